Context: an optimization exercise on an open-source flow, tuned for small area and a short achievable clock period. The choices shown serve that exercise and are no tape-out recipe.
RTL that was checked went through simulation tests only; none was proved equivalent to the original.
Runs are listed by start time; runs that overlapped did not see each other's results, and the first one shown may already differ from the original design.
Not every run is shown, and edits may drop behaviour that the tests do not exercise.
Function not checked in runs 2 to 4, 8 to 10, 16 and 20: the RTL went through the layout flow alone.
Power figures rest on the tool's default switching activity, not on a simulated workload.

==> flow/run.sh <==
#!/bin/bash
# synth_recipe.tcl (not shown) runs the flow's synth.tcl, then flattens the netlist and writes it again
# the make line also repeats each setting of config.mk as NAME=value (left out here)
make -C /OpenROAD-flow-scripts/flow DESIGN_CONFIG=/design/flow/config.mk WORK_HOME=/design/flow/orfs CLKGATE_MAP_FILE= SYNTH_SCRIPT=/design/flow/synth_recipe.tcl finish
==> flow/config.mk <==
export PLATFORM = sky130hd
export DESIGN_NAME = SingleCycleCPU
export DESIGN_NICKNAME = SingleCycleCPU
export VERILOG_FILES = /design/flow/design.v
export SDC_FILE = /design/flow/constraint.sdc
export NUM_CORES = 8
export LEC_CHECK = 0
export CAP_MARGIN = 30
export CORE_MARGIN = 2
export CORE_UTILIZATION = 22
export SLEW_MARGIN = 30
==> flow/constraint.sdc <==
create_clock -name core_clock -period 20.0 [get_ports {clk}]
set_input_delay 4.0000 -clock core_clock [delete_from_list [all_inputs] [get_ports {clk}]]
set_output_delay 4.0000 -clock core_clock [all_outputs]
set_load 0.01 [all_outputs]
==> flow/design.v <==
`timescale 1ns / 1ps
module Extend(
    input [15:0] Immediate,
    input ExtSel,
    output [31:0] ImExt
    );
    assign ImExt = (ExtSel == 1 && Immediate[15] == 1) ? 
                   {16'hFFFF, Immediate} : {16'h0000, Immediate};
endmodule
`timescale 1ns / 1ps
module Ins_Mem(
    input [31:0] Ins,
    input InsMemRW,
    output [5:0] opCode,   
    output [4:0] rs, rt, rd,  
    output [15:0] Immediate,
    output [25:0] j_addr,
    output [5:0] sa
    );
    assign opCode = Ins[31:26];
    assign rs = Ins[25:21];
    assign rt = Ins[20:16];
    assign rd = Ins[15:11];
    assign Immediate = Ins[15:0];
    assign j_addr = Ins[25:0];
    assign sa = Ins[10:6];
endmodule
`timescale 1ns / 1ps
module PC(
    input PCWre,
    input [1:0] PCSrc,
    input CLK,
    input Reset,
    input [31:0] ImExt,  
    input [25:0] j_addr,       
    output reg [31:0] currentPC,
    output reg [31:0] nextPC
    );
    always @(posedge CLK or negedge Reset) begin
        if (Reset == 0) begin
            currentPC <= 0;
        end
        else if (PCWre == 1) begin
            currentPC <= nextPC;
        end 
    end
    always @(*) begin
        if (PCWre == 1) begin
            if (PCSrc == 2'b00) 
                nextPC = currentPC + 4;
            else if (PCSrc == 2'b01)
                nextPC = currentPC + 4 + (ImExt << 2);
            else if (PCSrc == 2'b10) begin
                nextPC = currentPC + 4;
                nextPC[27:2] = j_addr;
                nextPC[1:0] = 2'b00;
            end
            else
                nextPC = currentPC + 4;
        end
        else nextPC = currentPC;
    end
endmodule
`timescale 1ns / 1ps
module CU(
    input [5:0] opCode,
    input zero,
    output InsMemRW,
    output ExtSel,
    output PCWre,
    output RegDst,
    output RegWre,
    output reg [2:0] ALUOp,
    output ALUSrcA,
    output ALUSrcB,
    output reg [1:0] PCSrc,
    output mRD,
    output mWR,
    output DBDataSrc
    );
    assign PCWre = (opCode == 6'b111111) ? 0:1;
    assign ALUSrcA = (opCode == 6'b011000) ? 1:0;
    assign ALUSrcB = (opCode == 6'b000001 || opCode == 6'b010000 || opCode == 6'b011011 || opCode == 6'b100110 || opCode == 6'b100111) ? 1:0;
    assign DBDataSrc = (opCode == 6'b100111) ? 1:0;
    assign InsMemRW = 0;
    assign mRD = (opCode == 6'b100111) ? 1:0;
    assign mWR = (opCode == 6'b100110) ? 1:0;
    assign RegDst = (opCode == 6'b000001 || opCode == 6'b010000 || opCode == 6'b100111 || opCode == 6'b011011) ? 0:1;
    assign RegWre = (opCode == 6'b110000 || opCode == 6'b110001 || opCode == 6'b100110 || opCode == 6'b111111 || opCode == 6'b111000) ? 0:1;
    assign ExtSel = (opCode == 6'b010000) ? 0:1;
    always @(opCode or zero) begin
        if ((opCode == 6'b110000&&zero == 1) || (opCode == 6'b110001&&zero == 0))
            PCSrc = 2'b01;
        else if (opCode == 6'b111000)
            PCSrc = 2'b10;
        else
            PCSrc = 2'b00;
        if (opCode == 6'b000000 || opCode == 6'b000001 || opCode == 6'b100110 || opCode == 6'b100111)
            ALUOp = 3'b000;
        else if (opCode == 6'b000010 || opCode == 6'b110000 || opCode == 6'b110001)
            ALUOp = 3'b001;
        else if (opCode == 6'b011000)
            ALUOp = 3'b010;
        else if (opCode == 6'b010000 || opCode == 6'b010010)
            ALUOp = 3'b011;
        else if (opCode == 6'b010001)
            ALUOp = 3'b100;
        else if (opCode == 6'b011011 )
            ALUOp = 3'b110;
        else
            ALUOp= 3'b000;
    end
endmodule
`timescale 1ns / 1ps
module ALU(
    input ALUSrcA,
    input ALUSrcB,
    input [4:0] sa,
    input [2:0] ALUOp,
    input [31:0] ReadData1,
    input [31:0] ReadData2,
    input [31:0] ImExt,
    output reg [31:0] result, 
    output reg zero
    );
    wire [31:0] A, B;
    assign A = (ALUSrcA == 0) ? ReadData1 : {24'h000000, 3'b000, sa};
    assign B = (ALUSrcB == 0) ? ReadData2 : ImExt;
    always @( ALUOp or A or B ) begin
        case (ALUOp)
            3'b000 : result = A + B;
            3'b001 : result = A - B;
            3'b010 : result = B << A;
            3'b011 : result = A | B;
            3'b100 : result = A & B;
            3'b101 : result = (A < B) ? 1 : 0;
            3'b110 : begin 
                        if(A < B && (A[31] == B[31])) result = 1;
                        else if (A[31] == 1 && B[31] == 0) result = 1;
                        else result = 0;
                     end
            3'b111 : result = A ^ B;
            default : begin
                result = 32'h00000000;
            end
        endcase
        zero = (result == 0) ? 1 : 0;
    end
endmodule
`timescale 1ns / 1ps
module Data_Mem(
    input clk,
    input RST,
    input [31:0] address,
    input [31:0] DataIn,  
    input mRD,  
    input mWR,  
    output [31:0] DataOut
    );
    reg [7:0] ram [0:63];
    integer i;  
    wire [5:0] a0 = address[5:0];
    wire [5:0] a1 = address[5:0] + 6'd1;
    wire [5:0] a2 = address[5:0] + 6'd2;
    wire [5:0] a3 = address[5:0] + 6'd3;
    assign DataOut[7:0] = (mRD==1)?ram[a3]:8'b0;
    assign DataOut[15:8] = (mRD==1)?ram[a2]:8'b0;
    assign DataOut[23:16] = (mRD==1)?ram[a1]:8'b0;
    assign DataOut[31:24] = (mRD==1)?ram[a0]:8'b0;
    always@( posedge clk or negedge RST) begin
        if (RST == 0) begin
            for (i = 0; i < 64; i = i+1) ram[i] <= 0;
        end
        else if( mWR==1 ) begin
            ram[a0] <= DataIn[31:24];
            ram[a1] <= DataIn[23:16];
            ram[a2] <= DataIn[15:8];
            ram[a3] <= DataIn[7:0];
        end
    end
endmodule
`timescale 1ns / 1ps
module RegisterFile(
    input CLK,
    input RST,
    input RegWre,
    input RegDst,
    input DBDataSrc,
    input [4:0] rs,
    input [4:0] rt,
    input [4:0] rd,
    input [31:0] ALUresult,
    input [31:0] DMDataOut,
    output [31:0] ReadData1,
    output [31:0] ReadData2
    );
    wire [4:0] WriteReg;
    wire [31:0] WriteData;
    reg [31:0] regFile[1:31];
    integer i;
    assign WriteReg = (RegDst == 1) ? rd : rt;
    assign WriteData = (DBDataSrc == 1) ? DMDataOut : ALUresult;
    assign ReadData1 = (rs == 0) ? 0 : regFile[rs];
    assign ReadData2 = (rt == 0) ? 0 : regFile[rt];
    always @ (posedge CLK or negedge RST) begin  
        if (RST == 0) begin
            for(i = 1; i < 32; i = i+1)
                regFile[i] <= 0;
        end
        else if(RegWre == 1 && WriteReg != 0)  
            regFile[WriteReg] <= WriteData;
    end
endmodule
`timescale 1ns / 1ps
module SingleCycleCPU(
    input clk, Reset,
    input [31:0] instr,
    output [5:0] opCode,
    output [31:0] ReadData1, ReadData2, currentPC, nextPC, result, DMOut,
    output [4:0] rs, rt
);
    wire [4:0] rd;
    wire [2:0] ALUOp;
    wire [1:0] PCSrc;
    wire [31:0] ImExt;
    wire [15:0] Immediate;
    wire [5:0] sa;
    wire [25:0] j_addr;
    wire zero, PCWre, ALUSrcA, ALUSrcB, DBDataSrc, RegWre, InsMemRW, mRD, mWR, ExtSel, RegDst;
    PC pc(PCWre, PCSrc, clk, Reset, ImExt, j_addr, currentPC, nextPC);
    Ins_Mem im(instr, InsMemRW, opCode, rs, rt, rd, Immediate, j_addr, sa);
    CU cu(opCode, zero, InsMemRW, ExtSel, PCWre, RegDst, RegWre, ALUOp, ALUSrcA, ALUSrcB, PCSrc, mRD, mWR, DBDataSrc);
    ALU alu(ALUSrcA, ALUSrcB, sa, ALUOp, ReadData1, ReadData2, ImExt, result, zero);
    Data_Mem dm(clk, Reset, result, ReadData2, mRD, mWR, DMOut);
    RegisterFile rf(clk, Reset, RegWre, RegDst, DBDataSrc, rs, rt, rd, result, DMOut, ReadData1, ReadData2);
    Extend ext(Immediate, ExtSel, ImExt);
endmodule
==> flow_summary.json, run 1 <==
{
  "clockBufferDepth": 4,
  "dieArea_um2": 509300,
  "viasPerCell": 6.870,
  "p_leak_nw": 56.35,
  "cp_slowest_cell": "nor4_1",
  "cts_setup_buffers": 0,
  "drv_slew": 0,
  "die-height_um": 713.6,
  "top_layer": "met5",
  "clk_latency_ps": 1020,
  "max_clock_freq_ghz": 0.05142,
  "postRouteAntennaNets": 0,
  "die_w_um": 713.6,
  "clk_pin_slew_ps": 50,
  "arrival_ps": 15450,
  "crit_family": "simple AND/OR/NAND/NOR gates",
  "synth_cells": 14221,
  "r2r-start": "rf.regFile[30][4]",
  "root_buffer": "clkbuf_16",
  "fill_cells": 54406,
  "yosysWarningCount": 8,
  "met1Wirelength_um": 442100,
  "wire_per_inst_um": 53.16,
  "finalPower_mw": 26.92,
  "ioPinCount": 242,
  "power_density_nw_per_um2": 195.6,
  "coreArea_um2": 501600,
  "cpMostUsedCell": "buf_4",
  "irDropWorstVdd_uv": 159.7,
  "syn_avg_cell_area_um2": 7.791,
  "ys_async_sr_fraction_pct": 100.0,
  "first_pass_iters": 10,
  "crit_buf_inv": 10,
  "crit_start": "instr[19]",
  "ys_types": 106,
  "crit_path_end_kind": "output pin",
  "maxCapViolCount": 0,
  "routabilityCongestion": 1.102,
  "layout-drive-gt1-share_pct": 16.28,
  "utilization_pct": 27.44,
  "period_needed_ps": 19450,
  "finalSetupTns_ps": 0,
  "vias": 147911,
  "status": "finished clean",
  "cts.sinks": 1536,
  "wl_um": 1145000,
  "placedCellCount": 21022,
  "hp-start": "dm.ram[32][6]",
  "cts_tree": "built",
  "grt_setup_unrepaired": "false",
  "relSlewSlack_pct": 16.23,
  "grt.total_usage_pct": 42.97,
  "cp_max_fo": 27,
  "start_util_pct": 22.09,
  "antenna_found_initial": 248,
  "wl_met3_um": 170400,
  "ctsResizeCount": 0,
  "netlist_area_um2": 110800,
  "htreeDepth": 4,
  "holdBufCountCts": 0,
  "hold_viol": 0,
  "worst_clock_skew_ps": 94.49,
  "dp_hpwl_um": 844900,
  "synth_top_flop_cell": "dfrtp_1",
  "globalRouteOverflowTotal": 0,
  "setup_viol": 0,
  "worstMarginPinSlew_ps": 1257,
  "port_buffers": 241,
  "drc_errors": 0,
  "instances_no_fill": 21531,
  "min_period_over_period_pct": 97.23,
  "cts_buffers": 192,
  "start_kind": "primary input",
  "rows": 260,
  "met2_length_um": 431800,
  "fin_nets": 14710,
  "grt_max_degree": 170,
  "synth-edff-count": 0,
  "cp.required_ps": 16000,
  "drt_iter0_drc": 28717,
  "area_delta_synth_final_pct": 24.22,
  "ys_seq_elements": 1536,
  "grt_pass1_vias": 129201,
  "max_stage_delay_ps": 810,
  "seq_area_frac_synth_pct": 34.69,
  "hp-class": "flip-flop to flip-flop",
  "grt_first_pass_wirelength_um": 1444000,
  "critPathKind": "primary input to output pin"
}
## layer usage
layer | GRT usage, % | vias to the layer above
li1 | - | 54421
met2 | 56.60 | 14856
met4 | 30.42 | 94
met5 | 0.3488 | -
met3 | 21.56 | 4009
met1 | 53.43 | 74531
## Yosys cell counts (89+ instances only)
cell type  count  share of area, %
nand2_1     1823               6.2
dfrtp_1     1536                35
o21ai_0     1322               6.0
clkbuf_1    1204               4.1
a21oi_1     1158               5.2
nor2_1      1120               3.8
a211oi_1     765               5.2
a22oi_1      591               4.0
and3_1       581               3.3
nand3_1      458               2.1
nand4_1      307               1.7
a221oi_1     258               2.0
mux2i_1      236               2.1
nor3_1       232               1.0
a22o_1       229               1.8
inv_1        188              0.64
a2111oi_0    171               1.4
buf_1        170              0.58
ha_1         127               1.4
buf_2        113              0.51
nor4_1       112              0.63
a31oi_1      105              0.59
o211ai_1     104              0.70
mux2_2        89              0.90
## worst register-to-register path: cells and delay by family, from the launching register on
kind	cells	cell delay, ps
adder cells (fa/ha/maj)	1	320
AND/OR/NAND/NOR	8	2310
flip-flops	1	510
AO/OA/AOI/OAI	14	5330
buffers and inverters	9	2220
## logic make-up (layout without fill, tap and decap cells)
| kind of cell | Yosys count | in the layout | share of synthesized area (%) |
|---|---|---|---|
| xor+xnor | 84 | 84 | 0.6708 |
| buf+inv | 1723 | 2196 | 6.101 |
| flops | 1536 | 1536 | 34.69 |
| compound gates | 5408 | 5408 | 32.43 |
| simple gates | 4995 | 4995 | 21.17 |
| mux | 345 | 345 | 3.443 |
| other cells | 0 | 156 | 0 |
| fa+ha+maj | 130 | 130 | 1.488 |
## path summary, 6_finish.rpt
| path | cells after the start | slack, ps | endpoint |
|---|---|---|---|
| setup / recovery | 34 | 550 | DMOut[9] |
| hold / removal | 2 | 480 | dm.ram[32][6] |
| setup reg to reg | 32 | 9150 | rf.regFile[29][28] |
| hold reg to reg | 2 | 480 | dm.ram[32][6] |
| max in group asynchronous | 6 | 12900 | dm.ram[4][2] |
| min in group asynchronous | 1 | 2850 | rf.regFile[31][17] |
## where the power goes
group / internal (mW) / switching, mW / leakage [nW]
registers: 4.21 / 2.14 / 20.2
logic: 4.29 / 12.5 / 32.9
clock network: 2.12 / 1.69 / 3.16
total: 10.6 / 16.3 / 56.4
## stage by stage
stage | hold WS, ps | instance area [um^2] | setup WS, ps
finish | 478.3 | 137600 | 553.7
global route | 516.2 | 137300 | 690.4
CTS | 485.9 | 136900 | 1088
detailed placement | 473.5 | 130500 | 1122
global placement | 466.5 | 130100 | 408.0
floorplan | 455.3 | 110800 | 3659
## final cells by class
type	instances	area (um^2)	area share (%)
Antenna cell	156	390.4	0.2837
Tap cell	6681	8359	6.074
Timing Repair Buffer	1653	14760	10.72
Inverter	201	764.5	0.5555
Clock buffer	258	5455	3.964
Multi-Input combinational cell	10962	68460	49.74
Sequential cell	1536	38440	27.93
Clock inverter	84	999.7	0.7264
## flip-flops by register name (all words and copies together) (netlist names)
name,count
rf.regFile,992
dm.ram,512
pc.currentPC,32
## cells in the final DEF (no fill, tap or decap), types with 122 or more instances in the layout
cell             netlist  final
o21ai_0             1322   1315
a221oi_1             258    255
nor3_1               232    122
buf_4                 30   1270
buf_12                 0    125
a21oi_1             1158   1116
a22oi_1              591    590
dfrtp_1             1536   1535
a2111oi_0            171    156
a211oi_1             765    758
clkdlybuf4s50_1        0    222
nand2_1             1823   1789
nand4_1              307    307
clkbuf_16              0    194
mux2i_1              236    234
inv_1                188    185
a22o_1               229    228
and3_1               581    577
nor2_1              1120   1025
diode_2                0    156
ha_1                 127    127
nand3_1              458    452
==> inputs of run 2 (changes only) <==
==> flow/design.v (replaced) <==
`timescale 1ns / 1ps
module g_aoi222(input a1, b1, a2, b2, a3, b3, output y);
    assign y = ~((a1 & b1) | (a2 & b2) | (a3 & b3));
endmodule
module g_nand2(input a, b, output y);
    assign y = ~(a & b);
endmodule
module g_nand3(input a, b, c, output y);
    assign y = ~(a & b & c);
endmodule
module g_nand4(input a, b, c, d, output y);
    assign y = ~(a & b & c & d);
endmodule
module g_or2(input a, b, output y);
    assign y = a | b;
endmodule
module g_or3(input a, b, c, output y);
    assign y = a | b | c;
endmodule
module g_ha(input a, b, output s, co);
    assign s = a ^ b;
    assign co = a & b;
endmodule
module g_mux2(input a0, a1, s, output y);
    assign y = s ? a1 : a0;
endmodule
module g_inv(input a, output y);
    assign y = ~a;
endmodule
module g_xor2(input a, b, output y);
    assign y = a ^ b;
endmodule
module g_and2(input a, b, output y);
    assign y = a & b;
endmodule
`timescale 1ns / 1ps
module aor31(input [30:0] d, input [30:0] s, output q);
    wire [10:0] n;
    genvar i;
    generate
        for (i = 0; i < 10; i = i + 1) begin : a
            g_aoi222 u(d[3*i], s[3*i], d[3*i+1], s[3*i+1], d[3*i+2], s[3*i+2], n[i]);
        end
    endgenerate
    g_nand2 u10(d[30], s[30], n[10]);
    wire x0, x1, x2;
    g_nand4 c0(n[0], n[1], n[2], n[3], x0);
    g_nand4 c1(n[4], n[5], n[6], n[7], x1);
    g_nand3 c2(n[8], n[9], n[10], x2);
    g_or3 o(x0, x1, x2, q);
endmodule
module aor16(input [15:0] d, input [15:0] s, output q);
    wire [5:0] n;
    genvar i;
    generate
        for (i = 0; i < 5; i = i + 1) begin : a
            g_aoi222 u(d[3*i], s[3*i], d[3*i+1], s[3*i+1], d[3*i+2], s[3*i+2], n[i]);
        end
    endgenerate
    g_nand2 u5(d[15], s[15], n[5]);
    wire x0, x1;
    g_nand3 c0(n[0], n[1], n[2], x0);
    g_nand3 c1(n[3], n[4], n[5], x1);
    g_or2 o(x0, x1, q);
endmodule
module aor4(input [3:0] d, input [3:0] s, output q);
    wire n0, n1;
    g_aoi222 u0(d[0], s[0], d[1], s[1], d[2], s[2], n0);
    g_nand2 u1(d[3], s[3], n1);
    g_nand2 o(n0, n1, q);
endmodule
module aor5(input [4:0] d, input [4:0] s, output q);
    wire n0, n1, n2;
    g_aoi222 u0(d[0], s[0], d[1], s[1], d[2], s[2], n0);
    g_nand2 u1(d[3], s[3], n1);
    g_nand2 u2(d[4], s[4], n2);
    g_nand3 o(n0, n1, n2, q);
endmodule
module aor3(input [2:0] d, input [2:0] s, output q);
    wire n0;
    g_aoi222 u0(d[0], s[0], d[1], s[1], d[2], s[2], n0);
    g_inv o(n0, q);
endmodule
module aorn #(parameter N = 8) (input [N-1:0] d, input [N-1:0] s, output q);
    localparam G = N / 3;               
    localparam R = N - 3 * G;           
    localparam L = G + R;               
    wire [L-1:0] n;
    genvar i;
    generate
        for (i = 0; i < G; i = i + 1) begin : a
            g_aoi222 u(d[3*i], s[3*i], d[3*i+1], s[3*i+1], d[3*i+2], s[3*i+2], n[i]);
        end
        for (i = 0; i < R; i = i + 1) begin : b
            g_nand2 u(d[3*G+i], s[3*G+i], n[G+i]);
        end
        if (N == 1) begin : c1
            g_and2 o(d[0], s[0], q);
        end else if (L == 1) begin : c2
            g_inv o(n[0], q);
        end else if (L == 2) begin : c3
            g_nand2 o(n[0], n[1], q);
        end else if (L == 3) begin : c4
            g_nand3 o(n[0], n[1], n[2], q);
        end else begin : c5
            g_nand4 o(n[0], n[1], n[2], n[3], q);
        end
    endgenerate
endmodule
`timescale 1ns / 1ps
module inc_r #(parameter W = 14) (input [W-1:0] a, input ci, output [W-1:0] y, output co);
    wire [W:0] c;
    assign c[0] = ci;
    genvar i;
    generate
        for (i = 0; i < W; i = i + 1) begin : b
            g_ha h(.a(a[i]), .b(c[i]), .s(y[i]), .co(c[i+1]));
        end
    endgenerate
    assign co = c[W];
endmodule
module dec_r #(parameter W = 14) (input [W-1:0] a, output [W-1:0] y);
    wire [W-1:0] an = ~a;
    wire [W-1:0] yn;
    wire co;
    inc_r #(W) u(.a(an), .ci(1'b1), .y(yn), .co(co));    
    assign y = ~yn;
endmodule
module add16c(input [15:0] a, input [15:0] b, output [15:0] s, output co);
    wire [16:0] p, g;
    adder #(17) u(.a({1'b0, a}), .b({1'b0, b}), .cin(1'b1), .s({co, s}), .p(p), .g(g));
endmodule
module PC(
    input [29:0] pc,
    input halt,
    input beq, bne, eq,
    input jump,
    input [15:0] imm,
    input [25:0] j_addr,
    output [29:0] npc
    );
    wire [15:0] p4_lo, bt_lo;
    wire c_lo, c16, c_y;
    inc_r #(16) il(.a(pc[15:0]), .ci(1'b1), .y(p4_lo), .co(c_lo));
    add16c al(.a(pc[15:0]), .b(imm), .s(bt_lo), .co(c16));
    wire [13:0] hi_p, hi_m;
    inc_r #(14) ip(.a(pc[29:16]), .ci(1'b1), .y(hi_p), .co(c_y));
    dec_r #(14) im(.a(pc[29:16]), .y(hi_m));
    wire taken = eq ? beq : bne;
    wire seq = ~(halt | jump);            
    wire s_bt = taken;
    wire s_p4 = taken ? 1'b0 : seq;
    wire b_same = c16 == imm[15];
    wire b_inc = c16 & ~imm[15];
    wire b_dec = ~c16 & imm[15];
    wire n_same = halt | (seq & ~c_lo);
    wire n_inc = seq & c_lo;
    wire s_same = taken ? b_same : n_same;
    wire s_inc = taken ? b_inc : n_inc;
    wire s_dec = taken & b_dec;
    wire s_same_j = taken ? b_same : (n_same | (jump & ~c_lo));    
    wire s_inc_j = taken ? b_inc : (n_inc | (jump & c_lo));
    genvar i;
    generate
        for (i = 0; i < 16; i = i + 1) begin : lo
            aor4 m(.d({bt_lo[i], j_addr[i], pc[i], p4_lo[i]}), .s({s_bt, jump, halt, s_p4}), .q(npc[i]));
        end
        for (i = 16; i < 26; i = i + 1) begin : mid
            aor4 m(.d({j_addr[i], hi_m[i-16], hi_p[i-16], pc[i]}),
                   .s({jump, s_dec, s_inc, s_same}), .q(npc[i]));
        end
        for (i = 26; i < 30; i = i + 1) begin : hi
            aor3 m(.d({hi_m[i-16], hi_p[i-16], pc[i]}),
                   .s({s_dec, s_inc_j, s_same_j}), .q(npc[i]));
        end
    endgenerate
endmodule
`timescale 1ns / 1ps
module CU(
    input [5:0] opCode,
    output op_ori, op_and, op_or, op_sll, op_slti,
    output op_sw, op_lw, op_beq, op_bne, op_j, op_halt,
    output useImm,    
    output subtract,  
    output RegWre,    
    output RegDst     
    );
    wire op_addi = opCode == 6'b000001;
    wire op_sub  = opCode == 6'b000010;
    assign op_ori  = opCode == 6'b010000;
    assign op_and  = opCode == 6'b010001;
    assign op_or   = opCode == 6'b010010;
    assign op_sll  = opCode == 6'b011000;
    assign op_slti = opCode == 6'b011011;
    assign op_sw   = opCode == 6'b100110;
    assign op_lw   = opCode == 6'b100111;
    assign op_beq  = opCode == 6'b110000;
    assign op_bne  = opCode == 6'b110001;
    assign op_j    = opCode == 6'b111000;
    assign op_halt = opCode == 6'b111111;
    assign useImm = op_addi | op_sw | op_lw | op_slti;
    assign subtract = op_sub | op_beq | op_bne | op_slti;
    assign RegWre = ~(op_sw | op_beq | op_bne | op_j | op_halt);
    assign RegDst = ~(op_addi | op_ori | op_lw | op_slti);
endmodule
`timescale 1ns / 1ps
module prefix #(parameter N = 32) (input [N-1:0] g, input [N-1:0] p, input cin, output [N-1:0] c);
    reg [N-1:0] G, P, Gn, Pn;
    integer l, i;
    always @(*) begin
        G = g;
        P = p;
        G[0] = g[0] | (p[0] & cin);
        for (l = 1; l < N; l = l * 2) begin
            Gn = G;
            Pn = P;
            for (i = l; i < N; i = i + 1) begin
                Gn[i] = G[i] | (P[i] & G[i-l]);
                Pn[i] = P[i] & P[i-l];
            end
            G = Gn;
            P = Pn;
        end
    end
    assign c = {G[N-2:0], cin};
endmodule
module adder #(parameter N = 32) (input [N-1:0] a, input [N-1:0] b, input cin,
                                  output [N-1:0] s, output [N-1:0] p, output [N-1:0] g);
    wire [N-1:0] c;
    genvar i;
    generate
        for (i = 0; i < N; i = i + 1) begin : b_
            g_xor2 xp(a[i], b[i], p[i]);
            g_and2 ag(a[i], b[i], g[i]);
            g_xor2 xs(p[i], c[i], s[i]);
        end
    endgenerate
    prefix #(N) pf(.g(g), .p(p), .cin(cin), .c(c));
endmodule
module eq32(input [31:0] a, input [31:0] b, output eq);
    assign eq = a == b;
endmodule
module shl32(input [31:0] a, input [4:0] sh, output [31:0] y);
    wire [3:0] d1 = 4'b1 << sh[1:0];
    wire [7:0] d2 = 8'b1 << sh[4:2];
    wire [31:0] t;
    genvar i, k;
    generate
        for (i = 0; i < 32; i = i + 1) begin : s1
            localparam N1 = (i < 3) ? i + 1 : 4;
            wire [N1-1:0] dd;
            for (k = 0; k < N1; k = k + 1) begin : t_
                assign dd[k] = a[i-k];
            end
            aorn #(N1) m(.d(dd), .s(d1[N1-1:0]), .q(t[i]));
        end
        for (i = 0; i < 32; i = i + 1) begin : s2
            localparam N2 = i / 4 + 1;
            wire [N2-1:0] dd;
            for (k = 0; k < N2; k = k + 1) begin : t_
                assign dd[k] = t[i-4*k];
            end
            aorn #(N2) m(.d(dd), .s(d2[N2-1:0]), .q(y[i]));
        end
    endgenerate
endmodule
module ALU(
    input [31:0] A,         
    input [31:0] R2,
    input [15:0] imm,
    input [4:0] sa,
    input op_ori, op_and, op_or, op_sll, op_slti,
    input useImm, subtract,
    output [31:0] result
    );
    wire useI = useImm | op_ori;
    wire [31:0] ext = {{16{imm[15] & ~op_ori}}, imm};
    wire [31:0] B = (useI ? ext : R2) ^ {32{subtract}};
    wire [31:0] sum, p, g;
    adder #(32) add(.a(A), .b(B), .cin(subtract), .s(sum), .p(p), .g(g));
    wire lt = (A[31] ^ imm[15]) ? A[31] : sum[31];
    wire [31:0] shl;
    shl32 sh(.a(R2), .sh(sa), .y(shl));
    wire is_sum = ~(op_ori | op_and | op_or | op_sll | op_slti);
    wire s_or = op_ori | op_or;           
    wire s_g = s_or | op_and;             
    aor5 r0(.d({sum[0], op_slti & lt, shl[0], g[0], p[0]}),
            .s({is_sum, 1'b1, op_sll, s_g, s_or}), .q(result[0]));
    genvar i;
    generate
        for (i = 1; i < 32; i = i + 1) begin : r
            aor4 m(.d({sum[i], shl[i], g[i], p[i]}), .s({is_sum, op_sll, s_g, s_or}), .q(result[i]));
        end
    endgenerate
endmodule
`timescale 1ns / 1ps
module MemSel(
    input [5:0] address,
    input we,
    output [63:0] rsel,       
    output [63:0] wen,
    output [15:0] wsel,       
    output [15:0] osel_n      
    );
    wire [3:0] row = address[5:2];
    wire [1:0] off = address[1:0];
    wire [15:0] oh = 16'b1 << row;
    wire [15:0] oh1 = {oh[14:0], oh[15]};
    genvar k, i;
    generate
        for (k = 0; k < 4; k = k + 1) begin : bank
            assign rsel[16*k +: 16] = (k < off) ? oh1 : oh;
            assign wen[16*k +: 16] = ((k < off) ? oh1 : oh) & {16{we}};
            for (i = 0; i < 4; i = i + 1) begin : b
                assign wsel[4*k + i] = ((k - off) & 2'd3) == i;
                assign osel_n[4*i + k] = ((off + i) & 2'd3) == k;
            end
        end
    endgenerate
endmodule
module MemRead(
    input [511:0] ram,         
    input [63:0] rsel,
    input [15:0] osel,
    output [31:0] word
    );
    wire [7:0] bout [0:3];
    genvar k, b, r, i;
    generate
        for (k = 0; k < 4; k = k + 1) begin : bank
            for (b = 0; b < 8; b = b + 1) begin : bit_
                wire [15:0] col;
                for (r = 0; r < 16; r = r + 1) begin : rr
                    assign col[r] = ram[8*(4*r+k) + b];
                end
                aor16 m(.d(col), .s(rsel[16*k +: 16]), .q(bout[k][b]));
            end
        end
        for (i = 0; i < 4; i = i + 1) begin : ob
            for (b = 0; b < 8; b = b + 1) begin : bit_
                aor4 m(.d({bout[3][b], bout[2][b], bout[1][b], bout[0][b]}),
                       .s(osel[4*i +: 4]), .q(word[31-8*i-7+b]));
            end
        end
    endgenerate
endmodule
module MemWData(
    input [31:0] DataIn,
    input [15:0] wsel,
    output [31:0] wbytes       
    );
    genvar k, b;
    generate
        for (k = 0; k < 4; k = k + 1) begin : bank
            for (b = 0; b < 8; b = b + 1) begin : bit_
                aor4 m(.d({DataIn[b], DataIn[8+b], DataIn[16+b], DataIn[24+b]}),
                       .s({wsel[4*k+3], wsel[4*k+2], wsel[4*k+1], wsel[4*k+0]}),
                       .q(wbytes[8*k+b]));
            end
        end
    endgenerate
endmodule
`timescale 1ns / 1ps
module RegRead(
    input [31*32-1:0] d,      
    input [31:1] valid,
    input [4:0] ra,
    output [31:0] q
    );
    wire [31:0] oh = 32'b1 << ra;
    wire [30:0] s = oh[31:1] & valid;
    genvar b, i;
    generate
        for (b = 0; b < 32; b = b + 1) begin : bit_
            wire [30:0] col;
            for (i = 0; i < 31; i = i + 1) begin : r
                assign col[i] = d[32*i + b];
            end
            aor31 m(.d(col), .s(s), .q(q[b]));
        end
    endgenerate
endmodule
`timescale 1ns / 1ps
module SingleCycleCPU(
    input clk, Reset,
    input [31:0] instr,
    output [5:0] opCode,
    output [31:0] ReadData1, ReadData2, currentPC, nextPC, result, DMOut,
    output [4:0] rs, rt
);
    wire [4:0] rd = instr[15:11];
    wire [4:0] sa = instr[10:6];
    wire [15:0] imm = instr[15:0];
    assign opCode = instr[31:26];
    assign rs = instr[25:21];
    assign rt = instr[20:16];
    wire op_ori, op_and, op_or, op_sll, op_slti, op_sw, op_lw, op_beq, op_bne, op_j, op_halt;
    wire useImm, subtract, RegWre, RegDst;
    CU cu(.opCode(opCode), .op_ori(op_ori), .op_and(op_and), .op_or(op_or), .op_sll(op_sll),
          .op_slti(op_slti), .op_sw(op_sw), .op_lw(op_lw), .op_beq(op_beq), .op_bne(op_bne),
          .op_j(op_j), .op_halt(op_halt), .useImm(useImm), .subtract(subtract),
          .RegWre(RegWre), .RegDst(RegDst));
    reg [31:2] pc;                
    reg [31:0] regFile [1:31];    
    reg [31:1] valid;             
    reg [7:0] ram [0:63];         
    reg [63:0] mvalid;            
    wire [31*32-1:0] rflat;
    genvar g;
    generate
        for (g = 1; g < 32; g = g + 1) begin : rf
            assign rflat[32*(g-1) +: 32] = regFile[g];
        end
    endgenerate
    RegRead rp1(.d(rflat), .valid(valid), .ra(rs), .q(ReadData1));
    RegRead rp2(.d(rflat), .valid(valid), .ra(rt), .q(ReadData2));
    ALU alu(.A(ReadData1), .R2(ReadData2), .imm(imm), .sa(sa),
            .op_ori(op_ori), .op_and(op_and), .op_or(op_or), .op_sll(op_sll),
            .op_slti(op_slti), .useImm(useImm), .subtract(subtract), .result(result));
    wire [5:0] maddr, ap, ag;     
    adder #(6) aa(.a(ReadData1[5:0]), .b(imm[5:0]), .cin(1'b0), .s(maddr), .p(ap), .g(ag));
    wire eq;
    eq32 cmp(.a(ReadData1), .b(ReadData2), .eq(eq));
    wire [29:0] npc;
    PC pcl(.pc(pc), .halt(op_halt), .beq(op_beq), .bne(op_bne), .eq(eq), .jump(op_j),
           .imm(imm), .j_addr(instr[25:0]), .npc(npc));
    assign currentPC = {pc, 2'b00};
    assign nextPC = {npc, 2'b00};
    wire [63:0] rsel, wen;
    wire [15:0] wsel, osel_n;
    MemSel ms(.address(maddr), .we(op_sw), .rsel(rsel), .wen(wen), .wsel(wsel), .osel_n(osel_n));
    wire [511:0] rambits;
    generate
        for (g = 0; g < 64; g = g + 1) begin : rb
            assign rambits[8*g +: 8] = ram[g];
        end
    endgenerate
    wire [63:0] rsel_v;
    generate
        for (g = 0; g < 64; g = g + 1) begin : rv
            assign rsel_v[g] = rsel[g] & mvalid[4*(g%16) + g/16];
        end
    endgenerate
    MemRead mr(.ram(rambits), .rsel(rsel_v), .osel(osel_n), .word(DMOut));
    wire [31:0] wd = op_lw ? DMOut : result;
    wire [31:0] wbytes;
    MemWData mw(.DataIn(ReadData2), .wsel(wsel), .wbytes(wbytes));
    wire [4:0] wa = RegDst ? rd : rt;
    integer j;
    always @(posedge clk or negedge Reset) begin
        if (Reset == 0) pc <= 0;
        else pc <= npc;
    end
    generate
        for (g = 1; g < 32; g = g + 1) begin : w
            wire wen_r = RegWre && wa == g;
            always @(posedge clk) if (wen_r) regFile[g] <= wd;
            always @(posedge clk or negedge Reset) begin
                if (Reset == 0) valid[g] <= 1'b0;
                else if (wen_r) valid[g] <= 1'b1;
            end
        end
        for (g = 0; g < 64; g = g + 1) begin : m
            always @(posedge clk) if (wen[16*(g%4) + g/4]) ram[g] <= wbytes[8*(g%4) +: 8];
            always @(posedge clk or negedge Reset) begin
                if (Reset == 0) mvalid[g] <= 1'b0;
                else if (wen[16*(g%4) + g/4]) mvalid[g] <= 1'b1;
            end
        end
    endgenerate
endmodule
==> flow/flow/run.sh (new file) <==
#!/bin/bash
# Layout flow: the standard synthesis unchanged, then the standard ORFS
# steps with our own port buffers, clock tree settings and timing target.
set -euo pipefail
HERE=$(cd "$(dirname "$0")" && pwd)
source "$HERE/settings.sh"

bash standard.sh synth > synth.log 2>&1
bash standard.sh \
  BUFFER_PORTS_ARGS="$PORT_BUF_ARGS" \
  CTS_ARGS="$CTS_ARGS_V" \
  SETUP_SLACK_MARGIN="$SETUP_MARGIN" \
  $EXTRA_MAKE_ARGS \
  finish > layout.log 2>&1
==> flow/flow/settings.sh (new file) <==
# Settings read by run.sh
PORT_BUF_ARGS="-buffer_cell sky130_fd_sc_hd__buf_2"
CTS_ARGS_V="-sink_clustering_enable -repair_clock_nets -buf_list {sky130_fd_sc_hd__clkbuf_8} -sink_clustering_size 16 -sink_clustering_max_diameter 50 -dont_use_dummy_load"
SETUP_MARGIN=9
EXTRA_MAKE_ARGS=""
==> flow/standard.sh (new file) <==
#!/bin/bash
# synth_recipe.tcl (not shown) runs the flow's synth.tcl, then flattens the netlist and writes it again
# the make line also repeats each setting of config.mk as NAME=value (left out here)
make -C /OpenROAD-flow-scripts/flow DESIGN_CONFIG=/design/flow/config.mk WORK_HOME=/design/flow/orfs CLKGATE_MAP_FILE= SYNTH_SCRIPT=/design/flow/synth_recipe.tcl "${@:-finish}"
--- a/flow/config.mk
+++ b/flow/config.mk
@@ -11 +11,3 @@
 export SLEW_MARGIN = 30
+export SYNTH_HIERARCHICAL = 1
+export SYNTH_MINIMUM_KEEP_SIZE = 0
removed: flow/run.sh
==> run 2 against run 1 <==
Compared with the run above:
- register-to-register slack better by 3800 ps
- design area is 35% lower
- first-iteration DRC count down 44%
- clock power down 55%
- non-clock buffer count is 826 lower
- core utilization increased by 0.19 points
- sequential power shrank 29%
- sequential share of layout area grew 26 points
- setup slack gained 5800 ps
- synthesized area down 36%
- largest power group is now sequential cells
- highest routed layer unchanged
==> flow_summary.json, run 2 <==
{
  "start_util_pct": 22.13,
  "first_pass_iters": 17,
  "htreeDepth": 4,
  "dieArea_um2": 327900,
  "min_period_over_period_pct": 68.44,
  "largest-register": "regFile",
  "port_buffers": 237,
  "cts.sinks": 1629,
  "wire_per_inst_um": 33.55,
  "die-height_um": 572.6,
  "globalRouteOverflowTotal": 0,
  "setup_viol": 0,
  "root_buffer": "clkbuf_8",
  "wl_um": 335900,
  "clk_latency_ps": 1000,
  "relSlewSlack_pct": 26.95,
  "r2r-start": "valid[9]",
  "hold_end": "mvalid[11]",
  "worst_clock_skew_ps": 176.7,
  "power_density_nw_per_um2": 106.2,
  "postRouteAntennaNets": 0,
  "vias": 59144,
  "hold_viol": 0,
  "period_needed_ps": 13690,
  "cp_max_fo": 8,
  "cts_tree": "built",
  "crit_path_end_kind": "output pin",
  "r2r-end": "regFile[29][5]",
  "dp_hpwl_um": 186400,
  "fin_nets": 5761,
  "rows": 208,
  "final_common_cell": "edfxtp_1",
  "regToRegSetupSlack_ps": 12940,
  "seq_power_share_pct": 47.5,
  "layout_common_cells": "edfxtp_1 (1504), a222oi_1 (992), buf_4 (434)",
  "p_int_mw": 5.981,
  "hp-start": "mvalid[11]",
  "hp-class": "flip-flop to flip-flop",
  "coreArea_um2": 321400,
  "antenna_found_initial": 38,
  "synth_cells": 4754,
  "instances_no_fill": 10014,
  "holdBufCountCts": 0,
  "die_w_um": 572.6,
  "viasPerCell": 5.906,
  "layout-drive-gt1-share_pct": 29.44,
  "status": "finished clean",
  "grt_max_degree": 68,
  "drc_errors": 0,
  "finalSetupTns_ps": 0,
  "maxCapViolCount": 0,
  "utilization_pct": 27.63,
  "fill_cells": 32163,
  "routabilityCongestion": 0.9035,
  "grt_first_pass_wirelength_um": 449800,
  "comb_power_share_pct": 34.3,
  "pwr-share-clk_pct": 18.2,
  "place_ws_ps": 4845,
  "rr_worst_depth": 23,
  "grt_pass1_vias": 54691,
  "cts_buffers": 140,
  "cp.required_ps": 16000,
  "grt_setup_unrepaired": "true",
  "yosysWarningCount": 13,
  "p_leak_nw": 30.88,
  "worstMarginPinSlew_ps": 1096,
  "clk_pin_slew_ps": 90,
  "netSwitchingPower_mw": 3.446,
  "ioPinCount": 242,
  "arrival_ps": 9690,
  "critPathKind": "primary input to output pin",
  "largest_reg_flops": 992,
  "reg_top3": "regFile: 992 flops, ram: 512 flops, mvalid: 64 flops",
  "start_kind": "primary input",
  "finalInstanceArea_um2": 88790,
  "setup_ws_ps": 6312,
  "min_path_cells": 1,
  "clockBufferDepth": 3,
  "grt.total_usage_pct": 19.58,
  "finalPower_mw": 9.427,
  "drt_iter0_drc": 16029,
  "drv_slew": 0,
  "irDropWorstVdd_uv": 92.55,
  "area_delta_synth_final_pct": 24.82,
  "hold_slack_ps": 466.4,
  "switching_share_pct": 36.56,
  "max_clock_freq_ghz": 0.07305,
  "dpl-instance-area_um2": 78920,
  "netlist_area_um2": 71130,
  "placedCellCount": 9286,
  "syn_avg_cell_area_um2": 14.96
}
run 2: power by group through the flow:
stage                     clock network [mW]  logic (mW)  registers (mW)
after floorplan                            0        1.25            4.49
after global placement                     0        2.38            4.52
after detailed placement                   0        2.44            4.52
after CTS                               1.71        3.00            4.47
after global routing                    1.83        3.31            4.49
final                                   1.72        3.23            4.48
run 2: critical path, cell delays in order:
cell and delay [ps]:
buf_12 120, and3b_2 270, and3_4 240, a222oi_1 390
nand4_1 370, or3_4 570, xor2_4 250, nand2_2 100
o21ai_4 200, a21o_1 230, xor2_4 360, or2_4 300
buf_6 140, nor2_1 50, and2_4 190, a222oi_1 600
nand3_1 130, or2_4 320, a222oi_1 340, nand2_2 260
buf_6 190
run 2: worst max path at each step:
stage / from / end / slack, ps / cells after the start
2_1_floorplan: instr[25] / DMOut[31] / 7940 / 19
3_3_place_gp: instr[25] / DMOut[12] / 4980 / 22
3_5_place_dp: instr[25] / DMOut[12] / 4840 / 22
4_1_cts: instr[23] / DMOut[3] / 6510 / 23
5_1_grt: instr[22] / DMOut[19] / 6250 / 20
6_report: instr[22] / DMOut[23] / 6310 / 21
run 2: area by class of cell:
type	instances	area, um^2	share of cell area [%]
inverter	74	279.0	0.3142
timing repair buffer	827	7579	8.535
sequential	1629	48290	54.39
tap	4305	5386	6.066
antenna	30	75.07	0.08455
clock buffer	140	1927	2.170
multi-input combinational	3009	25250	28.44
run 2: what timing repair did:
action                     CTS  global route
setup endpoints to repair   94            97
gates resized for setup    549           115
gates cloned                70             5
setup buffers              398            84
pin swaps                  417           253
run 2: metal layers:
layer	track usage, %	part of all wire (%)	up-vias
li1	-	-	22752
met1	22.03	32	29223
met2	30.33	44	5737
met3	7.444	15	1410
met4	14.23	9.5	22
met5	0	0.059	-
==> inputs of run 3 (changes only) <==
==> flow/flow/settings.sh (replaced) <==
# Settings read by run.sh
PORT_BUF_ARGS="-buffer_cell sky130_fd_sc_hd__buf_2"
CTS_ARGS_V="-sink_clustering_enable -repair_clock_nets -buf_list {sky130_fd_sc_hd__clkbuf_8} -sink_clustering_size 16 -sink_clustering_max_diameter 50 -dont_use_dummy_load"
SETUP_MARGIN=12
EXTRA_MAKE_ARGS=""
==> run 3 against run 2 <==
Compared with the run above:
- the flow now stops in global routing (5_1_grt)
- synthesized area stayed put
- synthesized cell count stayed put
==> flow_summary.json, run 3 <==
{
  "status": "stopped before the end",
  "lastStage": "global routing (5_1_grt)",
  "tool.error": "[ERROR GRT-0232] Routing congestion too high. Check the congestion heatmap in the GUI.",
  "holdBufCountCts": 0,
  "netlist_area_um2": 71130,
  "start_util_pct": 22.13,
  "port_buffers": 237,
  "yosysWarningCount": 13,
  "htreeDepth": 4,
  "grt.total_usage_pct": 21.67,
  "cts.sinks": 1629,
  "rows": 208,
  "dp_hpwl_um": 190600,
  "grt_max_degree": 122,
  "ioPinCount": 242,
  "die_w_um": 572.6,
  "clockBufferDepth": 3,
  "syn_avg_cell_area_um2": 14.96,
  "root_buffer": "clkbuf_8",
  "routabilityCongestion": 0.9392,
  "synth_cells": 4754,
  "placedCellCount": 9280,
  "die-height_um": 572.6,
  "globalRouteOverflowTotal": 1,
  "cts_buffers": 142
}
==> run 3: metrics by stage <==
step | area, um^2 | hold slack [ps] | setup slack (ps)
2_1_floorplan | 72380 | 430.0 | 7940
3_3_place_gp | 79070 | 441.4 | 5307
3_5_place_dp | 79190 | 444.5 | 5172
4_1_cts | 90100 | 463.7 | 6696
==> run 3: timing repair <==
action	4_1_cts
gates cloned	157
resized for setup	826
endpoints found under the hold margin	0
setup buffers	479
endpoints found under the setup margin	2159
pin swaps	479
==> run 3: worst max-delay path by stage <==
stage	start	endpoint	slack, ps
after detailed placement	instr[21]	DMOut[0]	5170
after global placement	instr[21]	DMOut[0]	5310
after CTS	instr[21]	DMOut[23]	6700
after floorplan	instr[25]	DMOut[15]	7940
==> run 3: metal layers <==
layer / global-route usage (%) / GRT overflow
met5: 1.675 / 0
met4: 15.01 / 0
met3: 12.13 / 1
met2: 31.07 / 0
met1: 24.13 / 0
==> run 3: power by group through the flow <==
stage,Combinational (mW),Clock (mW),Sequential [mW]
CTS,3.74,1.73,4.46
floorplan,1.28,0,4.49
global placement,2.46,0,4.51
detailed placement,2.52,0,4.52
==> inputs of run 4 (changes only) <==
--- a/flow/design.v
+++ b/flow/design.v
@@ -299,2 +299,3 @@
     input we,
+    input [63:0] mvalid,      
     output [63:0] rsel,       
@@ -304,11 +305,18 @@
     );
-    wire [3:0] row = address[5:2];
     wire [1:0] off = address[1:0];
-    wire [15:0] oh = 16'b1 << row;
-    wire [15:0] oh1 = {oh[14:0], oh[15]};
-    genvar k, i;
+    wire [3:0] lo = 4'b1 << address[3:2];
+    wire [3:0] hi = 4'b1 << address[5:4];
+    wire [3:0] lo1 = {lo[2:0], lo[3]};
+    wire [3:0] hi1 = {hi[2:0], hi[3]};
+    genvar k, i, r;
     generate
         for (k = 0; k < 4; k = k + 1) begin : bank
-            assign rsel[16*k +: 16] = (k < off) ? oh1 : oh;
-            assign wen[16*k +: 16] = ((k < off) ? oh1 : oh) & {16{we}};
+            wire nx = k < off;
+            wire [3:0] lo_k = nx ? lo1 : lo;
+            wire [3:0] hi_k = (nx & lo[3]) ? hi1 : hi;
+            wire [3:0] lo_kw = lo_k & {4{we}};
+            for (r = 0; r < 16; r = r + 1) begin : row
+                assign rsel[16*k + r] = hi_k[r/4] & lo_k[r%4] & mvalid[4*r + k];
+                assign wen[16*k + r] = hi_k[r/4] & lo_kw[r%4];
+            end
             for (i = 0; i < 4; i = i + 1) begin : b
@@ -430,3 +438,3 @@
     wire [15:0] wsel, osel_n;
-    MemSel ms(.address(maddr), .we(op_sw), .rsel(rsel), .wen(wen), .wsel(wsel), .osel_n(osel_n));
+    MemSel ms(.address(maddr), .we(op_sw), .mvalid(mvalid), .rsel(rsel), .wen(wen), .wsel(wsel), .osel_n(osel_n));
     wire [511:0] rambits;
@@ -437,9 +445,3 @@
     endgenerate
-    wire [63:0] rsel_v;
-    generate
-        for (g = 0; g < 64; g = g + 1) begin : rv
-            assign rsel_v[g] = rsel[g] & mvalid[4*(g%16) + g/16];
-        end
-    endgenerate
-    MemRead mr(.ram(rambits), .rsel(rsel_v), .osel(osel_n), .word(DMOut));
+    MemRead mr(.ram(rambits), .rsel(rsel), .osel(osel_n), .word(DMOut));
     wire [31:0] wd = op_lw ? DMOut : result;
==> flow/flow/settings.sh (replaced) <==
# Settings read by run.sh
PORT_BUF_ARGS="-buffer_cell sky130_fd_sc_hd__buf_2"
CTS_ARGS_V="-sink_clustering_enable -repair_clock_nets -buf_list {sky130_fd_sc_hd__clkbuf_8} -sink_clustering_size 16 -sink_clustering_max_diameter 50 -dont_use_dummy_load"
SETUP_MARGIN=7
EXTRA_MAKE_ARGS=""
==> run 4 against run 3 <==
Compared with the run above:
- now clean on timing, DRC and antenna
- synthesized cell count decreased by 0.84%
- synthesized area decreased by 0.18%
==> flow_summary.json, run 4 <==
{
  "wl_um": 319400,
  "grt_max_degree": 83,
  "final_common_cell": "edfxtp_1",
  "cts_tree": "built",
  "worst_clock_skew_ps": 185.0,
  "cts_buffers": 153,
  "synth_cells": 4714,
  "fin_nets": 5519,
  "dieArea_um2": 327300,
  "grt_setup_unrepaired": "true",
  "clk_latency_ps": 1000,
  "drv_slew": 0,
  "holdBufCountCts": 0,
  "syn_avg_cell_area_um2": 15.06,
  "setup_viol": 0,
  "area_delta_synth_final_pct": 21.34,
  "hp-class": "flip-flop to flip-flop",
  "seq_power_share_pct": 48.5,
  "drt_iter0_drc": 14493,
  "clockBufferDepth": 4,
  "critPathKind": "primary input to output pin",
  "coreArea_um2": 321100,
  "hold_viol": 0,
  "htreeDepth": 4,
  "max_clock_freq_ghz": 0.07442,
  "cts.sinks": 1629,
  "vias": 56082,
  "port_buffers": 237,
  "grt_first_pass_wirelength_um": 420200,
  "placedCellCount": 9320,
  "wire_per_inst_um": 32.70,
  "largest_reg_flops": 992,
  "p_int_mw": 5.829,
  "routabilityCongestion": 0.9298,
  "postRouteAntennaNets": 0,
  "period_needed_ps": 13440,
  "start_kind": "primary input",
  "arrival_ps": 9440,
  "min_period_over_period_pct": 67.18,
  "pwr-share-clk_pct": 19.5,
  "status": "finished clean",
  "root_buffer": "clkbuf_8",
  "dp_hpwl_um": 195900,
  "globalRouteOverflowTotal": 0,
  "yosysWarningCount": 13,
  "largest-register": "regFile",
  "worstMarginPinSlew_ps": 1109,
  "p_leak_nw": 29.80,
  "rows": 208,
  "finalSetupTns_ps": 0,
  "relSlewSlack_pct": 26.04,
  "reg_top3": "regFile: 992 flops, ram: 512 flops, mvalid: 64 flops",
  "crit_path_end_kind": "output pin",
  "layout-drive-gt1-share_pct": 24.65,
  "power_density_nw_per_um2": 106.7,
  "netlist_area_um2": 71000,
  "die_w_um": 572.1,
  "instances_no_fill": 9767,
  "comb_power_share_pct": 32.0,
  "cp_max_fo": 8,
  "netSwitchingPower_mw": 3.362,
  "layout_common_cells": "edfxtp_1 (1504), a222oi_1 (992), nand2_1 (458)",
  "antenna_found_initial": 54,
  "cp.required_ps": 16000,
  "finalPower_mw": 9.192,
  "switching_share_pct": 36.58,
  "fill_cells": 32539,
  "die-height_um": 572.1,
  "drc_errors": 0,
  "grt_pass1_vias": 52218,
  "start_util_pct": 22.11,
  "first_pass_iters": 17,
  "grt.total_usage_pct": 18.17,
  "ioPinCount": 242,
  "irDropWorstVdd_uv": 74.26,
  "viasPerCell": 5.742,
  "maxCapViolCount": 0,
  "clk_pin_slew_ps": 50
}
run 4: what timing repair did:
action / CTS / global route
gates resized for setup: 480 / 167
pin swaps: 227 / 196
endpoints found under the setup margin: 89 / 82
gates cloned: 24 / 17
buffers inserted: 123 / 104
hold endpoints to repair: 0 / 0
run 4: power groups by stage:
| stage | combinational (mW) | sequential, mW | clock [mW] |
|---|---|---|---|
| after floorplan | 1.18 | 4.49 | 0 |
| after global placement | 2.37 | 4.52 | 0 |
| after detailed placement | 2.43 | 4.53 | 0 |
| after CTS | 2.71 | 4.46 | 1.80 |
| after global routing | 3.00 | 4.47 | 1.91 |
| final | 2.94 | 4.46 | 1.79 |
run 4: layer usage:
layer	up-vias	wire, um	global-route usage (%)	part of all wire, %
li1	22147	-	-	-
met1	28036	104100	20.99	33
met2	4862	141100	28.12	44
met3	1011	44920	5.435	14
met4	26	29110	14.26	9.1
met5	-	177	0.1029	0.055
run 4: final cells by class:
class                      instances  area (um^2)  area share [%]
sequential                      1629        48290           56.05
inverter                          74        279.0          0.3239
timing repair buffer             662         6280           7.289
clock buffer                     153         2106           2.444
tap                             4305         5386           6.252
multi-input combinational       2919        23750           27.56
antenna                           25        62.56         0.07262
run 4: path summary, 6_finish.rpt:
path                       startpoint         endpoint  slack [ps]  depth (start not counted)
setup reg to reg             valid[1]  regFile[28][12]       13260                         22
hold reg to reg            mvalid[19]       mvalid[19]         460                          1
setup / recovery            instr[22]        DMOut[28]        6560                         23
hold / removal             mvalid[19]       mvalid[19]         460                          1
min in group asynchronous       Reset           pc[11]        3150                          1
max in group asynchronous       Reset           pc[25]       15560                          2
run 4: per-stage QoR:
stage / utilization [%] / cell area (um^2) / hold WS (ps) / setup slack [ps]
after global routing: 26.81 / 86110 / 470.0 / 6523
after global placement: 24.41 / 78400 / 442.5 / 5236
final: 26.83 / 86150 / 460.4 / 6563
after detailed placement: 24.44 / 78490 / 444.5 / 5185
after CTS: 26.21 / 84180 / 460.9 / 6711
after floorplan: - / 71030 / 430.1 / 7401
run 4: critical path: stages:
cell      delay, ps
buf_12          110
and3b_2         250
and3_4          190
buf_12          130
a222oi_1        380
nand4_1         320
or3_4           520
and2_4          190
a21oi_4         170
o21ai_2          90
buf_4           160
xor2_4          210
buf_12          160
buf_4           140
nand2b_4        110
mux2i_4         130
and3_4          250
a222oi_1        520
nand3_1         300
or2_4           350
a222oi_1        320
nand2_1         190
buf_2           180
==> inputs of run 5 (changes only) <==
--- a/flow/design.v
+++ b/flow/design.v
@@ -35,2 +35,17 @@
 endmodule
+module g_xnor2(input a, b, output y);
+    assign y = ~(a ^ b);
+endmodule
+module g_nor2(input a, b, output y);
+    assign y = ~(a | b);
+endmodule
+module g_aoi21(input a1, a2, b, output y);
+    assign y = ~((a1 & a2) | b);
+endmodule
+module g_oai21(input a1, a2, b, output y);
+    assign y = ~((a1 | a2) & b);
+endmodule
+module g_and4(input a, b, c, d, output y);
+    assign y = a & b & c & d;
+endmodule
 `timescale 1ns / 1ps
@@ -279,3 +294,3 @@
     wire [31:0] sum, p, g;
-    adder #(32) add(.a(A), .b(B), .cin(subtract), .s(sum), .p(p), .g(g));
+    adder32k add(.a(A), .b(B), .cin(subtract), .s(sum), .p(p), .g(g));
     wire lt = (A[31] ^ imm[15]) ? A[31] : sum[31];
@@ -295,5 +310,372 @@
 endmodule
+module adder32k(input [31:0] a, input [31:0] b, input cin,
+               output [31:0] s, output [31:0] p, output [31:0] g);
+    wire w0, w1, w2, w3, w4, w5, w6, w7, w8, w9, w10, w11, w12, w13, w14, w15, w16, w17, w18, w19, w20, w21, w22, w23, w24, w25, w26, w27, w28, w29, w30, w31, w32, w33, w34, w35, w36, w37, w38, w39, w40, w41, w42, w43, w44, w45, w46, w47, w48, w49, w50, w51, w52, w53, w54, w55, w56, w57, w58, w59, w60, w61, w62, w63, w64, w65, w66, w67, w68, w69, w70, w71, w72, w73, w74, w75, w76, w77, w78, w79, w80, w81, w82, w83, w84, w85, w86, w87, w88, w89, w90, w91, w92, w93, w94, w95, w96, w97, w98, w99, w100, w101, w102, w103, w104, w105, w106, w107, w108, w109, w110, w111, w112, w113, w114, w115, w116, w117, w118, w119, w120, w121, w122, w123, w124, w125, w126, w127, w128, w129, w130, w131, w132, w133, w134, w135, w136, w137, w138, w139, w140, w141, w142, w143, w144, w145, w146, w147, w148, w149, w150, w151, w152, w153, w154, w155, w156, w157, w158, w159, w160, w161, w162, w163, w164, w165, w166, w167, w168, w169, w170, w171, w172, w173, w174, w175, w176, w177, w178, w179, w180, w181, w182, w183, w184, w185, w186, w187, w188, w189, w190, w191, w192, w193, w194, w195, w196, w197, w198, w199, w200, w201, w202, w203, w204, w205, w206, w207, w208, w209, w210, w211, w212, w213, w214, w215, w216, w217, w218, w219, w220, w221, w222, w223, w224, w225, w226, w227, w228, w229, w230, w231, w232, w233, w234, w235, w236, w237, w238;
+    g_xor2 xp0(a[0], b[0], p[0]);
+    g_and2 ag0(a[0], b[0], g[0]);
+    g_xor2 xp1(a[1], b[1], p[1]);
+    g_and2 ag1(a[1], b[1], g[1]);
+    g_xor2 xp2(a[2], b[2], p[2]);
+    g_and2 ag2(a[2], b[2], g[2]);
+    g_xor2 xp3(a[3], b[3], p[3]);
+    g_and2 ag3(a[3], b[3], g[3]);
+    g_xor2 xp4(a[4], b[4], p[4]);
+    g_and2 ag4(a[4], b[4], g[4]);
+    g_xor2 xp5(a[5], b[5], p[5]);
+    g_and2 ag5(a[5], b[5], g[5]);
+    g_xor2 xp6(a[6], b[6], p[6]);
+    g_and2 ag6(a[6], b[6], g[6]);
+    g_xor2 xp7(a[7], b[7], p[7]);
+    g_and2 ag7(a[7], b[7], g[7]);
+    g_xor2 xp8(a[8], b[8], p[8]);
+    g_and2 ag8(a[8], b[8], g[8]);
+    g_xor2 xp9(a[9], b[9], p[9]);
+    g_and2 ag9(a[9], b[9], g[9]);
+    g_xor2 xp10(a[10], b[10], p[10]);
+    g_and2 ag10(a[10], b[10], g[10]);
+    g_xor2 xp11(a[11], b[11], p[11]);
+    g_and2 ag11(a[11], b[11], g[11]);
+    g_xor2 xp12(a[12], b[12], p[12]);
+    g_and2 ag12(a[12], b[12], g[12]);
+    g_xor2 xp13(a[13], b[13], p[13]);
+    g_and2 ag13(a[13], b[13], g[13]);
+    g_xor2 xp14(a[14], b[14], p[14]);
+    g_and2 ag14(a[14], b[14], g[14]);
+    g_xor2 xp15(a[15], b[15], p[15]);
+    g_and2 ag15(a[15], b[15], g[15]);
+    g_xor2 xp16(a[16], b[16], p[16]);
+    g_and2 ag16(a[16], b[16], g[16]);
+    g_xor2 xp17(a[17], b[17], p[17]);
+    g_and2 ag17(a[17], b[17], g[17]);
+    g_xor2 xp18(a[18], b[18], p[18]);
+    g_and2 ag18(a[18], b[18], g[18]);
+    g_xor2 xp19(a[19], b[19], p[19]);
+    g_and2 ag19(a[19], b[19], g[19]);
+    g_xor2 xp20(a[20], b[20], p[20]);
+    g_and2 ag20(a[20], b[20], g[20]);
+    g_xor2 xp21(a[21], b[21], p[21]);
+    g_and2 ag21(a[21], b[21], g[21]);
+    g_xor2 xp22(a[22], b[22], p[22]);
+    g_and2 ag22(a[22], b[22], g[22]);
+    g_xor2 xp23(a[23], b[23], p[23]);
+    g_and2 ag23(a[23], b[23], g[23]);
+    g_xor2 xp24(a[24], b[24], p[24]);
+    g_and2 ag24(a[24], b[24], g[24]);
+    g_xor2 xp25(a[25], b[25], p[25]);
+    g_and2 ag25(a[25], b[25], g[25]);
+    g_xor2 xp26(a[26], b[26], p[26]);
+    g_and2 ag26(a[26], b[26], g[26]);
+    g_xor2 xp27(a[27], b[27], p[27]);
+    g_and2 ag27(a[27], b[27], g[27]);
+    g_xor2 xp28(a[28], b[28], p[28]);
+    g_and2 ag28(a[28], b[28], g[28]);
+    g_xor2 xp29(a[29], b[29], p[29]);
+    g_and2 ag29(a[29], b[29], g[29]);
+    g_xor2 xp30(a[30], b[30], p[30]);
+    g_and2 ag30(a[30], b[30], g[30]);
+    g_xor2 xp31(a[31], b[31], p[31]);
+    g_and2 ag31(a[31], b[31], g[31]);
+    g_xor2 xs0(p[0], cin, s[0]);
+    g_xnor2 xs1(p[1], w0, s[1]);
+    g_xnor2 xs2(p[2], w2, s[2]);
+    g_xor2 xs3(p[3], w63, s[3]);
+    g_xor2 xs4(p[4], w64, s[4]);
+    g_xnor2 xs5(p[5], w122, s[5]);
+    g_xnor2 xs6(p[6], w124, s[6]);
+    g_xnor2 xs7(p[7], w125, s[7]);
+    g_xnor2 xs8(p[8], w126, s[8]);
+    g_xor2 xs9(p[9], w175, s[9]);
+    g_xor2 xs10(p[10], w176, s[10]);
+    g_xor2 xs11(p[11], w178, s[11]);
+    g_xor2 xs12(p[12], w180, s[12]);
+    g_xor2 xs13(p[13], w181, s[13]);
+    g_xor2 xs14(p[14], w182, s[14]);
+    g_xor2 xs15(p[15], w183, s[15]);
+    g_xor2 xs16(p[16], w184, s[16]);
+    g_xnor2 xs17(p[17], w218, s[17]);
+    g_xnor2 xs18(p[18], w220, s[18]);
+    g_xnor2 xs19(p[19], w221, s[19]);
+    g_xnor2 xs20(p[20], w222, s[20]);
+    g_xnor2 xs21(p[21], w224, s[21]);
+    g_xnor2 xs22(p[22], w226, s[22]);
+    g_xnor2 xs23(p[23], w228, s[23]);
+    g_xnor2 xs24(p[24], w230, s[24]);
+    g_xnor2 xs25(p[25], w231, s[25]);
+    g_xnor2 xs26(p[26], w232, s[26]);
+    g_xnor2 xs27(p[27], w233, s[27]);
+    g_xnor2 xs28(p[28], w234, s[28]);
+    g_xnor2 xs29(p[29], w235, s[29]);
+    g_xnor2 xs30(p[30], w236, s[30]);
+    g_xnor2 xs31(p[31], w237, s[31]);
+    g_aoi21 u0(p[0], cin, g[0], w0);
+    g_inv u1(w0, w1);
+    g_aoi21 u2(p[1], w1, g[1], w2);
+    g_aoi21 u3(p[2], g[1], g[2], w3);
+    g_nand2 u4(p[2], p[1], w4);
+    g_aoi21 u5(p[3], g[2], g[3], w5);
+    g_nand2 u6(p[3], p[2], w6);
+    g_aoi21 u7(p[4], g[3], g[4], w7);
+    g_nand2 u8(p[4], p[3], w8);
+    g_aoi21 u9(p[5], g[4], g[5], w9);
+    g_nand2 u10(p[5], p[4], w10);
+    g_aoi21 u11(p[6], g[5], g[6], w11);
+    g_nand2 u12(p[6], p[5], w12);
+    g_aoi21 u13(p[7], g[6], g[7], w13);
+    g_nand2 u14(p[7], p[6], w14);
+    g_aoi21 u15(p[8], g[7], g[8], w15);
+    g_nand2 u16(p[8], p[7], w16);
+    g_aoi21 u17(p[9], g[8], g[9], w17);
+    g_nand2 u18(p[9], p[8], w18);
+    g_aoi21 u19(p[10], g[9], g[10], w19);
+    g_nand2 u20(p[10], p[9], w20);
+    g_aoi21 u21(p[11], g[10], g[11], w21);
+    g_nand2 u22(p[11], p[10], w22);
+    g_aoi21 u23(p[12], g[11], g[12], w23);
+    g_nand2 u24(p[12], p[11], w24);
+    g_aoi21 u25(p[13], g[12], g[13], w25);
+    g_nand2 u26(p[13], p[12], w26);
+    g_aoi21 u27(p[14], g[13], g[14], w27);
+    g_nand2 u28(p[14], p[13], w28);
+    g_aoi21 u29(p[15], g[14], g[15], w29);
+    g_nand2 u30(p[15], p[14], w30);
+    g_aoi21 u31(p[16], g[15], g[16], w31);
+    g_nand2 u32(p[16], p[15], w32);
+    g_aoi21 u33(p[17], g[16], g[17], w33);
+    g_nand2 u34(p[17], p[16], w34);
+    g_aoi21 u35(p[18], g[17], g[18], w35);
+    g_nand2 u36(p[18], p[17], w36);
+    g_aoi21 u37(p[19], g[18], g[19], w37);
+    g_nand2 u38(p[19], p[18], w38);
+    g_aoi21 u39(p[20], g[19], g[20], w39);
+    g_nand2 u40(p[20], p[19], w40);
+    g_aoi21 u41(p[21], g[20], g[21], w41);
+    g_nand2 u42(p[21], p[20], w42);
+    g_aoi21 u43(p[22], g[21], g[22], w43);
+    g_nand2 u44(p[22], p[21], w44);
+    g_aoi21 u45(p[23], g[22], g[23], w45);
+    g_nand2 u46(p[23], p[22], w46);
+    g_aoi21 u47(p[24], g[23], g[24], w47);
+    g_nand2 u48(p[24], p[23], w48);
+    g_aoi21 u49(p[25], g[24], g[25], w49);
+    g_nand2 u50(p[25], p[24], w50);
+    g_aoi21 u51(p[26], g[25], g[26], w51);
+    g_nand2 u52(p[26], p[25], w52);
+    g_aoi21 u53(p[27], g[26], g[27], w53);
+    g_nand2 u54(p[27], p[26], w54);
+    g_aoi21 u55(p[28], g[27], g[28], w55);
+    g_nand2 u56(p[28], p[27], w56);
+    g_aoi21 u57(p[29], g[28], g[29], w57);
+    g_nand2 u58(p[29], p[28], w58);
+    g_aoi21 u59(p[30], g[29], g[30], w59);
+    g_nand2 u60(p[30], p[29], w60);
+    g_aoi21 u61(p[31], g[30], g[31], w61);
+    g_nand2 u62(p[31], p[30], w62);
+    g_oai21 u63(w4, w0, w3, w63);
+    g_oai21 u64(w6, w2, w5, w64);
+    g_oai21 u65(w8, w3, w7, w65);
+    g_nor2 u66(w8, w4, w66);
+    g_oai21 u67(w10, w5, w9, w67);
+    g_nor2 u68(w10, w6, w68);
+    g_oai21 u69(w12, w7, w11, w69);
+    g_nor2 u70(w12, w8, w70);
+    g_oai21 u71(w14, w9, w13, w71);
+    g_nor2 u72(w14, w10, w72);
+    g_oai21 u73(w16, w11, w15, w73);
+    g_nor2 u74(w16, w12, w74);
+    g_oai21 u75(w18, w13, w17, w75);
+    g_nor2 u76(w18, w14, w76);
+    g_oai21 u77(w20, w15, w19, w77);
+    g_nor2 u78(w20, w16, w78);
+    g_oai21 u79(w22, w17, w21, w79);
+    g_nor2 u80(w22, w18, w80);
+    g_oai21 u81(w24, w19, w23, w81);
+    g_nor2 u82(w24, w20, w82);
+    g_oai21 u83(w26, w21, w25, w83);
+    g_nor2 u84(w26, w22, w84);
+    g_oai21 u85(w28, w23, w27, w85);
+    g_nor2 u86(w28, w24, w86);
+    g_oai21 u87(w30, w25, w29, w87);
+    g_nor2 u88(w30, w26, w88);
+    g_oai21 u89(w32, w27, w31, w89);
+    g_nor2 u90(w32, w28, w90);
+    g_oai21 u91(w34, w29, w33, w91);
+    g_nor2 u92(w34, w30, w92);
+    g_oai21 u93(w36, w31, w35, w93);
+    g_nor2 u94(w36, w32, w94);
+    g_oai21 u95(w38, w33, w37, w95);
+    g_nor2 u96(w38, w34, w96);
+    g_oai21 u97(w40, w35, w39, w97);
+    g_nor2 u98(w40, w36, w98);
+    g_oai21 u99(w42, w37, w41, w99);
+    g_nor2 u100(w42, w38, w100);
+    g_oai21 u101(w44, w39, w43, w101);
+    g_nor2 u102(w44, w40, w102);
+    g_oai21 u103(w46, w41, w45, w103);
+    g_nor2 u104(w46, w42, w104);
+    g_oai21 u105(w48, w43, w47, w105);
+    g_nor2 u106(w48, w44, w106);
+    g_oai21 u107(w50, w45, w49, w107);
+    g_nor2 u108(w50, w46, w108);
+    g_oai21 u109(w52, w47, w51, w109);
+    g_nor2 u110(w52, w48, w110);
+    g_oai21 u111(w54, w49, w53, w111);
+    g_nor2 u112(w54, w50, w112);
+    g_oai21 u113(w56, w51, w55, w113);
+    g_nor2 u114(w56, w52, w114);
+    g_oai21 u115(w58, w53, w57, w115);
+    g_nor2 u116(w58, w54, w116);
+    g_oai21 u117(w60, w55, w59, w117);
+    g_nor2 u118(w60, w56, w118);
+    g_oai21 u119(w62, w57, w61, w119);
+    g_nor2 u120(w62, w58, w120);
+    g_inv u121(w0, w121);
+    g_aoi21 u122(w66, w121, w65, w122);
+    g_inv u123(w2, w123);
+    g_aoi21 u124(w68, w123, w67, w124);
+    g_aoi21 u125(w70, w63, w69, w125);
+    g_aoi21 u126(w72, w64, w71, w126);
+    g_aoi21 u127(w74, w65, w73, w127);
+    g_nand2 u128(w74, w66, w128);
+    g_aoi21 u129(w76, w67, w75, w129);
+    g_nand2 u130(w76, w68, w130);
+    g_aoi21 u131(w78, w69, w77, w131);
+    g_nand2 u132(w78, w70, w132);
+    g_aoi21 u133(w80, w71, w79, w133);
+    g_nand2 u134(w80, w72, w134);
+    g_aoi21 u135(w82, w73, w81, w135);
+    g_nand2 u136(w82, w74, w136);
+    g_aoi21 u137(w84, w75, w83, w137);
+    g_nand2 u138(w84, w76, w138);
+    g_aoi21 u139(w86, w77, w85, w139);
+    g_nand2 u140(w86, w78, w140);
+    g_aoi21 u141(w88, w79, w87, w141);
+    g_nand2 u142(w88, w80, w142);
+    g_aoi21 u143(w90, w81, w89, w143);
+    g_nand2 u144(w90, w82, w144);
+    g_aoi21 u145(w92, w83, w91, w145);
+    g_nand2 u146(w92, w84, w146);
+    g_aoi21 u147(w94, w85, w93, w147);
+    g_nand2 u148(w94, w86, w148);
+    g_aoi21 u149(w96, w87, w95, w149);
+    g_nand2 u150(w96, w88, w150);
+    g_aoi21 u151(w98, w89, w97, w151);
+    g_nand2 u152(w98, w90, w152);
+    g_aoi21 u153(w100, w91, w99, w153);
+    g_nand2 u154(w100, w92, w154);
+    g_aoi21 u155(w102, w93, w101, w155);
+    g_nand2 u156(w102, w94, w156);
+    g_aoi21 u157(w104, w95, w103, w157);
+    g_nand2 u158(w104, w96, w158);
+    g_aoi21 u159(w106, w97, w105, w159);
+    g_nand2 u160(w106, w98, w160);
+    g_aoi21 u161(w108, w99, w107, w161);
+    g_nand2 u162(w108, w100, w162);
+    g_aoi21 u163(w110, w101, w109, w163);
+    g_nand2 u164(w110, w102, w164);
+    g_aoi21 u165(w112, w103, w111, w165);
+    g_nand2 u166(w112, w104, w166);
+    g_aoi21 u167(w114, w105, w113, w167);
+    g_nand2 u168(w114, w106, w168);
+    g_aoi21 u169(w116, w107, w115, w169);
+    g_nand2 u170(w116, w108, w170);
+    g_aoi21 u171(w118, w109, w117, w171);
+    g_nand2 u172(w118, w110, w172);
+    g_aoi21 u173(w120, w111, w119, w173);
+    g_nand2 u174(w120, w112, w174);
+    g_oai21 u175(w128, w0, w127, w175);
+    g_oai21 u176(w130, w2, w129, w176);
+    g_inv u177(w63, w177);
+    g_oai21 u178(w132, w177, w131, w178);
+    g_inv u179(w64, w179);
+    g_oai21 u180(w134, w179, w133, w180);
+    g_oai21 u181(w136, w122, w135, w181);
+    g_oai21 u182(w138, w124, w137, w182);
+    g_oai21 u183(w140, w125, w139, w183);
+    g_oai21 u184(w142, w126, w141, w184);
+    g_oai21 u185(w144, w127, w143, w185);
+    g_nor2 u186(w144, w128, w186);
+    g_oai21 u187(w146, w129, w145, w187);
+    g_nor2 u188(w146, w130, w188);
+    g_oai21 u189(w148, w131, w147, w189);
+    g_nor2 u190(w148, w132, w190);
+    g_oai21 u191(w150, w133, w149, w191);
+    g_nor2 u192(w150, w134, w192);
+    g_oai21 u193(w152, w135, w151, w193);
+    g_nor2 u194(w152, w136, w194);
+    g_oai21 u195(w154, w137, w153, w195);
+    g_nor2 u196(w154, w138, w196);
+    g_oai21 u197(w156, w139, w155, w197);
+    g_nor2 u198(w156, w140, w198);
+    g_oai21 u199(w158, w141, w157, w199);
+    g_nor2 u200(w158, w142, w200);
+    g_oai21 u201(w160, w143, w159, w201);
+    g_nor2 u202(w160, w144, w202);
+    g_oai21 u203(w162, w145, w161, w203);
+    g_nor2 u204(w162, w146, w204);
+    g_oai21 u205(w164, w147, w163, w205);
+    g_nor2 u206(w164, w148, w206);
+    g_oai21 u207(w166, w149, w165, w207);
+    g_nor2 u208(w166, w150, w208);
+    g_oai21 u209(w168, w151, w167, w209);
+    g_nor2 u210(w168, w152, w210);
+    g_oai21 u211(w170, w153, w169, w211);
+    g_nor2 u212(w170, w154, w212);
+    g_oai21 u213(w172, w155, w171, w213);
+    g_nor2 u214(w172, w156, w214);
+    g_oai21 u215(w174, w157, w173, w215);
+    g_nor2 u216(w174, w158, w216);
+    g_inv u217(w0, w217);
+    g_aoi21 u218(w186, w217, w185, w218);
+    g_inv u219(w2, w219);
+    g_aoi21 u220(w188, w219, w187, w220);
+    g_aoi21 u221(w190, w63, w189, w221);
+    g_aoi21 u222(w192, w64, w191, w222);
+    g_inv u223(w122, w223);
+    g_aoi21 u224(w194, w223, w193, w224);
+    g_inv u225(w124, w225);
+    g_aoi21 u226(w196, w225, w195, w226);
+    g_inv u227(w125, w227);
+    g_aoi21 u228(w198, w227, w197, w228);
+    g_inv u229(w126, w229);
+    g_aoi21 u230(w200, w229, w199, w230);
+    g_aoi21 u231(w202, w175, w201, w231);
+    g_aoi21 u232(w204, w176, w203, w232);
+    g_aoi21 u233(w206, w178, w205, w233);
+    g_aoi21 u234(w208, w180, w207, w234);
+    g_aoi21 u235(w210, w181, w209, w235);
+    g_aoi21 u236(w212, w182, w211, w236);
+    g_aoi21 u237(w214, w183, w213, w237);
+    g_aoi21 u238(w216, w184, w215, w238);
+endmodule
 `timescale 1ns / 1ps
+module SumDec4(input [3:0] a, input [3:0] b, output [15:0] m);
+    wire [3:0] x, xn, o, g;
+    genvar i, r;
+    generate
+        for (i = 0; i < 4; i = i + 1) begin : b_
+            g_xor2 ux(a[i], b[i], x[i]);
+            g_inv un(x[i], xn[i]);
+            g_or2 uo(a[i], b[i], o[i]);
+            g_and2 ua(a[i], b[i], g[i]);
+        end
+        wire [3:0] t1, t2, t3;
+        for (i = 1; i < 4; i = i + 1) begin : t_
+            wire e00, e01, e10, e11;
+            g_xnor2 u00(x[i], o[i-1], e00);    
+            g_xor2  u01(x[i], o[i-1], e01);    
+            g_xnor2 u10(x[i], g[i-1], e10);    
+            g_xor2  u11(x[i], g[i-1], e11);    
+            if (i == 1) assign t1 = {e11, e10, e01, e00};
+            if (i == 2) assign t2 = {e11, e10, e01, e00};
+            if (i == 3) assign t3 = {e11, e10, e01, e00};
+        end
+        for (r = 0; r < 16; r = r + 1) begin : m_
+            g_and4 u(r[0] ? x[0] : xn[0],
+                     t1[{r[0], r[1]}], t2[{r[1], r[2]}], t3[{r[2], r[3]}], m[r]);
+        end
+    endgenerate
+endmodule
 module MemSel(
-    input [5:0] address,
+    input [5:0] ra,           
+    input [5:0] ia,           
     input we,
@@ -305,7 +687,28 @@
     );
-    wire [1:0] off = address[1:0];
-    wire [3:0] lo = 4'b1 << address[3:2];
-    wire [3:0] hi = 4'b1 << address[5:4];
-    wire [3:0] lo1 = {lo[2:0], lo[3]};
-    wire [3:0] hi1 = {hi[2:0], hi[3]};
+    reg [43:0] sel;
+    always @(*) begin
+        case ({ra[1:0], ia[1:0]})
+            4'd0: sel = {16'h8421, 16'h8421, 12'h249};
+            4'd1: sel = {16'h1842, 16'h4218, 12'h24a};
+            4'd2: sel = {16'h2184, 16'h2184, 12'h252};
+            4'd3: sel = {16'h4218, 16'h1842, 12'h292};
+            4'd4: sel = {16'h1842, 16'h4218, 12'h24a};
+            4'd5: sel = {16'h2184, 16'h2184, 12'h252};
+            4'd6: sel = {16'h4218, 16'h1842, 12'h292};
+            4'd7: sel = {16'h8421, 16'h8421, 12'h492};
+            4'd8: sel = {16'h2184, 16'h2184, 12'h252};
+            4'd9: sel = {16'h4218, 16'h1842, 12'h292};
+            4'd10: sel = {16'h8421, 16'h8421, 12'h492};
+            4'd11: sel = {16'h1842, 16'h4218, 12'h494};
+            4'd12: sel = {16'h4218, 16'h1842, 12'h292};
+            4'd13: sel = {16'h8421, 16'h8421, 12'h492};
+            4'd14: sel = {16'h1842, 16'h4218, 12'h494};
+            4'd15: sel = {16'h2184, 16'h2184, 12'h4a4};
+            default: sel = 44'b0;
+        endcase
+    end
+    assign osel_n = sel[43:28];
+    assign wsel = sel[27:12];
+    wire [15:0] m;
+    SumDec4 sd(.a(ra[5:2]), .b(ia[5:2]), .m(m));
     genvar k, i, r;
@@ -313,13 +716,7 @@
         for (k = 0; k < 4; k = k + 1) begin : bank
-            wire nx = k < off;
-            wire [3:0] lo_k = nx ? lo1 : lo;
-            wire [3:0] hi_k = (nx & lo[3]) ? hi1 : hi;
-            wire [3:0] lo_kw = lo_k & {4{we}};
+            wire s0 = sel[3*k], s1 = sel[3*k+1], s2 = sel[3*k+2];
+            wire [15:0] rs = ({16{s0}} & m) | ({16{s1}} & {m[14:0], m[15]}) | ({16{s2}} & {m[13:0], m[15:14]});
             for (r = 0; r < 16; r = r + 1) begin : row
-                assign rsel[16*k + r] = hi_k[r/4] & lo_k[r%4] & mvalid[4*r + k];
-                assign wen[16*k + r] = hi_k[r/4] & lo_kw[r%4];
-            end
-            for (i = 0; i < 4; i = i + 1) begin : b
-                assign wsel[4*k + i] = ((k - off) & 2'd3) == i;
-                assign osel_n[4*i + k] = ((off + i) & 2'd3) == k;
+                assign rsel[16*k + r] = rs[r] & mvalid[4*r + k];
+                assign wen[16*k + r] = rs[r] & we;
             end
@@ -427,4 +824,2 @@
             .op_slti(op_slti), .useImm(useImm), .subtract(subtract), .result(result));
-    wire [5:0] maddr, ap, ag;     
-    adder #(6) aa(.a(ReadData1[5:0]), .b(imm[5:0]), .cin(1'b0), .s(maddr), .p(ap), .g(ag));
     wire eq;
@@ -438,3 +833,3 @@
     wire [15:0] wsel, osel_n;
-    MemSel ms(.address(maddr), .we(op_sw), .mvalid(mvalid), .rsel(rsel), .wen(wen), .wsel(wsel), .osel_n(osel_n));
+    MemSel ms(.ra(ReadData1[5:0]), .ia(imm[5:0]), .we(op_sw), .mvalid(mvalid), .rsel(rsel), .wen(wen), .wsel(wsel), .osel_n(osel_n));
     wire [511:0] rambits;
==> flow/flow/settings.sh (replaced) <==
# Settings read by run.sh
PORT_BUF_ARGS="-buffer_cell sky130_fd_sc_hd__buf_2"
CTS_ARGS_V="-sink_clustering_enable -repair_clock_nets -buf_list {sky130_fd_sc_hd__clkbuf_8} -sink_clustering_size 16 -sink_clustering_max_diameter 50 -dont_use_dummy_load"
SETUP_MARGIN=6
EXTRA_MAKE_ARGS=""
--- a/flow/config.mk
+++ b/flow/config.mk
@@ -9,3 +9,3 @@
 export CORE_MARGIN = 2
-export CORE_UTILIZATION = 22
+export CORE_UTILIZATION = 40
 export SLEW_MARGIN = 30
==> run 5 against run 4 <==
Compared with the run above:
- critical path depth shrank 6
- clock skew decreased by 54 ps
- critical endpoint is now nextPC[19]
- core utilization rose by 18 points
- synthesized area increased by 2.1%
- worst hold slack worse by 4.5 ps
- combinational power shrank 25%
- sequential power is 1% lower
- sequential share of layout area is 4.1 points higher
- via count fell by 2.1%
- register-to-register slack worse by 120 ps
- clock-buffer cell count is 1 higher
==> flow_summary.json, run 5 <==
{
  "cp_cell_sequence": "buf_2 -> and3b_1 -> and3_1 -> buf_4 -> a222oi_1 -> nand4_1 -> or3_2 -> xor2_1 -> nor4_4 -> nand4_1 -> nor2_1 -> mux2_4 -> nor2b_4 -> a21oi_2 -> a222oi_1 -> nand2_1 -> buf_2",
  "hold_viol": 0,
  "antenna_found_initial": 17,
  "netlist_area_um2": 72500,
  "largest_reg_flops": 992,
  "wire_per_inst_um": 36.71,
  "crit_path_end_kind": "output pin",
  "holdBufCountCts": 0,
  "cts_buffers": 154,
  "yosysWarningCount": 12,
  "crit_family": "simple AND/OR/NAND/NOR gates",
  "ioPinCount": 242,
  "cts.sinks": 1629,
  "min_period_over_period_pct": 70.55,
  "drt_iter0_drc": 12420,
  "hp-class": "flip-flop to flip-flop",
  "max_clock_freq_ghz": 0.07087,
  "start_util_pct": 40.20,
  "cp_slowest_cell": "or3_2",
  "start_kind": "primary input",
  "grt.total_usage_pct": 29.76,
  "switching_share_pct": 34.32,
  "drv_slew": 0,
  "finalPower_mw": 8.376,
  "power_density_nw_per_um2": 104.3,
  "reg_top3": "regFile: 992 flops, ram: 512 flops, mvalid: 64 flops",
  "cts_tree": "built",
  "htreeDepth": 4,
  "die-height_um": 429.7,
  "grt_pass1_vias": 52394,
  "comb_power_share_pct": 26.4,
  "clockBufferDepth": 3,
  "syn_avg_cell_area_um2": 14.77,
  "cp.required_ps": 16000,
  "fin_nets": 5459,
  "vias": 54904,
  "dpl-instance-area_um2": 77660,
  "final_common_cell": "edfxtp_1",
  "p_int_mw": 5.502,
  "p_leak_nw": 27.56,
  "hold_slack_ps": 455.8,
  "largest-register": "regFile",
  "rows": 156,
  "maxCapViolCount": 0,
  "finalSetupTns_ps": 0,
  "status": "finished clean",
  "layout-drive-gt1-share_pct": 18.90,
  "dp_hpwl_um": 184600,
  "dieArea_um2": 184700,
  "fill_cells": 16044,
  "die_w_um": 429.7,
  "first_pass_iters": 17,
  "layout_common_cells": "edfxtp_1 (1504), a222oi_1 (992), nand2_1 (504)",
  "postRouteAntennaNets": 0,
  "grt_setup_unrepaired": "true",
  "setup_viol": 0,
  "viasPerCell": 7.082,
  "coreArea_um2": 180400,
  "finalInstanceArea_um2": 80310,
  "irDropWorstVdd_uv": 72.34,
  "utilization_pct": 44.53,
  "grt_max_degree": 73,
  "period_needed_ps": 14110,
  "cp_max_fo": 25,
  "globalRouteOverflowTotal": 0,
  "synth_cells": 4908,
  "critPathKind": "primary input to output pin",
  "worstMarginPinSlew_ps": 1035,
  "drc_errors": 0,
  "max_stage_delay_ps": 860,
  "seq_power_share_pct": 52.7,
  "clk_pin_slew_ps": 30,
  "root_buffer": "clkbuf_8",
  "pwr-share-clk_pct": 20.9,
  "arrival_ps": 10110,
  "clk_latency_ps": 970,
  "relSlewSlack_pct": 30.98,
  "crit_buf_inv": 3,
  "netSwitchingPower_mw": 2.875,
  "wl_um": 284600,
  "worst_clock_skew_ps": 130.8,
  "port_buffers": 237,
  "area_delta_synth_final_pct": 10.78,
  "routabilityCongestion": 1.026,
  "grt_first_pass_wirelength_um": 393800
}
==> run 5: final timing paths <==
check	start	end	slack, ps	cells past startpoint
worst max-delay path	instr[19]	nextPC[19]	5890	17
max in group asynchronous	Reset	mvalid[52]	15540	2
worst min-delay path	mvalid[52]	mvalid[52]	460	1
min in group asynchronous	Reset	mvalid[25]	3140	1
worst min register to register	mvalid[52]	mvalid[52]	460	1
worst max register to register	valid[2]	regFile[22][14]	13140	16
==> run 5: timing repair <==
item                                    in CTS  in global routing
buffers inserted                             1                  5
endpoints found under the setup margin      64                 64
gates resized for setup                     36                 71
pin swaps                                    1                  8
==> run 5: metal layers <==
metal  part of all wire, %  track usage (%)  wire, um
met1                    35            36.86    100000
met2                    45            45.49    126900
met3                    12            7.878     35010
met4                   7.9            20.56     22560
met5                 0.050           0.3383       143
==> run 5: power by group through the flow <==
stage | logic, mW | clock network [mW] | registers (mW)
4_1_cts | 2.14 | 1.78 | 4.41
3_5_place_dp | 2.14 | 0 | 4.48
5_1_grt | 2.31 | 1.89 | 4.43
6_report | 2.21 | 1.75 | 4.41
2_1_floorplan | 1.10 | 0 | 4.45
3_3_place_gp | 2.10 | 0 | 4.48
==> run 5: cell type report <==
cell class	count	area, um^2	area share (%)
inverters	76	285.3	0.3552
diodes	6	15.01	0.01870
well taps	2370	2965	3.692
flip-flops and latches	1629	48290	60.13
multi-input cells	3082	23880	29.73
clock buffers	154	2120	2.639
repair buffers	436	2755	3.431
==> run 5: stage by stage <==
stage                     setup slack (ps)  cells
after global placement                5306   7583
final                                 5890   7753
after CTS                             6002   7741
after detailed placement              5128   7586
after global routing                  5903   7749
after floorplan                       7842   4914
==> inputs of run 6 (changes only) <==
--- a/flow/config.mk
+++ b/flow/config.mk
@@ -9,3 +9,4 @@
 export CORE_MARGIN = 2
-export CORE_UTILIZATION = 40
+export CORE_UTILIZATION = 55
+export PLACE_DENSITY = 0.7
 export SLEW_MARGIN = 30
==> run 6 against run 5 <==
Compared with the run above:
- still clean on timing, DRC and antenna
- routed wire length is 4.1% lower
- global-route usage increased by 9.2 points
- maximum frequency is 0.45% higher
==> flow_summary.json, run 6 <==
{
  "status": "finished clean",
  "port_buffers": 237,
  "setup_viol": 0,
  "crit_path_end_kind": "output pin",
  "postRouteAntennaNets": 0,
  "placedCellCount": 6954,
  "largest_reg_flops": 992,
  "grt_setup_unrepaired": "true",
  "dp_hpwl_um": 171900,
  "maxCapViolCount": 0,
  "max_clock_freq_ghz": 0.07119,
  "reg_top3": "regFile: 992 flops, ram: 512 flops, mvalid: 64 flops",
  "cp_max_fo": 32,
  "wire_per_inst_um": 38.40,
  "arrival_ps": 10050,
  "hold_viol": 0,
  "irDropWorstVdd_uv": 84.52,
  "instances_no_fill": 7106,
  "yosysWarningCount": 12,
  "ioPinCount": 242,
  "coreArea_um2": 131100,
  "start_kind": "primary input",
  "worst_clock_skew_ps": 154.1,
  "grt_max_degree": 65,
  "dieArea_um2": 134700,
  "period_needed_ps": 14050,
  "holdBufCountCts": 0,
  "fin_nets": 5426,
  "die-height_um": 367.1,
  "hp-class": "flip-flop to flip-flop",
  "grt_first_pass_wirelength_um": 375800,
  "p_leak_nw": 27.39,
  "cp.required_ps": 16000,
  "clockBufferDepth": 3,
  "die_w_um": 367.1,
  "synth_cells": 4908,
  "worstMarginPinSlew_ps": 1191,
  "clk_pin_slew_ps": 60,
  "rows": 133,
  "routabilityCongestion": 1.042,
  "grt.total_usage_pct": 38.93,
  "drv_slew": 0,
  "layout_common_cells": "edfxtp_1 (1504), a222oi_1 (992), nand2_1 (508)",
  "cts_tree": "built",
  "first_pass_iters": 22,
  "finalSetupTns_ps": 0,
  "final_common_cell": "edfxtp_1",
  "netlist_area_um2": 72500,
  "cts_buffers": 145,
  "area_delta_synth_final_pct": 9.111,
  "antenna_found_initial": 17,
  "wl_um": 272800,
  "grt_pass1_vias": 52227,
  "clk_latency_ps": 950,
  "place_ws_ps": 5521,
  "drc_errors": 0,
  "drt_iter0_drc": 15485,
  "critPathKind": "primary input to output pin",
  "layout-drive-gt1-share_pct": 17.70,
  "min_period_over_period_pct": 70.23,
  "start_util_pct": 55.29,
  "cts.sinks": 1629,
  "syn_avg_cell_area_um2": 14.77,
  "relSlewSlack_pct": 20.62,
  "globalRouteOverflowTotal": 0,
  "largest-register": "regFile",
  "cts_setup_buffers": 0,
  "vias": 56554,
  "setup_ws_ps": 5954,
  "root_buffer": "clkbuf_8",
  "power_density_nw_per_um2": 105.8,
  "viasPerCell": 7.959,
  "htreeDepth": 4
}
## run 6: repair_timing
item,4_1_cts,5_1_grt
pin swaps,1,3
setup endpoints to repair,33,51
gates resized for setup,17,36
cloned,0,0
## run 6: per-layer routing
metal | vias to the layer above | routed length (um) | global-route usage [%]
met1 | 27503 | 90270 | 50.14
met5 | - | 96 | 0
li1 | 22331 | - | -
met2 | 5625 | 114800 | 55.65
met4 | 14 | 22200 | 25.98
met3 | 1081 | 45490 | 13.75
## run 6: path summary, 6_finish.rpt
path / startpoint / endpoint / slack, ps / cells past startpoint
max in group asynchronous: Reset / mvalid[40] / 15670 / 2
worst max register to register: valid[13] / regFile[28][14] / 13060 / 16
worst min-delay path: mvalid[36] / mvalid[36] / 460 / 1
worst max-delay path: instr[25] / DMOut[14] / 5950 / 18
min in group asynchronous: Reset / pc[3] / 3120 / 1
worst min register to register: mvalid[36] / mvalid[36] / 460 / 1
## run 6: metrics by stage
step | hold WS [ps] | total power [mW] | utilization [%] | area [um^2]
finish | 463.5 | 8.373 | 60.32 | 79100
global route | 466.4 | 8.529 | 60.31 | 79090
CTS | 461.9 | 8.230 | 60.16 | 78890
detailed placement | 446.8 | 6.602 | 58.58 | 76810
global placement | 442.7 | 6.552 | 58.45 | 76650
floorplan | 432.4 | 5.550 | - | 72520
## run 6: layout make-up
type	instances	area, um^2
well taps	1755	2196
multi-input cells	3082	23710
diodes	7	17.52
inverters	76	285.3
flip-flops and latches	1629	48290
clock buffers	145	1996
fillers	10101	52030
repair buffers	412	2603
## run 6: power by group
group / total (mW) / switching [mW] / internal (mW)
sequential: 4.41 / 0.0821 / 4.33
clock: 1.69 / 1.05 / 0.646
combinational: 2.27 / 1.79 / 0.482
## run 6: worst max-delay path: stages
cell      delay (ps)
buf_2            220
and3b_2          270
and3_1           180
buf_4            280
a222oi_1         510
nand4_1          390
or3_4            630
or2_1            300
xnor2_1          320
and4_2           540
o21ai_0          190
a21boi_0         830
a222oi_1         290
nand3_1          230
or2_1            300
nand2_1           90
nand2_1          240
buf_2            190
==> inputs of run 7 (changes only) <==
==> flow/flow/settings.sh (replaced) <==
# Settings read by run.sh
PORT_BUF_ARGS="-buffer_cell sky130_fd_sc_hd__buf_2"
CTS_ARGS_V="-sink_clustering_enable -repair_clock_nets -buf_list {sky130_fd_sc_hd__clkbuf_8} -sink_clustering_size 16 -sink_clustering_max_diameter 50 -dont_use_dummy_load"
SETUP_MARGIN=7
EXTRA_MAKE_ARGS=""
--- a/flow/config.mk
+++ b/flow/config.mk
@@ -9,4 +9,3 @@
 export CORE_MARGIN = 2
-export CORE_UTILIZATION = 55
-export PLACE_DENSITY = 0.7
+export CORE_UTILIZATION = 22
 export SLEW_MARGIN = 30
==> run 7 against run 6 <==
Compared with the run above:
- final cell count increased by 39%
- non-clock buffer count rose by 205
- routed wire length up 16%
- worst hold slack gained 5.2 ps
- highest routed layer unchanged
- clock power barely moved
- still clean
- critical path type unchanged
- combinational power increased by 19%
- first-iteration DRC count fell by 11%
==> flow_summary.json, run 7 <==
{
  "status": "finished clean",
  "met1Wirelength_um": 111800,
  "hold_viol": 0,
  "area_delta_synth_final_pct": 19.17,
  "first_pass_iters": 17,
  "grt_max_degree": 66,
  "clk_latency_ps": 960,
  "crit_path_end_kind": "output pin",
  "final_common_cell": "edfxtp_1",
  "instances_no_fill": 9908,
  "worstMarginPinSlew_ps": 1092,
  "clockBufferDepth": 4,
  "setup_ws_ps": 6602,
  "root_buffer": "clkbuf_8",
  "cpMostUsedCell": "a222oi_1",
  "start_util_pct": 22.13,
  "p_leak_nw": 28.86,
  "finalPower_mw": 8.835,
  "placedCellCount": 9554,
  "synth_cells": 4908,
  "relSlewSlack_pct": 27.17,
  "fill_cells": 33266,
  "max_clock_freq_ghz": 0.07464,
  "antenna_found_initial": 15,
  "port_buffers": 237,
  "cp.required_ps": 16000,
  "cts.sinks": 1629,
  "holdBufCountCts": 0,
  "layout_common_cells": "edfxtp_1 (1504), a222oi_1 (992), nand2_1 (473)",
  "syn_avg_cell_area_um2": 14.77,
  "seq_power_share_pct": 50.0,
  "top_layer": "met5",
  "period_needed_ps": 13400,
  "min_period_over_period_pct": 66.99,
  "dp_hpwl_um": 200900,
  "maxCapViolCount": 0,
  "drc_errors": 0,
  "grt.total_usage_pct": 17.79,
  "comb_power_share_pct": 30.6,
  "cts_buffers": 142,
  "grt_setup_unrepaired": "true",
  "drt_iter0_drc": 13843,
  "place_ws_ps": 5305,
  "globalRouteOverflowTotal": 0,
  "largest_reg_flops": 992,
  "power_density_nw_per_um2": 102.3,
  "hold_slack_ps": 468.8,
  "wire_per_inst_um": 32.05,
  "p_int_mw": 5.617,
  "start_kind": "primary input",
  "irDropWorstVdd_uv": 76.94,
  "postRouteAntennaNets": 0,
  "die-height_um": 578.0,
  "switching_share_pct": 36.42,
  "worst_clock_skew_ps": 146.4,
  "rows": 210,
  "critPathKind": "primary input to output pin",
  "vias": 57425,
  "finalSetupTns_ps": 0,
  "die_w_um": 578.0,
  "fin_nets": 5632,
  "cp_max_fo": 10,
  "hp-class": "flip-flop to flip-flop",
  "clk_pin_slew_ps": 100,
  "wl_um": 317500,
  "pwr-share-clk_pct": 19.5,
  "reg_top3": "regFile: 992 flops, ram: 512 flops, mvalid: 64 flops",
  "dieArea_um2": 334100,
  "cp_cell_sequence": "buf_8 -> and3b_2 -> and3_4 -> buf_12 -> buf_4 -> a222oi_1 -> nand4_1 -> or3_4 -> or2_1 -> xnor2_1 -> and4_4 -> a22oi_2 -> a21boi_4 -> a222oi_1 -> nand3_1 -> or2_4 -> a222oi_1 -> nand2_1 -> buf_2",
  "viasPerCell": 5.796,
  "coreArea_um2": 327700,
  "netSwitchingPower_mw": 3.218,
  "htreeDepth": 4,
  "yosysWarningCount": 12,
  "largest-register": "regFile",
  "grt_pass1_vias": 53760,
  "layout-drive-gt1-share_pct": 25.12,
  "cp_slowest_cell": "a222oi_1",
  "max_stage_delay_ps": 650,
  "setup_viol": 0,
  "grt_first_pass_wirelength_um": 425500,
  "met2_length_um": 137900,
  "ioPinCount": 242,
  "cts_tree": "built",
  "drv_slew": 0,
  "routabilityCongestion": 0.9586,
  "arrival_ps": 9400,
  "wl_met3_um": 47510,
  "netlist_area_um2": 72500
}
## run 7: changes by cell type in the layout (fill, tap and decap cells not counted), moves of 24 or more
cell,delta
nand2_1,-35
buf_12,+36
xor2_1,-26
a21boi_1,-35
buf_2,-30
or3_4,+32
a21boi_2,+26
nand2_2,+27
or3_1,-33
buf_6,+55
buf_4,+123
xor2_2,+24
## run 7: power groups by stage
stage,Combinational (mW),Sequential (mW),Clock [mW]
after floorplan,1.10,4.45,0
after global placement,2.32,4.48,0
after detailed placement,2.36,4.49,0
after CTS,2.51,4.41,1.73
after global routing,2.79,4.42,1.86
final,2.70,4.41,1.72
## run 7: cell type report
| cell class | count | area, um^2 | area share (%) |
|---|---|---|---|
| timing repair buffer | 617 | 5201 | 6.020 |
| sequential | 1629 | 48290 | 55.90 |
| inverter | 76 | 285.3 | 0.3302 |
| antenna | 12 | 30.03 | 0.03476 |
| multi-input combinational | 3086 | 25200 | 29.16 |
| clock buffer | 142 | 1954 | 2.262 |
| tap | 4346 | 5438 | 6.294 |
## run 7: worst paths after layout
path	cells past startpoint	startpoint	slack [ps]	endpoint
worst max-delay path	19	instr[21]	6600	DMOut[4]
worst min-delay path	1	mvalid[29]	470	mvalid[29]
worst max register to register	18	valid[22]	13460	regFile[21][29]
worst min register to register	1	mvalid[29]	470	mvalid[29]
max in group asynchronous	2	Reset	15600	pc[31]
min in group asynchronous	1	Reset	3140	pc[5]
## run 7: through the flow
stage | cell area [um^2] | utilization (%)
2_1_floorplan | 72520 | -
3_3_place_gp | 79980 | 24.41
3_5_place_dp | 80010 | 24.42
4_1_cts | 84620 | 25.83
5_1_grt | 86370 | 26.36
6_report | 86400 | 26.37
## run 7: what timing repair did
action	4_1_cts	5_1_grt
cloned	10	12
setup endpoints to repair	92	88
resized for setup	399	211
pin swaps	182	190
setup buffers	102	75
## run 7: metal layers
metal	track usage (%)	up-vias
li1	-	22745
met1	22.04	29016
met2	27.24	4809
met3	5.974	849
met4	9.653	6
met5	0	-
## run 7: worst max-delay path, delay by kind of cell
family / cells / cell delay (ps)
buf+inv: 4 / 630
simple gates: 9 / 2660
compound gates: 5 / 1870
xor+xnor: 1 / 210
==> inputs of run 8 (changes only) <==
--- a/flow/design.v
+++ b/flow/design.v
@@ -164,5 +164,7 @@
     wire taken = eq ? beq : bne;
+    wire taken_n = ~taken;
     wire seq = ~(halt | jump);            
-    wire s_bt = taken;
-    wire s_p4 = taken ? 1'b0 : seq;
+    wire n_same = halt | ((seq | jump) & ~c_lo);    
+    wire n_inc = (seq | jump) & c_lo;               
+    wire [29:0] other, bt;
     wire b_same = c16 == imm[15];
@@ -170,9 +172,2 @@
     wire b_dec = ~c16 & imm[15];
-    wire n_same = halt | (seq & ~c_lo);
-    wire n_inc = seq & c_lo;
-    wire s_same = taken ? b_same : n_same;
-    wire s_inc = taken ? b_inc : n_inc;
-    wire s_dec = taken & b_dec;
-    wire s_same_j = taken ? b_same : (n_same | (jump & ~c_lo));    
-    wire s_inc_j = taken ? b_inc : (n_inc | (jump & c_lo));
     genvar i;
@@ -180,11 +175,19 @@
         for (i = 0; i < 16; i = i + 1) begin : lo
-            aor4 m(.d({bt_lo[i], j_addr[i], pc[i], p4_lo[i]}), .s({s_bt, jump, halt, s_p4}), .q(npc[i]));
+            aor3 m(.d({j_addr[i], pc[i], p4_lo[i]}), .s({jump, halt, seq}), .q(other[i]));
+            assign bt[i] = bt_lo[i];
         end
         for (i = 16; i < 26; i = i + 1) begin : mid
-            aor4 m(.d({j_addr[i], hi_m[i-16], hi_p[i-16], pc[i]}),
-                   .s({jump, s_dec, s_inc, s_same}), .q(npc[i]));
+            aor3 m(.d({j_addr[i], hi_p[i-16], pc[i]}), .s({jump, n_inc & ~jump, n_same & ~jump}), .q(other[i]));
         end
         for (i = 26; i < 30; i = i + 1) begin : hi
-            aor3 m(.d({hi_m[i-16], hi_p[i-16], pc[i]}),
-                   .s({s_dec, s_inc_j, s_same_j}), .q(npc[i]));
+            aor3 m(.d({1'b0, hi_p[i-16], pc[i]}), .s({1'b0, n_inc, ~n_inc}), .q(other[i]));
+        end
+        for (i = 16; i < 30; i = i + 1) begin : bh
+            aor3 m(.d({hi_m[i-16], hi_p[i-16], pc[i]}), .s({b_dec, b_inc, b_same}), .q(bt[i]));
+        end
+        for (i = 0; i < 30; i = i + 1) begin : f
+            wire n0, n1;
+            g_nand2 u0(other[i], taken_n, n0);
+            g_nand2 u1(bt[i], taken, n1);
+            g_nand2 u2(n0, n1, npc[i]);
         end
@@ -711,2 +714,3 @@
     assign wsel = sel[27:12];
+    wire we_n = ~we;
     wire [15:0] m;
@@ -716,7 +720,9 @@
         for (k = 0; k < 4; k = k + 1) begin : bank
-            wire s0 = sel[3*k], s1 = sel[3*k+1], s2 = sel[3*k+2];
-            wire [15:0] rs = ({16{s0}} & m) | ({16{s1}} & {m[14:0], m[15]}) | ({16{s2}} & {m[13:0], m[15:14]});
             for (r = 0; r < 16; r = r + 1) begin : row
-                assign rsel[16*k + r] = rs[r] & mvalid[4*r + k];
-                assign wen[16*k + r] = rs[r] & we;
+                wire n;    
+                g_aoi222 u(m[r], sel[3*k], m[(r+15)%16], sel[3*k+1], m[(r+14)%16], sel[3*k+2], n);
+                wire vn;
+                g_inv uv(mvalid[4*r + k], vn);
+                g_nor2 ur(n, vn, rsel[16*k + r]);
+                g_nor2 uw(n, we_n, wen[16*k + r]);
             end
==> flow/flow/settings.sh (replaced) <==
# Settings read by run.sh
PORT_BUF_ARGS="-buffer_cell sky130_fd_sc_hd__buf_2"
CTS_ARGS_V="-sink_clustering_enable -repair_clock_nets -buf_list {sky130_fd_sc_hd__clkbuf_8} -sink_clustering_size 16 -sink_clustering_max_diameter 50 -dont_use_dummy_load"
SETUP_MARGIN=6
EXTRA_MAKE_ARGS=""
==> run 8 against run 7 <==
Compared with the run above:
- still clean
- clock skew grew 21 ps
- combinational power down 6%
- power down 2.0%
- via count is 3.2% lower
- setup slack worse by 610 ps
- sequential share of layout area increased by 2.6 points
- worst hold slack worse by 0.89 ps
- register-to-register slack lost 210 ps
- routed wire length down 7.3%
- core utilization shrank 1.1 points
- clock-buffer cell count grew 1
- largest cell class unchanged
- highest routed layer unchanged
==> flow_summary.json, run 8 <==
{
  "first_pass_iters": 22,
  "routabilityCongestion": 0.9332,
  "fin_nets": 5563,
  "cts_buffers": 143,
  "worstMarginPinSlew_ps": 1082,
  "root_buffer": "clkbuf_8",
  "critPathKind": "primary input to output pin",
  "instances_no_fill": 9853,
  "drv_slew": 0,
  "grt_max_degree": 66,
  "grt_setup_unrepaired": "false",
  "worst_clock_skew_ps": 167.2,
  "utilization_pct": 25.25,
  "syn_avg_cell_area_um2": 14.57,
  "p_leak_nw": 27.94,
  "finalInstanceArea_um2": 82520,
  "placedCellCount": 9647,
  "ioPinCount": 242,
  "port_buffers": 237,
  "area_delta_synth_final_pct": 14.29,
  "die-height_um": 576.9,
  "start_kind": "primary input",
  "dp_hpwl_um": 194600,
  "layout-drive-gt1-share_pct": 17.08,
  "dpl-instance-area_um2": 79840,
  "layout_common_cells": "edfxtp_1 (1504), a222oi_1 (1070), nand2_1 (529)",
  "hp-class": "flip-flop to flip-flop",
  "htreeDepth": 4,
  "finalPower_mw": 8.659,
  "cts_tree": "built",
  "setup_viol": 0,
  "fill_cells": 33689,
  "setup_ws_ps": 5992,
  "final_common_cell": "edfxtp_1",
  "drt_iter0_drc": 13886,
  "cts.sinks": 1629,
  "die_w_um": 576.9,
  "wire_per_inst_um": 29.87,
  "clockBufferDepth": 3,
  "antenna_found_initial": 42,
  "multi_input_area_um2": 23360,
  "maxCapViolCount": 0,
  "relSlewSlack_pct": 27.89,
  "seqCellArea_um2": 48290,
  "crit_path_end_kind": "output pin",
  "max_clock_freq_ghz": 0.07139,
  "netlist_area_um2": 72200,
  "coreArea_um2": 326900,
  "period_needed_ps": 14010,
  "largest-register": "regFile",
  "clk_latency_ps": 1010,
  "grt.total_usage_pct": 16.82,
  "drc_errors": 0,
  "hold_slack_ps": 467.9,
  "reg_top3": "regFile: 992 flops, ram: 512 flops, mvalid: 64 flops",
  "start_util_pct": 22.09,
  "cp.required_ps": 16000,
  "largest_reg_flops": 992,
  "holdBufCountCts": 0,
  "power_density_nw_per_um2": 104.9,
  "irDropWorstVdd_uv": 85.29,
  "finalSetupTns_ps": 0,
  "yosysWarningCount": 12,
  "arrival_ps": 10010,
  "dieArea_um2": 332800,
  "grt_first_pass_wirelength_um": 403000,
  "hold_viol": 0,
  "cp_max_fo": 32,
  "grt_pass1_vias": 52392,
  "min_period_over_period_pct": 70.04,
  "synth_cells": 4954,
  "place_ws_ps": 4757,
  "viasPerCell": 5.641,
  "globalRouteOverflowTotal": 0,
  "vias": 55582,
  "postRouteAntennaNets": 0,
  "rows": 210,
  "wl_um": 294300,
  "clk_pin_slew_ps": 70,
  "status": "finished clean"
}
## run 8: path summary, 6_finish.rpt
check / startpoint / end / slack (ps) / depth (start not counted)
setup / recovery: instr[23] / DMOut[23] / 5990 / 19
hold / removal: mvalid[42] / mvalid[42] / 470 / 1
setup reg to reg: valid[1] / regFile[15][9] / 13250 / 17
hold reg to reg: mvalid[42] / mvalid[42] / 470 / 1
max in group asynchronous: Reset / valid[14] / 15440 / 2
min in group asynchronous: Reset / mvalid[40] / 3080 / 1
## run 8: critical path, cell delays in order
cell and delay (ps):
buf_2 250, nor2_1 110, and3_1 190, buf_4 270, a222oi_1 460, nand4_1 400
or3_4 570, or2_1 280, xor2_1 220, and4_2 400, a222oi_1 790, nor2_1 300
nand2_1 140, nand3_1 90, or2_1 380, a222oi_1 660, nand2_2 90, buf_6 180
buf_2 140
## run 8: layout make-up
type,instances,share of cell area [%]
clock buffers,143,2.385
diodes,26,0.07884
inverters,183,0.8324
multi-input cells,3099,28.31
well taps,4346,6.590
flip-flops and latches,1629,58.52
repair buffers,427,3.284
## run 8: power breakdown
part | switching, mW | total [mW] | internal, mW | leakage [nW]
sequential | 0.0871 | 4.42 | 4.33 | 15.2
clock | 1.07 | 1.71 | 0.637 | 1.03
combinational | 1.98 | 2.53 | 0.556 | 11.7
total | 3.13 | 8.66 | 5.52 | 27.9
## run 8: metal layers
| metal | up-vias | track usage [%] | wire, um |
|---|---|---|---|
| li1 | 22550 | - | - |
| met1 | 27885 | 20.54 | 103400 |
| met2 | 4414 | 26.99 | 134900 |
| met3 | 717 | 5.204 | 39870 |
| met4 | 16 | 7.945 | 15920 |
| met5 | - | 0 | 163 |
## run 8: timing repair
item / in CTS / in global routing
buffers inserted: 30 / 7
gates resized for setup: 41 / 64
setup endpoints to repair: 32 / 37
pin swaps: 43 / 44
==> inputs of run 9 (changes only) <==
--- a/flow/design.v
+++ b/flow/design.v
@@ -50,2 +50,5 @@
 endmodule
+module g_mux2i(input a0, a1, s, output y);
+    assign y = ~(s ? a1 : a0);
+endmodule
 `timescale 1ns / 1ps
@@ -147,2 +150,6 @@
 endmodule
+module takensel(input eq, beq, bne, beq_n, bne_n, output t, tn);
+    g_mux2i u0(.a0(bne_n), .a1(beq_n), .s(eq), .y(t));
+    g_mux2i u1(.a0(bne), .a1(beq), .s(eq), .y(tn));
+endmodule
 module PC(
@@ -163,4 +170,4 @@
     dec_r #(14) im(.a(pc[29:16]), .y(hi_m));
-    wire taken = eq ? beq : bne;
-    wire taken_n = ~taken;
+    wire beq_n = ~beq, bne_n = ~bne;
+    wire [4:0] tk, tkn;
     wire seq = ~(halt | jump);            
@@ -187,4 +194,9 @@
         end
+        for (i = 0; i < 5; i = i + 1) begin : tc
+            takensel ts(.eq(eq), .beq(beq), .bne(bne), .beq_n(beq_n), .bne_n(bne_n),
+                        .t(tk[i]), .tn(tkn[i]));
+        end
         for (i = 0; i < 30; i = i + 1) begin : f
             wire n0, n1;
+            wire taken = tk[i / 6], taken_n = tkn[i / 6];
             g_nand2 u0(other[i], taken_n, n0);
@@ -297,4 +309,5 @@
     wire [31:0] sum, p, g;
-    adder32k add(.a(A), .b(B), .cin(subtract), .s(sum), .p(p), .g(g));
-    wire lt = (A[31] ^ imm[15]) ? A[31] : sum[31];
+    wire c31;
+    adder32k add(.a(A), .b(B), .cin(subtract), .s(sum), .p(p), .g(g), .cm(c31));
+    wire lt = (A[31] ^ imm[15]) ? A[31] : ~c31;
     wire [31:0] shl;
@@ -314,4 +327,4 @@
 module adder32k(input [31:0] a, input [31:0] b, input cin,
-               output [31:0] s, output [31:0] p, output [31:0] g);
-    wire w0, w1, w2, w3, w4, w5, w6, w7, w8, w9, w10, w11, w12, w13, w14, w15, w16, w17, w18, w19, w20, w21, w22, w23, w24, w25, w26, w27, w28, w29, w30, w31, w32, w33, w34, w35, w36, w37, w38, w39, w40, w41, w42, w43, w44, w45, w46, w47, w48, w49, w50, w51, w52, w53, w54, w55, w56, w57, w58, w59, w60, w61, w62, w63, w64, w65, w66, w67, w68, w69, w70, w71, w72, w73, w74, w75, w76, w77, w78, w79, w80, w81, w82, w83, w84, w85, w86, w87, w88, w89, w90, w91, w92, w93, w94, w95, w96, w97, w98, w99, w100, w101, w102, w103, w104, w105, w106, w107, w108, w109, w110, w111, w112, w113, w114, w115, w116, w117, w118, w119, w120, w121, w122, w123, w124, w125, w126, w127, w128, w129, w130, w131, w132, w133, w134, w135, w136, w137, w138, w139, w140, w141, w142, w143, w144, w145, w146, w147, w148, w149, w150, w151, w152, w153, w154, w155, w156, w157, w158, w159, w160, w161, w162, w163, w164, w165, w166, w167, w168, w169, w170, w171, w172, w173, w174, w175, w176, w177, w178, w179, w180, w181, w182, w183, w184, w185, w186, w187, w188, w189, w190, w191, w192, w193, w194, w195, w196, w197, w198, w199, w200, w201, w202, w203, w204, w205, w206, w207, w208, w209, w210, w211, w212, w213, w214, w215, w216, w217, w218, w219, w220, w221, w222, w223, w224, w225, w226, w227, w228, w229, w230, w231, w232, w233, w234, w235, w236, w237, w238;
+               output [31:0] s, output [31:0] p, output [31:0] g, output cm);
+    wire w0, w1, w2, w3, w4, w5, w6, w7, w8, w9, w10, w11, w12, w13, w14, w15, w16, w17, w18, w19, w20, w21, w22, w23, w24, w25, w26, w27, w28, w29, w30, w31, w32, w33, w34, w35, w36, w37, w38, w39, w40, w41, w42, w43, w44, w45, w46, w47, w48, w49, w50, w51, w52, w53, w54, w55, w56, w57, w58, w59, w60, w61, w62, w63, w64, w65, w66, w67, w68, w69, w70, w71, w72, w73, w74, w75, w76, w77, w78, w79, w80, w81, w82, w83, w84, w85, w86, w87, w88, w89, w90, w91, w92, w93, w94, w95, w96, w97, w98, w99, w100, w101, w102, w103, w104, w105, w106, w107, w108, w109, w110, w111, w112, w113, w114, w115, w116, w117, w118, w119, w120, w121, w122, w123, w124, w125, w126, w127, w128, w129, w130, w131, w132, w133, w134, w135, w136, w137, w138, w139, w140, w141, w142, w143, w144, w145, w146, w147, w148, w149, w150, w151, w152, w153, w154, w155, w156, w157, w158, w159, w160, w161, w162, w163, w164, w165, w166, w167, w168, w169, w170, w171, w172, w173, w174, w175, w176, w177, w178, w179, w180, w181, w182, w183, w184, w185, w186, w187, w188, w189, w190, w191, w192, w193, w194, w195, w196, w197, w198, w199, w200, w201, w202, w203, w204, w205, w206, w207, w208, w209, w210, w211, w212, w213, w214, w215, w216, w217, w218, w219, w220, w221, w222, w223, w224, w225, w226, w227, w228, w229, w230, w231, w232, w233, w234, w235, w236, w237, w238, w239;
     g_xor2 xp0(a[0], b[0], p[0]);
@@ -412,2 +425,3 @@
     g_xnor2 xs31(p[31], w237, s[31]);
+    assign cm = w239;
     g_aoi21 u0(p[0], cin, g[0], w0);
@@ -651,2 +665,3 @@
     g_aoi21 u238(w216, w184, w215, w238);
+    g_inv u239(w237, w239);
 endmodule
--- a/flow/flow/run.sh
+++ b/flow/flow/run.sh
@@ -12,2 +12,3 @@
   SETUP_SLACK_MARGIN="$SETUP_MARGIN" \
+  PRE_RESIZE_TCL="$HERE/pre_resize.tcl" \
   $EXTRA_MAKE_ARGS \
==> flow/flow/pre_resize.tcl (new file) <==
# Stronger buffers on the input ports (they drive the decoders directly).
foreach inst [get_cells input*] {
  replace_cell $inst sky130_fd_sc_hd__buf_8
}
==> run 9 against run 8 <==
Compared with the run above:
- sequential power about the same
- largest power group unchanged
- flip-flop and latch count unchanged
- synthesized area rose by 0.14%
- still clean on timing, DRC and antenna
==> flow_summary.json, run 9 <==
{
  "largest-register": "regFile",
  "routabilityCongestion": 0.9493,
  "p_leak_nw": 27.96,
  "yosysWarningCount": 12,
  "cpMostUsedCell": "a222oi_1",
  "comb_power_share_pct": 29.1,
  "drc_errors": 0,
  "setup_viol": 0,
  "r2r-start": "valid[6]",
  "power_density_nw_per_um2": 104.3,
  "cp_cell_sequence": "buf_8 -> nor2b_1 -> and3_1 -> buf_6 -> a222oi_1 -> nand4_1 -> or3_4 -> and2_1 -> xor2_1 -> and4_1 -> a222oi_1 -> nor2_1 -> a222oi_1 -> nand3_1 -> or2_1 -> a222oi_1 -> nand2_1 -> buf_2",
  "globalRouteOverflowTotal": 0,
  "port_buffers": 237,
  "area_delta_synth_final_pct": 14.34,
  "layout-drive-gt1-share_pct": 16.44,
  "antenna_found_initial": 35,
  "critPathKind": "primary input to output pin",
  "place_ws_ps": 5122,
  "grt_pass1_vias": 53282,
  "hp-class": "flip-flop to flip-flop",
  "utilization_pct": 25.27,
  "ioPinCount": 242,
  "grt_first_pass_wirelength_um": 409200,
  "cp_max_fo": 32,
  "worstMarginPinSlew_ps": 1081,
  "status": "finished clean",
  "arrival_ps": 10040,
  "layout_common_cells": "edfxtp_1 (1504), a222oi_1 (1070), nand2_1 (537)",
  "irDropWorstVdd_uv": 81.27,
  "setup_ws_ps": 5957,
  "worst_clock_skew_ps": 153.8,
  "wire_per_inst_um": 30.72,
  "hold_slack_ps": 469.2,
  "drv_slew": 0,
  "fill_cells": 33597,
  "netlist_area_um2": 72300,
  "dp_hpwl_um": 197100,
  "cp.required_ps": 16000,
  "cts_buffers": 140,
  "max_clock_freq_ghz": 0.07121,
  "finalInstanceArea_um2": 82670,
  "synth_cells": 4964,
  "clk_pin_slew_ps": 50,
  "postRouteAntennaNets": 0,
  "cts.sinks": 1629,
  "reg_top3": "regFile: 992 flops, ram: 512 flops, mvalid: 64 flops",
  "coreArea_um2": 327100,
  "crit_start": "instr[23]",
  "min_period_over_period_pct": 70.22,
  "root_buffer": "clkbuf_8",
  "netSwitchingPower_mw": 3.117,
  "seq_power_share_pct": 51.2,
  "finalSetupTns_ps": 0,
  "cp_slowest_cell": "or3_4",
  "relSlewSlack_pct": 27.96,
  "p_int_mw": 5.507,
  "grt_max_degree": 69,
  "largest_reg_flops": 992,
  "syn_avg_cell_area_um2": 14.57,
  "grt_setup_unrepaired": "false",
  "htreeDepth": 4,
  "switching_share_pct": 36.15,
  "holdBufCountCts": 0,
  "viasPerCell": 5.741,
  "max_stage_delay_ps": 630,
  "dieArea_um2": 333200,
  "rows": 210,
  "first_pass_iters": 23,
  "pwr-share-clk_pct": 19.7,
  "grt.total_usage_pct": 17.14,
  "regToRegSetupSlack_ps": 12960,
  "start_kind": "primary input",
  "period_needed_ps": 14040,
  "clockBufferDepth": 3,
  "cts_tree": "built",
  "hold_viol": 0,
  "fin_nets": 5550,
  "crit_path_end_kind": "output pin",
  "maxCapViolCount": 0,
  "final_common_cell": "edfxtp_1",
  "drt_iter0_drc": 14083,
  "r2r-end": "regFile[9][19]",
  "wl_um": 301900,
  "die-height_um": 577.3,
  "clk_latency_ps": 970,
  "vias": 56425,
  "die_w_um": 577.3,
  "start_util_pct": 22.10,
  "min_path_cells": 1,
  "cp-endpoint": "DMOut[27]",
  "dpl-instance-area_um2": 80150,
  "rr_worst_depth": 17
}
==> run 9: worst min path at each step <==
stage	startpoint	end	slack [ps]
after floorplan	mvalid[0]	mvalid[0]	440
after global placement	mvalid[16]	mvalid[16]	450
after detailed placement	mvalid[43]	mvalid[43]	450
after CTS	mvalid[8]	mvalid[8]	470
after global routing	mvalid[4]	mvalid[4]	480
final	mvalid[8]	mvalid[8]	470
==> run 9: repair_timing <==
action	CTS	global route
resized for setup	17	57
buffers inserted	7	21
endpoints found under the setup margin	32	44
gates cloned	0	1
pin swaps	15	65
==> run 9: power by group through the flow <==
stage	combinational [mW]	clock, mW	sequential (mW)
after floorplan	1.17	0	4.46
after global placement	2.33	0	4.48
after detailed placement	2.40	0	4.49
after CTS	2.41	1.71	4.41
after global routing	2.60	1.83	4.43
final	2.51	1.70	4.42
==> run 9: metrics by stage <==
step           cells  power, mW
2_1_floorplan   5008      5.634
4_1_cts         9791      8.528
5_1_grt         9817      8.860
3_5_place_dp    9644      6.885
3_3_place_gp    9644      6.817
6_report        9829      8.624
==> run 9: layout make-up <==
class,count,area [um^2],share of cell area (%)
Multi-Input combinational cell,3106,23410,28.32
Tap cell,4346,5438,6.578
Timing Repair Buffer,407,2864,3.465
Sequential cell,1629,48290,58.42
Inverter,186,698.2,0.8446
Clock buffer,140,1927,2.331
Antenna cell,15,37.54,0.04541
==> run 9: metal layers <==
metal / up-vias / routed length, um / global-route usage, % / part of all wire (%)
met2: 4712 / 133500 / 26.49 / 44
met5: - / 51 / 0 / 0.017
met4: 8 / 19750 / 10.00 / 6.5
li1: 22561 / - / - / -
met1: 28282 / 106500 / 20.85 / 35
met3: 862 / 42090 / 5.627 / 14
==> run 9: worst max-delay path: cells and delay by family <==
| kind | cells | cell delay, ps |
|---|---|---|
| buf+inv | 3 | 590 |
| compound gates | 4 | 2110 |
| xor+xnor | 1 | 210 |
| simple gates | 10 | 3090 |
==> inputs of run 10 (changes only) <==
==> flow/flow/settings.sh (replaced) <==
# Settings read by run.sh
PORT_BUF_ARGS="-buffer_cell sky130_fd_sc_hd__buf_2"
CTS_ARGS_V="-sink_clustering_enable -repair_clock_nets -buf_list {sky130_fd_sc_hd__clkbuf_8} -sink_clustering_size 16 -sink_clustering_max_diameter 50 -dont_use_dummy_load"
SETUP_MARGIN=7
EXTRA_MAKE_ARGS=""
==> run 10 against run 9 <==
Compared with the run above:
- still clean on timing, DRC and antenna
- sequential share of layout area fell by 1.7 points
- maximum frequency is 2.1% higher
- synthesized area unchanged
- flip-flop and latch count stayed put
- clock skew fell by 5.8 ps
- power grew 1.7%
- worst hold slack got worse by 3.6 ps
- combinational power up 6%
- core utilization increased by 0.74 points
- sequential power about the same
- clock-buffer cell count unchanged
- non-clock buffer count rose by 141
- critical path type unchanged
- largest cell class unchanged
- largest power group unchanged
- highest routed layer unchanged
==> flow_summary.json, run 10 <==
{
  "min_period_over_period_pct": 68.76,
  "placedCellCount": 9644,
  "worst_clock_skew_ps": 148.0,
  "grt_pass1_vias": 54287,
  "largest_reg_flops": 992,
  "critPathKind": "primary input to output pin",
  "hold_slack_ps": 465.6,
  "setup_viol": 0,
  "dieArea_um2": 333200,
  "fin_nets": 5691,
  "layout_common_cells": "edfxtp_1 (1504), a222oi_1 (1070), nand2_1 (517)",
  "max_clock_freq_ghz": 0.07272,
  "clk_pin_slew_ps": 50,
  "clk_latency_ps": 970,
  "viasPerCell": 5.731,
  "die_w_um": 577.3,
  "die-height_um": 577.3,
  "antenna_found_initial": 30,
  "ioPinCount": 242,
  "grt_max_degree": 69,
  "cp.required_ps": 16000,
  "grt_first_pass_wirelength_um": 417200,
  "port_buffers": 237,
  "drt_iter0_drc": 13998,
  "utilization_pct": 26.02,
  "p_leak_nw": 28.97,
  "finalSetupTns_ps": 0,
  "drv_slew": 0,
  "rows": 210,
  "dp_hpwl_um": 197100,
  "yosysWarningCount": 12,
  "root_buffer": "clkbuf_8",
  "start_util_pct": 22.10,
  "cts_buffers": 140,
  "worstMarginPinSlew_ps": 1024,
  "area_delta_synth_final_pct": 17.71,
  "wl_um": 307500,
  "largest-register": "regFile",
  "syn_avg_cell_area_um2": 14.57,
  "reg_top3": "regFile: 992 flops, ram: 512 flops, mvalid: 64 flops",
  "postRouteAntennaNets": 0,
  "grt_setup_unrepaired": "true",
  "instances_no_fill": 9966,
  "start_kind": "primary input",
  "arrival_ps": 9750,
  "crit_path_end_kind": "output pin",
  "netlist_area_um2": 72300,
  "htreeDepth": 4,
  "wire_per_inst_um": 30.85,
  "grt.total_usage_pct": 17.50,
  "period_needed_ps": 13750,
  "coreArea_um2": 327100,
  "routabilityCongestion": 0.9493,
  "hp-class": "flip-flop to flip-flop",
  "layout-drive-gt1-share_pct": 20.75,
  "clockBufferDepth": 3,
  "cts.sinks": 1629,
  "vias": 57114,
  "synth_cells": 4964,
  "drc_errors": 0,
  "cts_tree": "built",
  "final_common_cell": "edfxtp_1",
  "hold_viol": 0,
  "globalRouteOverflowTotal": 0,
  "cp_max_fo": 8,
  "maxCapViolCount": 0,
  "power_density_nw_per_um2": 103.0,
  "irDropWorstVdd_uv": 81.16,
  "status": "finished clean",
  "first_pass_iters": 21,
  "relSlewSlack_pct": 31.71
}
## run 10: cell count changes in the layout (fill, tap and decap cells not counted), sizes merged
cell    change
bufbuf     +10
diode       -4
buf       +131
## run 10: worst paths after layout
| kind | startpoint | to | slack [ps] | cells after the start |
|---|---|---|---|---|
| max in group asynchronous | Reset | valid[2] | 15510 | 2 |
| hold reg to reg | mvalid[8] | mvalid[8] | 470 | 1 |
| setup / recovery | instr[24] | DMOut[17] | 6250 | 20 |
| min in group asynchronous | Reset | mvalid[28] | 3110 | 1 |
| hold / removal | mvalid[8] | mvalid[8] | 470 | 1 |
| setup reg to reg | valid[4] | regFile[3][21] | 13120 | 18 |
## run 10: per-layer routing
layer  vias to the layer above  global-route usage (%)  routed length [um]
met4                         6                   11.14               21900
met5                         -                       0                  56
met1                     28480                   21.12              106400
met3                       941                   5.858               44270
li1                      22806                       -                   -
met2                      4881                   26.73              134900
## run 10: where the power goes
| part | switching, mW | leakage [nW] | internal, mW |
|---|---|---|---|
| Combinational | 2.00 | 12.7 | 0.650 |
| Clock | 1.07 | 1.01 | 0.624 |
| Sequential | 0.0884 | 15.2 | 4.33 |
| Total | 3.16 | 29.0 | 5.61 |
## run 10: final cells by class
| class | count | area (um^2) |
|---|---|---|
| Inverter | 186 | 698.2 |
| Tap cell | 4346 | 5438 |
| Clock buffer | 140 | 1927 |
| Timing Repair Buffer | 548 | 4611 |
| Multi-Input combinational cell | 3106 | 24110 |
| Sequential cell | 1629 | 48290 |
| Fill cell | 33380 | 242000 |
| Antenna cell | 11 | 27.53 |
## run 10: worst max-delay path, cell delays in order
cell	delay (ps)
clkbuf_16	140
and3b_2	240
and3_4	200
buf_12	140
a222oi_1	350
nand4_1	430
or3_4	620
xor2_4	280
inv_1	170
and4_4	230
a222oi_1	560
nor2_2	150
buf_4	180
buf_4	130
a222oi_1	510
nand3_1	220
or2_4	340
a222oi_1	420
nand2_1	230
buf_6	180
## run 10: stage by stage
stage	total power, mW	cell area (um^2)	setup WS [ps]
after floorplan	5.634	72470	7163
after global placement	6.817	79810	4912
after detailed placement	6.885	80150	5122
after CTS	8.643	84420	6543
after global routing	9.007	85090	6276
final	8.769	85100	6249
## run 10: repair_timing
action / 4_1_cts / 5_1_grt
setup buffers: 121 / 39
cloned: 10 / 1
hold buffers: 0 / 0
pin swaps: 178 / 99
gates resized for setup: 276 / 63
setup endpoints to repair: 88 / 85
==> inputs of run 11 (changes only) <==
--- a/flow/design.v
+++ b/flow/design.v
@@ -695,2 +695,31 @@
 endmodule
+module SumDecC(input [3:0] a, input [3:0] b, input c, output [15:0] mn);
+    wire [3:0] x, o, g;
+    wire x0c, x0cn;
+    genvar i, r;
+    generate
+        for (i = 0; i < 4; i = i + 1) begin : b_
+            g_xor2 ux(a[i], b[i], x[i]);
+            g_or2 uo(a[i], b[i], o[i]);
+            g_and2 ua(a[i], b[i], g[i]);
+        end
+        g_xor2 uc(x[0], c, x0c);           
+        g_inv ucn(x0c, x0cn);
+        wire [3:0] t1, t2, t3;
+        for (i = 1; i < 4; i = i + 1) begin : t_
+            wire e00, e01, e10, e11;
+            g_xnor2 u00(x[i], o[i-1], e00);
+            g_xor2  u01(x[i], o[i-1], e01);
+            g_xnor2 u10(x[i], g[i-1], e10);
+            g_xor2  u11(x[i], g[i-1], e11);
+            if (i == 1) assign t1 = {e11, e10, e01, e00};
+            if (i == 2) assign t2 = {e11, e10, e01, e00};
+            if (i == 3) assign t3 = {e11, e10, e01, e00};
+        end
+        for (r = 0; r < 16; r = r + 1) begin : m_
+            g_nand4 u(r[0] ? x0c : x0cn,
+                      t1[{r[0], r[1]}], t2[{r[1], r[2]}], t3[{r[2], r[3]}], mn[r]);
+        end
+    endgenerate
+endmodule
 module MemSel(
@@ -705,39 +734,39 @@
     );
-    reg [43:0] sel;
+    reg [31:0] sel;
     always @(*) begin
         case ({ra[1:0], ia[1:0]})
-            4'd0: sel = {16'h8421, 16'h8421, 12'h249};
-            4'd1: sel = {16'h1842, 16'h4218, 12'h24a};
-            4'd2: sel = {16'h2184, 16'h2184, 12'h252};
-            4'd3: sel = {16'h4218, 16'h1842, 12'h292};
-            4'd4: sel = {16'h1842, 16'h4218, 12'h24a};
-            4'd5: sel = {16'h2184, 16'h2184, 12'h252};
-            4'd6: sel = {16'h4218, 16'h1842, 12'h292};
-            4'd7: sel = {16'h8421, 16'h8421, 12'h492};
-            4'd8: sel = {16'h2184, 16'h2184, 12'h252};
-            4'd9: sel = {16'h4218, 16'h1842, 12'h292};
-            4'd10: sel = {16'h8421, 16'h8421, 12'h492};
-            4'd11: sel = {16'h1842, 16'h4218, 12'h494};
-            4'd12: sel = {16'h4218, 16'h1842, 12'h292};
-            4'd13: sel = {16'h8421, 16'h8421, 12'h492};
-            4'd14: sel = {16'h1842, 16'h4218, 12'h494};
-            4'd15: sel = {16'h2184, 16'h2184, 12'h4a4};
-            default: sel = 44'b0;
+            4'd0: sel = {16'h8421, 16'h8421};
+            4'd1: sel = {16'h1842, 16'h4218};
+            4'd2: sel = {16'h2184, 16'h2184};
+            4'd3: sel = {16'h4218, 16'h1842};
+            4'd4: sel = {16'h1842, 16'h4218};
+            4'd5: sel = {16'h2184, 16'h2184};
+            4'd6: sel = {16'h4218, 16'h1842};
+            4'd7: sel = {16'h8421, 16'h8421};
+            4'd8: sel = {16'h2184, 16'h2184};
+            4'd9: sel = {16'h4218, 16'h1842};
+            4'd10: sel = {16'h8421, 16'h8421};
+            4'd11: sel = {16'h1842, 16'h4218};
+            4'd12: sel = {16'h4218, 16'h1842};
+            4'd13: sel = {16'h8421, 16'h8421};
+            4'd14: sel = {16'h1842, 16'h4218};
+            4'd15: sel = {16'h2184, 16'h2184};
+            default: sel = 32'b0;
         endcase
     end
-    assign osel_n = sel[43:28];
-    assign wsel = sel[27:12];
+    assign osel_n = sel[31:16];
+    assign wsel = sel[15:0];
     wire we_n = ~we;
-    wire [15:0] m;
-    SumDec4 sd(.a(ra[5:2]), .b(ia[5:2]), .m(m));
-    genvar k, i, r;
+    genvar k, r;
     generate
         for (k = 0; k < 4; k = k + 1) begin : bank
+            wire [5:0] bk = ia + 6'd3 - k;
+            wire ck = (ra[1] & bk[1]) | ((ra[1] | bk[1]) & ra[0] & bk[0]);
+            wire [15:0] mn;
+            SumDecC sd(.a(ra[5:2]), .b(bk[5:2]), .c(ck), .mn(mn));
             for (r = 0; r < 16; r = r + 1) begin : row
-                wire n;    
-                g_aoi222 u(m[r], sel[3*k], m[(r+15)%16], sel[3*k+1], m[(r+14)%16], sel[3*k+2], n);
                 wire vn;
                 g_inv uv(mvalid[4*r + k], vn);
-                g_nor2 ur(n, vn, rsel[16*k + r]);
-                g_nor2 uw(n, we_n, wen[16*k + r]);
+                g_nor2 ur(mn[r], vn, rsel[16*k + r]);
+                g_nor2 uw(mn[r], we_n, wen[16*k + r]);
             end
==> flow/flow/settings.sh (replaced) <==
# Settings read by run.sh
PORT_BUF_ARGS="-buffer_cell sky130_fd_sc_hd__buf_2"
CTS_ARGS_V="-sink_clustering_enable -repair_clock_nets -buf_list {sky130_fd_sc_hd__clkbuf_8} -sink_clustering_size 16 -sink_clustering_max_diameter 50 -dont_use_dummy_load"
SETUP_MARGIN=6
EXTRA_MAKE_ARGS=""
==> run 11 against run 10 <==
Compared with the run above:
- still clean on timing, DRC and antenna
- clock skew rose by 23 ps
- flip-flop and latch count unchanged
- design area is 2.2% lower
- worst hold slack improved by 4.8 ps
==> flow_summary.json, run 11 <==
{
  "start_util_pct": 22.10,
  "maxCapViolCount": 0,
  "placedCellCount": 9753,
  "arrival_ps": 9910,
  "cts.sinks": 1629,
  "rows": 211,
  "grt_pass1_vias": 53744,
  "wire_per_inst_um": 30.59,
  "cp.required_ps": 16000,
  "drt_iter0_drc": 14177,
  "netlist_area_um2": 72920,
  "coreArea_um2": 330000,
  "globalRouteOverflowTotal": 0,
  "layout-drive-gt1-share_pct": 15.64,
  "dp_hpwl_um": 199600,
  "cp_slowest_cell": "or3_4",
  "die_w_um": 579.7,
  "max_stage_delay_ps": 610,
  "die-height_um": 579.7,
  "crit_family": "simple AND/OR/NAND/NOR gates",
  "crit_buf_inv": 4,
  "wl_um": 304200,
  "largest-register": "regFile",
  "clk_pin_slew_ps": 80,
  "cts_tree": "built",
  "grt_first_pass_wirelength_um": 413000,
  "grt_setup_unrepaired": "false",
  "fill_cells": 33891,
  "finalSetupTns_ps": 0,
  "routabilityCongestion": 0.9705,
  "irDropWorstVdd_uv": 73.30,
  "cp_cell_sequence": "buf_8 -> and3b_1 -> and3_1 -> buf_4 -> a222oi_1 -> nand4_1 -> or3_4 -> nor2b_1 -> maj3_1 -> xor2_4 -> inv_1 -> nand4_1 -> nor2_1 -> a222oi_1 -> nand3_1 -> or2_1 -> a222oi_1 -> nand2_2 -> buf_2",
  "max_clock_freq_ghz": 0.07187,
  "relSlewSlack_pct": 27.46,
  "yosysWarningCount": 12,
  "crit_path_end_kind": "output pin",
  "p_leak_nw": 28.24,
  "power_density_nw_per_um2": 105.4,
  "port_buffers": 237,
  "worst_clock_skew_ps": 171.0,
  "htreeDepth": 4,
  "reg_top3": "regFile: 992 flops, ram: 512 flops, mvalid: 64 flops",
  "ioPinCount": 242,
  "setup_viol": 0,
  "hp-class": "flip-flop to flip-flop",
  "drc_errors": 0,
  "cpMostUsedCell": "a222oi_1",
  "syn_avg_cell_area_um2": 14.39,
  "clk_latency_ps": 970,
  "viasPerCell": 5.668,
  "largest_reg_flops": 992,
  "layout_common_cells": "edfxtp_1 (1504), a222oi_1 (1006), nand2_1 (541)",
  "hold_viol": 0,
  "final_common_cell": "edfxtp_1",
  "period_needed_ps": 13910,
  "root_buffer": "clkbuf_8",
  "area_delta_synth_final_pct": 14.09,
  "vias": 56360,
  "clockBufferDepth": 3,
  "worstMarginPinSlew_ps": 1058,
  "status": "finished clean",
  "rr_worst_depth": 16,
  "postRouteAntennaNets": 0,
  "antenna_found_initial": 46,
  "fin_nets": 5641,
  "first_pass_iters": 20,
  "synth_cells": 5067,
  "min_period_over_period_pct": 69.57,
  "dieArea_um2": 336100,
  "cts_buffers": 162,
  "start_kind": "primary input",
  "critPathKind": "primary input to output pin",
  "worst-path-stages": 19,
  "grt_max_degree": 65,
  "grt.total_usage_pct": 17.07,
  "instances_no_fill": 9943,
  "min_path_cells": 1,
  "drv_slew": 0,
  "cp_max_fo": 32
}
run 11: power by group:
part	internal [mW]	total, mW	switching (mW)
Clock	0.717	1.80	1.08
Sequential	4.32	4.41	0.0886
Combinational	0.556	2.55	2.00
run 11: timing repair:
| action | CTS | global route |
|---|---|---|
| endpoints found under the setup margin | 16 | 28 |
| pin swaps | 0 | 1 |
| setup buffers | 0 | 2 |
| hold endpoints to repair | 0 | 0 |
| gates resized for setup | 3 | 15 |
| hold buffers | 0 | 0 |
run 11: worst paths after layout:
check                                  endpoint        from  slack [ps]
worst max-delay path                  DMOut[21]   instr[24]        6090
worst min-delay path                 mvalid[47]  mvalid[47]         470
worst max register to register  regFile[30][13]   valid[10]       12990
worst min register to register       mvalid[47]  mvalid[47]         470
max in group asynchronous             valid[15]       Reset       15820
min in group asynchronous            mvalid[28]       Reset        2960
run 11: metrics by stage:
stage	setup WS, ps	area, um^2	util (%)	total power, mW	hold slack, ps
5_1_grt	6001	83140	25.19	8.992	485.6
2_1_floorplan	7642	72970	-	5.674	439.6
4_1_cts	6006	83020	25.16	8.693	468.9
3_3_place_gp	5485	80440	24.37	6.876	450.9
6_report	6086	83190	25.21	8.768	470.4
3_5_place_dp	5727	80780	24.48	6.946	453.1
run 11: final cells by class:
| cell class | count | area [um^2] | share of cell area (%) |
|---|---|---|---|
| flip-flops and latches | 1629 | 48290 | 58.05 |
| multi-input cells | 3170 | 23710 | 28.50 |
| well taps | 4366 | 5463 | 6.566 |
| repair buffers | 394 | 2695 | 3.240 |
| clock buffers | 162 | 2230 | 2.680 |
| inverters | 196 | 735.7 | 0.8843 |
| diodes | 26 | 65.06 | 0.07821 |
run 11: routing by layer:
layer,wire length (um),up-vias,track usage (%)
met2,137400,4656,27.05
met3,42810,875,5.439
li1,-,22727,-
met5,89,-,0
met4,20620,14,10.27
met1,103300,28088,20.18
==> inputs of run 12 (changes only) <==
==> flow/flow/settings.sh (replaced) <==
# Settings read by run.sh
PORT_BUF_ARGS="-buffer_cell sky130_fd_sc_hd__buf_2"
CTS_ARGS_V="-sink_clustering_enable -repair_clock_nets -buf_list {sky130_fd_sc_hd__clkbuf_8} -sink_clustering_size 16 -sink_clustering_max_diameter 50 -dont_use_dummy_load"
SETUP_MARGIN=7
EXTRA_MAKE_ARGS=""
==> run 12 against run 11 <==
Compared with the run above:
- setup slack improved by 800 ps
- sequential share of layout area decreased by 1.6 points
- design area increased by 2.8%
- via count increased by 1.8%
- die area unchanged
- flip-flop and latch count unchanged
- combinational power increased by 6%
- synthesized cell count unchanged
- global-route usage about the same
- critical path depth increased by 3
- critical endpoint is now result[0]
- largest power group unchanged
- highest routed layer unchanged
==> flow_summary.json, run 12 <==
{
  "status": "finished clean",
  "worst_clock_skew_ps": 146.4,
  "hp-class": "flip-flop to flip-flop",
  "seq_power_share_pct": 49.5,
  "hold_end": "mvalid[19]",
  "finalPower_mw": 8.917,
  "switching_share_pct": 36.32,
  "postRouteAntennaNets": 0,
  "setup_viol": 0,
  "grt_max_degree": 65,
  "fin_nets": 5736,
  "critPathKind": "primary input to output pin",
  "worstMarginPinSlew_ps": 1067,
  "min_path_cells": 1,
  "arrival_ps": 9120,
  "htreeDepth": 4,
  "crit_path_end_kind": "output pin",
  "port_buffers": 237,
  "largest-register": "regFile",
  "viasPerCell": 5.717,
  "vias": 57391,
  "cts_buffers": 162,
  "p_int_mw": 5.678,
  "netSwitchingPower_mw": 3.238,
  "finalSetupTns_ps": 0,
  "coreArea_um2": 330000,
  "relSlewSlack_pct": 28.71,
  "hold_viol": 0,
  "largest_reg_flops": 992,
  "die_w_um": 579.7,
  "hp-start": "mvalid[19]",
  "utilization_pct": 25.92,
  "power_density_nw_per_um2": 104.2,
  "grt.total_usage_pct": 17.11,
  "drc_errors": 0,
  "start_kind": "primary input",
  "fill_cells": 33702,
  "rr_worst_depth": 19,
  "period_needed_ps": 13120,
  "synth_cells": 5067,
  "regToRegSetupSlack_ps": 13790,
  "clk_pin_slew_ps": 80,
  "min_period_over_period_pct": 65.59,
  "netlist_area_um2": 72920,
  "holdBufCountCts": 0,
  "dp_hpwl_um": 199600,
  "clk_latency_ps": 970,
  "yosysWarningCount": 12,
  "rows": 211,
  "comb_power_share_pct": 30.3,
  "cp_max_fo": 32,
  "drt_iter0_drc": 14971,
  "layout-drive-gt1-share_pct": 20.32,
  "clockBufferDepth": 3,
  "cts_tree": "built",
  "start_util_pct": 22.10,
  "drv_slew": 0,
  "r2r-end": "regFile[15][10]",
  "setup_ws_ps": 6882,
  "pwr-share-clk_pct": 20.2,
  "reg_top3": "regFile: 992 flops, ram: 512 flops, mvalid: 64 flops",
  "max_clock_freq_ghz": 0.07623,
  "cts.sinks": 1629,
  "area_delta_synth_final_pct": 17.30,
  "layout_common_cells": "edfxtp_1 (1504), a222oi_1 (1006), nand2_1 (508)",
  "syn_avg_cell_area_um2": 14.39,
  "grt_first_pass_wirelength_um": 414400,
  "wire_per_inst_um": 31.08,
  "root_buffer": "clkbuf_8",
  "r2r-start": "valid[10]",
  "ioPinCount": 242,
  "antenna_found_initial": 42,
  "place_ws_ps": 5727,
  "wl_um": 312000,
  "final_common_cell": "edfxtp_1",
  "grt_setup_unrepaired": "true",
  "finalInstanceArea_um2": 85530,
  "cp.required_ps": 16000,
  "grt_pass1_vias": 53960,
  "die-height_um": 579.7,
  "routabilityCongestion": 0.9705,
  "dpl-instance-area_um2": 80780,
  "maxCapViolCount": 0,
  "irDropWorstVdd_uv": 76.04,
  "dieArea_um2": 336100,
  "first_pass_iters": 22,
  "p_leak_nw": 28.94,
  "globalRouteOverflowTotal": 0
}
-- run 12: cell count changes in the layout (fill, tap and decap cells not counted), sizes merged --
cell | before | now
buf | 394 | 476
clkbuf | 162 | 175
-- run 12: cell type report --
type                    instances  area (um^2)  share of cell area [%]
flip-flops and latches       1629        48290                   56.46
multi-input cells            3170        24710                   28.89
well taps                    4366         5463                   6.387
repair buffers                489         4034                   4.716
clock buffers                 162         2230                   2.607
inverters                     196        738.2                  0.8631
diodes                         26        65.06                 0.07607
-- run 12: critical path, cell delays in order --
cell      delay [ps]
buf_8            140
nor3b_2          210
and3_1           180
buf_4            280
a222oi_1         420
nand4_1          510
or3_4            540
buf_4            230
mux2i_2          210
xnor2_1          150
xor2_2           250
a21oi_2          200
o21ai_2          130
a21oi_2          180
o21ai_1          130
a21oi_2          200
inv_1             70
maj3_1           350
nor2b_1          180
nand2_1          120
nand3_4          160
buf_4            190
-- run 12: worst max path at each step --
| stage | cells past startpoint | start | to |
|---|---|---|---|
| after floorplan | 17 | instr[24] | DMOut[27] |
| after global placement | 19 | instr[25] | DMOut[22] |
| after detailed placement | 19 | instr[25] | DMOut[20] |
| after CTS | 19 | instr[24] | DMOut[27] |
| after global routing | 21 | instr[17] | result[25] |
| final | 22 | instr[17] | result[0] |
-- run 12: repair_timing --
action                                  4_1_cts  5_1_grt
pin swaps                                    64      145
endpoints found under the setup margin       59       72
resized for setup                           128      224
gates cloned                                  0       13
buffers inserted                             25       59
-- run 12: power by group through the flow --
stage | Sequential [mW] | Clock (mW) | Combinational, mW
after CTS | 4.41 | 1.82 | 2.52
after global routing | 4.43 | 1.94 | 2.77
after global placement | 4.48 | 0 | 2.40
final | 4.41 | 1.80 | 2.70
after detailed placement | 4.48 | 0 | 2.46
after floorplan | 4.45 | 0 | 1.22
-- run 12: per-stage QoR --
| stage | hold slack [ps] | std cells |
|---|---|---|
| 2_1_floorplan | 439.6 | 5080 |
| 3_3_place_gp | 450.9 | 9753 |
| 3_5_place_dp | 453.1 | 9753 |
| 4_1_cts | 468.9 | 9940 |
| 5_1_grt | 485.6 | 10017 |
| 6_report | 470.4 | 10038 |
-- run 12: routing by layer --
layer	share of wire [%]	track usage (%)
met5	0.053	0
met4	7.2	10.13
met3	14	5.359
met2	45	27.10
met1	34	20.35
==> inputs of run 13 (changes only) <==
--- a/flow/flow/pre_resize.tcl
+++ b/flow/flow/pre_resize.tcl
@@ -4 +4,9 @@
 }
+# The last gate of each register-file read bit drives the ALU, comparator,
+# memory and output port: use the strongest or3.
+foreach inst [get_cells -filter "ref_name == sky130_fd_sc_hd__or3_1"] {
+  set net [get_full_name [get_nets -of_objects [get_pins [get_full_name $inst]/A]]]
+  if {[string match "rp*" $net]} {
+    replace_cell $inst sky130_fd_sc_hd__or3_4
+  }
+}
==> run 13 against run 12 <==
Compared with the run above:
- critical path depth shrank 4
- final cell count shrank 0.16%
- power grew 0.22%
- synthesized area is the same
- still clean on timing, DRC and antenna
==> flow_summary.json, run 13 <==
{
  "dp_hpwl_um": 199600,
  "crit_family": "simple AND/OR/NAND/NOR gates",
  "worstMarginPinSlew_ps": 1052,
  "drt_iter0_drc": 14853,
  "cp_max_fo": 16,
  "clk_pin_slew_ps": 50,
  "syn_avg_cell_area_um2": 14.39,
  "cp.required_ps": 16000,
  "die-height_um": 579.7,
  "cp-endpoint": "DMOut[17]",
  "cpMostUsedCell": "a222oi_1",
  "cts_tree": "built",
  "first_pass_iters": 17,
  "utilization_pct": 25.97,
  "maxCapViolCount": 0,
  "cts_buffers": 162,
  "routabilityCongestion": 0.9705,
  "grt_setup_unrepaired": "true",
  "netlist_area_um2": 72920,
  "vias": 57228,
  "postRouteAntennaNets": 0,
  "cp_cell_sequence": "buf_12 -> and3b_2 -> and3_4 -> buf_12 -> buf_4 -> a222oi_1 -> nand4_1 -> or3_4 -> or2_1 -> xnor2_1 -> nand4_1 -> nor2_4 -> a222oi_1 -> nand3_1 -> or2_4 -> a222oi_1 -> nand2_1 -> buf_2",
  "start_util_pct": 22.10,
  "max_stage_delay_ps": 730,
  "synth_cells": 5067,
  "reg_top3": "regFile: 992 flops, ram: 512 flops, mvalid: 64 flops",
  "globalRouteOverflowTotal": 0,
  "yosysWarningCount": 12,
  "rr_worst_depth": 17,
  "period_needed_ps": 13140,
  "clockBufferDepth": 3,
  "max_clock_freq_ghz": 0.07611,
  "crit_buf_inv": 4,
  "setup_ws_ps": 6862,
  "p_leak_nw": 28.86,
  "largest-register": "regFile",
  "grt_max_degree": 65,
  "coreArea_um2": 330000,
  "r2r-end": "regFile[15][9]",
  "die_w_um": 579.7,
  "worst-path-stages": 18,
  "setup_viol": 0,
  "antenna_found_initial": 30,
  "power_density_nw_per_um2": 104.3,
  "irDropWorstVdd_uv": 73.48,
  "root_buffer": "clkbuf_8",
  "cp_slowest_cell": "or3_4",
  "hp-class": "flip-flop to flip-flop",
  "cts.sinks": 1629,
  "ioPinCount": 242,
  "wl_um": 311300,
  "worst_clock_skew_ps": 163.8,
  "instances_no_fill": 10022,
  "layout_common_cells": "edfxtp_1 (1504), a222oi_1 (1006), nand2_1 (510)",
  "rows": 211,
  "port_buffers": 237,
  "fin_nets": 5726,
  "fill_cells": 33740,
  "min_period_over_period_pct": 65.69,
  "viasPerCell": 5.710,
  "clk_latency_ps": 980,
  "dieArea_um2": 336100,
  "crit_path_end_kind": "output pin",
  "layout-drive-gt1-share_pct": 20.92,
  "finalSetupTns_ps": 0,
  "area_delta_synth_final_pct": 17.52,
  "crit_start": "instr[24]",
  "relSlewSlack_pct": 29.83,
  "largest_reg_flops": 992,
  "grt_pass1_vias": 53902,
  "critPathKind": "primary input to output pin",
  "place_ws_ps": 5967,
  "arrival_ps": 9140,
  "grt_first_pass_wirelength_um": 414900,
  "hp-start": "mvalid[31]",
  "final_common_cell": "edfxtp_1",
  "htreeDepth": 4,
  "placedCellCount": 9753,
  "wire_per_inst_um": 31.06,
  "drc_errors": 0,
  "r2r-start": "valid[1]",
  "grt.total_usage_pct": 17.15,
  "hold_viol": 0,
  "drv_slew": 0,
  "start_kind": "primary input",
  "holdBufCountCts": 0,
  "status": "finished clean",
  "regToRegSetupSlack_ps": 13680
}
[run 13: area by class of cell]
cell class	count	area (um^2)	share of cell area [%]
multi-input combinational	3170	24840	28.99
inverter	196	738.2	0.8614
antenna	20	50.05	0.05840
clock buffer	162	2230	2.602
timing repair buffer	479	4084	4.766
sequential	1629	48290	56.35
tap	4366	5463	6.375
[run 13: power breakdown]
part	internal [mW]	leakage [nW]	switching, mW
clock	0.717	1.16	1.09
sequential	4.32	15.2	0.0892
combinational	0.652	12.5	2.06
total	5.69	28.9	3.24
[run 13: metrics by stage]
stage          hold WS, ps  power [mW]  area, um^2
2_1_floorplan        439.6       5.674       72970
3_3_place_gp         450.9       6.876       80440
3_5_place_dp         452.7       6.967       81100
4_1_cts              468.8       8.782       84010
5_1_grt              488.4       9.154       85650
6_report             464.6       8.936       85690
[run 13: repair_timing]
action,CTS,global route
pin swaps,56,159
endpoints found under the setup margin,56,68
gates resized for setup,112,230
setup buffers,20,52
gates cloned,0,15
[run 13: per-layer routing]
layer / wire length [um] / up-vias / global-route usage (%) / share of wire, %
li1: - / 22871 / - / -
met1: 105900 / 28609 / 20.71 / 34
met2: 139400 / 4911 / 26.87 / 45
met3: 43450 / 827 / 4.984 / 14
met4: 22510 / 10 / 10.66 / 7.2
met5: 69 / - / 0 / 0.022
[run 13: worst min-delay path by stage]
stage	endpoint	depth (start not counted)	slack, ps
floorplan	mvalid[0]	1	440
global placement	mvalid[47]	1	450
detailed placement	mvalid[49]	1	450
CTS	mvalid[58]	1	470
global route	mvalid[4]	1	490
finish	mvalid[31]	1	460
==> inputs of run 14 (changes only) <==
--- a/flow/config.mk
+++ b/flow/config.mk
@@ -9,3 +9,4 @@
 export CORE_MARGIN = 2
-export CORE_UTILIZATION = 22
+export CORE_UTILIZATION = 35
+export PLACE_DENSITY = 0.65
 export SLEW_MARGIN = 30
==> run 14 against run 13 <==
Compared with the run above:
- via count down 0.82%
- maximum frequency up 0.49%
- synthesized area unchanged
- critical path depth up 1
- synthesized cell count unchanged
- die area down 37%
- final cell count down 16%
- first-iteration DRC count down 1.6%
- flip-flop and latch count unchanged
- sequential power about the same
- worst hold slack worse by 1.1 ps
- largest cell class unchanged
- highest routed layer unchanged
==> flow_summary.json, run 14 <==
{
  "hold_slack_ps": 463.6,
  "routabilityCongestion": 0.9604,
  "root_buffer": "clkbuf_8",
  "power_density_nw_per_um2": 102.9,
  "layout-drive-gt1-share_pct": 20.39,
  "irDropWorstVdd_uv": 86.70,
  "die-height_um": 460.5,
  "place_ws_ps": 5993,
  "cp_max_fo": 32,
  "drc_errors": 0,
  "grt_pass1_vias": 52138,
  "crit_buf_inv": 5,
  "relSlewSlack_pct": 35.03,
  "drv_slew": 0,
  "netlist_area_um2": 72920,
  "cts_buffers": 139,
  "rows": 167,
  "wl_um": 283800,
  "start_util_pct": 35.22,
  "clk_latency_ps": 990,
  "period_needed_ps": 13070,
  "max_clock_freq_ghz": 0.07649,
  "first_pass_iters": 17,
  "arrival_ps": 9070,
  "largest-register": "regFile",
  "synth_cells": 5067,
  "hold_viol": 0,
  "postRouteAntennaNets": 0,
  "cts.sinks": 1629,
  "vias": 56757,
  "start_kind": "primary input",
  "setup_viol": 0,
  "coreArea_um2": 207100,
  "worst_clock_skew_ps": 161.3,
  "yosysWarningCount": 12,
  "globalRouteOverflowTotal": 0,
  "max_stage_delay_ps": 550,
  "viasPerCell": 6.742,
  "r2r-start": "valid[9]",
  "crit_family": "simple AND/OR/NAND/NOR gates",
  "antenna_found_initial": 17,
  "grt_first_pass_wirelength_um": 380200,
  "holdBufCountCts": 0,
  "clockBufferDepth": 3,
  "status": "finished clean",
  "placedCellCount": 8169,
  "clk_pin_slew_ps": 50,
  "cp.required_ps": 16000,
  "cpMostUsedCell": "buf_12",
  "hp-class": "flip-flop to flip-flop",
  "cp_cell_sequence": "buf_12 -> nor3b_2 -> and3_4 -> buf_12 -> a222oi_1 -> nand4_1 -> or3_4 -> buf_12 -> xor2_4 -> buf_12 -> xnor2_2 -> nand4_1 -> nor2_4 -> a222oi_1 -> nand3_1 -> or2_4 -> a222oi_1 -> nand2_2 -> buf_6",
  "largest_reg_flops": 992,
  "maxCapViolCount": 0,
  "grt_setup_unrepaired": "true",
  "die_w_um": 460.5,
  "area_delta_synth_final_pct": 14.40,
  "grt_max_degree": 66,
  "dp_hpwl_um": 178200,
  "hp-start": "mvalid[61]",
  "worstMarginPinSlew_ps": 974.6,
  "reg_top3": "regFile: 992 flops, ram: 512 flops, mvalid: 64 flops",
  "finalSetupTns_ps": 0,
  "crit_path_end_kind": "output pin",
  "fin_nets": 5710,
  "setup_ws_ps": 6926,
  "dieArea_um2": 212000,
  "cp_slowest_cell": "a222oi_1",
  "layout_common_cells": "edfxtp_1 (1504), a222oi_1 (1006), nand2_1 (515)",
  "crit_start": "instr[24]",
  "min_period_over_period_pct": 65.37,
  "grt.total_usage_pct": 24.72,
  "cts_tree": "built",
  "ioPinCount": 242,
  "htreeDepth": 4,
  "wire_per_inst_um": 33.71,
  "critPathKind": "primary input to output pin",
  "drt_iter0_drc": 14614,
  "fill_cells": 18946,
  "instances_no_fill": 8418,
  "syn_avg_cell_area_um2": 14.39,
  "p_leak_nw": 28.75,
  "port_buffers": 237,
  "final_common_cell": "edfxtp_1"
}
## run 14: cell count changes in the layout (fill, tap and decap cells not counted), moves of 5 or more
cell and change:
and3_1 -6, and3_4 +8, buf_6 -5, clkbuf_8 -23, diode_2 -10, mux2i_1 +5, nand2_1 +5, nor2_2 +6
or2_1 +10, or2_4 -10, xor2_1 +9, xor2_2 -12
## run 14: timing repair
| item | 4_1_cts | 5_1_grt |
|---|---|---|
| pin swaps | 48 | 103 |
| setup endpoints to repair | 38 | 53 |
| hold endpoints to repair | 0 | 0 |
| resized for setup | 115 | 196 |
| setup buffers | 18 | 62 |
| gates cloned | 2 | 17 |
## run 14: power by group
group	leakage, nW	internal [mW]	switching [mW]
Clock	0.999	0.620	1.05
Combinational	12.5	0.639	1.86
Sequential	15.2	4.32	0.0900
## run 14: path summary, 6_finish.rpt
kind / end / slack, ps / cells after the start
max in group asynchronous: valid[6] / 15570 / 2
setup / recovery: DMOut[14] / 6930 / 19
hold reg to reg: mvalid[61] / 460 / 1
setup reg to reg: regFile[10][14] / 13920 / 18
min in group asynchronous: mvalid[13] / 3040 / 1
hold / removal: mvalid[61] / 460 / 1
## run 14: per-stage QoR
stage               total power, mW  utilization, %  cell area, um^2
floorplan                     5.674               -            72970
global placement              6.684           37.86            78410
detailed placement            6.767           38.20            79090
CTS                           8.422           39.45            81690
global route                  8.808           40.28            83410
finish                        8.585           40.29            83420
## run 14: layout make-up
type                            instances  area, um^2  share of cell area (%)
Sequential cell                      1629       48290                   57.89
Antenna cell                           10       25.02                 0.03000
Tap cell                             2788        3488                   4.181
Inverter                              196       735.7                  0.8819
Multi-Input combinational cell       3170       24750                   29.67
Timing Repair Buffer                  486        4220                   5.059
Clock buffer                          139        1913                   2.293
## run 14: per-layer routing
layer / up-vias / share of wire [%] / GRT usage, %
met4: 12 / 6.2 / 11.80
li1: 22826 / - / -
met3: 772 / 14 / 6.468
met2: 4774 / 45 / 38.21
met1: 28373 / 35 / 32.28
met5: - / 0.025 / 0
==> inputs of run 15 (changes only) <==
--- a/flow/flow/settings.sh
+++ b/flow/flow/settings.sh
@@ -4,2 +4,2 @@
 SETUP_MARGIN=7
-EXTRA_MAKE_ARGS=""
+EXTRA_MAKE_ARGS="TNS_END_PERCENT=20"
--- a/flow/config.mk
+++ b/flow/config.mk
@@ -9,4 +9,3 @@
 export CORE_MARGIN = 2
-export CORE_UTILIZATION = 35
-export PLACE_DENSITY = 0.65
+export CORE_UTILIZATION = 22
 export SLEW_MARGIN = 30
==> run 15 against run 14 <==
Compared with the run above:
- routed wire length grew 8.7%
- first-iteration DRC count shrank 1.7%
- synthesized cell count is the same
- clock skew grew 6.4 ps
- sequential share of layout area shrank 1.2 points
- die area grew 59%
- setup slack lost 150 ps
- still clean
- critical endpoint is now DMOut[17]
==> flow_summary.json, run 15 <==
{
  "vias": 57276,
  "clk_pin_slew_ps": 50,
  "clk_latency_ps": 970,
  "drt_iter0_drc": 14362,
  "worstMarginPinSlew_ps": 1038,
  "p_leak_nw": 28.63,
  "arrival_ps": 9220,
  "period_needed_ps": 13220,
  "setup_viol": 0,
  "grt_pass1_vias": 53890,
  "hold_end": "mvalid[31]",
  "seq_power_share_pct": 49.6,
  "first_pass_iters": 15,
  "utilization_pct": 25.79,
  "drv_slew": 0,
  "postRouteAntennaNets": 0,
  "irDropWorstVdd_uv": 70.97,
  "grt_setup_unrepaired": "true",
  "status": "finished clean",
  "largest_reg_flops": 992,
  "setup_ws_ps": 6781,
  "wire_per_inst_um": 30.86,
  "cp_max_fo": 16,
  "netSwitchingPower_mw": 3.227,
  "start_util_pct": 22.10,
  "place_ws_ps": 5967,
  "power_density_nw_per_um2": 104.6,
  "dieArea_um2": 336100,
  "min_path_cells": 1,
  "finalSetupTns_ps": 0,
  "area_delta_synth_final_pct": 16.73,
  "dp_hpwl_um": 199600,
  "worst_clock_skew_ps": 167.7,
  "critPathKind": "primary input to output pin",
  "hold_slack_ps": 463.7,
  "routabilityCongestion": 0.9705,
  "syn_avg_cell_area_um2": 14.39,
  "hold_viol": 0,
  "largest-register": "regFile",
  "switching_share_pct": 36.24,
  "drc_errors": 0,
  "layout-drive-gt1-share_pct": 19.91,
  "comb_power_share_pct": 30.1,
  "max_clock_freq_ghz": 0.07565,
  "cts.sinks": 1629,
  "rr_worst_depth": 16,
  "instances_no_fill": 10000,
  "cts_tree": "built",
  "cts_buffers": 162,
  "hp-class": "flip-flop to flip-flop",
  "min_period_over_period_pct": 66.10,
  "fin_nets": 5695,
  "die_w_um": 579.7,
  "p_int_mw": 5.676,
  "root_buffer": "clkbuf_8",
  "fill_cells": 33810,
  "grt.total_usage_pct": 17.13,
  "yosysWarningCount": 12,
  "grt_max_degree": 65,
  "relSlewSlack_pct": 30.79,
  "viasPerCell": 5.728,
  "grt_first_pass_wirelength_um": 414700,
  "clockBufferDepth": 3,
  "crit_path_end_kind": "output pin",
  "regToRegSetupSlack_ps": 13720,
  "htreeDepth": 4,
  "maxCapViolCount": 0,
  "die-height_um": 579.7,
  "synth_cells": 5067,
  "layout_common_cells": "edfxtp_1 (1504), a222oi_1 (1006), nand2_1 (514)",
  "reg_top3": "regFile: 992 flops, ram: 512 flops, mvalid: 64 flops",
  "coreArea_um2": 330000,
  "r2r-end": "regFile[23][9]",
  "finalPower_mw": 8.903,
  "rows": 211,
  "netlist_area_um2": 72920,
  "placedCellCount": 9753,
  "dpl-instance-area_um2": 81100,
  "port_buffers": 237,
  "wl_um": 308600,
  "start_kind": "primary input",
  "ioPinCount": 242,
  "finalInstanceArea_um2": 85120,
  "antenna_found_initial": 33,
  "r2r-start": "valid[2]",
  "globalRouteOverflowTotal": 0,
  "hp-start": "mvalid[31]",
  "holdBufCountCts": 0,
  "pwr-share-clk_pct": 20.3,
  "final_common_cell": "edfxtp_1",
  "cp.required_ps": 16000
}
run 15: area by class of cell:
class / instances / area, um^2 / area share [%]
flip-flops and latches: 1629 / 48290 / 56.73
multi-input cells: 3170 / 24730 / 29.05
well taps: 4366 / 5463 / 6.417
repair buffers: 448 / 3605 / 4.235
clock buffers: 162 / 2230 / 2.619
inverters: 196 / 735.7 / 0.8643
diodes: 29 / 72.57 / 0.08525
run 15: worst max path at each step:
stage	slack [ps]	end	from	cells after the start
after global routing	6860	DMOut[20]	instr[23]	20
final	6780	DMOut[17]	instr[23]	19
after floorplan	7640	DMOut[27]	instr[24]	17
after CTS	6850	result[31]	instr[18]	21
after global placement	5490	DMOut[22]	instr[25]	19
after detailed placement	5970	DMOut[22]	instr[25]	19
run 15: timing repair:
action | CTS | global route
endpoints found under the setup margin | 56 | 67
hold endpoints to repair | 0 | 0
gates resized for setup | 88 | 187
buffers inserted | 18 | 31
pin swaps | 47 | 103
cloned | 0 | 7
run 15: critical path, stage by stage:
cell	delay, ps
buf_8	140
nor2b_1	180
and3_4	250
buf_12	180
a222oi_1	410
nand4_1	510
or3_4	560
buf_12	170
xor2_4	200
xor2_4	200
buf_4	170
nand4_1	170
nor2_2	120
a222oi_1	460
nand3_1	270
or2_4	330
a222oi_1	400
nand2_1	240
buf_2	200
run 15: power groups by stage:
| stage | Combinational (mW) | Clock, mW | Sequential (mW) |
|---|---|---|---|
| 2_1_floorplan | 1.22 | 0 | 4.45 |
| 3_3_place_gp | 2.40 | 0 | 4.48 |
| 3_5_place_dp | 2.48 | 0 | 4.48 |
| 4_1_cts | 2.53 | 1.83 | 4.41 |
| 5_1_grt | 2.76 | 1.94 | 4.43 |
| 6_report | 2.68 | 1.81 | 4.41 |
run 15: metal layers:
layer / track usage, % / vias up / routed length (um) / share of wire, %
li1: - / 22818 / - / -
met1: 20.75 / 28701 / 105800 / 34
met2: 27.09 / 4870 / 138600 / 45
met3: 4.790 / 883 / 42360 / 14
met4: 10.21 / 4 / 21770 / 7.1
met5: 0 / - / 16 / 0.0052
==> inputs of run 16 (changes only) <==
--- a/flow/design.v
+++ b/flow/design.v
@@ -127,2 +127,14 @@
 endmodule
+module aor16h(input [15:0] d, input [15:0] s, output x0, x1);
+    wire [5:0] n;
+    genvar i;
+    generate
+        for (i = 0; i < 5; i = i + 1) begin : a
+            g_aoi222 u(d[3*i], s[3*i], d[3*i+1], s[3*i+1], d[3*i+2], s[3*i+2], n[i]);
+        end
+    endgenerate
+    g_nand2 u5(d[15], s[15], n[5]);
+    g_nand3 c0(n[0], n[1], n[2], x0);
+    g_nand3 c1(n[3], n[4], n[5], x1);
+endmodule
 `timescale 1ns / 1ps
@@ -781,3 +793,4 @@
     );
-    wire [7:0] bout [0:3];
+    wire [7:0] bx0 [0:3];
+    wire [7:0] bx1 [0:3];
     genvar k, b, r, i;
@@ -790,3 +803,3 @@
                 end
-                aor16 m(.d(col), .s(rsel[16*k +: 16]), .q(bout[k][b]));
+                aor16h m(.d(col), .s(rsel[16*k +: 16]), .x0(bx0[k][b]), .x1(bx1[k][b]));
             end
@@ -795,4 +808,7 @@
             for (b = 0; b < 8; b = b + 1) begin : bit_
-                aor4 m(.d({bout[3][b], bout[2][b], bout[1][b], bout[0][b]}),
-                       .s(osel[4*i +: 4]), .q(word[31-8*i-7+b]));
+                aorn #(8) m(.d({bx1[3][b], bx0[3][b], bx1[2][b], bx0[2][b],
+                                bx1[1][b], bx0[1][b], bx1[0][b], bx0[0][b]}),
+                            .s({osel[4*i+3], osel[4*i+3], osel[4*i+2], osel[4*i+2],
+                                osel[4*i+1], osel[4*i+1], osel[4*i], osel[4*i]}),
+                            .q(word[31-8*i-7+b]));
             end
--- a/flow/flow/settings.sh
+++ b/flow/flow/settings.sh
@@ -4,2 +4,2 @@
 SETUP_MARGIN=7
-EXTRA_MAKE_ARGS="TNS_END_PERCENT=20"
+EXTRA_MAKE_ARGS=""
--- a/flow/config.mk
+++ b/flow/config.mk
@@ -9,3 +9,4 @@
 export CORE_MARGIN = 2
-export CORE_UTILIZATION = 22
+export CORE_UTILIZATION = 35
+export PLACE_DENSITY = 0.65
 export SLEW_MARGIN = 30
==> run 16 against run 15 <==
Compared with the run above:
- power decreased by 2.6%
- die area is 37% lower
- largest cell class unchanged
- sequential power about the same
- critical path depth grew 3
- synthesized area rose by 0.45%
- register-to-register slack improved by 230 ps
- routed wire length decreased by 9.1%
- clock power shrank 7%
==> flow_summary.json, run 16 <==
{
  "die-height_um": 461.5,
  "setup_ws_ps": 6862,
  "first_pass_iters": 19,
  "finalSetupTns_ps": 0,
  "worstMarginPinSlew_ps": 975.3,
  "final_common_cell": "edfxtp_1",
  "r2r-end": "regFile[10][0]",
  "max_stage_delay_ps": 540,
  "grt_setup_unrepaired": "true",
  "reg_top3": "regFile: 992 flops, ram: 512 flops, mvalid: 64 flops",
  "layout-drive-gt1-share_pct": 20.40,
  "clk_pin_slew_ps": 70,
  "hp-start": "mvalid[28]",
  "netlist_area_um2": 73250,
  "hp-class": "flip-flop to flip-flop",
  "setup_viol": 0,
  "rows": 167,
  "cp_max_fo": 32,
  "globalRouteOverflowTotal": 0,
  "yosysWarningCount": 12,
  "irDropWorstVdd_uv": 82.42,
  "hold_viol": 0,
  "period_needed_ps": 13140,
  "finalInstanceArea_um2": 83770,
  "clk_latency_ps": 990,
  "cts.sinks": 1629,
  "cts_buffers": 143,
  "instances_no_fill": 8475,
  "syn_avg_cell_area_um2": 14.35,
  "holdBufCountCts": 0,
  "place_ws_ps": 6001,
  "clockBufferDepth": 3,
  "grt_pass1_vias": 52995,
  "ioPinCount": 242,
  "grt_first_pass_wirelength_um": 383900,
  "antenna_found_initial": 25,
  "htreeDepth": 4,
  "cp_slowest_cell": "or3_4",
  "critPathKind": "primary input to output pin",
  "start_util_pct": 35.30,
  "postRouteAntennaNets": 0,
  "cpMostUsedCell": "a21oi_2",
  "largest-register": "regFile",
  "cts_tree": "built",
  "crit_buf_inv": 5,
  "fill_cells": 18991,
  "coreArea_um2": 207500,
  "power_density_nw_per_um2": 103.5,
  "worst_clock_skew_ps": 205.4,
  "root_buffer": "clkbuf_8",
  "worst-path-stages": 22,
  "routabilityCongestion": 0.9734,
  "viasPerCell": 6.710,
  "drt_iter0_drc": 13491,
  "regToRegSetupSlack_ps": 13950,
  "drv_slew": 0,
  "die_w_um": 461.5,
  "dieArea_um2": 213000,
  "largest_reg_flops": 992,
  "rr_worst_depth": 21,
  "vias": 56867,
  "drc_errors": 0,
  "hold_slack_ps": 468.5,
  "layout_common_cells": "edfxtp_1 (1504), a222oi_1 (1038), nand2_1 (532)",
  "crit_family": "simple AND/OR/NAND/NOR gates",
  "cp.required_ps": 16000,
  "dp_hpwl_um": 180000,
  "placedCellCount": 8217,
  "synth_cells": 5104,
  "dpl-instance-area_um2": 79480,
  "wl_um": 280500,
  "p_leak_nw": 28.84,
  "wire_per_inst_um": 33.10,
  "min_period_over_period_pct": 65.69,
  "hold_end": "mvalid[28]",
  "maxCapViolCount": 0,
  "port_buffers": 237,
  "grt.total_usage_pct": 24.90,
  "arrival_ps": 9140,
  "start_kind": "primary input",
  "crit_path_end_kind": "output pin",
  "max_clock_freq_ghz": 0.07612,
  "area_delta_synth_final_pct": 14.37,
  "cp_cell_sequence": "buf_8 -> and3b_1 -> and3_1 -> buf_12 -> a222oi_1 -> nand4_1 -> or3_4 -> buf_6 -> mux2i_2 -> xnor2_1 -> xor2_2 -> a21oi_2 -> o21ai_2 -> a21oi_2 -> o21ai_1 -> a21oi_2 -> inv_1 -> maj3_1 -> nor2b_1 -> nand2_1 -> nand3_1 -> buf_2",
  "relSlewSlack_pct": 34.98,
  "r2r-start": "valid[10]",
  "fin_nets": 5756,
  "status": "finished clean",
  "utilization_pct": 40.37,
  "min_path_cells": 1,
  "grt_max_degree": 97,
  "finalPower_mw": 8.672
}
-- run 16: area by class of cell --
cell class | count | area (um^2) | share of cell area, %
sequential | 1629 | 48290 | 57.65
multi-input combinational | 3206 | 25210 | 30.10
timing repair buffer | 493 | 4023 | 4.802
tap | 2788 | 3488 | 4.164
clock buffer | 143 | 1968 | 2.349
inverter | 195 | 734.5 | 0.8767
antenna | 21 | 52.55 | 0.06273
-- run 16: layer usage --
layer / share of wire [%] / routed length [um] / global-route usage (%) / vias to the layer above
met4: 6.1 / 16990 / 13.80 / 14
met1: 35 / 99290 / 31.57 / 28361
li1: - / - / - / 23181
met5: 0.030 / 84 / 0 / -
met2: 45 / 125800 / 38.42 / 4522
met3: 14 / 38370 / 6.859 / 789
-- run 16: power breakdown --
part	internal [mW]	total, mW	switching [mW]
sequential	4.32	4.41	0.0886
clock	0.637	1.69	1.05
combinational	0.646	2.58	1.93
total	5.60	8.67	3.07
-- run 16: timing repair --
action / in CTS / in global routing
pin swaps: 51 / 92
gates resized for setup: 55 / 242
hold endpoints to repair: 0 / 0
setup endpoints to repair: 47 / 54
gates cloned: 0 / 11
setup buffers: 30 / 53
-- run 16: worst max path at each step --
stage,start,to,slack (ps)
detailed placement,instr[22],DMOut[12],6000
CTS,instr[24],DMOut[13],6940
global route,instr[25],DMOut[28],6910
global placement,instr[24],DMOut[12],5840
finish,instr[19],result[0],6860
floorplan,instr[24],DMOut[27],7720
==> inputs of run 17 (changes only) <==
--- a/flow/design.v
+++ b/flow/design.v
@@ -127,14 +127,2 @@
 endmodule
-module aor16h(input [15:0] d, input [15:0] s, output x0, x1);
-    wire [5:0] n;
-    genvar i;
-    generate
-        for (i = 0; i < 5; i = i + 1) begin : a
-            g_aoi222 u(d[3*i], s[3*i], d[3*i+1], s[3*i+1], d[3*i+2], s[3*i+2], n[i]);
-        end
-    endgenerate
-    g_nand2 u5(d[15], s[15], n[5]);
-    g_nand3 c0(n[0], n[1], n[2], x0);
-    g_nand3 c1(n[3], n[4], n[5], x1);
-endmodule
 `timescale 1ns / 1ps
@@ -793,4 +781,3 @@
     );
-    wire [7:0] bx0 [0:3];
-    wire [7:0] bx1 [0:3];
+    wire [7:0] bout [0:3];
     genvar k, b, r, i;
@@ -803,3 +790,3 @@
                 end
-                aor16h m(.d(col), .s(rsel[16*k +: 16]), .x0(bx0[k][b]), .x1(bx1[k][b]));
+                aor16 m(.d(col), .s(rsel[16*k +: 16]), .q(bout[k][b]));
             end
@@ -808,7 +795,4 @@
             for (b = 0; b < 8; b = b + 1) begin : bit_
-                aorn #(8) m(.d({bx1[3][b], bx0[3][b], bx1[2][b], bx0[2][b],
-                                bx1[1][b], bx0[1][b], bx1[0][b], bx0[0][b]}),
-                            .s({osel[4*i+3], osel[4*i+3], osel[4*i+2], osel[4*i+2],
-                                osel[4*i+1], osel[4*i+1], osel[4*i], osel[4*i]}),
-                            .q(word[31-8*i-7+b]));
+                aor4 m(.d({bout[3][b], bout[2][b], bout[1][b], bout[0][b]}),
+                       .s(osel[4*i +: 4]), .q(word[31-8*i-7+b]));
             end
==> flow/flow/settings.sh (replaced) <==
# Settings read by run.sh
PORT_BUF_ARGS="-buffer_cell sky130_fd_sc_hd__buf_2"
CTS_ARGS_V="-sink_clustering_enable -repair_clock_nets -buf_list {sky130_fd_sc_hd__clkbuf_8} -sink_clustering_size 16 -sink_clustering_max_diameter 50 -dont_use_dummy_load"
SETUP_MARGIN=7.5
EXTRA_MAKE_ARGS="TNS_END_PERCENT=20"
==> run 17 against run 16 <==
Compared with the run above:
- via count increased by 0.86%
- flip-flop and latch count unchanged
- clock power about the same
- register-to-register slack got worse by 90 ps
- sequential share of layout area decreased by 0.76 points
==> flow_summary.json, run 17 <==
{
  "status": "finished clean",
  "clk_latency_ps": 990,
  "hp-class": "flip-flop to flip-flop",
  "grt_max_degree": 66,
  "finalSetupTns_ps": 0,
  "finalInstanceArea_um2": 84900,
  "layout_common_cells": "edfxtp_1 (1504), a222oi_1 (1006), nand2_1 (507)",
  "cp.required_ps": 16000,
  "netSwitchingPower_mw": 3.050,
  "wl_um": 287500,
  "drt_iter0_drc": 14688,
  "start_util_pct": 35.22,
  "rows": 167,
  "antenna_found_initial": 19,
  "dpl-instance-area_um2": 79090,
  "layout-drive-gt1-share_pct": 22.92,
  "postRouteAntennaNets": 0,
  "seq_power_share_pct": 50.7,
  "cp_max_fo": 5,
  "area_delta_synth_final_pct": 16.42,
  "root_buffer": "clkbuf_8",
  "clockBufferDepth": 3,
  "grt_first_pass_wirelength_um": 389100,
  "vias": 57358,
  "power_density_nw_per_um2": 102.5,
  "ioPinCount": 242,
  "worst_clock_skew_ps": 159.5,
  "coreArea_um2": 207100,
  "die_w_um": 460.5,
  "synth_cells": 5067,
  "grt_setup_unrepaired": "true",
  "r2r-end": "regFile[6][25]",
  "relSlewSlack_pct": 37.14,
  "clk_pin_slew_ps": 50,
  "htreeDepth": 4,
  "max_clock_freq_ghz": 0.07677,
  "hp-start": "mvalid[61]",
  "rr_worst_depth": 20,
  "min_path_cells": 1,
  "met1Wirelength_um": 97980,
  "largest-register": "regFile",
  "top_layer": "met5",
  "final_common_cell": "edfxtp_1",
  "globalRouteOverflowTotal": 0,
  "setup_viol": 0,
  "cts_buffers": 139,
  "pwr-share-clk_pct": 19.2,
  "fin_nets": 5774,
  "comb_power_share_pct": 30.1,
  "hold_slack_ps": 464.6,
  "met2_length_um": 128200,
  "min_period_over_period_pct": 65.13,
  "netlist_area_um2": 72920,
  "port_buffers": 237,
  "regToRegSetupSlack_ps": 13860,
  "arrival_ps": 9030,
  "grt_pass1_vias": 52893,
  "dp_hpwl_um": 178200,
  "crit_path_end_kind": "output pin",
  "start_kind": "primary input",
  "cts.sinks": 1629,
  "drc_errors": 0,
  "critPathKind": "primary input to output pin",
  "cts_tree": "built",
  "switching_share_pct": 35.06,
  "wire_per_inst_um": 33.90,
  "routabilityCongestion": 0.9604,
  "r2r-start": "valid[1]",
  "dieArea_um2": 212000,
  "p_int_mw": 5.650,
  "irDropWorstVdd_uv": 87.32,
  "die-height_um": 460.5,
  "hold_end": "mvalid[61]",
  "syn_avg_cell_area_um2": 14.39,
  "reg_top3": "regFile: 992 flops, ram: 512 flops, mvalid: 64 flops",
  "maxCapViolCount": 0,
  "worstMarginPinSlew_ps": 942.9,
  "first_pass_iters": 17,
  "wl_met3_um": 42300,
  "p_leak_nw": 29.33,
  "viasPerCell": 6.765,
  "period_needed_ps": 13030,
  "hold_viol": 0,
  "largest_reg_flops": 992,
  "holdBufCountCts": 0,
  "drv_slew": 0,
  "yosysWarningCount": 12,
  "grt.total_usage_pct": 25.44
}
run 17: worst max path at each step:
stage / cells past startpoint / slack, ps / to / from
after global routing: 19 / 7020 / DMOut[14] / instr[24]
final: 18 / 6970 / DMOut[14] / instr[24]
after floorplan: 17 / 7640 / DMOut[27] / instr[24]
after detailed placement: 20 / 5990 / DMOut[10] / instr[24]
after CTS: 20 / 7150 / DMOut[14] / instr[21]
after global placement: 20 / 5940 / DMOut[21] / instr[24]
run 17: metal layers:
layer  up-vias  global-route usage, %
met5         -                 0.1148
met4        14                  13.52
met3       896                  6.773
met2      5002                  39.23
met1     28511                  32.67
li1      22935                      -
run 17: cell type report:
class	instances	area (um^2)
flip-flops and latches	1629	48290
inverters	196	738.2
clock buffers	139	1913
diodes	7	17.52
fillers	18788	122200
well taps	2788	3488
multi-input cells	3171	25330
repair buffers	549	5115
run 17: repair_timing:
action                                  in CTS  in global routing
endpoints found under the setup margin      58                 90
resized for setup                          238                241
setup buffers                               59                 79
gates cloned                                14                 11
pin swaps                                  101                144
run 17: worst max-delay path, stage by stage:
cell and delay [ps]:
buf_12 100, and3b_2 260, and3_4 240, buf_12 160
a222oi_1 370, nand4_1 420, or3_4 540, buf_12 170
xor2_4 300, xnor2_2 140, nand4_1 260, nor2_4 100
a222oi_1 530, nand3_1 230, or2_4 320, a222oi_1 440
nand2_2 230, buf_6 180
run 17: power groups by stage:
stage / sequential (mW) / combinational [mW] / clock, mW
2_1_floorplan: 4.45 / 1.22 / 0
3_3_place_gp: 4.47 / 2.21 / 0
3_5_place_dp: 4.48 / 2.29 / 0
4_1_cts: 4.40 / 2.39 / 1.69
5_1_grt: 4.42 / 2.70 / 1.80
6_report: 4.41 / 2.62 / 1.67
run 17: through the flow:
| stage | cells | power [mW] | setup slack [ps] | util (%) |
|---|---|---|---|---|
| final | 8479 | 8.700 | 6974 | 41.00 |
| after global routing | 8476 | 8.927 | 7017 | 40.99 |
| after CTS | 8381 | 8.483 | 7150 | 40.05 |
| after detailed placement | 8169 | 6.767 | 5993 | 38.20 |
| after global placement | 8168 | 6.684 | 5937 | 37.86 |
| after floorplan | 5080 | 5.674 | 7642 | - |
==> inputs of run 18 (changes only) <==
==> flow/flow/settings.sh (replaced) <==
# Settings read by run.sh
PORT_BUF_ARGS="-buffer_cell sky130_fd_sc_hd__buf_2"
CTS_ARGS_V="-sink_clustering_enable -repair_clock_nets -buf_list {sky130_fd_sc_hd__clkbuf_8} -sink_clustering_size 16 -sink_clustering_max_diameter 50 -dont_use_dummy_load"
SETUP_MARGIN=7
EXTRA_MAKE_ARGS="TNS_END_PERCENT=20"
==> run 18 against run 17 <==
Compared with the run above:
- maximum frequency decreased by 0.67%
- critical endpoint unchanged
- flip-flop and latch count unchanged
- design area decreased by 2.2%
- core utilization decreased by 0.91 points
- synthesized cell count unchanged
- still clean
==> flow_summary.json, run 18 <==
{
  "pwr-share-clk_pct": 19.5,
  "cp_slowest_cell": "a222oi_1",
  "reg_top3": "regFile: 992 flops, ram: 512 flops, mvalid: 64 flops",
  "ioPinCount": 242,
  "relSlewSlack_pct": 36.09,
  "drv_slew": 0,
  "placedCellCount": 8169,
  "worstMarginPinSlew_ps": 958.7,
  "regToRegSetupSlack_ps": 13890,
  "largest-register": "regFile",
  "finalPower_mw": 8.553,
  "instances_no_fill": 8397,
  "hp-start": "mvalid[33]",
  "power_density_nw_per_um2": 103.0,
  "grt_setup_unrepaired": "true",
  "grt_max_degree": 66,
  "drt_iter0_drc": 14595,
  "finalSetupTns_ps": 0,
  "max_stage_delay_ps": 560,
  "syn_avg_cell_area_um2": 14.39,
  "fill_cells": 18990,
  "netSwitchingPower_mw": 2.994,
  "grt_use_met3_pct": 6.365,
  "dp_hpwl_um": 178200,
  "status": "finished clean",
  "crit_path_end_kind": "output pin",
  "dieArea_um2": 212000,
  "p_int_mw": 5.560,
  "min_period_over_period_pct": 65.57,
  "grt_first_pass_wirelength_um": 380100,
  "synth_cells": 5067,
  "period_needed_ps": 13110,
  "switching_share_pct": 35.00,
  "holdBufCountCts": 0,
  "area_delta_synth_final_pct": 13.84,
  "cts_tree": "built",
  "crit_buf_inv": 4,
  "critPathKind": "primary input to output pin",
  "htreeDepth": 4,
  "layout_common_cells": "edfxtp_1 (1504), a222oi_1 (1006), nand2_1 (517)",
  "grt.busiest_layer": "met2",
  "routabilityCongestion": 0.9604,
  "root_buffer": "clkbuf_8",
  "met2_usage_pct": 38.29,
  "fin_nets": 5688,
  "clk_pin_slew_ps": 50,
  "max_clock_freq_ghz": 0.07625,
  "place_ws_ps": 5993,
  "cp.required_ps": 16000,
  "maxCapViolCount": 0,
  "rows": 167,
  "start_util_pct": 35.22,
  "r2r-start": "valid[22]",
  "port_buffers": 237,
  "seq_power_share_pct": 51.6,
  "vias": 56650,
  "clk_latency_ps": 990,
  "netlist_area_um2": 72920,
  "globalRouteOverflowTotal": 0,
  "die-height_um": 460.5,
  "antenna_found_initial": 19,
  "postRouteAntennaNets": 0,
  "cts_buffers": 139,
  "setup_viol": 0,
  "die_w_um": 460.5,
  "wl_um": 281900,
  "crit_start": "instr[24]",
  "setup_ws_ps": 6885,
  "coreArea_um2": 207100,
  "viasPerCell": 6.746,
  "drc_errors": 0,
  "hp-class": "flip-flop to flip-flop",
  "irDropWorstVdd_uv": 89.80,
  "largest_reg_flops": 992,
  "comb_power_share_pct": 28.9,
  "arrival_ps": 9110,
  "p_leak_nw": 28.58,
  "grt.total_usage_pct": 24.69,
  "layout-drive-gt1-share_pct": 19.69,
  "worst_clock_skew_ps": 152.5,
  "cp_max_fo": 32,
  "final_common_cell": "edfxtp_1",
  "utilization_pct": 40.09,
  "yosysWarningCount": 12,
  "clockBufferDepth": 3,
  "start_kind": "primary input",
  "first_pass_iters": 17,
  "cts.sinks": 1629,
  "grt_use_met1_pct": 32.18,
  "crit_family": "simple AND/OR/NAND/NOR gates",
  "wire_per_inst_um": 33.57,
  "grt_pass1_vias": 52144,
  "cp_cell_sequence": "buf_12 -> nor3b_2 -> and3_1 -> buf_6 -> a222oi_1 -> nand4_1 -> or3_4 -> buf_6 -> xor2_4 -> xnor2_1 -> nand4_1 -> nor2_4 -> a222oi_1 -> nand3_1 -> or2_4 -> a222oi_1 -> nand2_2 -> buf_6",
  "hold_viol": 0
}
-- run 18: final timing paths --
| path | cells past startpoint | endpoint |
|---|---|---|
| worst min-delay path | 1 | mvalid[33] |
| min in group asynchronous | 1 | mvalid[13] |
| max in group asynchronous | 2 | valid[6] |
| worst max-delay path | 18 | DMOut[14] |
| worst max register to register | 19 | regFile[10][14] |
| worst min register to register | 1 | mvalid[33] |
-- run 18: area by class of cell --
| cell class | count | area [um^2] | share of cell area, % |
|---|---|---|---|
| Sequential cell | 1629 | 48290 | 58.17 |
| Multi-Input combinational cell | 3171 | 24650 | 29.69 |
| Timing Repair Buffer | 463 | 3911 | 4.711 |
| Tap cell | 2788 | 3488 | 4.202 |
| Clock buffer | 139 | 1913 | 2.304 |
| Inverter | 196 | 735.7 | 0.8862 |
| Antenna cell | 11 | 27.53 | 0.03316 |
-- run 18: per-layer routing --
metal	vias to the layer above	wire length [um]
met5	-	71
met4	14	17010
met3	749	41290
met2	4825	126300
met1	28268	97180
li1	22794	-
-- run 18: through the flow --
step / cell area (um^2) / hold slack [ps]
finish: 83020 / 463.2
global route: 83000 / 466.3
CTS: 81670 / 464.3
detailed placement: 79090 / 452.5
global placement: 78410 / 450.9
floorplan: 72970 / 439.6
-- run 18: power by group through the flow --
stage	Sequential, mW	Combinational (mW)	Clock, mW
3_5_place_dp	4.48	2.29	0
3_3_place_gp	4.47	2.21	0
6_report	4.41	2.47	1.67
4_1_cts	4.40	2.33	1.69
5_1_grt	4.42	2.56	1.80
2_1_floorplan	4.45	1.22	0
-- run 18: timing repair --
item	in CTS	in global routing
gates resized for setup	110	161
cloned	2	15
pin swaps	45	86
buffers inserted	18	42
setup endpoints to repair	38	53
-- run 18: worst reg2reg max path: cells and delay by family, from the launching register on --
kind / cells / cell delay (ps)
buffers and inverters: 4 / 720
AOI/OAI and AO/OA: 3 / 1390
adders and majority gates: 1 / 360
xor gates and xnor gates: 1 / 180
and+or+nand+nor: 9 / 2110
DFF: 1 / 420
muxes: 1 / 520
==> inputs of run 19 (changes only) <==
--- a/flow/flow/pre_resize.tcl
+++ b/flow/flow/pre_resize.tcl
@@ -12 +12,8 @@
 }
+# Outputs with plenty of slack get the smallest buffer.
+foreach inst [get_cells output*] {
+  set net [get_full_name [get_nets -of_objects [get_pins [get_full_name $inst]/X]]]
+  if {[regexp {^(currentPC|opCode|rs|rt|ReadData1|ReadData2)} $net]} {
+    replace_cell $inst sky130_fd_sc_hd__buf_1
+  }
+}
==> run 19 against run 18 <==
Compared with the run above:
- still clean
- worst hold slack gained 7.6 ps
- non-clock buffer count shrank 6
- global-route usage grew 0.10 points
- synthesized cell count is the same
- maximum frequency shrank 0.18%
- clock skew grew 33 ps
- synthesized area is the same
==> flow_summary.json, run 19 <==
{
  "status": "finished clean",
  "drv_slew": 0,
  "cts_tree": "built",
  "coreArea_um2": 207100,
  "fin_nets": 5685,
  "maxCapViolCount": 0,
  "cp_cell_sequence": "buf_8 -> nor2b_2 -> and3_1 -> buf_12 -> a222oi_1 -> nand4_1 -> or3_4 -> buf_12 -> nor2b_4 -> maj3_2 -> xor2_4 -> buf_6 -> nand4_1 -> nor2_4 -> a222oi_1 -> nand3_1 -> or2_4 -> a222oi_1 -> nand2_2 -> buf_6",
  "dp_hpwl_um": 178200,
  "largest_reg_flops": 992,
  "postRouteAntennaNets": 0,
  "cts.sinks": 1629,
  "critPathKind": "primary input to output pin",
  "relSlewSlack_pct": 33.21,
  "seq_power_share_pct": 51.5,
  "drc_errors": 0,
  "clockBufferDepth": 3,
  "grt_max_degree": 66,
  "cpMostUsedCell": "a222oi_1",
  "htreeDepth": 4,
  "globalRouteOverflowTotal": 0,
  "routabilityCongestion": 0.9604,
  "yosysWarningCount": 12,
  "reg_top3": "regFile: 992 flops, ram: 512 flops, mvalid: 64 flops",
  "largest-register": "regFile",
  "arrival_ps": 9140,
  "worst_clock_skew_ps": 185.5,
  "vias": 56273,
  "pwr-share-clk_pct": 19.7,
  "rows": 167,
  "irDropWorstVdd_uv": 92.65,
  "placedCellCount": 8169,
  "clk_pin_slew_ps": 40,
  "synth_cells": 5067,
  "netlist_area_um2": 72920,
  "comb_power_share_pct": 28.8,
  "die-height_um": 460.5,
  "viasPerCell": 6.707,
  "crit_path_end_kind": "output pin",
  "r2r-end": "regFile[18][14]",
  "grt_setup_unrepaired": "true",
  "grt.total_usage_pct": 24.80,
  "cp_slowest_cell": "a222oi_1",
  "ioPinCount": 242,
  "grt_first_pass_wirelength_um": 381000,
  "hold_viol": 0,
  "r2r-start": "valid[10]",
  "crit_start": "instr[23]",
  "root_buffer": "clkbuf_8",
  "cp.required_ps": 16000,
  "clk_latency_ps": 1030,
  "setup_viol": 0,
  "p_int_mw": 5.571,
  "max_clock_freq_ghz": 0.07612,
  "grt_pass1_vias": 52235,
  "min_period_over_period_pct": 65.69,
  "final_common_cell": "edfxtp_1",
  "first_pass_iters": 14,
  "start_kind": "primary input",
  "antenna_found_initial": 15,
  "cts_buffers": 143,
  "p_leak_nw": 28.19,
  "layout_common_cells": "edfxtp_1 (1504), a222oi_1 (1006), nand2_1 (519)",
  "wire_per_inst_um": 32.99,
  "max_stage_delay_ps": 550,
  "hp-class": "flip-flop to flip-flop",
  "dieArea_um2": 212000,
  "power_density_nw_per_um2": 103.6,
  "switching_share_pct": 34.91,
  "drt_iter0_drc": 14048,
  "finalSetupTns_ps": 0,
  "period_needed_ps": 13140,
  "rr_worst_depth": 16,
  "cp_max_fo": 32,
  "instances_no_fill": 8390,
  "regToRegSetupSlack_ps": 13830,
  "wl_um": 276800,
  "cp-endpoint": "DMOut[14]",
  "syn_avg_cell_area_um2": 14.39,
  "layout-drive-gt1-share_pct": 17.73,
  "die_w_um": 460.5,
  "netSwitchingPower_mw": 2.989,
  "hold_slack_ps": 470.8,
  "worstMarginPinSlew_ps": 997.4,
  "area_delta_synth_final_pct": 13.32,
  "start_util_pct": 35.22,
  "port_buffers": 237
}
## run 19: power groups by stage
stage	logic (mW)	clock network (mW)	registers, mW
after floorplan	1.22	0	4.45
after global placement	2.21	0	4.47
after detailed placement	2.28	0	4.48
after CTS	2.32	1.70	4.40
after global routing	2.56	1.82	4.42
final	2.46	1.69	4.41
## run 19: area by class of cell
class / count / area (um^2)
Multi-Input combinational cell: 3170 / 24610
Antenna cell: 7 / 17.52
Timing Repair Buffer: 457 / 3520
Fill cell: 19051 / 124400
Tap cell: 2788 / 3488
Sequential cell: 1629 / 48290
Clock buffer: 143 / 1968
Inverter: 196 / 738.2
## run 19: through the flow
stage          utilization [%]  power (mW)  worst slack (ps)  instance area (um^2)
3_3_place_gp             37.86       6.684              5937                 78410
2_1_floorplan                -       5.674              7642                 72970
6_report                 39.91       8.560              6862                 82640
3_5_place_dp             38.13       6.756              5962                 78950
4_1_cts                  39.43       8.428              6909                 81650
5_1_grt                  39.90       8.797              6915                 82630
## run 19: critical path: cells and delay by family
kind	cells	cell delay, ps
adder cells (fa/ha/maj)	1	340
buffers and inverters	5	800
AND/OR/NAND/NOR	10	2430
XOR/XNOR	1	190
AO/OA/AOI/OAI	3	1320
## run 19: worst min path at each step
stage                           from         end  slack [ps]  depth (start not counted)
after floorplan            mvalid[0]   mvalid[0]         440                          1
after global placement    mvalid[11]  mvalid[11]         450                          1
after detailed placement  mvalid[41]  mvalid[41]         450                          1
after CTS                 mvalid[60]  mvalid[60]         470                          1
after global routing      mvalid[60]  mvalid[60]         480                          1
final                     mvalid[60]  mvalid[60]         470                          1
## run 19: repair_timing
item                       CTS  global route
pin swaps                   47            96
buffers inserted            24            37
resized for setup          109           129
hold buffers                 0             0
setup endpoints to repair   37            57
gates cloned                 3             7
## run 19: routing by layer
| metal | track usage [%] | vias up | share of wire [%] |
|---|---|---|---|
| met5 | 0 | - | 0.069 |
| met4 | 11.59 | 17 | 5.5 |
| met3 | 6.523 | 800 | 14 |
| met2 | 38.46 | 4726 | 45 |
| met1 | 32.35 | 27974 | 35 |
| li1 | - | 22756 | - |
==> inputs of run 20 (changes only) <==
--- a/flow/design.v
+++ b/flow/design.v
@@ -303,3 +303,4 @@
     input useImm, subtract,
-    output [31:0] result
+    output [31:0] result,
+    output eq               
     );
@@ -309,2 +310,3 @@
     wire [31:0] sum, p, g;
+    assign eq = &p;
     wire c31;
@@ -871,7 +873,6 @@
     RegRead rp2(.d(rflat), .valid(valid), .ra(rt), .q(ReadData2));
+    wire eq;
     ALU alu(.A(ReadData1), .R2(ReadData2), .imm(imm), .sa(sa),
             .op_ori(op_ori), .op_and(op_and), .op_or(op_or), .op_sll(op_sll),
-            .op_slti(op_slti), .useImm(useImm), .subtract(subtract), .result(result));
-    wire eq;
-    eq32 cmp(.a(ReadData1), .b(ReadData2), .eq(eq));
+            .op_slti(op_slti), .useImm(useImm), .subtract(subtract), .result(result), .eq(eq));
     wire [29:0] npc;
==> run 20 against run 19 <==
Compared with the run above:
- critical path depth shrank 2
- clock skew shrank 13 ps
- sequential share of layout area shrank 0.49 points
- design area grew 0.84%
- synthesized cell count shrank 0.51%
- global-route usage grew 0.60 points
- routed wire length grew 3.9%
- via count grew 1.1%
- flip-flop and latch count is the same
- non-clock buffer count grew 44
- still clean
- final cell count shrank 0.51%
- highest routed layer unchanged
==> flow_summary.json, run 20 <==
{
  "max_clock_freq_ghz": 0.07602,
  "worstMarginPinSlew_ps": 1086,
  "final_common_cell": "edfxtp_1",
  "postRouteAntennaNets": 0,
  "root_buffer": "clkbuf_8",
  "cts_buffers": 153,
  "max_stage_delay_ps": 590,
  "pwr-share-clk_pct": 19.9,
  "antenna_found_initial": 23,
  "grt_use_met1_pct": 32.49,
  "htreeDepth": 4,
  "netlist_area_um2": 72660,
  "grt.busiest_layer": "met2",
  "clockBufferDepth": 3,
  "crit_family": "simple AND/OR/NAND/NOR gates",
  "largest-register": "regFile",
  "rows": 167,
  "period_needed_ps": 13150,
  "syn_avg_cell_area_um2": 14.41,
  "wl_um": 287500,
  "critPathKind": "primary input to output pin",
  "p_leak_nw": 28.39,
  "grt_max_degree": 77,
  "switching_share_pct": 35.66,
  "crit_path_end_kind": "output pin",
  "grt_pass1_vias": 52097,
  "ioPinCount": 242,
  "holdBufCountCts": 0,
  "fin_nets": 5716,
  "dp_hpwl_um": 183900,
  "layout-drive-gt1-share_pct": 19.64,
  "hp-class": "flip-flop to flip-flop",
  "setup_viol": 0,
  "comb_power_share_pct": 29.8,
  "setup_ws_ps": 6845,
  "synth_cells": 5041,
  "grt_first_pass_wirelength_um": 386600,
  "clk_latency_ps": 960,
  "worst_clock_skew_ps": 172.5,
  "reg_top3": "regFile: 992 flops, ram: 512 flops, mvalid: 64 flops",
  "routabilityCongestion": 0.9918,
  "die_w_um": 459.6,
  "cts.sinks": 1629,
  "globalRouteOverflowTotal": 0,
  "p_int_mw": 5.667,
  "viasPerCell": 6.816,
  "cp_slowest_cell": "or3_4",
  "seq_power_share_pct": 50.3,
  "port_buffers": 237,
  "cp.required_ps": 16000,
  "place_ws_ps": 5853,
  "status": "finished clean",
  "irDropWorstVdd_uv": 70.12,
  "clk_pin_slew_ps": 40,
  "min_period_over_period_pct": 65.77,
  "maxCapViolCount": 0,
  "netSwitchingPower_mw": 3.141,
  "met2_usage_pct": 37.67,
  "crit_buf_inv": 4,
  "grt.total_usage_pct": 25.40,
  "hold_viol": 0,
  "drv_slew": 0,
  "relSlewSlack_pct": 27.58,
  "start_util_pct": 35.16,
  "finalSetupTns_ps": 0,
  "wire_per_inst_um": 34.45,
  "cp_cell_sequence": "buf_12 -> and3b_2 -> and3_4 -> buf_12 -> a222oi_1 -> nand4_1 -> or3_4 -> buf_12 -> or2_1 -> xor2_1 -> nand4_1 -> nor2_2 -> a222oi_1 -> nand3_1 -> or2_4 -> a222oi_1 -> nand2_2 -> buf_2",
  "cp_max_fo": 10,
  "first_pass_iters": 17,
  "cts_tree": "built",
  "start_kind": "primary input",
  "vias": 56892,
  "arrival_ps": 9150,
  "coreArea_um2": 206700,
  "yosysWarningCount": 12,
  "layout_common_cells": "edfxtp_1 (1504), a222oi_1 (1006), nand2_1 (517)",
  "die-height_um": 459.6,
  "grt_use_met3_pct": 8.754,
  "dieArea_um2": 211300,
  "grt_setup_unrepaired": "true",
  "drt_iter0_drc": 15168,
  "power_density_nw_per_um2": 105.7,
  "largest_reg_flops": 992,
  "drc_errors": 0,
  "area_delta_synth_final_pct": 14.69
}
-- run 20: power by group through the flow --
stage / clock (mW) / sequential, mW / combinational [mW]
2_1_floorplan: 0 / 4.46 / 1.21
3_3_place_gp: 0 / 4.49 / 2.30
3_5_place_dp: 0 / 4.50 / 2.35
4_1_cts: 1.76 / 4.42 / 2.46
5_1_grt: 1.88 / 4.44 / 2.71
6_report: 1.75 / 4.43 / 2.63
-- run 20: what timing repair did --
action,4_1_cts,5_1_grt
resized for setup,158,156
cloned,2,13
endpoints found under the setup margin,85,76
setup buffers,71,57
pin swaps,117,143
-- run 20: final timing paths --
kind,startpoint,slack [ps],to,cells past startpoint
min reg2reg,mvalid[29],460,mvalid[29],1
min,mvalid[29],460,mvalid[29],1
max,instr[24],6850,DMOut[15],18
min in group asynchronous,Reset,3070,mvalid[13],1
max in group asynchronous,Reset,15560,mvalid[3],2
max reg2reg,valid[4],13490,regFile[24][29],19
-- run 20: per-stage QoR --
| step | total power [mW] | instances | cell area, um^2 | hold WS [ps] | util [%] |
|---|---|---|---|---|---|
| finish | 8.808 | 8347 | 83330 | 462.7 | 40.33 |
| global route | 9.025 | 8333 | 83300 | 478.6 | 40.31 |
| CTS | 8.640 | 8260 | 81910 | 462.5 | 39.63 |
| detailed placement | 6.844 | 8034 | 78410 | 452.5 | 37.94 |
| global placement | 6.787 | 8034 | 77890 | 450.1 | 37.69 |
| floorplan | 5.672 | 5054 | 72710 | 439.6 | - |
-- run 20: metal layers --
metal  wire length [um]  share of wire (%)
met5                272              0.095
met4              18660                6.5
met3              44470                 15
met2             124600                 43
met1              99530                 35
-- run 20: final cells by class --
cell class / count / area (um^2)
Fill cell: 18783 / 123300
Sequential cell: 1629 / 48290
Multi-Input combinational cell: 3148 / 24880
Timing Repair Buffer: 501 / 3899
Tap cell: 2704 / 3383
Clock buffer: 153 / 2106
Inverter: 195 / 734.5
Antenna cell: 17 / 42.54

re-timing with driven ports:
No port has a modelled driver above. Below, the same layouts with a new extraction and two added sets of constraints.
Step 1: set_driving_cell puts a clkbuf_16 on clk and a buf_2 on each other input, an assumption about the parent block.
Step 2 also shifts input and output timing later by t, the mid clock arrival at the registers, as if the neighbouring blocks saw the same clock.
a / b / c = ideal ports / drivers / drivers and shift; a / b = the first two.
run	t, ns	slack for setup (ns)	worst register clock-pin slew, ns
run 1	1.081	0.554 / 0.483 / 0.483	0.08 / 0.08
run 2	0.994	6.312 / 6.218 / 6.218	0.11 / 0.11
run 4	0.988	6.563 / 6.469 / 6.469	0.11 / 0.11
run 5	0.991	5.890 / 5.865 / 5.865	0.10 / 0.10
run 6	0.952	5.954 / 5.931 / 5.931	0.10 / 0.10
run 7	0.986	6.602 / 6.498 / 6.498	0.11 / 0.11
run 8	1.018	5.992 / 5.961 / 5.961	0.11 / 0.11
run 9	1.002	5.957 / 5.873 / 5.873	0.11 / 0.11
run 10	1.003	6.249 / 5.997 / 5.997	0.12 / 0.12
run 11	0.959	6.086 / 5.995 / 5.995	0.10 / 0.10
run 12	0.976	6.882 / 6.823 / 6.823	0.10 / 0.10
run 13	0.984	6.862 / 6.622 / 6.622	0.10 / 0.10
run 14	0.992	6.926 / 6.865 / 6.865	0.11 / 0.11
run 15	0.963	6.781 / 6.642 / 6.642	0.11 / 0.11
run 16	0.969	6.862 / 6.795 / 6.795	0.11 / 0.11
run 17	1.002	6.974 / 6.768 / 6.768	0.11 / 0.11
run 18	1.006	6.885 / 6.827 / 6.827	0.11 / 0.11
run 19	1.020	6.862 / 6.733 / 6.733	0.10 / 0.10
run 20	0.957	6.845 / 6.674 / 6.674	0.11 / 0.11
After both steps setup and hold are still met in every run listed. For run 10, which loses most, drivers alone change the setup slack by -0.252 ns; drivers and shift together by -0.252 ns.
